This design comes from an exercise in tuning for small area on the open sky130 flow, not from production work.
At most, simulation tests tie the RTL to the original design; equivalence was not proved.
Order is by start time. A run may have started before the one above it ended, and the first run may already hold edits.
The series may have gaps, and a smaller design here may also do less where the tests do not look.
No functional check of the RTL was part of runs 3 to 7.
The clock cells of runs 10 and 11 come from the design's own scripts or RTL, not from TritonCTS.
No driver is modelled on the clock port, so clock power and skew are understated where the tree is cut down; a real chip needs a root buffer or a tree.
Power and IR drop assume default switching activity.

==> design/flow/design.v <==
`timescale 1ns / 1ps
module my_dff(
    input i_clk,
    input i_ena,
    input i_d,
    output reg o_q
    );
	 always @(posedge i_clk) begin
		if (i_ena) o_q <= i_d;
	 end
endmodule
`timescale 1ns / 1ps
module decade_counter(
    input i_clk,				 
    input i_reset,			 
	 input i_ena,
	 input i_inc,
	 input i_wr,
	 input [3:0] i_in,
	 output reg o_roll_high,		 
	 output reg o_roll_low,
    output reg[3:0] o_q	 
    );
	 always @(posedge i_clk) begin					 
		if (i_ena) begin	
			o_roll_high <= ((o_q==4'h8&i_inc)|(o_q==4'h0&~i_inc));
			o_roll_low <= ((o_q==4'h1&~i_inc)|(o_q==4'h9&i_inc));
			if (i_reset) begin
				o_q <= 1'h0;
				o_roll_low <= 1'b1;
			end else if (i_wr) o_q <= i_in;
			else if (i_inc) begin
				if (o_q==4'h9) o_q <= 4'h0;
				else o_q <= o_q+1'h1;
			end else begin
				if (o_q==4'h0) o_q <= 4'h9;
				else o_q <= o_q-1'h1;
			end
		end
	 end
endmodule
`timescale 1ns / 1ps
module demux_1_to_4(							 
    input [1:0] i_sel,
	 input i_in,
    output reg o_a,
    output reg o_b,
    output reg o_c,
    output reg o_d
    );
	 always @(*) begin
		o_a = 1'b0;
		o_b = 1'b0;
		o_c = 1'b0;
		o_d = 1'b0;
		case (i_sel)
			2'b00	:	o_a = i_in;
			2'b01	:	o_b = i_in;
			2'b10	:	o_c = i_in;
			2'b11	:	o_d = i_in;
		endcase
	 end
endmodule
`timescale 1ns / 1ps
module count_to_60(
    input i_clk,			 
    input i_reset,		 
	 input i_ena,
	 input i_inc,
    output reg o_roll,		 
    output [7:0] o_q	 
    );
	 wire w_carry_high, w_carry_low;
	 wire w_ena2;
	 wire w_roll_htl, w_roll_lth;
	 reg r_roll_htl, r_roll_lth;
	 reg r_ena2;
	 assign w_ena2 = i_ena&((i_inc&w_carry_high)|(~i_inc&w_carry_low));
	 assign w_roll_htl = ((o_q[7:4]==4'h5)&i_inc);
	 assign w_roll_lth = ((o_q[7:4]==4'h0)&~i_inc);
	 decade_counter first_digit	(.i_clk(i_clk),				 
											 .i_reset(i_reset),
											 .i_ena(i_ena),
											 .i_inc(i_inc),
											 .i_wr(1'b0),
											 .i_in(4'h0),
											 .o_roll_high(w_carry_high),
											 .o_roll_low(w_carry_low),
											 .o_q(o_q[3:0]));
	 decade_counter second_digit	(.i_clk(i_clk),
											 .i_reset(i_reset|w_roll_htl), 			 
											 .i_ena(w_ena2|i_reset),	 
											 .i_inc(i_inc),
											 .i_wr(w_roll_lth),
											 .i_in(4'h5),
											 .o_roll_high(),							 
											 .o_roll_low(),
											 .o_q(o_q[7:4]));	
	 always @(posedge i_clk) begin
		if (i_reset) o_roll <= 1'b0;
		else o_roll <= (o_q==8'h59&i_inc)|(o_q==8'h00&~i_inc);  
	 end
endmodule
`timescale 1ns / 1ps
module count_to_12(
    input i_clk,				
    input i_reset,			 
	 input i_ena,
	 input i_inc,
    output reg o_roll,		 
    output [7:0] o_q			 
    );
	 wire w_carry_high, w_carry_low;
	 wire w_ena2;
	 assign w_ena2 = i_ena&((i_inc&w_carry_high)|(~i_inc&w_carry_low)|o_roll);
	 decade_counter first_digit	(.i_clk(i_clk),						
											 .i_reset(i_reset|(o_roll&i_inc)),			
											 .i_ena(i_ena),
											 .i_inc(i_inc),
											 .i_wr(w_carry_low&~i_inc&~o_q[4]),
											 .i_in(4'h1),
											 .o_roll_high(w_carry_high),
											 .o_roll_low(w_carry_low),
											 .o_q(o_q[3:0]));
	 my_dff second_digit (.i_clk(i_clk),
								 .i_ena(w_ena2|i_reset),
								 .i_d(~i_reset&~o_q[4]),
								 .o_q(o_q[4]));
	 assign o_q[7:5] = 3'b000;
	 always @(posedge i_clk) begin	
		if (i_reset) o_roll <= 1'b0;
		else o_roll <= (o_q==8'h11&i_inc)|(o_q==8'h00&&~i_inc);			 
	 end
endmodule
`timescale 1ns / 1ps
module clock_control(
    input i_clk,			 
    input i_reset,		 
	 input [1:0] i_sel,	 
    input i_pulse_f,		 
	 input i_pulse_n,		 
	 input i_inc_pulse,	 
	 input i_dec_pulse,	 
	 input i_wr,			 
    output o_pm,			 
    output [7:0] o_hh,	 
    output [7:0] o_mm,	 
    output [7:0] o_ss	 
    );
	 wire w_ena, w_inc;
	 wire w_ena_ss, w_ena_mm, w_ena_hh, w_ena_pm;
	 wire w_ss_roll, w_mm_roll, w_hh_roll;
	 wire w_inc_ss, w_inc_mm, w_inc_hh, w_inc_pm;
	 assign w_ena_ss = (i_pulse_n&~i_wr)|(i_pulse_f&i_wr&w_inc_ss);
	 assign w_ena_mm = (i_pulse_n&~i_wr&w_ss_roll)|(i_pulse_f&i_wr&w_inc_mm);
	 assign w_ena_hh = (i_pulse_n&~i_wr&w_ss_roll&w_mm_roll)|(i_pulse_f&i_wr&w_inc_hh);
	 assign w_ena_pm = (i_pulse_n&~i_wr&w_ss_roll&w_mm_roll&w_hh_roll)|(i_pulse_f&i_wr&w_inc_pm);
	 assign w_inc = (i_inc_pulse|~i_wr);
	 demux_1_to_4 write_sel (.i_sel(i_sel),						
									 .i_in(i_inc_pulse|i_dec_pulse),
									 .o_a(w_inc_ss),
									 .o_b(w_inc_mm),
									 .o_c(w_inc_hh),
									 .o_d(w_inc_pm));
	 count_to_60 time_ss (.i_clk(i_clk),
								 .i_reset(i_reset),
								 .i_ena(w_ena_ss|i_reset),
								 .i_inc(w_inc),
								 .o_roll(w_ss_roll),
								 .o_q(o_ss));
	 count_to_60 time_mm (.i_clk(i_clk),
								 .i_reset(i_reset),
								 .i_ena(w_ena_mm|i_reset),
								 .i_inc(w_inc),
								 .o_roll(w_mm_roll),
								 .o_q(o_mm));
	 count_to_12 time_hh (.i_clk(i_clk),
								 .i_reset(i_reset),
								 .i_ena(w_ena_hh|i_reset),
								 .i_inc(w_inc),
								 .o_roll(w_hh_roll),
								 .o_q(o_hh));	
	 my_dff time_pm		(.i_clk(i_clk),
								 .i_ena((w_ena_pm)|i_reset),
								 .i_d(~i_reset&~o_pm),
								 .o_q(o_pm));								 
endmodule
`timescale 1ns / 1ps
module pulse_gen(
    input i_clk,					 
    input i_reset,
    output reg o_pulse_vf,  	 
	 output reg o_pulse_f,		 
	 output reg o_pulse_n		 
    );
	 reg [3:0] r_cnt_vf;			 
	 reg [8:0] r_cnt_f;			 
	 reg [1:0] r_cnt_n;			 
	 always @(posedge i_clk) begin
		if (i_reset) begin							 
			o_pulse_vf <= 1'b0;
			o_pulse_f <= 1'b0;
			o_pulse_n <= 1'b0;
			r_cnt_vf <= 4'h0;
			r_cnt_f <= 9'h000;
			r_cnt_n <= 2'h0;
		end else begin										 
			o_pulse_vf <= (r_cnt_vf==4'd15);
			o_pulse_f <= (r_cnt_f==9'd449);
			o_pulse_n <= (r_cnt_n==2'd3);
			if (r_cnt_vf==4'd15) r_cnt_vf <= 4'h0;
			else r_cnt_vf <= r_cnt_vf+1'b1;
			if (r_cnt_f==9'd449) r_cnt_f <= 9'h000;
			else r_cnt_f <= r_cnt_f+o_pulse_vf;
			if (r_cnt_n==2'd3) r_cnt_n <= 2'h0;
			else r_cnt_n <= r_cnt_n+o_pulse_f;
		end
	 end
endmodule
`timescale 1ns / 1ps
module button_debounce(
    input i_clk,
	 input i_reset,
	 input i_ena,
    input i_btn,
    output o_pulse
    );
	 wire w_delay1;
	 wire w_pq0, w_pq1, w_nq1;
	 my_dff_r dff_ms0 (.i_clk(i_clk),			 
						  .i_reset(i_reset),
						  .i_ena(i_ena),
						  .i_d(i_btn),
						  .o_q(w_delay1));
	 my_dff_r dff_pq0 (.i_clk(i_clk),
						  .i_reset(i_reset),
						  .i_ena(i_ena),
						  .i_d(w_delay1),
						  .o_q(w_pq0));
	 my_dff_r dff_pq1 (.i_clk(i_clk),			
						  .i_reset(i_reset),
						  .i_ena(i_ena),
						  .i_d(w_pq0),
						  .o_q(w_pq1));
	 assign w_nq1 = ~w_pq1;
	 assign o_pulse = w_nq1&w_pq0;  
endmodule
module my_dff_r(
    input i_clk,
    input i_reset,
    input i_ena,
    input i_d,
    output reg o_q
    );
	 always @(posedge i_clk) begin
		if (i_reset) o_q <= 1'b0;
		else if (i_ena) o_q <= i_d;
	 end
endmodule
`timescale 1ns / 1ps
module input_debounce(
    input i_clk,
	 input i_reset,
	 input i_ena,
    input i_wr_btn,
    input i_val_inc_btn,
    input i_val_dec_btn,
    input i_sel_inc_btn,
    input i_sel_dec_btn,
	 output o_wr_pulse,
	 output o_val_inc_pulse,
	 output o_val_dec_pulse,
	 output o_sel_inc_pulse,
	 output o_sel_dec_pulse
    );
	 wire w_wr_btn_n, w_val_inc_btn_n, w_val_dec_btn_n, w_sel_inc_btn_n, w_sel_dec_btn_n;
	 assign w_wr_btn_n = ~i_wr_btn;
	 assign w_val_inc_btn_n = ~i_val_inc_btn;
	 assign w_val_dec_btn_n = ~i_val_dec_btn;
	 assign w_sel_inc_btn_n = ~i_sel_inc_btn;
	 assign w_sel_dec_btn_n = ~i_sel_dec_btn;
	 button_debounce wr_btn	 	  (.i_clk(i_clk),
											.i_reset(i_reset),
											.i_ena(i_ena),
											.i_btn(w_wr_btn_n),
											.o_pulse(o_wr_pulse));										 
	 button_debounce val_inc_btn (.i_clk(i_clk),
										   .i_reset(i_reset),
										   .i_ena(i_ena),
											.i_btn(w_val_inc_btn_n),
											.o_pulse(o_val_inc_pulse));							
	 button_debounce val_dec_btn (.i_clk(i_clk),
											.i_reset(i_reset),
											.i_ena(i_ena),
											.i_btn(w_val_dec_btn_n),
											.o_pulse(o_val_dec_pulse));
	 button_debounce sel_inc_btn (.i_clk(i_clk),
											.i_reset(i_reset),
											.i_ena(i_ena),
											.i_btn(w_sel_inc_btn_n),
											.o_pulse(o_sel_inc_pulse));
	 button_debounce sel_dec_btn (.i_clk(i_clk),
											.i_reset(i_reset),
											.i_ena(i_ena),
											.i_btn(w_sel_dec_btn_n),
											.o_pulse(o_sel_dec_pulse));
endmodule
`timescale 1ns / 1ps
module pulse_to_toggle(
    input i_clk,
	 input i_ena,
    input i_reset,
    input i_pulse,
    output o_toggle
    );
	 wire w_ena_p2t;
	 assign w_ena_p2t = i_ena&i_pulse;
	 my_dff p2t (.i_clk(i_clk),
					 .i_ena(w_ena_p2t|i_reset),
					 .i_d(~i_reset&~o_toggle),
					 .o_q(o_toggle));								 
endmodule
`timescale 1ns / 1ps
module sel_control(
    input i_clk,
	 input i_ena,
    input i_reset,
    input i_inc_pulse,
    input i_dec_pulse,
    output [1:0] o_val
    );
	 wire [1:0] unused;
	 wire w_ena_sel, w_roll_htl, w_roll_lth;
	 assign w_ena_sel = i_ena&(i_inc_pulse|i_dec_pulse);
	 assign w_roll_htl = (o_val==2'b11)&i_inc_pulse;
	 assign w_roll_lth = (o_val==2'b00)&~i_inc_pulse;
	 decade_counter sel (.i_clk(i_clk),
								.i_reset(i_reset|w_roll_htl),
								.i_ena(w_ena_sel|i_reset),
								.i_inc(i_inc_pulse),
								.i_wr(w_roll_lth),
								.i_in(4'h3),
								.o_roll_high(),
								.o_roll_low(),
								.o_q({unused, o_val}));
endmodule
`timescale 1ns / 1ps
module input_control(
	 input i_clk,
	 input i_ena,
	 input i_reset,
	 input i_wr_pulse,
	 input i_sel_inc_pulse,
	 input i_sel_dec_pulse,
	 output o_wr_toggle,
	 output [1:0] o_sel_val
    );
	 pulse_to_toggle wr_control (.i_clk(i_clk),
										  .i_ena(i_ena),
										  .i_reset(i_reset),
										  .i_pulse(i_wr_pulse),
										  .o_toggle(o_wr_toggle));
	 sel_control sel_control    (.i_clk(i_clk),
										  .i_ena(i_ena),
										  .i_reset(i_reset),
										  .i_inc_pulse(i_sel_inc_pulse),
										  .i_dec_pulse(i_sel_dec_pulse),
										  .o_val(o_sel_val));
endmodule
`timescale 1ns / 1ps
module ST7066U_update_pulse(
    input i_clk,
    input i_ena,
    input i_clock_pulse,
    input i_input_pulse,
	 input i_inc_pulse,
	 input i_dec_pulse,
    input i_wr,
    output reg o_update_pulse
    );
	 always @(posedge i_clk) begin
		if ((i_clock_pulse&~i_wr)|((i_inc_pulse|i_dec_pulse)*i_input_pulse&i_wr)) o_update_pulse <= 1'b1;
		else if (i_ena) o_update_pulse <= 1'b0;
	 end
endmodule
`timescale 1ns / 1ps
module ST7066U_control(
    input i_clk,
    input i_ena,
    input i_reset,
	 input i_update_pulse,
    input i_pm,
    input [7:0] i_hh,
    input [7:0] i_mm,
    input [7:0] i_ss,
	 output reg o_data,
	 output reg o_e_trigger,
	 output reg [2:0] o_sel,
	 output reg [3:0] o_val
    );
	 parameter [5:0] LFI = 6'd0, ST1 = 6'd1, ST2 = 6'd2, ST3 = 6'd3, ST4 = 6'd4, ST5 = 6'd5;
	 parameter [5:0] SET = 6'd6, UPH = 6'd7, LWH = 6'd8, UPM = 6'd9, LWM = 6'd10, UPS = 6'd11, LWS = 6'd12, UPP = 6'd13, LWP = 6'd14;
	 parameter [5:0] H2M = 6'd15, M2S = 6'd16, S2P = 6'd17, S1W = 6'd18, S2W = 6'd19, S3W = 6'd20, S4W = 6'd21;
	 parameter [5:0] SAW = 6'd22, W01 = 6'd23, W02 = 6'd24, W03 = 6'd25, W04 = 6'd26, W05 = 6'd27, W06 = 6'd28, W07 = 6'd29, W08 = 6'd30, W09 = 6'd31, W10 = 6'd32, W11 = 6'd33, ASW = 6'd34;
	 reg [5:0] state, next_state;
	 reg [11:0] r_cnt;
	 always @(*) begin
		next_state = LFI;
		case(state)
			LFI:	next_state = i_update_pulse? SET:LFI;
			ST1:	next_state = S1W;
			S1W:	next_state = (r_cnt==12'd32)? ST2:S1W;		 
			ST2:	next_state = S2W;
			S2W:	next_state = (r_cnt==12'd64)? ST3:S2W;		 
			ST3:	next_state = S3W;
			S3W:	next_state = (r_cnt==12'd96)? ST4:S3W;		 
			ST4:	next_state = S4W;
			S4W:	next_state = (r_cnt==12'd1320)? ST5:S4W;	 
			ST5:	next_state = ASW;									 
			ASW:	next_state = (r_cnt==12'd1352)? SET:ASW;
			SET:	next_state = SAW;
			SAW:	next_state = (r_cnt==12'd32)? UPH:SAW;
			UPH:	next_state = W01;
			W01:	next_state = (r_cnt==12'd67)? LWH:W01;
			LWH:	next_state = W02;
			W02:	next_state = (r_cnt==12'd102)? H2M:W02;
			H2M:	next_state = W03;
			W03:	next_state = (r_cnt==12'd137)? UPM:W03;
			UPM:	next_state = W04;
			W04:	next_state = (r_cnt==12'd172)? LWM:W04;
			LWM:	next_state = W05;
			W05:	next_state = (r_cnt==12'd207)? M2S:W05;
			M2S:	next_state = W06;
			W06:	next_state = (r_cnt==12'd242)? UPS:W06;
			UPS:	next_state = W07;
			W07:	next_state = (r_cnt==12'd277)? LWS:W07;
			LWS:	next_state = W08;
			W08:	next_state = (r_cnt==12'd312)? S2P:W08;
			S2P:	next_state = W09;
			W09:	next_state = (r_cnt==12'd347)? UPP:W09;
			UPP:	next_state = W10;
			W10:	next_state = (r_cnt==12'd382)? LWP:W10;
			LWP: 	next_state = W11;
			W11:	next_state = (r_cnt==12'd417)? LFI:W11;
			default: next_state = LFI;
		endcase
	 end
	 always @(posedge i_clk) begin
		if (i_reset) begin	 
			state <= ST1;
			r_cnt <= 12'd0;
		end else if (i_ena) begin	 
			state <= next_state;
			r_cnt <= (state==SET)? 12'd0:r_cnt+1'b1;
		end
		o_e_trigger <= 1'b1;	 
		if (state==ST1) begin
			o_data <= 1'b0;
			o_sel <= 3'b100;	
		end else if (state==ST2) begin
			o_data <= 1'b0;
			o_sel <= 3'b100;
		end else if (state==ST3) begin
			o_data <= 1'b0;
			o_sel <= 3'b101;		
		end else if (state==ST4) begin
			o_data <= 1'b0;
			o_sel <= 3'b110;		
		end else if (state==ST5) begin
			o_data <= 1'b0;
			o_sel <= 3'b111;	
		end else if (state==SET) begin
			o_data <= 1'b0;
			o_sel <= 3'b000;	
			o_val <= 4'h0;
		end else if (state==UPH) begin
			o_data <= 1'b1;
			o_sel[1:0] <= 2'b00;
			o_val <= i_hh[7:4];
		end else if (state==LWH) begin
			o_data <= 1'b1;
			o_sel[1:0] <= 2'b00;
			o_val <= i_hh[3:0];	
		end else if (state==H2M) begin
			o_data <= 1'b1;
			o_sel[1:0] <= 2'b01;
			o_val[0] <= 1'b0;		
		end else if (state==UPM) begin
			o_data <= 1'b1;
			o_sel[1:0] <= 2'b00;
			o_val <= i_mm[7:4];	
		end else if (state==LWM) begin
			o_data <= 1'b1;
			o_sel[1:0] <= 2'b00;
			o_val <= i_mm[3:0];	
		end else if (state==M2S) begin
			o_data <= 1'b1;
			o_sel[1:0] <= 2'b01;
			o_val[0] <= 1'b0;
		end else if (state==UPS) begin
			o_data <= 1'b1;
			o_sel[1:0] <= 2'b00;
			o_val <= i_ss[7:4];	
		end else if (state==LWS) begin
			o_data <= 1'b1;
			o_sel[1:0] <= 2'b00;
			o_val <= i_ss[3:0];	
		end else if (state==S2P) begin
			o_data <= 1'b1;
			o_sel[1:0] <= 2'b01;
			o_val[0] <= 1'b1;
		end else if (state==UPP) begin
			o_data <= 1'b1;
			o_sel[1:0] <= 2'b11;
			o_val[0] <= i_pm;		
		end else if (state==LWP) begin
			o_data <= 1'b1;
			o_sel[1:0] <= 2'b10;		
		end else if (state==LFI) o_e_trigger <= 1'b0;
		else if (state==S1W) o_e_trigger <= 1'b0;
		else if (state==S2W) o_e_trigger <= 1'b0;
		else if (state==S3W) o_e_trigger <= 1'b0;
		else if (state==S4W) o_e_trigger <= 1'b0;
		else if (state==ASW) o_e_trigger <= 1'b0;
		else if (state==SAW) o_e_trigger <= 1'b0;
		else if (state==W01) o_e_trigger <= 1'b0;
		else if (state==W02) o_e_trigger <= 1'b0;
		else if (state==W03) o_e_trigger <= 1'b0;
		else if (state==W04) o_e_trigger <= 1'b0;
		else if (state==W05) o_e_trigger <= 1'b0;
		else if (state==W06) o_e_trigger <= 1'b0;
		else if (state==W07) o_e_trigger <= 1'b0;
		else if (state==W08) o_e_trigger <= 1'b0;
		else if (state==W09) o_e_trigger <= 1'b0;
		else if (state==W10) o_e_trigger <= 1'b0;
		else if (state==W11) o_e_trigger <= 1'b0;
	 end
endmodule
`timescale 1ns / 1ps
module ST7066U_write_operation(
    input i_clk,
    input i_ena,
	 input i_reset,
	 input i_data,
	 input i_e_trigger,
    output reg o_rs,
    output reg o_e
    );
	 reg [2:0] r_cnt;
	 always @(posedge i_clk) begin
		if (i_reset) begin
			o_e <= 1'b0;
			r_cnt <= 3'b0;
		end else begin
			if (i_ena&i_e_trigger) begin
				o_rs <= i_data;
				o_e <= 1'b1;
				r_cnt <= 3'b0;
			end
			if (o_e) begin
				r_cnt <= r_cnt + 1'b1;
				o_e <= ~(r_cnt==3'b110);
			end
		end
	 end
endmodule
`timescale 1ns / 1ps
module ST7066U_data_output(
    input i_clk,
    input i_ena,				 
	 input i_data,				 
	 input [2:0] i_sel,		 
    input [3:0] i_d,			 
    output reg [7:0] o_q	 
    );
	 always @(posedge i_clk) begin
		if (i_ena) begin
			if (i_data) begin
				if (i_sel[1:0] == 2'b11) begin
					if (i_d[0]==1'b1) o_q <= 8'h50;  
					else o_q <= 8'h41;				   
				end
				if (i_sel[1:0] == 2'b10) o_q <= 8'h4d;  
				if (i_sel[1:0] == 2'b01) begin
					if (i_d[0]==1'b0) o_q <=8'h3a;  
					if (i_d[0]==1'b1) o_q <=8'h20;  
				end
				if (i_sel[1:0] == 2'b00) o_q <= {4'h3, i_d};	 
			end else begin
				if (i_sel[2] == 1'b0) o_q <= {1'b1, i_sel[0], 1'b0, i_sel[1], i_d};  
				if (i_sel[2] == 1'b1) begin
					if (i_sel[1:0] == 2'b00) o_q <= 8'h38;  
					if (i_sel[1:0] == 2'b01) o_q <= 8'h0c;  
					if (i_sel[1:0] == 2'b10) o_q <= 8'h01;  
					if (i_sel[1:0] == 2'b11) o_q <= 8'h06;  
				end
			end
		end
	 end
endmodule
`timescale 1ns / 1ps
module ST7066U_driver(
    input i_clk,
    input i_ena,
	 input i_reset,
    input i_clock_pulse,
    input i_input_pulse,
	 input i_inc_pulse,
	 input i_dec_pulse,
    input i_wr,
    input i_pm,
    input [7:0] i_hh,
    input [7:0] i_mm,
    input [7:0] i_ss,
    output o_rs,
    output o_e,
    output [7:0] o_d
    );
	 wire w_update_pulse, w_lcd_data, w_e_trigger;
	 wire [2:0] w_lcd_sel;
	 wire [3:0] w_lcd_val;
	 ST7066U_update_pulse lcd_pulse_gen   (.i_clk(i_clk),
														.i_ena(i_ena),
														.i_clock_pulse(i_clock_pulse),
														.i_input_pulse(i_input_pulse),
														.i_inc_pulse(i_inc_pulse),
														.i_dec_pulse(i_dec_pulse),
														.i_wr(i_wr),
														.o_update_pulse(w_update_pulse));
	 ST7066U_control control_fsm	  		  (.i_clk(i_clk),
														.i_ena(i_ena),
														.i_reset(i_reset),
														.i_update_pulse(w_update_pulse),
														.i_pm(i_pm),
														.i_hh(i_hh),
														.i_mm(i_mm),
														.i_ss(i_ss),
														.o_data(w_lcd_data),
														.o_e_trigger(w_e_trigger),
														.o_sel(w_lcd_sel),
														.o_val(w_lcd_val));
	 ST7066U_write_operation rs_e_output  (.i_clk(i_clk),
														.i_ena(i_ena),
														.i_reset(i_reset),
														.i_data(w_lcd_data),
														.i_e_trigger(w_e_trigger),
														.o_rs(o_rs),
														.o_e(o_e));
	 ST7066U_data_output d_output			  (.i_clk(i_clk),
														.i_ena(i_ena),
														.i_data(w_lcd_data),
														.i_sel(w_lcd_sel),
														.i_d(w_lcd_val),
														.o_q(o_d));
endmodule
`timescale 1ns / 1ps
module top_module(
    input i_clk,			 
	 input i_reset_btn,
	 input i_wr_btn,
	 input i_val_inc_btn,
	 input i_val_dec_btn,
	 input i_sel_inc_btn,
	 input i_sel_dec_btn,
	 output o_rs,
	 output o_e,
	 output [7:0] o_d
    );
	 wire [1:0] w_sel;
	 wire w_pm;
	 wire [7:0] w_hh, w_mm, w_ss;
	 wire w_reset_n, w_lcd_pulse, w_input_pulse, w_clock_pulse;
	 wire w_val_inc_pulse, w_val_dec_pulse, w_wr_pulse, w_sel_inc_pulse, w_sel_dec_pulse, w_wr;
	 assign w_reset_n = ~i_reset_btn;
	 pulse_gen pulse_gen 	  (.i_clk(i_clk),
										.i_reset(w_reset_n),
										.o_pulse_vf(w_lcd_pulse),
										.o_pulse_f(w_input_pulse),
										.o_pulse_n(w_clock_pulse));
	 clock_control time_keeper 	(.i_clk(i_clk),
											 .i_reset(w_reset_n),
											 .i_sel(w_sel),
											 .i_pulse_f(w_input_pulse),
											 .i_pulse_n(w_clock_pulse),
											 .i_inc_pulse(w_val_inc_pulse),
											 .i_dec_pulse(w_val_dec_pulse),
											 .i_wr(w_wr),
											 .o_pm(w_pm),
											 .o_ss(w_ss),
											 .o_mm(w_mm),
											 .o_hh(w_hh));
	 input_debounce btn_debouncer (.i_clk(i_clk),
											 .i_reset(w_reset_n),
											 .i_ena(w_input_pulse),
											 .i_wr_btn(i_wr_btn),
											 .i_val_inc_btn(i_val_inc_btn),
											 .i_val_dec_btn(i_val_dec_btn),
											 .i_sel_inc_btn(i_sel_inc_btn),
											 .i_sel_dec_btn(i_sel_dec_btn),
											 .o_wr_pulse(w_wr_pulse),
											 .o_val_inc_pulse(w_val_inc_pulse),
											 .o_val_dec_pulse(w_val_dec_pulse),
											 .o_sel_inc_pulse(w_sel_inc_pulse),
											 .o_sel_dec_pulse(w_sel_dec_pulse));
	 input_control wr_sel_control (.i_clk(i_clk),
											 .i_ena(w_input_pulse),
											 .i_reset(w_reset_n),
											 .i_wr_pulse(w_wr_pulse),
											 .i_sel_inc_pulse(w_sel_inc_pulse),
											 .i_sel_dec_pulse(w_sel_dec_pulse),
											 .o_wr_toggle(w_wr),
											 .o_sel_val(w_sel));
	 ST7066U_driver lcd_driver 	(.i_clk(i_clk),
											 .i_ena(w_lcd_pulse),
											 .i_reset(w_reset_n),
											 .i_clock_pulse(w_clock_pulse),
											 .i_input_pulse(w_input_pulse),
											 .i_inc_pulse(w_val_inc_pulse),
											 .i_dec_pulse(w_val_dec_pulse),
											 .i_wr(w_wr),
											 .i_pm(w_pm),
											 .i_hh(w_hh),
											 .i_mm(w_mm),
											 .i_ss(w_ss),
											 .o_rs(o_rs),
											 .o_e(o_e),
											 .o_d(o_d));
endmodule
==> design/flow/run.sh <==
#!/bin/bash
# synth_recipe.tcl (not shown) runs the flow's synth.tcl, then flattens the netlist and writes it again
# the make line also repeats each setting of config.mk as NAME=value (left out here)
make -C /OpenROAD-flow-scripts/flow DESIGN_CONFIG=/design/flow/config.mk WORK_HOME=/design/flow/orfs CLKGATE_MAP_FILE= SYNTH_SCRIPT=/design/flow/synth_recipe.tcl finish
==> design/flow/config.mk <==
export PLATFORM = sky130hd
export DESIGN_NAME = top_module
export DESIGN_NICKNAME = top_module
export VERILOG_FILES = /design/flow/design.v
export SDC_FILE = /design/flow/constraint.sdc
export NUM_CORES = 4
export LEC_CHECK = 0
export CAP_MARGIN = 20
export CORE_MARGIN = 2
export CORE_UTILIZATION = 40
export SLEW_MARGIN = 20
==> design/flow/constraint.sdc <==
create_clock -name core_clock -period 10.0 [get_ports {i_clk}]
set_input_delay 2.0000 -clock core_clock [delete_from_list [all_inputs] [get_ports {i_clk}]]
set_output_delay 2.0000 -clock core_clock [all_outputs]
set_load 0.01 [all_outputs]
==> results.sh, run 1 <==
export IMPL_status="finished clean"
export IMPL_grt_pass1_wl_um=26360
export IMPL_fin_crit_sh_pct=39.30
export IMPL_synth_cell_types=75
export IMPL_r2r_start="pulse_gen.o_pulse_f"
export IMPL_wl_um=15910
export IMPL_multi_input_area_um2=3630
export IMPL_synth_area_per_cell_um2=8.320
export IMPL_cpPeakStageDelay_ns=1.03
export IMPL_gr_total_overflow=0
export IMPL_ios=17
export IMPL_yosysWarnings=11
export IMPL_utilization_pct=43.90
export IMPL_cts_sinks=110
export IMPL_place_worst_setup_slack_ns=5.702
export IMPL_wl_per_cell_um=16.02
export IMPL_cp_required_ns=10.20
export IMPL_dieArea_um2=17690
export IMPL_rr_worst_depth=4
export IMPL_area_growth_synth_to_final_pct=8.196
export IMPL_fmax_mhz=254.4
export IMPL_placed_cell_area_um2=6872
export IMPL_ctsResizeCount=0
export IMPL_synth_edf_count=46
export IMPL_worstMarginPinSlew_ns=0.9910
export IMPL_clock_path_buffers=2
export IMPL_initial_utilization_pct=40.57
export IMPL_fin_crit_ns=3.930
export IMPL_nFillCells=1568
export IMPL_crit_fanout=52
export IMPL_drc=0
export IMPL_cp_start_kind="primary input"
export IMPL_numPortBuffers=16
export IMPL_ir_drop_v=0.00006759
export IMPL_crit_cells=6
export IMPL_fin_hold_ws_ns=0.4595
export IMPL_path_cells="clkdlybuf4s50_1 > clkinv_1 > buf_4 > a21oi_1 > nand2_1 > nor2_1"
export IMPL_hpwlAfterDp_um=11240
export IMPL_async_flop_share_pct=0
export IMPL_reg2reg_slack_ns=7.20
export IMPL_ys_seq_elements=110
export IMPL_dieHeight_um=133
export IMPL_drt_initial_drc_count=431
export IMPL_fin_tns_setup_ns=0
export IMPL_grt_usage_pct=18.15
export IMPL_end_kind="flop"
export IMPL_gp_congestion=0.8963
export IMPL_worstSkewPairLatency_ns=0.35
export IMPL_cp_slowest_cell="clkdlybuf4s50_1"
export IMPL_path_class="primary input to flop"
export IMPL_drt_first_pass_iters=5
export IMPL_n_antenna_cell=0
export IMPL_final_cells=993
export IMPL_rsz0062_at_grt="no"
export IMPL_htreeDepth=3
export IMPL_register_area_um2=2663
export IMPL_min_from="pulse_gen.r_cnt_n[1]"
export IMPL_max_slew_margin_rel_pct=33.84
export IMPL_core_area_um2=16410
export IMPL_drive_gt1_share_pct=6.468
export IMPL_antenna_found_initial=0
export IMPL_grt_max_degree=53
export IMPL_power_leakage_nw=2.507
export IMPL_ctsHoldBuffers=0
export IMPL_synth_main_ff_cell="dfxtp_1"
export IMPL_hp_class="flop to flop"
export IMPL_final_cell_mix="nor2_1 (137), nand2_1 (71), dfxtp_1 (64)"
export IMPL_finalHoldViolCount=0
export IMPL_cap_violations=0
export IMPL_finalPower_uw=950.0
export IMPL_maxSlewViolCount=0
export IMPL_synth_cells=800
export IMPL_r2r_end="time_keeper.time_mm.second_digit.o_q[0]"
export IMPL_cts_tree="built"
export IMPL_seq_area_frac_synth_pct=40.00
export IMPL_path_clk_slew_ns=0.07
export IMPL_numCtsBuffers=9
export IMPL_setup_slack_ns=6.070
export IMPL_p_per_area_nw_per_um2=131.9
export IMPL_critPathTopFamily="buffers and inverters"
export IMPL_ant_nets=0
export IMPL_dp_cells=977
export IMPL_whs_path_depth=1
export IMPL_final_area_um2=7202
export IMPL_cts_setup_buffers=0
export IMPL_nNetsFinal=785
export IMPL_cts_root_buffer="clkbuf_16"
export IMPL_cp_num_buf_inv=3
export IMPL_rows=47
export IMPL_grt_pass1_vias=5224
export IMPL_setup_viol=0
export IMPL_worst_hold_path_endpoint="pulse_gen.r_cnt_n[0]"
export IMPL_synth_nets=817
export IMPL_finClkSkew_ns=0.007348
export IMPL_mostFrequentLayoutCell="nor2_1"
export IMPL_via_per_inst=5.745
export IMPL_vias=5705
export IMPL_die_w_um=133
export IMPL_synth_area_um2=6656
export IMPL_arrival_ns=4.13
## area by class of cell
| class | instances | area share (%) |
|---|---|---|
| flip-flops and latches | 110 | 36.97 |
| well taps | 220 | 3.822 |
| multi-input cells | 599 | 50.40 |
| clock buffers | 11 | 3.666 |
| clock inverters | 5 | 0.8860 |
| repair buffers | 23 | 2.953 |
| inverters | 25 | 1.303 |
## layer usage
metal	part of all wire, %	up-vias	GRT usage [%]
met3	3.5	18	3.180
li1	-	2813	-
met4	1.4	0	4.958
met1	46	2730	23.93
met2	49	144	30.74
met5	0	-	0
## cell families after synthesis
logic type | after synthesis | synth area share [%]
simple gates | 352 | 25.70
compound gates | 178 | 17.99
flops | 110 | 40.00
buf+inv | 91 | 5.508
xor+xnor | 32 | 4.211
mux | 27 | 4.718
fa+ha+maj | 10 | 1.880
## worst register-to-register path, stage by stage, from the launching register on
cell      delay [ns]
dfxtp_1         0.98
nand3_1         0.32
o311ai_0        0.42
buf_4           0.23
a21boi_0        0.49
## where the power goes
part / internal, mW / switching (mW)
combinational: 0.0291 / 0.0350
sequential: 0.480 / 0.0222
clock: 0.218 / 0.165
total: 0.728 / 0.222
## flip-flops by register name, summed over array words and instances (netlist names), 3 cells and up
name,flops
pulse_gen.r_cnt_f,9
time_keeper.time_ss.first_digit.o_q,4
lcd_driver.control_fsm.o_val,4
lcd_driver.control_fsm.r_cnt,12
pulse_gen.r_cnt_vf,4
lcd_driver.rs_e_output.r_cnt,3
time_keeper.time_mm.second_digit.o_q,4
lcd_driver.control_fsm.o_sel,3
time_keeper.time_mm.first_digit.o_q,4
wr_sel_control.sel_control.sel.o_q,4
time_keeper.time_hh.first_digit.o_q,4
lcd_driver.control_fsm.state,6
lcd_driver.d_output.o_q,8
time_keeper.time_ss.second_digit.o_q,4
## cells in the mapped netlist (4+ instances only)
cell type / instances / area (um2)
nor2_1: 137 / 514.2
nand2_1: 72 / 270.3
dfxtp_1: 64 / 1281
o21ai_0: 49 / 245.2
edfxtp_1: 46 / 1381
clkbuf_1: 38 / 142.6
a21oi_1: 34 / 170.2
nand3_1: 33 / 165.2
inv_1: 24 / 90.09
buf_2: 20 / 100.1
mux2i_1: 19 / 190.2
xnor2_1: 19 / 166.4
nor3_1: 18 / 90.09
nand2b_1: 16 / 100.1
nor2b_1: 13 / 81.33
xor2_1: 13 / 113.9
nand4_1: 11 / 68.82
and3_1: 10 / 62.56
ha_1: 10 / 125.1
buf_1: 8 / 30.03
nor4_1: 8 / 50.05
o211ai_1: 8 / 60.06
o22ai_1: 8 / 50.05
a22oi_1: 7 / 52.55
a211oi_1: 6 / 45.04
a32oi_1: 6 / 52.55
and2_1: 6 / 37.54
a311oi_1: 5 / 43.79
a31oi_1: 5 / 31.28
mux2_2: 5 / 56.30
o311ai_0: 5 / 43.79
a21o_1: 4 / 30.03
a221oi_1: 4 / 35.03
and4_1: 4 / 35.03
nand3b_1: 4 / 30.03
## worst max path at each step
stage	startpoint	endpoint	slack, ns
4_1_cts	i_reset_btn	time_keeper.time_hh.first_digit.o_q[3]	6.05
6_report	i_reset_btn	time_keeper.time_hh.first_digit.o_q[3]	6.07
5_1_grt	i_reset_btn	time_keeper.time_hh.first_digit.o_q[3]	5.82
3_5_place_dp	i_reset_btn	time_keeper.time_hh.first_digit.o_q[3]	5.70
3_3_place_gp	i_reset_btn	time_keeper.time_mm.second_digit.o_q[0]	5.79
2_1_floorplan	i_reset_btn	time_keeper.time_mm.second_digit.o_q[0]	6.71
==> run 2: changes to the inputs <==
==> design/flow/design.v (replaced) <==
`timescale 1ns / 1ps
module top_module(
    input i_clk,
    input i_reset_btn,
    input i_wr_btn,
    input i_val_inc_btn,
    input i_val_dec_btn,
    input i_sel_inc_btn,
    input i_sel_dec_btn,
    output o_rs,
    output o_e,
    output [7:0] o_d
    );
    wire rst = ~i_reset_btn;
    reg [3:0] p;
    reg [3:0] a;
    reg [5:0] b;
    reg [1:0] q;
    reg [1:0] m;
    reg [3:0] ss_u, mm_u, hh_u;
    reg [2:0] ss_t, mm_t;
    reg hh_t, pm;
    reg wr;
    reg [1:0] sel;
    reg [4:0] d1, d2, d3;
    wire [4:0] pr = d2 & ~d3;    
    wire wrap  = a[3] & a[2] & b[4] & b[3] & b[2];   
    wire at448 = wrap & ~b[0];
    wire b34   = b[5] & b[1];
    wire f_ev  = at448 & (p == 4'd2);
    wire n_ev  = at448 & (q == 2'd0) & (p == 4'd4);
    wire ss59 = (ss_t == 3'd5) & (ss_u == 4'd9);
    wire mm59 = (mm_t == 3'd5) & (mm_u == 4'd9);
    wire hh11 = hh_t & (hh_u == 4'd1);
    wire edit = f_ev & wr & (pr[1] | pr[2]);
    wire run  = n_ev & ~wr;
    wire inc  = pr[1] | ~wr;
    wire en_ss = (edit & (sel == 2'd0)) | run;
    wire en_mm = (edit & (sel == 2'd1)) | (run & ss59);
    wire en_hh = (edit & (sel == 2'd2)) | (run & ss59 & mm59);
    wire en_pm = (edit & (sel == 2'd3)) | (run & ss59 & mm59 & hh11);
    always @(posedge i_clk) begin
        if (rst) begin
            p <= 4'd0;
            a <= 4'd12;
            b <= 6'd29;
            q <= 2'd0;
            m <= 2'd0;
            ss_u <= 4'd0; ss_t <= 3'd0;
            mm_u <= 4'd0; mm_t <= 3'd0;
            hh_u <= 4'd0; hh_t <= 1'b0;
            pm <= 1'b0;
            wr <= 1'b0;
            sel <= 2'd0;
            d1 <= 5'd0; d2 <= 5'd0; d3 <= 5'd0;
        end else begin
            p <= p + 1'b1;
            if (p == 4'd15) begin
                if (wrap) begin
                    a <= 4'd0;
                    b <= 6'd0;
                    q <= (q == 2'd2) ? 2'd0 : q + 1'b1;
                end else if (b34) begin
                    a <= a + 1'b1;
                    b <= 6'd0;
                end else
                    b <= b + 1'b1;
            end
            if (f_ev) begin
                d1 <= ~{i_sel_dec_btn, i_sel_inc_btn, i_val_dec_btn, i_val_inc_btn, i_wr_btn};
                d2 <= d1;
                d3 <= d2;
                wr <= wr ^ pr[0];
                if (pr[3]) sel <= sel + 1'b1;
                else if (pr[4]) sel <= sel - 1'b1;
                if (m != 2'd0) m <= {1'b1, edit};
                else m <= {1'b0, q == 2'd0};
            end
            if (n_ev & m[1] & ~wr) m[0] <= 1'b1;
            if (en_ss) begin
                if (inc) begin
                    if (ss_u == 4'd9) begin
                        ss_u <= 4'd0;
                        ss_t <= (ss_t == 3'd5) ? 3'd0 : ss_t + 1'b1;
                    end else ss_u <= ss_u + 1'b1;
                end else begin
                    if (ss_u == 4'd0) begin
                        ss_u <= 4'd9;
                        ss_t <= (ss_t == 3'd0) ? 3'd5 : ss_t - 1'b1;
                    end else ss_u <= ss_u - 1'b1;
                end
            end
            if (en_mm) begin
                if (inc) begin
                    if (mm_u == 4'd9) begin
                        mm_u <= 4'd0;
                        mm_t <= (mm_t == 3'd5) ? 3'd0 : mm_t + 1'b1;
                    end else mm_u <= mm_u + 1'b1;
                end else begin
                    if (mm_u == 4'd0) begin
                        mm_u <= 4'd9;
                        mm_t <= (mm_t == 3'd0) ? 3'd5 : mm_t - 1'b1;
                    end else mm_u <= mm_u - 1'b1;
                end
            end
            if (en_hh) begin
                if (inc) begin
                    if (hh11) begin
                        hh_u <= 4'd0; hh_t <= 1'b0;
                    end else if (hh_u == 4'd9) begin
                        hh_u <= 4'd0; hh_t <= 1'b1;
                    end else hh_u <= hh_u + 1'b1;
                end else begin
                    if (~hh_t & (hh_u == 4'd0)) begin
                        hh_u <= 4'd1; hh_t <= 1'b1;
                    end else if (hh_u == 4'd0) begin
                        hh_u <= 4'd9; hh_t <= 1'b0;
                    end else hh_u <= hh_u - 1'b1;
                end
            end
            if (en_pm) pm <= ~pm;
        end
    end
    wire a0   = (a == 4'd0);
    wire a_ch = ~a0 & ~(a[3] & a[2]);                
    wire mB   = (m == 2'b01);
    wire mN1  = (m == 2'b11);
    wire mA   = (m == 2'b00);
    wire w_char = a_ch & ((mB & (b == 6'd5)) | (mN1 & (b == 6'd0)));
    wire w_set  = a0 & ((mB & (b == 6'd6)) | (mN1 & (b == 6'd1)));
    wire w_pu   = mA & (((q == 2'd1) & (((a == 4'd0) & ((b == 6'd0) | (b == 6'd33))) |
                                        ((a == 4'd1) & (b == 6'd30)) |
                                        ((a == 4'd2) & (b == 6'd27)))) |
                        ((q == 2'd0) & (a == 4'd12) & (b == 6'd3)));
    wire wt = w_char | w_set | w_pu;
    assign o_e = wt & ~p[3] & (p[2:0] != 3'd0);
    assign o_rs = ~mA & ~a0;
    reg [7:0] d;
    always @(*) begin
        if (mA) begin
            case (a)
                4'd0: d = 8'h38;
                4'd1: d = 8'h0c;
                4'd2: d = 8'h01;
                default: d = 8'h06;
            endcase
        end else begin
            case (a)
                4'd0: d = 8'h80;
                4'd1: d = {7'h18, hh_t};
                4'd2: d = {4'h3, hh_u};
                4'd3: d = 8'h3a;
                4'd4: d = {5'h06, mm_t};
                4'd5: d = {4'h3, mm_u};
                4'd6: d = 8'h3a;
                4'd7: d = {5'h06, ss_t};
                4'd8: d = {4'h3, ss_u};
                4'd9: d = 8'h20;
                4'd10: d = pm ? 8'h50 : 8'h41;
                default: d = 8'h4d;
            endcase
        end
    end
    assign o_d = d;
endmodule
==> run 2 against run 1 <==
Sequential share of layout area decreased by 10 points. Sequential power decreased by 55%. Global-route usage increased by 0.69 points. Critical path type is now flop to primary output.
==> results.sh, run 2 <==
export IMPL_status="finished clean"
export IMPL_grt_usage_pct=18.84
export IMPL_mostFrequentLayoutCell="dfxtp_1"
export IMPL_p_per_area_nw_per_um2=92.30
export IMPL_synth_area_um2=3930
export IMPL_seq_area_frac_synth_pct=28.53
export IMPL_finalPower_uw=384.9
export IMPL_die_w_um=103.1
export IMPL_drc=0
export IMPL_worst_hold_path_endpoint="d3[3]"
export IMPL_drive_gt1_share_pct=6.012
export IMPL_rsz0062_at_grt="no"
export IMPL_synth_top_area_cell="dfxtp_1"
export IMPL_r2r_start="a[3]"
export IMPL_grt_pass1_vias=3248
export IMPL_final_cell_mix="dfxtp_1 (56), nand2_1 (52), nor2_1 (48)"
export IMPL_cp_required_ns=8.00
export IMPL_fmax_mhz=197.7
export IMPL_hp_class="flop to flop"
export IMPL_crit_fanout=16
export IMPL_synth_main_ff_cell="dfxtp_1"
export IMPL_place_worst_setup_slack_ns=5.326
export IMPL_synth_area_top_cells="dfxtp_1 (29%), ha_1 (6.4%), a21oi_1 (6.0%)"
export IMPL_cp_start_kind="flop"
export IMPL_largest_reg_flops=6
export IMPL_cap_violations=0
export IMPL_setup_slack_ns=4.942
export IMPL_initial_utilization_pct=40.77
export IMPL_n_antenna_cell=0
export IMPL_max_slew_margin_rel_pct=38.78
export IMPL_async_flop_share_pct=0
export IMPL_setup_viol=0
export IMPL_power_leakage_nw=1.402
export IMPL_via_per_inst=5.778
export IMPL_dieHeight_um=103.1
export IMPL_drt_first_pass_iters=4
export IMPL_whs_path_depth=2
export IMPL_rows=36
export IMPL_antenna_found_initial=0
export IMPL_path_clk_slew_ns=0.12
export IMPL_synth_nets=545
export IMPL_ys_seq_elements=56
export IMPL_ctsHoldBuffers=0
export IMPL_numCtsBuffers=5
export IMPL_reg2reg_slack_ns=7.04
export IMPL_synth_cells=518
export IMPL_grt_max_degree=47
export IMPL_rr_worst_depth=5
export IMPL_dp_cells=624
export IMPL_dieArea_um2=10630
export IMPL_grt_pass1_wl_um=16130
export IMPL_wl_um=9570
export IMPL_synth_top_area_share_pct=28.53
export IMPL_synth_area_per_cell_um2=7.587
export IMPL_synth_edf_count=0
export IMPL_min_from="d3[3]"
export IMPL_gp_congestion=0.9007
export IMPL_area_growth_synth_to_final_pct=6.113
export IMPL_post_synth_top_count_cell="dfxtp_1"
export IMPL_hpwlAfterDp_um=6644
export IMPL_ctsResizeCount=0
export IMPL_top_register="b"
export IMPL_ir_drop_v=0.00006884
export IMPL_finalHoldViolCount=0
export IMPL_cts_setup_buffers=0
export IMPL_cts_tree="built"
export IMPL_maxSlewViolCount=0
export IMPL_end_kind="primary output"
export IMPL_final_cells=632
export IMPL_gr_total_overflow=0
export IMPL_wl_per_cell_um=15.14
export IMPL_arrival_ns=3.06
export IMPL_finClkSkew_ns=0.008239
export IMPL_drt_initial_drc_count=252
export IMPL_netlist_top_cells_count="dfxtp_1 (56), nand2_1 (52), nor2_1 (48)"
export IMPL_nFillCells=1003
export IMPL_clock_path_buffers=2
export IMPL_ant_nets=0
export IMPL_vias=3652
export IMPL_r2r_end="mm_t[2]"
export IMPL_fin_crit_ns=5.058
export IMPL_htreeDepth=2
export IMPL_path_class="flop to primary output"
export IMPL_numPortBuffers=16
export IMPL_cts_sinks=56
export IMPL_fin_crit_sh_pct=50.58
export IMPL_synth_cell_types=73
export IMPL_yosysWarnings=1
export IMPL_fin_tns_setup_ns=0
export IMPL_cts_root_buffer="clkbuf_8"
export IMPL_ios=17
export IMPL_nNetsFinal=525
export IMPL_worstMarginPinSlew_ns=0.9133
export IMPL_core_area_um2=9639
export IMPL_worstSkewPairLatency_ns=0.32
[run 2: changes by cell type after synthesis, sizes merged, moves of 11 or more]
| cell | change |
|---|---|
| clkbuf | -12 |
| edfxtp | -46 |
| o21ai | -19 |
| mux2i | -14 |
| xnor2 | -11 |
| a21oi | +15 |
| nand2 | -21 |
| nor2 | -89 |
| nand3 | -16 |
[run 2: area by class of cell]
| type | instances | area (um2) | share of cell area [%] |
|---|---|---|---|
| Clock buffer | 5 | 68.82 | 1.650 |
| Inverter | 25 | 93.84 | 2.250 |
| Multi-Input combinational cell | 393 | 2524 | 60.52 |
| Tap cell | 133 | 166.4 | 3.990 |
| Timing Repair Buffer | 17 | 167.7 | 4.020 |
| Sequential cell | 56 | 1121 | 26.88 |
| Clock inverter | 3 | 28.78 | 0.6901 |
[run 2: critical path: stages (launching register included)]
cell and delay [ns]:
dfxtp_1 0.37, inv_1 0.11, ha_1 0.49, inv_1 0.19, a2111oi_0 0.35, o31ai_1 0.13, a2111oi_0 0.38, o21a_1 0.18
clkdlybuf4s50_1 0.53
[run 2: logic make-up after synthesis]
group | share of synthesized area (%)
AND/OR/NAND/NOR | 26.07
AO/OA/AOI/OAI | 26.46
buffers and inverters | 7.259
flip-flops | 28.53
adder cells (fa/ha/maj) | 6.367
XOR/XNOR | 2.897
multiplexers | 2.420
[run 2: per-layer routing]
layer | vias to the layer above | global-route usage (%) | share of wire (%)
met3 | 15 | 3.051 | 4.3
met5 | - | 0 | 0
met2 | 79 | 30.22 | 46
met1 | 1722 | 26.34 | 48
met4 | 0 | 4.960 | 1.5
li1 | 1836 | - | -
[run 2: power breakdown]
group	internal, mW	switching (mW)
sequential	0.224	0.00188
clock	0.0533	0.0895
combinational	0.00654	0.00932
total	0.284	0.101
[run 2: stage by stage]
step | area [um2] | utilization, % | hold slack (ns)
detailed placement | 4073 | 42.25 | 0.4400
finish | 4170 | 43.26 | 0.4545
global placement | 4073 | 42.25 | 0.4339
CTS | 4170 | 43.26 | 0.4559
global route | 4170 | 43.26 | 0.4723
floorplan | 3930 | - | 0.4267
[run 2: how the worst max path moves through the flow]
stage	startpoint	to	slack, ns	cells past startpoint
finish	a[0]	o_e	4.94	8
floorplan	a[0]	o_e	6.25	8
detailed placement	a[0]	o_e	5.33	8
CTS	a[0]	o_e	4.94	8
global placement	m[1]	o_e	5.39	6
global route	a[0]	o_e	4.73	8
==> run 3: changes to the inputs <==
==> design/flow/design.v (replaced) <==
`timescale 1ns / 1ps
module top_module(
    input i_clk,
    input i_reset_btn,
    input i_wr_btn,
    input i_val_inc_btn,
    input i_val_dec_btn,
    input i_sel_inc_btn,
    input i_sel_dec_btn,
    output o_rs,
    output o_e,
    output [7:0] o_d
    );
    wire rst = ~i_reset_btn;
    reg [3:0] P;
    reg [3:0] a;
    reg [5:0] b;
    reg [1:0] q;
    reg [1:0] m;
    reg [3:0] R0, R1, R2, R3;
    reg [3:0] h;                 
    reg pm;
    reg C;
    reg wr;
    reg [1:0] sel;
    reg [4:0] d1, d2, d3;
    wire [4:0] pr;               
    wire a12   = a[3] & a[2];
    wire wrap  = a12 & b[4] & b[3] & b[2];            
    wire at448 = wrap & ~b[0];                       
    wire e_tk  = a12 & b[4] & b[3] & ~b[2] & b[1] & b[0];    
    wire b34   = b[5] & b[1];
    wire f_ev  = at448 & (P == 4'd13);
    wire mA   = (m == 2'b00);
    wire g12  = mA & (q != 2'd0);
    wire g3   = mA & (q == 2'd0);
    assign pr = d2 & ~d3;
    wire edit_req = wr & (pr[1] | pr[2]);
    wire run_req  = (q == 2'd0) & ~wr;
    wire inc = ~e_tk | pr[1];
    wire units = P[0];
    wire wmax = units ? (R3 == 4'd9) : (R3[2:0] == 3'd5);
    wire w = inc ? wmax : (R3 == 4'd0);
    wire [3:0] rdn = w ? (inc ? 4'd0 : (units ? 4'd9 : 4'd5)) : (inc ? R3 + 1'b1 : R3 - 1'b1);
    wire [3:0] rnew = rst ? 4'd0 : ((C & P[3]) ? rdn : R3);
    wire hh11 = (h == 4'd11);
    wire hh_en = (P == 4'd7) & (e_tk ? (edit_req & (sel == 2'd2)) : C);
    wire pm_en = (P == 4'd7) & (e_tk ? (edit_req & (sel == 2'd3)) : (C & hh11));
    always @(posedge i_clk) begin
        if (rst) begin d1 <= 0; d2 <= 0; d3 <= 0; end else if (f_ev) begin
            d1 <= ~{i_sel_dec_btn, i_sel_inc_btn, i_val_dec_btn, i_val_inc_btn, i_wr_btn};
            d2 <= d1;
            d3 <= d2;
        end
        R0 <= rnew;
        R1 <= R0;
        R2 <= R1;
        R3 <= R2;
        if (rst) begin
            P <= 4'd15;
            a <= 4'd12;
            b <= 6'd29;
            q <= 2'd0;
            m <= 2'd0;
            h <= 4'd0;
            pm <= 1'b0;
            C <= 1'b0;
            wr <= 1'b0;
            sel <= 2'd0;
        end else begin
            P <= P - 1'b1;
            if (P == 4'd0) begin
                if (wrap) begin
                    a <= 4'd0;
                    b <= 6'd0;
                    q <= (q == 2'd2) ? 2'd0 : q + 1'b1;
                end else if (b34) begin
                    a <= a + 1'b1;
                    b <= 6'd0;
                end else
                    b <= b + 1'b1;
            end
            if (f_ev) begin
                wr <= wr ^ pr[0];
                if (pr[3]) sel <= sel + 1'b1;
                else if (pr[4]) sel <= sel - 1'b1;
                if (m != 2'd0) m <= {1'b1, edit_req};
                else m <= {1'b0, q == 2'd0};
            end
            case (P)
                4'd12: begin
                    C <= e_tk ? (edit_req & (sel == 2'd0)) : (at448 & run_req);
                    if (at448 & run_req & m[1]) m[0] <= 1'b1;
                end
                4'd11, 4'd9: C <= C & w;
                4'd10: C <= e_tk ? (edit_req & (sel == 2'd1)) : (C & w);
                4'd8: C <= ~e_tk & C & w;
                4'd7: C <= 1'b0;
                default: ;
            endcase
            if (hh_en) begin
                if (inc) h <= hh11 ? 4'd0 : h + 1'b1;
                else h <= (h == 4'd0) ? 4'd11 : h - 1'b1;
            end
            if (pm_en) pm <= ~pm;
        end
    end
    wire [1:0] slot = {a[3] | a[1], a[3] | (a[0] & ~a[1])};
    wire [1:0] stg = slot + ~P[1:0];
    reg [3:0] rd;
    always @(*) begin
        case (stg)
            2'd0: rd = R0;
            2'd1: rd = R1;
            2'd2: rd = R2;
            default: rd = R3;
        endcase
    end
    wire hh_t = h[3] & h[1];
    wire [3:0] hh_u = {h[3] & ~hh_t, h[2:1] & {2{~hh_t}}, h[0]};
    wire [3:0] D = (~a[3] & ~a[2]) ? (a[1] ? hh_u : {3'd0, hh_t}) : rd;
    wire a0   = (a == 4'd0);
    wire a_ch = ~a0 & ~a12;                          
    wire mB   = (m == 2'b01);
    wire mN1  = (m == 2'b11);
    wire w_char = a_ch & ((mB & (b == 6'd5)) | (mN1 & (b == 6'd0)));
    wire w_set  = a0 & ((mB & (b == 6'd6)) | (mN1 & (b == 6'd1)));
    wire w_pu   = mA & (((q == 2'd1) & (((a == 4'd0) & ((b == 6'd0) | (b == 6'd33))) |
                                        ((a == 4'd1) & (b == 6'd30)) |
                                        ((a == 4'd2) & (b == 6'd27)))) |
                        ((q == 2'd0) & (a == 4'd12) & (b == 6'd3)));
    wire wt = w_char | w_set | w_pu;
    assign o_e = wt & P[3] & (P[2:0] != 3'd7);
    assign o_rs = ~mA & ~a0;
    reg [7:0] d;
    always @(*) begin
        if (mA) begin
            case (a)
                4'd0: d = 8'h38;
                4'd1: d = 8'h0c;
                4'd2: d = 8'h01;
                default: d = 8'h06;
            endcase
        end else begin
            case (a)
                4'd0: d = 8'h80;
                4'd3, 4'd6: d = 8'h3a;
                4'd9: d = 8'h20;
                4'd10: d = pm ? 8'h50 : 8'h41;
                4'd11: d = 8'h4d;
                default: d = {4'h3, D};
            endcase
        end
    end
    assign o_d = d;
endmodule
==> design/flow/flow/run.sh (new file) <==
#!/bin/bash
# Standard ORFS layout, with the synthesis's ABC step run on an area-only
# script (flow/abc_area.script: choice + amap, no buffering or upsizing).
# The synthesis is otherwise the standard flow's own (synth_recipe.tcl), so the
# registers are the standard synthesis's.
set -euo pipefail
W=$PWD
rm -rf "$W/myscripts"
cp -r "$FLOW_HOME/scripts" "$W/myscripts"
cp "$W/flow/abc_area.script" "$W/myscripts/abc_area.script"
bash standard.sh SCRIPTS_DIR="$W/myscripts" ABC_AREA=1 synth > "$W/synth.log" 2>&1
bash standard.sh finish > "$W/layout.log" 2>&1
==> design/flow/flow/abc_area.script (new file) <==
strash
dch
amap
topo
==> design/flow/standard.sh (new file) <==
#!/bin/bash
# synth_recipe.tcl (not shown) runs the flow's synth.tcl, then flattens the netlist and writes it again
# the make line also repeats each setting of config.mk as NAME=value (left out here)
make -C /OpenROAD-flow-scripts/flow DESIGN_CONFIG=/design/flow/config.mk WORK_HOME=/design/flow/orfs CLKGATE_MAP_FILE= SYNTH_SCRIPT=/design/flow/synth_recipe.tcl "${@:-finish}"
removed: design/flow/run.sh
==> run 3 against run 2 <==
Worst setup slack worse by 0.68 ns. Critical path depth up 4. Maximum frequency shrank 12%. First-iteration DRC count shrank 51%. Wire length is 22% lower. Sequential share of layout area increased by 5.8 points. Utilization grew 5.4 points. Worst hold slack got worse by 0.10 ns. Synthesized cell count decreased by 24%. Global-route usage increased by 0.15 points. Count of clock-buffer cells in the layout is 4 higher. Critical path type unchanged. Largest cell class unchanged. Highest routed layer unchanged.
==> results.sh, run 3 <==
export IMPL_synth_top_area_share_pct=38.35
export IMPL_drt_first_pass_iters=4
export IMPL_arrival_ns=3.74
export IMPL_synth_nets=423
export IMPL_numCtsBuffers=9
export IMPL_synth_cell_types=35
export IMPL_ios=17
export IMPL_synth_area_um2=3028
export IMPL_cpPeakStageDelay_ns=0.57
export IMPL_cts_setup_buffers=0
export IMPL_grt_pass1_wl_um=12760
export IMPL_wl_um=7469
export IMPL_netlist_top_cells_count="nor2_1 (80), dfxtp_1 (58), clkinv_1 (54)"
export IMPL_ant_nets=0
export IMPL_nNetsFinal=454
export IMPL_path_class="flop to primary output"
export IMPL_vias=2885
export IMPL_r2r_start="a[3]"
export IMPL_max_slew_margin_rel_pct=53.60
export IMPL_drt_initial_drc_count=123
export IMPL_rr_worst_depth=15
export IMPL_finalPower_uw=493.1
export IMPL_area_growth_synth_to_final_pct=17.23
export IMPL_cp_slowest_cell="clkdlybuf4s50_1"
export IMPL_die_w_um=91.01
export IMPL_dieHeight_um=91.01
export IMPL_wl_per_cell_um=14.09
export IMPL_top_register="b"
export IMPL_synth_cells=395
export IMPL_path_cells="clkinv_1 > ha_1 > or2_0 > ha_1 > o21ai_0 > clkinv_1 > nor2_1 > a222oi_1 > a221oi_1 > o21bai_1 > a32oi_1 > clkdlybuf4s50_1"
export IMPL_worstSkewPairLatency_ns=0.34
export IMPL_power_leakage_nw=1.246
export IMPL_drc=0
export IMPL_gr_total_overflow=0
export IMPL_synth_edf_count=0
export IMPL_r2r_end="R0[2]"
export IMPL_antenna_found_initial=0
export IMPL_synth_main_ff_cell="dfxtp_1"
export IMPL_clock_path_buffers=2
export IMPL_fmax_mhz=174.3
export IMPL_post_synth_top_count_cell="nor2_1"
export IMPL_cap_violations=0
export IMPL_mostFrequentLayoutCell="nor2_1"
export IMPL_cts_root_buffer="clkbuf_8"
export IMPL_synth_area_top_cells="dfxtp_1 (38%), nor2_1 (9.9%), ha_1 (8.7%)"
export IMPL_ctsHoldBuffers=0
export IMPL_status="finished clean"
export IMPL_utilization_pct=48.68
export IMPL_synth_area_per_cell_um2=7.666
export IMPL_largest_reg_flops=6
export IMPL_fin_crit_sh_pct=57.37
export IMPL_cp_required_ns=8.00
export IMPL_reg2reg_slack_ns=6.11
export IMPL_fin_tns_setup_ns=0
export IMPL_htreeDepth=3
export IMPL_path_clk_slew_ns=0.07
export IMPL_async_flop_share_pct=0
export IMPL_nFillCells=783
export IMPL_fin_crit_ns=5.737
export IMPL_rows=31
export IMPL_min_from="R1[0]"
export IMPL_maxSlewViolCount=0
export IMPL_cts_sinks=58
export IMPL_ctsResizeCount=0
export IMPL_worstMarginPinSlew_ns=0.6907
export IMPL_crit_fanout=7
export IMPL_cts_tree="built"
export IMPL_initial_utilization_pct=41.52
export IMPL_finClkSkew_ns=0.01448
export IMPL_setup_viol=0
export IMPL_synth_top_area_cell="dfxtp_1"
export IMPL_grt_usage_pct=19.00
export IMPL_hpwlAfterDp_um=5562
export IMPL_ys_seq_elements=58
export IMPL_grt_max_degree=26
export IMPL_dieArea_um2=8282
export IMPL_final_cell_mix="nor2_1 (80), dfxtp_1 (58), clkinv_1 (54)"
export IMPL_yosysWarnings=1
export IMPL_end_kind="primary output"
export IMPL_n_antenna_cell=0
export IMPL_via_per_inst=5.443
export IMPL_p_per_area_nw_per_um2=138.9
export IMPL_crit_end="o_d[3]"
export IMPL_drive_gt1_share_pct=4.872
export IMPL_place_worst_setup_slack_ns=4.638
export IMPL_numPortBuffers=16
export IMPL_gp_congestion=0.9101
export IMPL_hp_class="flop to flop"
export IMPL_cp_start_kind="flop"
export IMPL_finalHoldViolCount=0
export IMPL_rsz0062_at_grt="no"
export IMPL_cp_startpoint="a[1]"
export IMPL_setup_slack_ns=4.263
export IMPL_seq_area_frac_synth_pct=38.35
export IMPL_grt_pass1_vias=2656
export IMPL_ir_drop_v=0.00007816
export IMPL_core_area_um2=7292
run 3: critical path: cells and delay by family (launching register included):
family,cells,cell delay (ns)
AND/OR/NAND/NOR,2,0.43
buffers and inverters,3,0.98
adder cells (fa/ha/maj),2,0.48
flip-flops,1,0.42
AO/OA/AOI/OAI,5,1.09
run 3: worst min-delay path by stage:
stage                     endpoint  slack (ns)  cells after the start
after floorplan              R2[0]        0.33                      0
after global placement       R2[1]        0.35                      0
after detailed placement     R2[1]        0.34                      0
after CTS                    R2[1]        0.36                      0
after global routing         R2[0]        0.37                      0
final                        R2[0]        0.35                      0
run 3: final cells by class:
type / count / area [um2] / share of cell area [%]
sequential: 58 / 1161 / 32.71
timing repair buffer: 20 / 190.2 / 5.358
clock buffer: 9 / 123.9 / 3.490
clock inverter: 7 / 77.57 / 2.185
multi-input combinational: 283 / 1670 / 47.06
tap: 99 / 123.9 / 3.490
inverter: 54 / 202.7 / 5.710
run 3: routing by layer:
| layer | routed length (um) | GRT usage (%) | part of all wire, % | vias to the layer above |
|---|---|---|---|---|
| met5 | 0 | 0 | 0 | - |
| li1 | - | - | - | 1490 |
| met1 | 3502 | 24.39 | 47 | 1322 |
| met4 | 181 | 7.576 | 2.4 | 0 |
| met2 | 3564 | 30.74 | 48 | 56 |
| met3 | 222 | 4.481 | 3.0 | 17 |
run 3: metrics by stage:
step | instances | area, um2 | hold slack (ns)
after floorplan | 395 | 3028 | 0.3298
after global placement | 514 | 3348 | 0.3479
after detailed placement | 514 | 3348 | 0.3445
after CTS | 530 | 3550 | 0.3574
after global routing | 530 | 3550 | 0.3658
final | 530 | 3550 | 0.3542
run 3: cell families after synthesis:
kind of cell	after synthesis	share of synthesized area, %
AND/OR/NAND/NOR	139	19.30
buffers and inverters	54	6.694
flip-flops	58	38.35
adder cells (fa/ha/maj)	21	8.678
AO/OA/AOI/OAI	123	26.98
run 3: power breakdown:
group	internal (mW)	total, mW	switching, mW
registers	0.237	0.243	0.00616
logic	0.0121	0.0299	0.0178
clock network	0.117	0.220	0.103
==> run 4: changes to the inputs <==
==> design/flow/flow/run.sh (replaced) <==
#!/bin/bash
# Standard ORFS layout with three changes that only affect cell area:
#  - synthesis's ABC step runs an area-only script (flow/abc_area.script:
#    choice + amap, no buffering or upsizing); the synthesis is otherwise
#    the standard flow's own (synth_recipe.tcl), so the registers are the standard ones;
#  - ports are buffered (as standard) but with the smallest buffer;
#  - CTS uses small clock buffers and no dummy loads.
set -euo pipefail
W=$PWD
rm -rf "$W/myscripts"
cp -r "$FLOW_HOME/scripts" "$W/myscripts"
cp "$W/flow/abc_area.script" "$W/myscripts/abc_area.script"
bash standard.sh SCRIPTS_DIR="$W/myscripts" ABC_AREA=1 synth > "$W/synth.log" 2>&1
bash standard.sh "BUFFER_PORTS_ARGS=-buffer_cell sky130_fd_sc_hd__buf_1" \
  "CTS_ARGS=-sink_clustering_enable -repair_clock_nets -dont_use_dummy_load -buf_list sky130_fd_sc_hd__clkbuf_4 -root_buf sky130_fd_sc_hd__clkbuf_4 -sink_clustering_size 30" \
  finish > "$W/layout.log" 2>&1
==> run 4 against run 3 <==
Still clean. Clock skew is 0.019 ns higher. Sequential power is essentially flat. Synthesized area did not move. Clock power down 46%. Critical path type unchanged. Critical endpoint unchanged. Largest cell class unchanged. Highest routed layer unchanged.
==> results.sh, run 4 <==
export IMPL_status="finished clean"
export IMPL_seq_area_frac_synth_pct=38.35
export IMPL_synth_nets=423
export IMPL_htreeDepth=3
export IMPL_cp_startpoint="a[1]"
export IMPL_path_clk_slew_ns=0.08
export IMPL_reg2reg_slack_ns=6.24
export IMPL_synth_area_per_cell_um2=7.666
export IMPL_cp_start_kind="flop"
export IMPL_nNetsFinal=453
export IMPL_synth_edf_count=0
export IMPL_ctsHoldBuffers=0
export IMPL_grt_max_degree=26
export IMPL_cts_root_buffer="clkbuf_4"
export IMPL_dieHeight_um=91.01
export IMPL_clock_path_buffers=2
export IMPL_power_leakage_nw=1.143
export IMPL_hp_class="flop to flop"
export IMPL_wl_um=7380
export IMPL_post_synth_top_count_cell="nor2_1"
export IMPL_synth_area_um2=3028
export IMPL_maxSlewViolCount=0
export IMPL_finalHoldViolCount=0
export IMPL_netlist_top_cells_count="nor2_1 (80), dfxtp_1 (58), clkinv_1 (54)"
export IMPL_final_cell_mix="nor2_1 (80), dfxtp_1 (58), clkinv_1 (54)"
export IMPL_worstMarginPinSlew_ns=0.6936
export IMPL_setup_viol=0
export IMPL_fin_tns_setup_ns=0
export IMPL_async_flop_share_pct=0
export IMPL_whs_path_depth=0
export IMPL_ctsResizeCount=0
export IMPL_drive_gt1_share_pct=3.073
export IMPL_dp_cells=513
export IMPL_hpwlAfterDp_um=5489
export IMPL_ir_drop_v=0.00006340
export IMPL_rsz0062_at_grt="no"
export IMPL_finalPower_uw=390.4
export IMPL_antenna_found_initial=0
export IMPL_utilization_pct=45.37
export IMPL_gr_total_overflow=0
export IMPL_end_kind="primary output"
export IMPL_drc=0
export IMPL_r2r_start="a[3]"
export IMPL_cp_num_buf_inv=3
export IMPL_fmax_mhz=185.3
export IMPL_fin_crit_ns=5.397
export IMPL_via_per_inst=5.531
export IMPL_path_cells="clkinv_1 > ha_1 > or2_0 > ha_1 > o21ai_0 > clkinv_1 > nor2_1 > a222oi_1 > a221oi_1 > o21bai_1 > a32oi_1 > buf_1"
export IMPL_vias=2887
export IMPL_critPathTopFamily="compound AO/OA/AOI/OAI gates"
export IMPL_largest_reg_flops=6
export IMPL_numPortBuffers=16
export IMPL_core_area_um2=7292
export IMPL_synth_cell_types=35
export IMPL_rows=31
export IMPL_mostFrequentLayoutCell="nor2_1"
export IMPL_path_class="flop to primary output"
export IMPL_top_register="b"
export IMPL_cp_slowest_cell="dfxtp_1"
export IMPL_setup_slack_ns=4.603
export IMPL_initial_utilization_pct=41.52
export IMPL_synth_top_area_share_pct=38.35
export IMPL_area_growth_synth_to_final_pct=9.256
export IMPL_synth_main_ff_cell="dfxtp_1"
export IMPL_grt_pass1_vias=2649
export IMPL_cts_sinks=58
export IMPL_ant_nets=0
export IMPL_cpPeakStageDelay_ns=0.42
export IMPL_synth_area_top_cells="dfxtp_1 (38%), nor2_1 (9.9%), ha_1 (8.7%)"
export IMPL_p_per_area_nw_per_um2=118.0
export IMPL_synth_top_area_cell="dfxtp_1"
export IMPL_wl_per_cell_um=14.14
export IMPL_drt_first_pass_iters=4
export IMPL_min_from="R1[1]"
export IMPL_place_worst_setup_slack_ns=5.051
export IMPL_cts_tree="built"
export IMPL_worst_hold_path_endpoint="R2[1]"
export IMPL_gp_congestion=0.8552
export IMPL_fin_hold_ws_ns=0.3620
export IMPL_cp_required_ns=8.00
export IMPL_ios=17
export IMPL_fin_crit_sh_pct=53.97
export IMPL_grt_usage_pct=18.65
export IMPL_finClkSkew_ns=0.03348
export IMPL_yosysWarnings=1
export IMPL_die_w_um=91.01
export IMPL_arrival_ns=3.40
export IMPL_synth_cells=395
export IMPL_nFillCells=773
export IMPL_numCtsBuffers=9
export IMPL_dieArea_um2=8282
export IMPL_grt_pass1_wl_um=12380
export IMPL_cap_violations=0
export IMPL_rr_worst_depth=15
export IMPL_drt_initial_drc_count=131
export IMPL_final_area_um2=3308
export IMPL_max_slew_margin_rel_pct=53.59
export IMPL_final_cells=522
export IMPL_worstSkewPairLatency_ns=0.41
export IMPL_placed_cell_area_um2=3241
export IMPL_cts_setup_buffers=0
export IMPL_ys_seq_elements=58
export IMPL_n_antenna_cell=0
export IMPL_crit_fanout=7
export IMPL_r2r_end="R0[2]"
run 4: cell counts after synthesis:
Identical to the previous run, type by type.
run 4: kinds of logic after synthesis:
kind of cell | count (synthesis) | share of synthesized area [%]
AOI/OAI and AO/OA | 123 | 26.98
adders and majority gates | 21 | 8.678
buffers and inverters | 54 | 6.694
DFF | 58 | 38.35
and+or+nand+nor | 139 | 19.30
run 4: area by class of cell:
class | count | area (um2) | area share, %
Multi-Input combinational cell | 283 | 1670 | 50.49
Sequential cell | 58 | 1161 | 35.10
Inverter | 54 | 202.7 | 6.127
Tap cell | 99 | 123.9 | 3.744
Timing Repair Buffer | 19 | 82.58 | 2.496
Clock buffer | 9 | 67.56 | 2.042
run 4: how the worst max path moves through the flow:
| stage | to | cells after the start |
|---|---|---|
| 4_1_cts | o_d[3] | 12 |
| 2_1_floorplan | sel[0] | 11 |
| 5_1_grt | o_d[3] | 12 |
| 3_5_place_dp | o_d[3] | 12 |
| 6_report | o_d[3] | 12 |
| 3_3_place_gp | o_d[3] | 12 |
run 4: worst register-to-register path, delay by kind of cell (launching register included):
family / cells / cell delay, ns
flip-flops: 1 / 0.47
AND/OR/NAND/NOR: 7 / 1.79
adder cells (fa/ha/maj): 1 / 0.18
AO/OA/AOI/OAI: 4 / 0.44
buffers and inverters: 3 / 0.82
run 4: per-layer routing:
layer | up-vias | GRT usage (%) | part of all wire, %
li1 | 1487 | - | -
met1 | 1317 | 23.19 | 47
met2 | 65 | 29.75 | 47
met3 | 18 | 5.394 | 4.1
met4 | 0 | 8.712 | 2.3
met5 | - | 0 | 0
run 4: report_power, final:
part	leakage (nW)	switching [mW]	total, mW	internal [mW]
logic	0.632	0.0184	0.0290	0.0106
registers	0.469	0.00661	0.244	0.237
clock network	0.0414	0.0758	0.118	0.0417
total	1.14	0.101	0.390	0.290
==> run 5: changes to the inputs <==
--- a/design/flow/flow/run.sh
+++ b/design/flow/flow/run.sh
@@ -12,5 +12,5 @@
 cp "$W/flow/abc_area.script" "$W/myscripts/abc_area.script"
 bash standard.sh SCRIPTS_DIR="$W/myscripts" ABC_AREA=1 synth > "$W/synth.log" 2>&1
 bash standard.sh "BUFFER_PORTS_ARGS=-buffer_cell sky130_fd_sc_hd__buf_1" \
-  "CTS_ARGS=-sink_clustering_enable -repair_clock_nets -dont_use_dummy_load -buf_list sky130_fd_sc_hd__clkbuf_4 -root_buf sky130_fd_sc_hd__clkbuf_4 -sink_clustering_size 30" \
+  "CTS_ARGS=-sink_clustering_enable -repair_clock_nets -dont_use_dummy_load -buf_list sky130_fd_sc_hd__clkbuf_2 -root_buf sky130_fd_sc_hd__clkbuf_8 -sink_clustering_size 12" \
   finish > "$W/layout.log" 2>&1
==> run 5 against run 4 <==
Still clean on timing, DRC and antenna. Total power up 11%. Final cell count unchanged. Combinational power about the same. Clock power up 36%. Highest routed layer unchanged.
==> results.sh, run 5 <==
export IMPL_status="finished clean"
export IMPL_synth_cell_types=35
export IMPL_gr_total_overflow=0
export IMPL_numPortBuffers=16
export IMPL_synth_simple_area_share_pct=19.30
export IMPL_numCtsBuffers=9
export IMPL_final_area_um2=3364
export IMPL_grt_pass1_wl_um=12410
export IMPL_via_per_inst=5.452
export IMPL_synth_nets=423
export IMPL_synth_top_area_cell="dfxtp_1"
export IMPL_ctsResizeCount=0
export IMPL_cts_setup_buffers=0
export IMPL_max_slew_margin_rel_pct=54.42
export IMPL_seq_area_frac_synth_pct=38.35
export IMPL_die_w_um=91.01
export IMPL_yosysWarnings=1
export IMPL_ios=17
export IMPL_rows=31
export IMPL_cap_violations=0
export IMPL_grt_pass1_vias=2622
export IMPL_synth_cells=395
export IMPL_cp_start_kind="flop"
export IMPL_crit_fanout=7
export IMPL_area_growth_synth_to_final_pct=11.12
export IMPL_yosys_area_share_adder_pct=8.678
export IMPL_n_antenna_cell=0
export IMPL_path_clk_slew_ns=0.05
export IMPL_grt_max_degree=26
export IMPL_cts_root_buffer="clkbuf_8"
export IMPL_synthMuxAreaShare_pct=0
export IMPL_largest_reg_flops=6
export IMPL_mostFrequentLayoutCell="nor2_1"
export IMPL_ys_seq_elements=58
export IMPL_maxSlewViolCount=0
export IMPL_core_area_um2=7292
export IMPL_worstMarginPinSlew_ns=0.6811
export IMPL_antenna_found_initial=0
export IMPL_dieHeight_um=91.01
export IMPL_p_per_area_nw_per_um2=128.9
export IMPL_top_register="b"
export IMPL_arrival_ns=3.36
export IMPL_gp_congestion=0.8552
export IMPL_fin_tns_setup_ns=0
export IMPL_hpwlAfterDp_um=5489
export IMPL_fmax_mhz=186.5
export IMPL_synth_area_per_cell_um2=7.666
export IMPL_drive_gt1_share_pct=3.073
export IMPL_synth_area_um2=3028
export IMPL_ant_nets=0
export IMPL_initial_utilization_pct=41.52
export IMPL_clock_path_buffers=2
export IMPL_vias=2846
export IMPL_cp_required_ns=8.00
export IMPL_drc=0
export IMPL_ctsHoldBuffers=0
export IMPL_end_kind="primary output"
export IMPL_drt_first_pass_iters=5
export IMPL_dieArea_um2=8282
export IMPL_post_synth_top_count_cell="nor2_1"
export IMPL_wl_per_cell_um=14.21
export IMPL_rsz0062_at_grt="no"
export IMPL_finClkSkew_ns=0.02056
export IMPL_synth_area_top_cells="dfxtp_1 (38%), nor2_1 (9.9%), ha_1 (8.7%)"
export IMPL_drt_initial_drc_count=159
export IMPL_grt_usage_pct=18.76
export IMPL_cts_sinks=58
export IMPL_finalHoldViolCount=0
export IMPL_path_class="flop to primary output"
export IMPL_synth_top_family_by_area="compound AO/OA/AOI/OAI gates"
export IMPL_fin_crit_ns=5.361
export IMPL_nNetsFinal=453
export IMPL_synth_top_area_share_pct=38.35
export IMPL_htreeDepth=3
export IMPL_synth_xor_area_share_pct=0
export IMPL_synth_edf_count=0
export IMPL_async_flop_share_pct=0
export IMPL_final_cell_mix="nor2_1 (80), dfxtp_1 (58), clkinv_1 (54)"
export IMPL_worstSkewPairLatency_ns=0.34
export IMPL_synth_compound_area_share_pct=26.98
export IMPL_nFillCells=768
export IMPL_setup_viol=0
export IMPL_placed_cell_area_um2=3241
export IMPL_netlist_top_cells_count="nor2_1 (80), dfxtp_1 (58), clkinv_1 (54)"
export IMPL_power_leakage_nw=1.166
export IMPL_hp_class="flop to flop"
export IMPL_fin_crit_sh_pct=53.61
export IMPL_synth_main_ff_cell="dfxtp_1"
export IMPL_cts_tree="built"
export IMPL_wl_um=7417
export IMPL_ir_drop_v=0.00008598
## run 5: cell types whose count changed in the layout (fill, tap and decap cells not counted)
cell      previous run  this run
clkbuf_8             0         9
clkbuf_4             9         0
## run 5: final cells by class
cell class	count	area (um2)	share of cell area [%]
clock buffer	9	123.9	3.682
inverter	54	202.7	6.025
multi-input combinational	283	1670	49.65
sequential	58	1161	34.51
tap	99	123.9	3.682
timing repair buffer	19	82.58	2.454
## run 5: cell families after synthesis
| logic type | Yosys count |
|---|---|
| adder cells (fa/ha/maj) | 21 |
| buffers and inverters | 54 |
| flip-flops | 58 |
| AND/OR/NAND/NOR | 139 |
| AO/OA/AOI/OAI | 123 |
## run 5: final timing paths
kind	depth (start not counted)	end	from	slack (ns)
min	0	R2[1]	R1[1]	0.36
max	12	o_d[3]	a[1]	4.64
min reg2reg	0	R2[1]	R1[1]	0.36
max reg2reg	15	R0[2]	a[3]	6.18
## run 5: per-stage QoR
stage,worst slack (ns),hold slack [ns],power (mW),utilization [%],cells
2_1_floorplan,5.429,0.3298,0.2669,-,395
3_3_place_gp,5.237,0.3490,0.2765,44.44,513
3_5_place_dp,5.051,0.3357,0.2778,44.44,513
4_1_cts,4.654,0.3553,0.4376,46.14,522
5_1_grt,4.300,0.3595,0.4523,46.14,522
6_report,4.639,0.3569,0.4336,46.14,522
## run 5: layer usage
metal  GRT usage [%]  part of all wire (%)
met1           23.35                    48
met2           30.00                    47
met3           4.813                   2.9
met4           9.470                   1.9
met5               0                     0
## run 5: report_power, final
group / internal (mW) / switching [mW] / total, mW
Combinational: 0.0106 / 0.0184 / 0.0290
Clock: 0.0798 / 0.0805 / 0.160
Sequential: 0.238 / 0.00662 / 0.244
## run 5: critical path, stage by stage (launching register included)
cell      delay, ns
dfxtp_1        0.42
clkinv_1       0.23
ha_1           0.27
or2_0          0.21
ha_1           0.19
o21ai_0        0.34
clkinv_1       0.15
nor2_1         0.25
a222oi_1       0.14
a221oi_1       0.30
o21bai_1       0.11
a32oi_1        0.26
buf_1          0.18
==> run 6: changes to the inputs <==
==> design/flow/design.v (replaced) <==
`timescale 1ns / 1ps
module top_module(
    input i_clk,
    input i_reset_btn,
    input i_wr_btn,
    input i_val_inc_btn,
    input i_val_dec_btn,
    input i_sel_inc_btn,
    input i_sel_dec_btn,
    output o_rs,
    output o_e,
    output [7:0] o_d
    );
    wire rst = ~i_reset_btn;
    reg [3:0] P;
    reg [3:0] a;
    reg [5:0] b;
    reg [1:0] q;
    reg [1:0] m;
    reg [3:0] R0, R1, R2, R3;
    reg [3:0] h;
    reg C, hc;
    reg wr;
    reg [1:0] sel;
    reg [4:0] d1, d2, d3;
    wire [4:0] pr = d2 & ~d3;    
    wire tk    = ~P[3] & ~P[2] & ~P[1] & ~P[0];      
    wire a12   = a[3] & a[2];
    wire wrap  = a12 & b[4] & b[3] & b[2];            
    wire at448 = wrap & ~b[0];                       
    wire e_tk  = a12 & b[4] & b[3] & ~b[2] & b[1] & b[0];    
    wire b34   = b[5] & b[1];
    wire f_ev  = at448 & P[3] & P[2] & ~P[1] & P[0];         
    wire [3:0] Pn = {P[3] ^ ~(P[2] | P[1] | P[0]), P[2] ^ ~(P[1] | P[0]), P[1] ^ ~P[0], ~P[0]};
    wire [5:0] bt;
    assign bt[0] = tk;
    assign bt[1] = tk & b[0];
    assign bt[2] = bt[1] & b[1];
    assign bt[3] = bt[2] & b[2];
    assign bt[4] = bt[3] & b[3];
    assign bt[5] = bt[4] & b[4];
    wire [5:0] bn = (b ^ bt) & {6{~(tk & (wrap | b34))}};
    wire ainc = tk & b34;
    wire [3:0] at;
    assign at[0] = ainc;
    assign at[1] = ainc & a[0];
    assign at[2] = at[1] & a[1];
    assign at[3] = at[2] & a[2];
    wire [3:0] an = (a ^ at) & {4{~(tk & wrap)}};
    wire [1:0] qn = (tk & wrap) ? {q[0], ~q[1] & ~q[0]} : q;
    wire edit_req = wr & (pr[1] | pr[2]);
    wire run_req  = (q == 2'd0) & ~wr;
    wire inc = ~e_tk | pr[1];
    wire units = P[0];
    wire wmax = units ? (R3[3] & R3[0]) : (R3[2] & R3[0]);        
    wire wmin = ~R3[2] & ~R3[1] & ~R3[0] & (~R3[3] | ~units);     
    wire w = inc ? wmax : wmin;
    wire [2:0] lo = w ? (inc ? 3'd0 : {units ? 3'd1 : 3'd5}) : (inc ? R3[2:0] + 1'b1 : R3[2:0] - 1'b1);
    wire b3u = w ? (~inc) : (inc ? (R3[3] | (R3[2] & R3[1] & R3[0])) : (R3[3] & (R3[2] | R3[1] | R3[0])));
    wire pm_tg = ~P[3] & P[2] & P[1] & ~P[0] & hc;                 
    wire [3:0] rdn = {units ? b3u : R3[3], lo};
    wire act = C & P[3];
    wire [3:0] rnew = rst ? 4'd0 : {act ? rdn[3] : (R3[3] ^ pm_tg), act ? lo : R3[2:0]};
    wire p12 = P[3] & P[2] & ~P[1] & ~P[0];
    wire p7  = ~P[3] & P[2] & P[1] & P[0];
    wire hh11 = h[3] & h[1] & h[0];
    wire hh_en = p7 & (e_tk ? (edit_req & (sel == 2'd2)) : C);
    always @(posedge i_clk) begin
        R0 <= rnew;
        R1 <= R0;
        R2 <= R1;
        R3 <= R2;
        P <= Pn | {4{rst}};
        a <= rst ? 4'd12 : an;
        b <= rst ? 6'd29 : bn;
        q <= rst ? 2'd0 : qn;
        if (rst) begin
            m <= 2'd0;
            h <= 4'd0;
            C <= 1'b0;
            hc <= 1'b0;
            wr <= 1'b0;
            sel <= 2'd0;
            d1 <= 5'd0; d2 <= 5'd0; d3 <= 5'd0;
        end else begin
            if (f_ev) begin
                d1 <= ~{i_sel_dec_btn, i_sel_inc_btn, i_val_dec_btn, i_val_inc_btn, i_wr_btn};
                d2 <= d1;
                d3 <= d2;
                wr <= wr ^ pr[0];
                if (pr[3]) sel <= sel + 1'b1;
                else if (pr[4]) sel <= sel - 1'b1;
                if (m != 2'd0) m <= {1'b1, edit_req};
                else m <= {1'b0, q == 2'd0};
            end
            if (p12 & at448 & run_req & m[1]) m[0] <= 1'b1;
            case (P)
                4'd12: C <= e_tk ? (edit_req & (sel == 2'd0)) : (at448 & run_req);
                4'd11, 4'd9: C <= C & w;
                4'd10: C <= e_tk ? (edit_req & (sel == 2'd1)) : (C & w);
                4'd8: C <= ~e_tk & C & w;
                4'd7: C <= 1'b0;
                default: ;
            endcase
            if (p7) hc <= e_tk ? (edit_req & (sel == 2'd3)) : (C & hh11);
            else hc <= 1'b0;
            if (hh_en) begin
                if (inc) h <= hh11 ? 4'd0 : h + 1'b1;
                else h <= (h == 4'd0) ? 4'd11 : h - 1'b1;
            end
        end
    end
    wire [1:0] slot = {a[3] | a[1], ~a[1] & (a[3] | a[0])};
    wire [1:0] stg = slot + ~P[1:0];
    reg [3:0] rd;
    always @(*) begin
        case (stg)
            2'd0: rd = R0;
            2'd1: rd = R1;
            2'd2: rd = R2;
            default: rd = R3;
        endcase
    end
    wire pm = rd[3];
    wire hh_t = h[3] & h[1];
    wire [3:0] hh_u = {h[3] & ~hh_t, h[2:1] & {2{~hh_t}}, h[0]};
    wire [3:0] D = (~a[3] & ~a[2]) ? (a[1] ? hh_u : {3'd0, hh_t}) : {rd[3] & ~(a[1] & a[0]), rd[2:0]};
    wire mA   = (m == 2'b00);
    wire a0z  = ~a[3] & ~a[2] & ~a[1] & ~a[0];
    wire a_ch = ~a0z & ~a12;                         
    wire mB   = (m == 2'b01);
    wire mN1  = (m == 2'b11);
    wire w_char = a_ch & ((mB & (b == 6'd5)) | (mN1 & (b == 6'd0)));
    wire w_set  = a0z & ((mB & (b == 6'd6)) | (mN1 & (b == 6'd1)));
    wire w_pu   = mA & (((q == 2'd1) & ((a0z & ((b == 6'd0) | (b == 6'd33))) |
                                        ((a == 4'd1) & (b == 6'd30)) |
                                        ((a == 4'd2) & (b == 6'd27)))) |
                        ((q == 2'd0) & a12 & (b == 6'd3)));
    wire wt = w_char | w_set | w_pu;
    assign o_e = wt & P[3] & ~(P[2] & P[1] & P[0]);
    assign o_rs = ~mA & ~a0z;
    wire a1011 = a[3] & a[1];                                    
    wire col = (~a[3] & ~a[2] & a[1] & a[0]) | (a[2] & a[1] & ~a[0]);    
    wire dg = ~a0z & ~a1011 & ~(a[3] & a[0]) & ~col;             
    assign o_d[7] = ~mA & a0z;
    assign o_d[6] = ~mA & a1011;
    assign o_d[5] = ~(mA ^ a0z) & ~a1011;
    assign o_d[4] = mA ? a0z : ((~a[3] & ~a0z) | (a[3] & ~a[0] & (~a[1] | pm)));
    wire [3:0] cA = a0z ? 4'b1000 : a[3] ? 4'b0110 : a[1] ? 4'b0001 : 4'b1100;
    wire [3:0] cN = col ? 4'b1010 : (a[3] & a[1] & a[0]) ? 4'b1101 : a1011 ? {3'b000, ~pm} : 4'b0000;
    assign o_d[3:0] = mA ? cA : (dg ? D : cN);
endmodule
--- a/design/flow/flow/run.sh
+++ b/design/flow/flow/run.sh
@@ -12,5 +12,5 @@
 cp "$W/flow/abc_area.script" "$W/myscripts/abc_area.script"
 bash standard.sh SCRIPTS_DIR="$W/myscripts" ABC_AREA=1 synth > "$W/synth.log" 2>&1
 bash standard.sh "BUFFER_PORTS_ARGS=-buffer_cell sky130_fd_sc_hd__buf_1" \
-  "CTS_ARGS=-sink_clustering_enable -repair_clock_nets -dont_use_dummy_load -buf_list sky130_fd_sc_hd__clkbuf_2 -root_buf sky130_fd_sc_hd__clkbuf_8 -sink_clustering_size 12" \
+  "CTS_ARGS=-sink_clustering_enable -repair_clock_nets -dont_use_dummy_load -buf_list sky130_fd_sc_hd__clkbuf_4 -root_buf sky130_fd_sc_hd__clkbuf_4 -sink_clustering_size 30" \
   finish > "$W/layout.log" 2>&1
==> run 6 against run 5 <==
Maximum frequency grew 3.6%. Wire length shrank 8.1%. Clock skew grew 0.024 ns. Worst setup slack gained 0.19 ns. Final cell count shrank 6.1%. Non-clock buffer count shrank 3. Worst hold slack lost 0.024 ns. Critical path depth shrank 1. Largest cell class unchanged. Synthesized cell count shrank 7.3%. Via count shrank 6.9%.
==> results.sh, run 6 <==
export IMPL_finClkSkew_ns=0.04407
export IMPL_grt_usage_pct=17.69
export IMPL_core_area_um2=7214
export IMPL_synth_cells=366
export IMPL_arrival_ns=3.17
export IMPL_drt_first_pass_iters=7
export IMPL_synth_area_per_cell_um2=8.058
export IMPL_end_kind="primary output"
export IMPL_worstMarginPinSlew_ns=0.9335
export IMPL_reg2reg_slack_ns=6.44
export IMPL_synth_top_area_cell="dfxtp_1"
export IMPL_n_antenna_cell=0
export IMPL_fin_tns_setup_ns=0
export IMPL_htreeDepth=3
export IMPL_cts_sinks=58
export IMPL_ant_nets=0
export IMPL_max_slew_margin_rel_pct=37.77
export IMPL_rsz0062_at_grt="no"
export IMPL_r2r_start="a[3]"
export IMPL_synth_nets=396
export IMPL_rows=31
export IMPL_via_per_inst=5.408
export IMPL_drive_gt1_share_pct=2.302
export IMPL_maxSlewViolCount=0
export IMPL_numCtsBuffers=9
export IMPL_grt_pass1_vias=2395
export IMPL_numPortBuffers=16
export IMPL_power_leakage_nw=1.137
export IMPL_dp_cells=481
export IMPL_die_w_um=89.87
export IMPL_top_register="b"
export IMPL_synth_main_ff_cell="dfxtp_1"
export IMPL_area_growth_synth_to_final_pct=8.528
export IMPL_cts_root_buffer="clkbuf_4"
export IMPL_cts_setup_buffers=0
export IMPL_fin_crit_sh_pct=51.74
export IMPL_drt_initial_drc_count=166
export IMPL_ir_drop_v=0.00007725
export IMPL_netlist_top_cells_count="dfxtp_1 (58), nor2_1 (52), clkinv_1 (50)"
export IMPL_nFillCells=784
export IMPL_finalHoldViolCount=0
export IMPL_fin_crit_ns=5.174
export IMPL_synth_area_top_cells="dfxtp_1 (39%), ha_1 (9.3%), nor2_1 (6.6%)"
export IMPL_yosysWarnings=1
export IMPL_gr_total_overflow=0
export IMPL_path_class="flop to primary output"
export IMPL_synth_cell_types=39
export IMPL_async_flop_share_pct=0
export IMPL_cp_required_ns=8.00
export IMPL_status="finished clean"
export IMPL_r2r_end="R0[2]"
export IMPL_nNetsFinal=423
export IMPL_grt_max_degree=27
export IMPL_seq_area_frac_synth_pct=39.37
export IMPL_mostFrequentLayoutCell="dfxtp_1"
export IMPL_final_cells=490
export IMPL_antenna_found_initial=0
export IMPL_cp_start_kind="flop"
export IMPL_synth_edf_count=0
export IMPL_final_cell_mix="dfxtp_1 (58), nor2_1 (52), clkinv_1 (50)"
export IMPL_ys_seq_elements=58
export IMPL_min_from="R1[2]"
export IMPL_cap_violations=0
export IMPL_setup_viol=0
export IMPL_gp_congestion=0.8573
export IMPL_hp_class="flop to flop"
export IMPL_vias=2650
export IMPL_whs_path_depth=0
export IMPL_wl_um=6814
export IMPL_synth_top_area_share_pct=39.37
export IMPL_synth_area_um2=2949
export IMPL_p_per_area_nw_per_um2=121.4
export IMPL_dieHeight_um=89.87
export IMPL_crit_fanout=8
export IMPL_worst_hold_path_endpoint="R2[2]"
export IMPL_clock_path_buffers=2
export IMPL_rr_worst_depth=11
export IMPL_dieArea_um2=8076
export IMPL_cts_tree="built"
export IMPL_post_synth_top_count_cell="dfxtp_1"
export IMPL_worstSkewPairLatency_ns=0.42
export IMPL_hpwlAfterDp_um=4923
export IMPL_fmax_mhz=193.3
export IMPL_ctsResizeCount=0
export IMPL_initial_utilization_pct=40.88
export IMPL_drc=0
export IMPL_path_clk_slew_ns=0.09
export IMPL_largest_reg_flops=6
export IMPL_ios=17
export IMPL_wl_per_cell_um=13.91
export IMPL_grt_pass1_wl_um=11520
export IMPL_ctsHoldBuffers=0
run 6: cell count changes in the layout (fill, tap and decap cells not counted), sizes merged, moves of 5 or more:
cell and delta:
a211oi -7, a21oi -12, nand2 +5, nor2 -28
nor3 +10
run 6: final cells by class:
type / count / area [um2] / share of cell area [%]
Inverter: 50 / 187.7 / 5.864
Timing Repair Buffer: 16 / 60.06 / 1.876
Clock buffer: 9 / 67.56 / 2.111
Sequential cell: 58 / 1161 / 36.28
Multi-Input combinational cell: 258 / 1600 / 50.00
Tap cell: 99 / 123.9 / 3.870
run 6: layer usage:
metal	up-vias	part of all wire, %	global-route usage (%)
met2	53	46	27.08
li1	1380	-	-
met3	7	3.9	4.778
met5	-	0	0
met1	1210	49	23.98
met4	0	1.0	6.538
run 6: kinds of logic after synthesis:
logic type / Yosys count / synth area share [%]
AND/OR/NAND/NOR: 128 / 19.22
AO/OA/AOI/OAI: 106 / 24.73
flip-flops: 58 / 39.37
buffers and inverters: 50 / 6.364
adder cells (fa/ha/maj): 23 / 10.01
XOR/XNOR: 1 / 0.2970
run 6: critical path, stage by stage (launching register included):
cell and delay (ns):
dfxtp_1 0.39, nor2_1 0.26, clkinv_1 0.22, nor2_1 0.36
clkinv_1 0.27, o32a_1 0.23, nor4_1 0.17, a31oi_1 0.06
nor3_1 0.17, o21ai_0 0.12, a311oi_1 0.34, buf_1 0.19
run 6: how the worst max path moves through the flow:
stage | from | end | slack [ns] | cells after the start
2_1_floorplan | P[0] | o_d[3] | 5.84 | 10
3_3_place_gp | a[3] | o_e | 5.33 | 11
3_5_place_dp | a[3] | o_e | 5.24 | 11
4_1_cts | a[3] | o_e | 4.76 | 11
5_1_grt | a[3] | o_e | 4.52 | 11
6_report | a[3] | o_e | 4.83 | 11
run 6: per-stage QoR:
stage / power [mW] / hold slack, ns / util [%] / instance area, um2 / setup slack [ns]
global route: 0.4084 / 0.3484 / 44.36 / 3201 / 4.525
detailed placement: 0.2747 / 0.3468 / 43.43 / 3133 / 5.237
floorplan: 0.2656 / 0.3298 / - / 2949 / 5.840
CTS: 0.3937 / 0.3342 / 44.36 / 3201 / 4.763
finish: 0.3885 / 0.3327 / 44.36 / 3201 / 4.826
global placement: 0.2746 / 0.3435 / 43.43 / 3133 / 5.328
run 6: power by group:
part           total (mW)  internal [mW]  switching (mW)
combinational      0.0273        0.00979          0.0175
sequential          0.242          0.236         0.00619
clock               0.119         0.0417          0.0771
total               0.389          0.288           0.101
==> run 7: changes to the inputs <==
--- a/design/flow/flow/run.sh
+++ b/design/flow/flow/run.sh
@@ -12,5 +12,5 @@
 cp "$W/flow/abc_area.script" "$W/myscripts/abc_area.script"
 bash standard.sh SCRIPTS_DIR="$W/myscripts" ABC_AREA=1 synth > "$W/synth.log" 2>&1
 bash standard.sh "BUFFER_PORTS_ARGS=-buffer_cell sky130_fd_sc_hd__buf_1" \
-  "CTS_ARGS=-sink_clustering_enable -repair_clock_nets -dont_use_dummy_load -buf_list sky130_fd_sc_hd__clkbuf_4 -root_buf sky130_fd_sc_hd__clkbuf_4 -sink_clustering_size 30" \
+  "CTS_ARGS=-sink_clustering_enable -repair_clock_nets -dont_use_dummy_load -buf_list sky130_fd_sc_hd__clkbuf_4 -root_buf sky130_fd_sc_hd__clkbuf_4 -sink_clustering_size 30 -sink_clustering_max_diameter 200" \
   finish > "$W/layout.log" 2>&1
==> run 7 against run 6 <==
Synthesized area unchanged. Critical path depth is the same. Via count stayed put. Synthesized cell count unchanged. Critical endpoint unchanged.
==> results.sh, run 7 <==
export IMPL_drt_initial_drc_count=166
export IMPL_rows=31
export IMPL_via_per_inst=5.408
export IMPL_rsz0062_at_grt="no"
export IMPL_wl_per_cell_um=13.91
export IMPL_final_cell_mix="dfxtp_1 (58), nor2_1 (52), clkinv_1 (50)"
export IMPL_drc=0
export IMPL_grt_pass1_wl_um=11520
export IMPL_r2r_start="a[3]"
export IMPL_fin_crit_ns=5.174
export IMPL_arrival_ns=3.17
export IMPL_ir_drop_v=0.00007725
export IMPL_power_leakage_nw=1.137
export IMPL_htreeDepth=3
export IMPL_setup_viol=0
export IMPL_finalHoldViolCount=0
export IMPL_drive_gt1_share_pct=2.302
export IMPL_initial_utilization_pct=40.88
export IMPL_rr_worst_depth=11
export IMPL_cts_root_buffer="clkbuf_4"
export IMPL_area_growth_synth_to_final_pct=8.528
export IMPL_synth_main_ff_cell="dfxtp_1"
export IMPL_vias=2650
export IMPL_wl_um=6814
export IMPL_crit_fanout=8
export IMPL_hp_class="flop to flop"
export IMPL_max_slew_margin_rel_pct=37.77
export IMPL_end_kind="primary output"
export IMPL_finClkSkew_ns=0.04407
export IMPL_numPortBuffers=16
export IMPL_largest_reg_flops=6
export IMPL_cp_start_kind="flop"
export IMPL_synth_area_per_cell_um2=8.058
export IMPL_yosysWarnings=1
export IMPL_ant_nets=0
export IMPL_path_class="flop to primary output"
export IMPL_utilization_pct=44.36
export IMPL_clock_path_buffers=2
export IMPL_n_antenna_cell=0
export IMPL_gp_congestion=0.8573
export IMPL_path_clk_slew_ns=0.09
export IMPL_worst_hold_path_endpoint="R2[2]"
export IMPL_whs_path_depth=0
export IMPL_cap_violations=0
export IMPL_p_per_area_nw_per_um2=121.4
export IMPL_synth_cell_types=39
export IMPL_ctsHoldBuffers=0
export IMPL_reg2reg_slack_ns=6.44
export IMPL_finalPower_uw=388.5
export IMPL_cts_setup_buffers=0
export IMPL_dieHeight_um=89.87
export IMPL_numCtsBuffers=9
export IMPL_cts_sinks=58
export IMPL_ys_seq_elements=58
export IMPL_netlist_top_cells_count="dfxtp_1 (58), nor2_1 (52), clkinv_1 (50)"
export IMPL_synth_cells=366
export IMPL_maxSlewViolCount=0
export IMPL_top_register="b"
export IMPL_synth_top_area_cell="dfxtp_1"
export IMPL_min_from="R1[2]"
export IMPL_mostFrequentLayoutCell="dfxtp_1"
export IMPL_die_w_um=89.87
export IMPL_nFillCells=784
export IMPL_synth_top_area_share_pct=39.37
export IMPL_ctsResizeCount=0
export IMPL_fin_tns_setup_ns=0
export IMPL_grt_max_degree=27
export IMPL_synth_nets=396
export IMPL_grt_usage_pct=17.69
export IMPL_drt_first_pass_iters=7
export IMPL_grt_pass1_vias=2395
export IMPL_dieArea_um2=8076
export IMPL_fin_crit_sh_pct=51.74
export IMPL_antenna_found_initial=0
export IMPL_seq_area_frac_synth_pct=39.37
export IMPL_async_flop_share_pct=0
export IMPL_synth_area_top_cells="dfxtp_1 (39%), ha_1 (9.3%), nor2_1 (6.6%)"
export IMPL_cp_required_ns=8.00
export IMPL_hpwlAfterDp_um=4923
export IMPL_synth_edf_count=0
export IMPL_gr_total_overflow=0
export IMPL_worstMarginPinSlew_ns=0.9335
export IMPL_nNetsFinal=423
export IMPL_r2r_end="R0[2]"
export IMPL_cts_tree="built"
export IMPL_worstSkewPairLatency_ns=0.42
export IMPL_ios=17
export IMPL_fmax_mhz=193.3
export IMPL_core_area_um2=7214
export IMPL_synth_area_um2=2949
export IMPL_post_synth_top_count_cell="dfxtp_1"
export IMPL_status="finished clean"
[run 7: cell counts in the layout (fill, tap and decap cells not counted)]
No cell type changed its count.
[run 7: per-layer routing]
metal / vias to the layer above / track usage (%) / part of all wire, %
met5: - / 0 / 0
met4: 0 / 6.538 / 1.0
met3: 7 / 4.778 / 3.9
met2: 53 / 27.08 / 46
met1: 1210 / 23.98 / 49
li1: 1380 / - / -
[run 7: critical path, stage by stage, from the launching register on]
cell and delay (ns):
dfxtp_1 0.39, nor2_1 0.26, clkinv_1 0.22, nor2_1 0.36, clkinv_1 0.27, o32a_1 0.23
nor4_1 0.17, a31oi_1 0.06, nor3_1 0.17, o21ai_0 0.12, a311oi_1 0.34, buf_1 0.19
[run 7: cells by family (layout without fill, tap and decap cells)]
| logic type | after synthesis | after routing | synth area share [%] |
|---|---|---|---|
| adders and majority gates | 23 | 23 | 10.01 |
| DFF | 58 | 58 | 39.37 |
| buffers and inverters | 50 | 75 | 6.364 |
| and+or+nand+nor | 128 | 128 | 19.22 |
| xor gates and xnor gates | 1 | 1 | 0.2970 |
| AOI/OAI and AO/OA | 106 | 106 | 24.73 |
[run 7: worst max path at each step]
stage | startpoint | endpoint | slack [ns] | cells past startpoint
2_1_floorplan | P[0] | o_d[3] | 5.84 | 10
3_3_place_gp | a[3] | o_e | 5.33 | 11
3_5_place_dp | a[3] | o_e | 5.24 | 11
4_1_cts | a[3] | o_e | 4.76 | 11
5_1_grt | a[3] | o_e | 4.52 | 11
6_report | a[3] | o_e | 4.83 | 11
[run 7: stage by stage]
stage / cells / hold WS [ns] / area [um2] / setup slack [ns]
final: 490 / 0.3327 / 3201 / 4.826
after global routing: 490 / 0.3484 / 3201 / 4.525
after CTS: 490 / 0.3342 / 3201 / 4.763
after detailed placement: 481 / 0.3468 / 3133 / 5.237
after global placement: 481 / 0.3435 / 3133 / 5.328
after floorplan: 366 / 0.3298 / 2949 / 5.840
[run 7: where the power goes]
part / internal (mW) / total [mW] / leakage, nW / switching (mW)
Sequential: 0.236 / 0.242 / 0.469 / 0.00619
Combinational: 0.00979 / 0.0273 / 0.627 / 0.0175
Clock: 0.0417 / 0.119 / 0.0414 / 0.0771
[run 7: area by class of cell]
cell class	instances	area, um2	area share (%)
multi-input combinational	258	1600	50.00
sequential	58	1161	36.28
inverter	50	187.7	5.864
tap	99	123.9	3.870
clock buffer	9	67.56	2.111
timing repair buffer	16	60.06	1.876
==> run 8: changes to the inputs <==
--- a/design/flow/design.v
+++ b/design/flow/design.v
@@ -19,7 +19,7 @@
     reg [1:0] m;
     reg [3:0] R0, R1, R2, R3;
     reg [3:0] h;
-    reg C, hc;
+    reg C;
     reg wr;
     reg [1:0] sel;
     reg [4:0] d1, d2, d3;
@@ -57,7 +57,8 @@
     wire w = inc ? wmax : wmin;
     wire [2:0] lo = w ? (inc ? 3'd0 : {units ? 3'd1 : 3'd5}) : (inc ? R3[2:0] + 1'b1 : R3[2:0] - 1'b1);
     wire b3u = w ? (~inc) : (inc ? (R3[3] | (R3[2] & R3[1] & R3[0])) : (R3[3] & (R3[2] | R3[1] | R3[0])));
-    wire pm_tg = ~P[3] & P[2] & P[1] & ~P[0] & hc;                 
+    wire p6  = ~P[3] & P[2] & P[1] & ~P[0];
+    wire pm_tg = p6 & (e_tk ? (edit_req & (sel == 2'd3)) : (C & (h == 4'd0)));
     wire [3:0] rdn = {units ? b3u : R3[3], lo};
     wire act = C & P[3];
     wire [3:0] rnew = rst ? 4'd0 : {act ? rdn[3] : (R3[3] ^ pm_tg), act ? lo : R3[2:0]};
@@ -78,7 +79,6 @@
             m <= 2'd0;
             h <= 4'd0;
             C <= 1'b0;
-            hc <= 1'b0;
             wr <= 1'b0;
             sel <= 2'd0;
             d1 <= 5'd0; d2 <= 5'd0; d3 <= 5'd0;
@@ -99,11 +99,9 @@
                 4'd11, 4'd9: C <= C & w;
                 4'd10: C <= e_tk ? (edit_req & (sel == 2'd1)) : (C & w);
                 4'd8: C <= ~e_tk & C & w;
-                4'd7: C <= 1'b0;
+                4'd6: C <= 1'b0;
                 default: ;
             endcase
-            if (p7) hc <= e_tk ? (edit_req & (sel == 2'd3)) : (C & hh11);
-            else hc <= 1'b0;
             if (hh_en) begin
                 if (inc) h <= hh11 ? 4'd0 : h + 1'b1;
                 else h <= (h == 4'd0) ? 4'd11 : h - 1'b1;
--- a/design/flow/flow/run.sh
+++ b/design/flow/flow/run.sh
@@ -12,5 +12,5 @@
 cp "$W/flow/abc_area.script" "$W/myscripts/abc_area.script"
 bash standard.sh SCRIPTS_DIR="$W/myscripts" ABC_AREA=1 synth > "$W/synth.log" 2>&1
 bash standard.sh "BUFFER_PORTS_ARGS=-buffer_cell sky130_fd_sc_hd__buf_1" \
-  "CTS_ARGS=-sink_clustering_enable -repair_clock_nets -dont_use_dummy_load -buf_list sky130_fd_sc_hd__clkbuf_4 -root_buf sky130_fd_sc_hd__clkbuf_4 -sink_clustering_size 30 -sink_clustering_max_diameter 200" \
+  "CTS_ARGS=-sink_clustering_enable -repair_clock_nets -dont_use_dummy_load -buf_list sky130_fd_sc_hd__clkbuf_4 -root_buf sky130_fd_sc_hd__clkbuf_4 -sink_clustering_size 30" \
   finish > "$W/layout.log" 2>&1
==> run 8 against run 7 <==
Design area fell by 1.0%. Sequential power barely moved. Critical path depth fell by 1.
==> results.sh, run 8 <==
export IMPL_status="finished clean"
export IMPL_gr_total_overflow=0
export IMPL_gp_congestion=0.9249
export IMPL_power_leakage_nw=1.169
export IMPL_dieArea_um2=7951
export IMPL_hp_class="flop to flop"
export IMPL_ir_drop_v=0.00007974
export IMPL_cap_violations=0
export IMPL_end_kind="primary output"
export IMPL_synth_xor_area_share_pct=0.6037
export IMPL_core_area_um2=7137
export IMPL_max_slew_margin_rel_pct=53.53
export IMPL_nNetsFinal=422
export IMPL_synth_cells=364
export IMPL_grt_pass1_vias=2478
export IMPL_wl_per_cell_um=13.50
export IMPL_yosysWarnings=1
export IMPL_wl_um=6614
export IMPL_synthMuxAreaShare_pct=0
export IMPL_finalPower_uw=381.9
export IMPL_fin_crit_ns=5.227
export IMPL_finClkSkew_ns=0.02457
export IMPL_seq_area_frac_synth_pct=39.33
export IMPL_hpwlAfterDp_um=4880
export IMPL_synth_compound_area_share_pct=26.65
export IMPL_grt_max_degree=33
export IMPL_cp_required_ns=8.00
export IMPL_worstMarginPinSlew_ns=0.6945
export IMPL_grt_pass1_wl_um=11070
export IMPL_drc=0
export IMPL_top_register="b"
export IMPL_path_cells="clkinv_1 > ha_1 > xor2_1 > nor2_1 > a22o_1 > a221oi_1 > nand2_1 > a32oi_1 > o22ai_1 > buf_1"
export IMPL_antenna_found_initial=0
export IMPL_numCtsBuffers=9
export IMPL_synth_top_area_share_pct=39.33
export IMPL_ios=17
export IMPL_fin_crit_sh_pct=52.27
export IMPL_path_clk_slew_ns=0.09
export IMPL_fin_tns_setup_ns=0
export IMPL_cts_sinks=57
export IMPL_initial_utilization_pct=40.66
export IMPL_htreeDepth=3
export IMPL_grt_usage_pct=18.21
export IMPL_ys_seq_elements=57
export IMPL_async_flop_share_pct=0
export IMPL_arrival_ns=3.23
export IMPL_cts_root_buffer="clkbuf_4"
export IMPL_synth_top_area_cell="dfxtp_1"
export IMPL_mostFrequentLayoutCell="dfxtp_1"
export IMPL_finalHoldViolCount=0
export IMPL_cpPeakStageDelay_ns=0.45
export IMPL_ant_nets=0
export IMPL_synth_cell_types=41
export IMPL_final_cell_mix="dfxtp_1 (57), nor2_1 (54), clkinv_1 (49)"
export IMPL_synth_simple_area_share_pct=17.34
export IMPL_synth_area_um2=2902
export IMPL_drt_first_pass_iters=4
export IMPL_cts_setup_buffers=0
export IMPL_rows=31
export IMPL_maxSlewViolCount=0
export IMPL_cp_start_kind="flop"
export IMPL_fmax_mhz=191.3
export IMPL_crit_fanout=12
export IMPL_drive_gt1_share_pct=2.813
export IMPL_n_antenna_cell=0
export IMPL_yosys_area_share_adder_pct=9.746
export IMPL_worstSkewPairLatency_ns=0.40
export IMPL_area_growth_synth_to_final_pct=9.185
export IMPL_critPathTopFamily="compound AO/OA/AOI/OAI gates"
export IMPL_rsz0062_at_grt="no"
export IMPL_synth_top_family_by_area="compound AO/OA/AOI/OAI gates"
export IMPL_cp_slowest_cell="dfxtp_1"
export IMPL_ctsHoldBuffers=0
export IMPL_clock_path_buffers=2
export IMPL_die_w_um=89.17
export IMPL_p_per_area_nw_per_um2=120.5
export IMPL_dieHeight_um=89.17
export IMPL_synth_main_ff_cell="dfxtp_1"
export IMPL_largest_reg_flops=6
export IMPL_vias=2625
export IMPL_setup_viol=0
export IMPL_ctsResizeCount=0
export IMPL_post_synth_top_count_cell="dfxtp_1"
export IMPL_cts_tree="built"
export IMPL_reg2reg_slack_ns=6.65
export IMPL_cp_num_buf_inv=2
export IMPL_numPortBuffers=16
export IMPL_via_per_inst=5.357
export IMPL_synth_area_top_cells="dfxtp_1 (39%), ha_1 (9.1%), nor2_1 (7.0%)"
export IMPL_synth_edf_count=0
export IMPL_path_class="flop to primary output"
export IMPL_netlist_top_cells_count="dfxtp_1 (57), nor2_1 (54), clkinv_1 (49)"
export IMPL_drt_initial_drc_count=175
export IMPL_synth_nets=393
export IMPL_synth_area_per_cell_um2=7.971
[run 8: cell count changes in the layout (fill, tap and decap cells not counted), sizes merged, moves of 4 or more]
| cell | change |
|---|---|
| a221oi | -4 |
| a22oi | -5 |
| o21ai | +9 |
| or3 | +4 |
| a21oi | +14 |
| nand2 | -9 |
[run 8: logic make-up (layout without fill, tap and decap cells)]
group / count (synthesis) / count (layout)
buf+inv: 49 / 76
xor+xnor: 2 / 2
simple gates: 115 / 115
compound gates: 119 / 119
fa+ha+maj: 22 / 22
flops: 57 / 57
[run 8: final timing paths]
path	startpoint	end	cells after the start
max	P[0]	o_d[4]	10
max reg2reg	a[3]	wr	11
min reg2reg	R0[3]	R1[3]	0
min	R0[3]	R1[3]	0
[run 8: power breakdown]
| part | switching (mW) | internal (mW) | total [mW] |
|---|---|---|---|
| Sequential | 0.00654 | 0.233 | 0.240 |
| Combinational | 0.0182 | 0.0107 | 0.0289 |
| Clock | 0.0714 | 0.0417 | 0.113 |
[run 8: routing by layer]
layer | GRT usage (%) | part of all wire, % | vias to the layer above
li1 | - | - | 1376
met1 | 22.43 | 47 | 1169
met2 | 29.63 | 46 | 69
met3 | 5.078 | 5.1 | 11
met4 | 8.141 | 1.8 | 0
met5 | 0 | 0 | -
[run 8: cell type report]
| type | count | area, um2 |
|---|---|---|
| Fill cell | 762 | 3969 |
| Multi-Input combinational cell | 258 | 1577 |
| Sequential cell | 57 | 1141 |
| Inverter | 49 | 183.9 |
| Tap cell | 99 | 123.9 |
| Timing Repair Buffer | 18 | 75.07 |
| Clock buffer | 9 | 67.56 |
[run 8: metrics by stage]
stage | instance area [um2] | std cells | hold slack, ns | util [%] | setup slack [ns]
after floorplan | 2902 | 364 | 0.3298 | - | 5.776
after global placement | 3100 | 481 | 0.3453 | 43.44 | 5.391
after detailed placement | 3100 | 481 | 0.3378 | 43.44 | 5.279
after CTS | 3168 | 490 | 0.3513 | 44.39 | 4.815
after global routing | 3168 | 490 | 0.3563 | 44.39 | 4.544
final | 3168 | 490 | 0.3493 | 44.39 | 4.773
==> run 9: changes to the inputs <==
--- a/design/flow/design.v
+++ b/design/flow/design.v
@@ -52,20 +52,29 @@
     wire run_req  = (q == 2'd0) & ~wr;
     wire inc = ~e_tk | pr[1];
     wire units = P[0];
-    wire wmax = units ? (R3[3] & R3[0]) : (R3[2] & R3[0]);        
-    wire wmin = ~R3[2] & ~R3[1] & ~R3[0] & (~R3[3] | ~units);     
-    wire w = inc ? wmax : wmin;
-    wire [2:0] lo = w ? (inc ? 3'd0 : {units ? 3'd1 : 3'd5}) : (inc ? R3[2:0] + 1'b1 : R3[2:0] - 1'b1);
-    wire b3u = w ? (~inc) : (inc ? (R3[3] | (R3[2] & R3[1] & R3[0])) : (R3[3] & (R3[2] | R3[1] | R3[0])));
+    wire r0 = R3[0], r1 = R3[1], r2 = R3[2], r3 = R3[3];
+    wire act = C & P[3];
     wire p6  = ~P[3] & P[2] & P[1] & ~P[0];
     wire pm_tg = p6 & (e_tk ? (edit_req & (sel == 2'd3)) : (C & (h == 4'd0)));
-    wire [3:0] rdn = {units ? b3u : R3[3], lo};
-    wire act = C & P[3];
-    wire [3:0] rnew = rst ? 4'd0 : {act ? rdn[3] : (R3[3] ^ pm_tg), act ? lo : R3[2:0]};
+    wire t1 = act & (inc ? (r0 & ~(units ? r3 : r2)) : (~r0 & (r1 | r2 | (units & r3))));
+    wire t2 = act & (inc ? (r0 & (r1 | (~units & r2))) : (~r0 & ~r1 & (~units | r2 | r3)));
+    wire t3 = act ? (units & (inc ? (r0 & ((r1 & r2) | r3)) : (~r0 & ~r1 & ~r2))) : pm_tg;
+    wire w = inc ? (r0 & (units ? r3 : r2)) : (~r0 & ~r1 & ~r2 & (~units | ~r3));
+    wire [3:0] rnew = (R3 ^ {t3, t2, t1, act}) & {4{~rst}};
     wire p12 = P[3] & P[2] & ~P[1] & ~P[0];
     wire p7  = ~P[3] & P[2] & P[1] & P[0];
-    wire hh11 = h[3] & h[1] & h[0];
     wire hh_en = p7 & (e_tk ? (edit_req & (sel == 2'd2)) : C);
+    wire [3:0] ht;
+    assign ht[0] = hh_en;
+    assign ht[1] = hh_en & ~(inc ^ h[0]);
+    assign ht[2] = hh_en & (inc ? (h[0] & h[1] & ~h[3]) : (~h[0] & ~h[1] & (h[2] | h[3])));
+    assign ht[3] = hh_en & (inc ? (h[0] & h[1] & (h[2] | h[3])) : (~h[0] & ~h[1] & ~h[2]));
+    wire [1:0] mn = f_ev ? ((m[1] | m[0]) ? {1'b1, edit_req} : {1'b0, q == 2'd0})
+                         : {m[1], m[0] | (p12 & at448 & run_req & m[1])};
+    wire cw = C & w;
+    wire Cn = p12 ? (e_tk ? (edit_req & (sel == 2'd0)) : (at448 & run_req))
+            : (P[3] & ~P[2]) ? (e_tk ? (P[1] ? (P[0] ? cw : (edit_req & (sel == 2'd1))) : (P[0] & cw)) : cw)
+            : p7 & C;
     always @(posedge i_clk) begin
         R0 <= rnew;
         R1 <= R0;
@@ -75,38 +84,14 @@
         a <= rst ? 4'd12 : an;
         b <= rst ? 6'd29 : bn;
         q <= rst ? 2'd0 : qn;
-        if (rst) begin
-            m <= 2'd0;
-            h <= 4'd0;
-            C <= 1'b0;
-            wr <= 1'b0;
-            sel <= 2'd0;
-            d1 <= 5'd0; d2 <= 5'd0; d3 <= 5'd0;
-        end else begin
-            if (f_ev) begin
-                d1 <= ~{i_sel_dec_btn, i_sel_inc_btn, i_val_dec_btn, i_val_inc_btn, i_wr_btn};
-                d2 <= d1;
-                d3 <= d2;
-                wr <= wr ^ pr[0];
-                if (pr[3]) sel <= sel + 1'b1;
-                else if (pr[4]) sel <= sel - 1'b1;
-                if (m != 2'd0) m <= {1'b1, edit_req};
-                else m <= {1'b0, q == 2'd0};
-            end
-            if (p12 & at448 & run_req & m[1]) m[0] <= 1'b1;
-            case (P)
-                4'd12: C <= e_tk ? (edit_req & (sel == 2'd0)) : (at448 & run_req);
-                4'd11, 4'd9: C <= C & w;
-                4'd10: C <= e_tk ? (edit_req & (sel == 2'd1)) : (C & w);
-                4'd8: C <= ~e_tk & C & w;
-                4'd6: C <= 1'b0;
-                default: ;
-            endcase
-            if (hh_en) begin
-                if (inc) h <= hh11 ? 4'd0 : h + 1'b1;
-                else h <= (h == 4'd0) ? 4'd11 : h - 1'b1;
-            end
-        end
+        h <= (h ^ ht) & {4{~rst}};
+        m <= mn & {2{~rst}};
+        C <= Cn & ~rst;
+        wr <= (wr ^ (f_ev & pr[0])) & ~rst;
+        sel <= (sel ^ {f_ev & (pr[3] ? sel[0] : (pr[4] & ~sel[0])), f_ev & (pr[3] | pr[4])}) & {2{~rst}};
+        d1 <= (f_ev ? ~{i_sel_dec_btn, i_sel_inc_btn, i_val_dec_btn, i_val_inc_btn, i_wr_btn} : d1) & {5{~rst}};
+        d2 <= (f_ev ? d1 : d2) & {5{~rst}};
+        d3 <= (f_ev ? d2 : d3) & {5{~rst}};
     end
     wire [1:0] slot = {a[3] | a[1], ~a[1] & (a[3] | a[0])};
     wire [1:0] stg = slot + ~P[1:0];
--- a/design/flow/flow/run.sh
+++ b/design/flow/flow/run.sh
@@ -1,7 +1,7 @@
 #!/bin/bash
 # Standard ORFS layout with three changes that only affect cell area:
 #  - synthesis's ABC step runs an area-only script (flow/abc_area.script:
-#    choice + amap, no buffering or upsizing); the synthesis is otherwise
+#    choice + amap with extra area-recovery passes, no buffering or upsizing); the synthesis is otherwise
 #    the standard flow's own (synth_recipe.tcl), so the registers are the standard ones;
 #  - ports are buffered (as standard) but with the smallest buffer;
 #  - CTS uses small clock buffers and no dummy loads.
==> design/flow/flow/abc_area.script (replaced) <==
strash
dch
amap -F 3 -A 10
topo
==> run 9 against run 8 <==
Wire length is 2.5% lower. Flip-flop and latch count stayed put. Non-clock buffer count stayed put. Clock power hardly changed. Critical path type unchanged. Highest routed layer unchanged.
==> results.sh, run 9 <==
export IMPL_final_cells=442
export IMPL_cpPeakStageDelay_ns=0.50
export IMPL_post_synth_top_count_cell="dfxtp_1"
export IMPL_finalPower_uw=360.2
export IMPL_ys_seq_elements=57
export IMPL_p_seq_share_pct=64.2
export IMPL_cap_violations=0
export IMPL_via_per_inst=5.744
export IMPL_netlist_top_cells_count="dfxtp_1 (57), clkinv_1 (53), nor2_1 (39)"
export IMPL_utilization_pct=45.64
export IMPL_fin_hold_ws_ns=0.3529
export IMPL_power_leakage_nw=1.022
export IMPL_ctsResizeCount=0
export IMPL_path_clk_slew_ns=0.08
export IMPL_power_share_clock_pct=31.8
export IMPL_cp_start_kind="flop"
export IMPL_cts_setup_buffers=0
export IMPL_finClkSkew_ns=0.02384
export IMPL_arrival_ns=3.31
export IMPL_critPathTopFamily="compound AO/OA/AOI/OAI gates"
export IMPL_dp_cells=433
export IMPL_gp_congestion=0.9068
export IMPL_worstSkewPairLatency_ns=0.40
export IMPL_cp_required_ns=8.00
export IMPL_drive_gt1_share_pct=3.014
export IMPL_fin_crit_ns=5.310
export IMPL_nFillCells=635
export IMPL_swShare_pct=23.78
export IMPL_comb_power_share_pct=4.1
export IMPL_drt_first_pass_iters=4
export IMPL_drt_initial_drc_count=202
export IMPL_async_flop_share_pct=0
export IMPL_die_w_um=86.29
export IMPL_grt_max_degree=30
export IMPL_ios=17
export IMPL_placed_cell_area_um2=2880
export IMPL_numCtsBuffers=9
export IMPL_grt_pass1_vias=2251
export IMPL_cp_common_cell="clkinv_1"
export IMPL_cp_slowest_cell="dfxtp_1"
export IMPL_gr_total_overflow=0
export IMPL_finalHoldViolCount=0
export IMPL_drc=0
export IMPL_core_area_um2=6459
export IMPL_n_antenna_cell=0
export IMPL_synth_cells=338
export IMPL_ant_nets=0
export IMPL_nNetsFinal=386
export IMPL_synth_cell_types=38
export IMPL_setup_slack_ns=4.690
export IMPL_hpwlAfterDp_um=4622
export IMPL_synth_area_um2=2709
export IMPL_fmax_mhz=188.3
export IMPL_largest_reg_flops=6
export IMPL_dieHeight_um=86.29
export IMPL_dieArea_um2=7446
export IMPL_register_area_um2=1141
export IMPL_synth_edf_count=0
export IMPL_p_per_area_nw_per_um2=122.2
export IMPL_synth_main_ff_cell="dfxtp_1"
export IMPL_worstMarginPinSlew_ns=0.7610
export IMPL_yosysWarnings=1
export IMPL_area_growth_synth_to_final_pct=8.822
export IMPL_crit_fanout=8
export IMPL_synth_area_top_cells="dfxtp_1 (42%), clkinv_1 (7.3%), o21ai_0 (6.7%)"
export IMPL_fin_tns_setup_ns=0
export IMPL_synth_top_area_share_pct=42.12
export IMPL_synth_top_area_cell="dfxtp_1"
export IMPL_max_slew_margin_rel_pct=49.08
export IMPL_clock_path_buffers=2
export IMPL_switching_power_uw=85.67
export IMPL_place_worst_setup_slack_ns=5.123
export IMPL_grt_pass1_wl_um=10600
export IMPL_rsz0062_at_grt="no"
export IMPL_mostFrequentLayoutCell="dfxtp_1"
export IMPL_cts_tree="built"
export IMPL_initial_utilization_pct=41.94
export IMPL_synth_nets=357
export IMPL_rr_worst_depth=8
export IMPL_wl_per_cell_um=14.58
export IMPL_cp_num_buf_inv=4
export IMPL_htreeDepth=3
export IMPL_vias=2539
export IMPL_seq_area_frac_synth_pct=42.12
export IMPL_fin_crit_sh_pct=53.10
export IMPL_path_cells="clkinv_1 > a21oi_1 > ha_1 > nor2_1 > a21oi_1 > clkinv_1 > nor2_1 > clkinv_1 > o21ai_0 > o21ai_0 > o32a_1 > o211ai_1 > a22o_1 > buf_1"
export IMPL_crit_cells=14
export IMPL_setup_viol=0
export IMPL_p_int_uw=274.5
export IMPL_final_area_um2=2948
export IMPL_wl_um=6446
export IMPL_ctsHoldBuffers=0
export IMPL_maxSlewViolCount=0
export IMPL_top_register="b"
export IMPL_numPortBuffers=16
export IMPL_rows=29
export IMPL_antenna_found_initial=0
export IMPL_whs_path_depth=0
export IMPL_hp_class="flop to flop"
export IMPL_path_class="flop to primary output"
export IMPL_synth_area_per_cell_um2=8.014
export IMPL_end_kind="primary output"
export IMPL_ir_drop_v=0.00005701
export IMPL_status="finished clean"
export IMPL_cts_root_buffer="clkbuf_4"
export IMPL_multi_input_area_um2=1369
export IMPL_cts_sinks=57
export IMPL_final_cell_mix="dfxtp_1 (57), clkinv_1 (53), nor2_1 (39)"
export IMPL_grt_usage_pct=18.27
-- run 9: changes by cell type in the layout (fill, tap and decap cells not counted), sizes merged, moves of 3 or more --
| cell | before | now |
|---|---|---|
| a21oi | 35 | 29 |
| o21ai | 30 | 36 |
| a311oi | 1 | 4 |
| nand2 | 23 | 18 |
| nor4 | 1 | 4 |
| clkinv | 49 | 53 |
| a31oi | 4 | 9 |
| ha | 21 | 12 |
| nor2 | 54 | 39 |
-- run 9: cell families after synthesis --
kind of cell / after synthesis / share of synthesized area, %
compound gates: 123 / 29.42
simple gates: 93 / 15.57
flops: 57 / 42.12
buf+inv: 53 / 7.344
fa+ha+maj: 12 / 5.543
-- run 9: final timing paths --
kind,startpoint,endpoint,slack (ns)
worst max-delay path,a[0],o_d[3],4.69
worst min-delay path,R1[2],R2[2],0.35
worst max register to register,a[3],sel[1],6.93
worst min register to register,R1[2],R2[2],0.35
-- run 9: cell type report --
class / instances / share of cell area (%)
Clock buffer: 9 / 2.292
Inverter: 53 / 6.749
Multi-Input combinational cell: 228 / 46.43
Timing Repair Buffer: 18 / 2.547
Sequential cell: 57 / 38.71
Tap cell: 77 / 3.268
-- run 9: power groups by stage --
stage	Sequential, mW	Clock, mW	Combinational (mW)
3_5_place_dp	0.236	0	0.0145
3_3_place_gp	0.236	0	0.0143
2_1_floorplan	0.236	0	0.00944
5_1_grt	0.232	0.129	0.0169
6_report	0.231	0.114	0.0146
4_1_cts	0.231	0.120	0.0145
-- run 9: routing by layer --
layer	GRT usage, %	share of wire (%)	up-vias
li1	-	-	1304
met1	23.39	48	1150
met2	28.82	44	75
met3	6.381	6.6	10
met4	6.108	1.5	0
met5	0	0	-
==> run 10: changes to the inputs <==
==> design/flow/flow/run.sh (replaced) <==
#!/bin/bash
# Standard ORFS layout with changes that only affect cell area:
#  - synthesis's ABC step runs an area-only script (flow/abc_area.script:
#    choice + amap with extra area-recovery passes, no buffering or
#    upsizing); the synthesis is otherwise the standard flow's own (synth_recipe.tcl), so
#    the registers are the standard ones;
#  - ports are buffered (as standard) but with the smallest buffer;
#  - after CTS, flow/clock_bands.tcl replaces the clock tree with two
#    clkbuf_16, each driven by the clock port and driving half the
#    registers (split by row position), so all registers see the same
#    buffer depth.
set -euo pipefail
W=$PWD
rm -rf "$W/myscripts"
cp -r "$FLOW_HOME/scripts" "$W/myscripts"
cp "$W/flow/abc_area.script" "$W/myscripts/abc_area.script"
bash standard.sh SCRIPTS_DIR="$W/myscripts" ABC_AREA=1 synth > "$W/synth.log" 2>&1
bash standard.sh "BUFFER_PORTS_ARGS=-buffer_cell sky130_fd_sc_hd__buf_1" \
  "CTS_ARGS=-sink_clustering_enable -repair_clock_nets -dont_use_dummy_load -buf_list sky130_fd_sc_hd__clkbuf_4 -root_buf sky130_fd_sc_hd__clkbuf_4 -sink_clustering_size 30" \
  "POST_CTS_TCL=$W/flow/clock_bands.tcl" CLK_LEAF_CELL=sky130_fd_sc_hd__clkbuf_16 CLK_NGROUPS=2 \
  finish > "$W/layout.log" 2>&1
==> design/flow/flow/clock_bands.tcl (new file) <==
set block [ord::get_db_block]
set db [ord::get_db]
set ng $::env(CLK_NGROUPS)
set master [$db findMaster $::env(CLK_LEAF_CELL)]
set clk_net [$block findNet i_clk]
# old clock buffers: everything with a clkbuf master reachable from i_clk
set old {}
set todo [list $clk_net]
set sinks {}
while {[llength $todo]} {
  set n [lindex $todo 0]; set todo [lrange $todo 1 end]
  foreach it [$n getITerms] {
    set inst [$it getInst]
    if {[$it isOutputSignal]} { continue }
    if {[string match "*clkbuf*" [[$inst getMaster] getName]]} {
      if {[lsearch -exact $old $inst] < 0} {
        lappend old $inst
        lappend todo [[$inst findITerm X] getNet]
      }
    } else {
      lappend sinks $it
    }
  }
}
# sort sinks by y
set keyed {}
foreach it $sinks {
  set b [[$it getInst] getBBox]
  lappend keyed [list [expr {([$b yMin] + [$b yMax]) / 2}] [expr {([$b xMin] + [$b xMax]) / 2}] $it]
}
set keyed [lsort -integer -index 0 $keyed]
set n [llength $keyed]
# remove the old tree
foreach inst $old {
  set onet [[$inst findITerm X] getNet]
  foreach it [$inst getITerms] { $it disconnect }
  odb::dbInst_destroy $inst
  if {$onet ne "" && $onet ne $clk_net} { odb::dbNet_destroy $onet }
}
for {set g 0} {$g < $ng} {incr g} {
  set lo [expr {$g * $n / $ng}]
  set hi [expr {($g + 1) * $n / $ng}]
  set net [odb::dbNet_create $block "clknet_band_$g"]
  $net setSigType CLOCK
  set buf [odb::dbInst_create $block $master "clkbuf_band_$g"]
  [$buf findITerm A] connect $clk_net
  [$buf findITerm X] connect $net
  set sx 0; set sy 0
  for {set i $lo} {$i < $hi} {incr i} {
    set e [lindex $keyed $i]
    set it [lindex $e 2]
    $it disconnect
    $it connect $net
    incr sy [lindex $e 0]; incr sx [lindex $e 1]
  }
  set cnt [expr {$hi - $lo}]
  $buf setLocation [expr {$sx / $cnt}] [expr {$sy / $cnt}]
  $buf setPlacementStatus PLACED
  puts "clock band $g: $cnt registers"
}
puts "clock tree replaced: [llength $old] CTS buffers removed, $ng $::env(CLK_LEAF_CELL) added"
detailed_placement
check_placement -verbose
estimate_parasitics -placement
==> run 10 against run 9 <==
Register-to-register slack about the same. Critical path depth decreased by 1. Design area decreased by 0.59%. Synthesized area unchanged. Critical path type unchanged. Largest cell class unchanged. Final cell count decreased by 1.6%. Highest routed layer unchanged. Still clean on timing, DRC and antenna. Combinational power about the same. Clock skew decreased by 0.014 ns. Clock power decreased by 15%. Die area unchanged. Largest power group unchanged. Worst setup slack improved by 0.21 ns.
==> results.sh, run 10 <==
export IMPL_status="finished clean"
export IMPL_finClkSkew_ns=0.009929
export IMPL_arrival_ns=3.10
export IMPL_maxSlewViolCount=0
export IMPL_path_clk_slew_ns=0.11
export IMPL_mostFrequentLayoutCell="dfxtp_1"
export IMPL_cpPeakStageDelay_ns=0.45
export IMPL_synth_area_per_cell_um2=8.014
export IMPL_place_worst_setup_slack_ns=5.123
export IMPL_area_growth_synth_to_final_pct=8.176
export IMPL_fin_crit_sh_pct=50.99
export IMPL_fin_hold_ws_ns=0.3579
export IMPL_ys_seq_elements=57
export IMPL_top_register="b"
export IMPL_gr_total_overflow=0
export IMPL_finalPower_uw=342.6
export IMPL_gp_congestion=0.9068
export IMPL_via_per_inst=5.703
export IMPL_grt_pass1_wl_um=10360
export IMPL_synth_edf_count=0
export IMPL_synth_cell_types=38
export IMPL_hp_class="flop to flop"
export IMPL_cap_violations=0
export IMPL_power_leakage_nw=1.005
export IMPL_synth_xor_area_share_pct=0
export IMPL_worstSkewPairLatency_ns=0.17
export IMPL_fin_tns_setup_ns=0
export IMPL_drive_gt1_share_pct=1.117
export IMPL_fin_crit_ns=5.099
export IMPL_grt_max_degree=30
export IMPL_synth_nets=357
export IMPL_post_synth_top_count_cell="dfxtp_1"
export IMPL_ios=17
export IMPL_path_class="flop to primary output"
export IMPL_drc=0
export IMPL_synth_simple_area_share_pct=15.57
export IMPL_wl_um=6292
export IMPL_seq_area_frac_synth_pct=42.12
export IMPL_critPathTopFamily="simple AND/OR/NAND/NOR gates"
export IMPL_grt_pass1_vias=2187
export IMPL_cp_required_ns=8.00
export IMPL_ant_nets=0
export IMPL_synth_compound_area_share_pct=29.42
export IMPL_final_cell_mix="dfxtp_1 (57), clkinv_1 (53), nor2_1 (39)"
export IMPL_setup_slack_ns=4.901
export IMPL_n_antenna_cell=0
export IMPL_antenna_found_initial=0
export IMPL_yosysWarnings=1
export IMPL_synth_top_family_by_area="compound AO/OA/AOI/OAI gates"
export IMPL_dieHeight_um=86.29
export IMPL_cp_num_buf_inv=3
export IMPL_synth_main_ff_cell="dfxtp_1"
export IMPL_finalHoldViolCount=0
export IMPL_crit_fanout=8
export IMPL_ir_drop_v=0.00008223
export IMPL_initial_utilization_pct=41.94
export IMPL_netlist_top_cells_count="dfxtp_1 (57), clkinv_1 (53), nor2_1 (39)"
export IMPL_setup_viol=0
export IMPL_cp_slowest_cell="nor3_1"
export IMPL_synthMuxAreaShare_pct=0
export IMPL_end_kind="primary output"
export IMPL_drt_initial_drc_count=160
export IMPL_wl_per_cell_um=14.46
export IMPL_grt_usage_pct=16.97
export IMPL_synth_area_top_cells="dfxtp_1 (42%), clkinv_1 (7.3%), o21ai_0 (6.7%)"
export IMPL_async_flop_share_pct=0
export IMPL_path_cells="nor2_1 > clkinv_1 > nor3_1 > clkinv_1 > nor2_1 > a41oi_1 > nor4_1 > a31oi_1 > nor3_1 > a41oi_1 > o21ai_0 > o311a_1 > buf_1"
export IMPL_cts_sinks=57
export IMPL_synth_top_area_cell="dfxtp_1"
export IMPL_numPortBuffers=16
export IMPL_nNetsFinal=379
export IMPL_rows=29
export IMPL_fmax_mhz=196.1
export IMPL_core_area_um2=6459
export IMPL_rsz0062_at_grt="no"
export IMPL_die_w_um=86.29
export IMPL_synth_area_um2=2709
export IMPL_vias=2481
export IMPL_yosys_area_share_adder_pct=5.543
export IMPL_p_per_area_nw_per_um2=116.9
export IMPL_drt_first_pass_iters=4
export IMPL_synth_top_area_share_pct=42.12
export IMPL_hpwlAfterDp_um=4622
export IMPL_dieArea_um2=7446
export IMPL_worstMarginPinSlew_ns=0.7220
export IMPL_max_slew_margin_rel_pct=51.69
export IMPL_largest_reg_flops=6
export IMPL_cp_start_kind="flop"
export IMPL_synth_cells=338
run 10: routing by layer:
| layer | share of wire [%] | GRT usage [%] | vias to the layer above |
|---|---|---|---|
| met4 | 0.79 | 3.409 | 0 |
| met3 | 4.0 | 2.095 | 5 |
| li1 | - | - | 1295 |
| met1 | 52 | 23.92 | 1124 |
| met2 | 43 | 28.12 | 57 |
| met5 | 0 | 0 | - |
run 10: report_power, final:
group	total, mW	internal (mW)	switching, mW	leakage [nW]
combinational	0.0146	0.00438	0.0102	0.520
clock	0.0966	0.0372	0.0594	0.0246
sequential	0.231	0.229	0.00272	0.460
run 10: metrics by stage:
step,utilization [%],area [um2],std cells
after floorplan,-,2709,338
after global placement,44.60,2880,433
after detailed placement,44.60,2880,433
after global routing,45.37,2930,435
final,45.37,2930,435
run 10: cells by family (layout without fill, tap and decap cells):
group	after synthesis	count (layout)
flip-flops	57	57
buffers and inverters	53	73
AO/OA/AOI/OAI	123	123
adder cells (fa/ha/maj)	12	12
AND/OR/NAND/NOR	93	93
run 10: area by class of cell:
cell class / count / area, um2
Tap cell: 77 / 96.34
Multi-Input combinational cell: 228 / 1369
Inverter: 53 / 198.9
Timing Repair Buffer: 18 / 75.07
Buffer: 2 / 50.05
Sequential cell: 57 / 1141
Fill cell: 640 / 3528
run 10: final timing paths:
kind / depth (start not counted) / from / slack [ns] / end
worst max-delay path: 13 / a[3] / 4.90 / o_e
worst min-delay path: 0 / R1[2] / 0.36 / R2[2]
worst max register to register: 8 / a[3] / 6.93 / sel[1]
worst min register to register: 0 / R1[2] / 0.36 / R2[2]
==> run 11: changes to the inputs <==
--- a/design/flow/flow/run.sh
+++ b/design/flow/flow/run.sh
@@ -1,7 +1,7 @@
 #!/bin/bash
 # Standard ORFS layout with changes that only affect cell area:
 #  - synthesis's ABC step runs an area-only script (flow/abc_area.script:
-#    choice + amap with extra area-recovery passes, no buffering or
+#    deepsyn (120 s) then choice + amap with extra area-recovery passes, no buffering or
 #    upsizing); the synthesis is otherwise the standard flow's own (synth_recipe.tcl), so
 #    the registers are the standard ones;
 #  - ports are buffered (as standard) but with the smallest buffer;
==> design/flow/flow/abc_area.script (replaced) <==
strash
&get -n
&deepsyn -T 120
&put
dch
amap -F 3 -A 10
topo
==> run 11 against run 10 <==
Still clean. Flip-flop and latch count unchanged. Wire length shrank 5.9%. Design area decreased by 2.4%. Die area shrank 2.2%. Synthesized cell count down 0.89%. Largest power group unchanged.
==> results.sh, run 11 <==
export IMPL_ir_drop_v=0.00008736
export IMPL_dieHeight_um=85.34
export IMPL_switching_power_uw=69.36
export IMPL_status="finished clean"
export IMPL_core_area_um2=6386
export IMPL_rows=29
export IMPL_synth_top_area_cell="dfxtp_1"
export IMPL_comb_power_share_pct=4.1
export IMPL_n_antenna_cell=0
export IMPL_cts_sinks=57
export IMPL_synth_main_ff_cell="dfxtp_1"
export IMPL_nNetsFinal=375
export IMPL_grt_pass1_vias=2182
export IMPL_grt_usage_pct=17.08
export IMPL_p_per_area_nw_per_um2=118.3
export IMPL_async_flop_share_pct=0
export IMPL_wl_um=5921
export IMPL_cp_start_kind="flop"
export IMPL_finClkSkew_ns=0.01117
export IMPL_top_register="b"
export IMPL_seq_area_frac_synth_pct=43.12
export IMPL_synth_cell_types=35
export IMPL_synth_nets=354
export IMPL_synth_area_top_cells="dfxtp_1 (43%), clkinv_1 (8.7%), nor2_1 (7.5%)"
export IMPL_fin_hold_ws_ns=0.3586
export IMPL_finalHoldViolCount=0
export IMPL_numPortBuffers=16
export IMPL_drive_gt1_share_pct=0.8475
export IMPL_drt_initial_drc_count=134
export IMPL_synth_area_per_cell_um2=7.899
export IMPL_drt_first_pass_iters=4
export IMPL_die_w_um=85.34
export IMPL_grt_pass1_wl_um=10090
export IMPL_gp_congestion=0.8808
export IMPL_fmax_mhz=192.9
export IMPL_netlist_top_cells_count="clkinv_1 (61), dfxtp_1 (57), nor2_1 (53)"
export IMPL_p_seq_share_pct=67.9
export IMPL_area_growth_synth_to_final_pct=8.085
export IMPL_wl_per_cell_um=13.74
export IMPL_max_slew_margin_rel_pct=48.46
export IMPL_synth_area_um2=2646
export IMPL_arrival_ns=3.18
export IMPL_dieArea_um2=7282
export IMPL_power_leakage_nw=0.9800
export IMPL_gr_total_overflow=0
export IMPL_hp_class="flop to flop"
export IMPL_end_kind="primary output"
export IMPL_setup_viol=0
export IMPL_cp_required_ns=8.00
export IMPL_cap_violations=0
export IMPL_synth_edf_count=0
export IMPL_antenna_found_initial=0
export IMPL_grt_max_degree=30
export IMPL_largest_reg_flops=6
export IMPL_ant_nets=0
export IMPL_min_from="R1[2]"
export IMPL_initial_utilization_pct=41.44
export IMPL_fin_crit_sh_pct=51.85
export IMPL_yosysWarnings=1
export IMPL_post_synth_top_count_cell="clkinv_1"
export IMPL_mostFrequentLayoutCell="clkinv_1"
export IMPL_p_int_uw=269.0
export IMPL_ys_seq_elements=57
export IMPL_worstSkewPairLatency_ns=0.17
export IMPL_worstMarginPinSlew_ns=0.7703
export IMPL_rsz0062_at_grt="no"
export IMPL_final_cell_mix="clkinv_1 (61), dfxtp_1 (57), nor2_1 (53)"
export IMPL_drc=0
export IMPL_ios=17
export IMPL_path_class="flop to primary output"
export IMPL_crit_fanout=8
export IMPL_fin_crit_ns=5.185
export IMPL_r2r_start="a[2]"
export IMPL_nFillCells=687
export IMPL_hpwlAfterDp_um=4490
export IMPL_cp_startpoint="a[3]"
export IMPL_swShare_pct=20.50
export IMPL_synth_top_area_share_pct=43.12
export IMPL_maxSlewViolCount=0
export IMPL_fin_tns_setup_ns=0
export IMPL_via_per_inst=5.360
export IMPL_power_share_clock_pct=27.9
export IMPL_vias=2310
export IMPL_path_clk_slew_ns=0.11
export IMPL_synth_cells=335
==> run 11: worst paths after layout <==
kind | end | slack (ns) | depth (start not counted)
worst min-delay path | R2[2] | 0.36 | 0
worst min register to register | R2[2] | 0.36 | 0
worst max register to register | C | 6.56 | 13
worst max-delay path | o_d[0] | 4.82 | 13
==> run 11: metrics by stage <==
stage | setup slack [ns] | area (um2) | instances | total power [mW] | utilization [%]
final | 4.815 | 2860 | 431 | 0.3383 | 44.79
after global routing | 4.539 | 2860 | 431 | 0.3510 | 44.79
after detailed placement | 5.081 | 2810 | 429 | 0.2487 | 44.00
after global placement | 5.230 | 2810 | 429 | 0.2483 | 44.00
after floorplan | 5.540 | 2646 | 335 | 0.2434 | -
==> run 11: power by group through the flow <==
stage	Sequential, mW	Clock (mW)	Combinational (mW)
global placement	0.235	0	0.0136
detailed placement	0.235	0	0.0138
floorplan	0.234	0	0.00909
global route	0.230	0.105	0.0162
finish	0.230	0.0946	0.0140
==> run 11: metal layers <==
layer	vias to the layer above	GRT usage, %	wire length (um)
li1	1250	-	-
met1	1008	24.83	3109
met2	43	25.99	2495
met3	9	1.848	185
met4	0	6.494	131
met5	-	0	0
==> run 11: critical path: stages, from the launching register on <==
cell	delay [ns]
dfxtp_1	0.41
clkinv_1	0.21
a21oi_1	0.21
ha_1	0.18
nor2_1	0.04
a21oi_1	0.17
nor2_1	0.06
a21oi_1	0.22
nor2_1	0.14
a222oi_1	0.38
a21boi_0	0.41
a211oi_1	0.14
o32ai_1	0.27
buf_1	0.19
==> run 11: area by class of cell <==
type,count,area (um2),area share [%]
Buffer,2,50.05,1.750
Inverter,61,229.0,8.005
Multi-Input combinational cell,217,1276,44.62
Sequential cell,57,1141,39.89
Tap cell,77,96.34,3.368
Timing Repair Buffer,17,67.56,2.362
==> run 11: cell families (layout without fill, tap and decap cells) <==
logic type | count (synthesis) | after routing | share of synthesized area (%)
compound gates | 96 | 96 | 24.59
simple gates | 109 | 109 | 17.97
buf+inv | 61 | 80 | 8.652
fa+ha+maj | 12 | 12 | 5.674
flops | 57 | 57 | 43.12

## afterwards: timing with drivers on the ports
The flow's constraints put no driver on any port. The routed layouts listed below were extracted and timed again, unchanged, in two steps.
Step 1 (the two cells are an assumption about what drives the block):
set clk [get_ports {i_clk}]
set_driving_cell -lib_cell sky130_fd_sc_hd__clkbuf_16 $clk
set_driving_cell -lib_cell sky130_fd_sc_hd__buf_2 [delete_from_list [all_inputs] $clk]
Step 2 adds t to the input delays and takes it off the output delays; t is the mean of the earliest and latest rising clock arrival at the registers after step 1. Input paths then give back, and output paths get back, about the clock's delay inside the block.
Slacks: no drivers / after step 1 / after step 2; pairs: no drivers / after step 1.
| run | t (ns) | setup slack, ns | latest minus earliest clock arrival (ns) |
|---|---|---|---|
| run 1 | 0.387 | 6.070 / 6.085 / 5.699 | 0.009 / 0.009 |
| run 2 | 0.353 | 4.942 / 4.909 / 5.262 | 0.008 / 0.008 |
| run 3 | 0.361 | 4.263 / 4.233 / 4.594 | 0.014 / 0.014 |
| run 4 | 0.424 | 4.603 / 4.576 / 5.000 | 0.033 / 0.034 |
| run 5 | 0.357 | 4.639 / 4.609 / 4.966 | 0.020 / 0.021 |
| run 6 | 0.427 | 4.826 / 4.795 / 5.222 | 0.044 / 0.045 |
| run 7 | 0.427 | 4.826 / 4.795 / 5.222 | 0.044 / 0.045 |
| run 8 | 0.416 | 4.773 / 4.744 / 5.161 | 0.024 / 0.025 |
| run 9 | 0.418 | 4.690 / 4.663 / 5.081 | 0.024 / 0.024 |
| run 10 | 0.213 | 4.901 / 4.853 / 5.066 | 0.012 / 0.012 |
| run 11 | 0.212 | 4.815 / 4.766 / 4.979 | 0.011 / 0.011 |
After both steps setup and hold are still met in every run listed. The setup slack of run 1, which loses most, moves by +0.015 ns with the drivers and by -0.371 ns with both steps.
